Context: an optimization exercise on an open-source flow, tuned for small area. The choices shown serve that exercise and are no tape-out recipe. Only simulation tests tie the RTL to the original design; equivalence was not proved. The runs stand in the order in which they began. Some may have run side by side, so a run need not build on the results above it, and the first need not be the original design. The series may have gaps, and a smaller design here may also do less where the tests do not look. The clock port is modelled as an ideal driver; clocking choices that lean on that would not hold on a real chip.

==> flow/design.v <==
module hex_to_7seg (
    input [3:0] hex_in,
    output reg [6:0] seg_out   
);
    always @(*) begin
        case (hex_in)
            4'h0: seg_out = 7'b0111111;   
            4'h1: seg_out = 7'b0000110;   
            4'h2: seg_out = 7'b1011011;   
            4'h3: seg_out = 7'b1001111;   
            4'h4: seg_out = 7'b1100110;   
            4'h5: seg_out = 7'b1101101;   
            4'h6: seg_out = 7'b1111101;   
            4'h7: seg_out = 7'b0000111;   
            4'h8: seg_out = 7'b1111111;   
            4'h9: seg_out = 7'b1101111;   
            4'hA: seg_out = 7'b1110111;   
            4'hB: seg_out = 7'b1110011;   
            4'hC: seg_out = 7'b1101101;   
            4'hD: seg_out = 7'b1110001;   
            4'hE: seg_out = 7'b0111000;   
            4'hF: seg_out = 7'b1000000;   
            default: seg_out = 7'b0000000;   
        endcase
    end
endmodule
module keypad_scanner (
    input wire clk,               
    input wire reset,             
    input wire [3:0] rows,        
    output reg [3:0] cols,        
    output reg [3:0] key_value,   
    output reg key_valid          
);
    reg [5:0] scan_timer;
    reg [1:0] scan_index;
    wire scan_tick;
    assign scan_tick = (scan_timer == 6'd49);
    always @(posedge clk or posedge reset) begin
        if (reset) begin
            scan_timer <= 6'd0;
            scan_index <= 2'd0;
        end else if (scan_tick) begin
            scan_timer <= 6'd0;
            scan_index <= scan_index + 2'd1;
        end else begin
            scan_timer <= scan_timer + 6'd1;
        end
    end
    always @(*) begin
        case (scan_index)
            2'b00: cols = 4'b1110; 
            2'b01: cols = 4'b1101; 
            2'b10: cols = 4'b1011; 
            2'b11: cols = 4'b0111; 
            default: cols = 4'b1111;
        endcase
    end
    reg [3:0] row_sync1, row_sync2;
    always @(posedge clk) begin
        row_sync1 <= rows;
        row_sync2 <= row_sync1;
    end
    reg [2:0] debounce_counter;
    reg [3:0] row_stable;
    reg [3:0] rows_debounced;
    always @(posedge clk or posedge reset) begin
        if (reset) begin
            debounce_counter <= 3'd0;
            row_stable <= 4'b1111;
            rows_debounced <= 4'b1111;
        end else begin
            if (row_sync2 != row_stable) begin
                debounce_counter <= 3'd0;
                row_stable <= row_sync2;
            end else begin
                if (debounce_counter < 3'd4) begin  
                    debounce_counter <= debounce_counter + 3'd1;
                end else begin
                    rows_debounced <= row_stable;
                end
            end
        end
    end
    wire [3:0] key_code;
    reg [3:0] key_code_reg;
    always @(*) begin
        key_code_reg = 4'hF;
        case (scan_index)
            2'b00: begin
                if (rows_debounced == 4'b1110)      key_code_reg = 4'h1;
                else if (rows_debounced == 4'b1101) key_code_reg = 4'h4;
                else if (rows_debounced == 4'b1011) key_code_reg = 4'h7;
                else if (rows_debounced == 4'b0111) key_code_reg = 4'hE;
            end
            2'b01: begin
                if (rows_debounced == 4'b1110)      key_code_reg = 4'h2;
                else if (rows_debounced == 4'b1101) key_code_reg = 4'h5;
                else if (rows_debounced == 4'b1011) key_code_reg = 4'h8;
                else if (rows_debounced == 4'b0111) key_code_reg = 4'h0;
            end
            2'b10: begin
                if (rows_debounced == 4'b1110)      key_code_reg = 4'h3;
                else if (rows_debounced == 4'b1101) key_code_reg = 4'h6;
                else if (rows_debounced == 4'b1011) key_code_reg = 4'h9;
                else if (rows_debounced == 4'b0111) key_code_reg = 4'hF;
            end
            2'b11: begin
                if (rows_debounced == 4'b1110)      key_code_reg = 4'hA;
                else if (rows_debounced == 4'b1101) key_code_reg = 4'hB;
                else if (rows_debounced == 4'b1011) key_code_reg = 4'hC;
                else if (rows_debounced == 4'b0111) key_code_reg = 4'hD;
            end
        endcase
    end
    assign key_code = key_code_reg;
    localparam IDLE = 2'b00;
    localparam KEY_DETECTED = 2'b01;
    localparam WAIT_RELEASE = 2'b10;
    reg [1:0] state;
    reg [3:0] detected_key;
    reg [11:0] release_timer;
    always @(posedge clk or posedge reset) begin
        if (reset) begin
            state <= IDLE;
            key_valid <= 1'b0;
            key_value <= 4'hF;
            detected_key <= 4'hF;
            release_timer <= 12'd0;
        end else begin
            key_valid <= 1'b0;   
            case (state)
                IDLE: begin
                    if (key_code != 4'hF) begin
                        detected_key <= key_code;
                        state <= KEY_DETECTED;
                        release_timer <= 12'd0;
                    end
                end
                KEY_DETECTED: begin
                    key_valid <= 1'b1;
                    key_value <= detected_key;
                    state <= WAIT_RELEASE;
                end
                WAIT_RELEASE: begin
                    if (key_code == 4'hF) begin
                        if (release_timer < 12'd2500) begin   
                            release_timer <= release_timer + 12'd1;
                        end else begin
                            state <= IDLE;
                            detected_key <= 4'hF;
                            release_timer <= 12'd0;
                        end
                    end else begin
                        release_timer <= 12'd0;
                    end
                end
                default: state <= IDLE;
            endcase
        end
    end
endmodule
module password_fsm (
    input wire clk,
    input wire reset,
    input wire [3:0] key_value,
    input wire key_valid,
    output reg [15:0] display_data
);
    localparam KEY_C = 4'hC;   
    localparam KEY_E = 4'hE;   
    localparam CHAR_A    = 4'hA;
    localparam CHAR_P    = 4'hB;
    localparam CHAR_S    = 4'hC;
    localparam CHAR_F    = 4'hD;
    localparam CHAR_L    = 4'hE;
	 localparam CHAR_I    = 4'h1;
    localparam CHAR_DASH = 4'hF;
    localparam DISP_FAIL = {CHAR_F, CHAR_A, CHAR_I, CHAR_L};   
    localparam DISP_PASS = {CHAR_P, CHAR_A, CHAR_S, CHAR_S};   
    localparam DISP_IDLE = {CHAR_DASH, CHAR_DASH, CHAR_DASH, CHAR_DASH};  
    localparam [15:0] PASSWORD = 16'h1234;   
    localparam S_IDLE     = 2'b00;
    localparam S_ENTERING = 2'b01;
    localparam S_SUCCESS  = 2'b10;
    localparam S_FAIL     = 2'b11;
    reg [1:0] state, next_state;
    reg [15:0] entered_digits;
    reg [1:0] digit_count;
    reg [16:0] timer;
    wire timer_done;
    assign timer_done = (timer == 17'd99999);
    always @(*) begin
        next_state = state;
        case (state)
            S_IDLE: begin
                if (key_valid && (key_value <= 4'd9))
                    next_state = S_ENTERING;
            end
            S_ENTERING: begin
                if (key_valid) begin
                    if (key_value == KEY_C)
                        next_state = S_IDLE;
                    else if (key_value == KEY_E)
                        next_state = (entered_digits == PASSWORD) ? S_SUCCESS : S_FAIL;
                    else if (key_value <= 4'd9 && digit_count == 2'd3)
                        next_state = (({entered_digits[11:0], key_value}) == PASSWORD) ? S_SUCCESS : S_FAIL;
                end
            end
            S_SUCCESS: begin
                if (timer_done)
                    next_state = S_IDLE;
            end
            S_FAIL: begin
                if (timer_done)
                    next_state = S_IDLE;
            end
        endcase
    end
    always @(posedge clk or posedge reset) begin
        if (reset) begin
            state <= S_IDLE;
            entered_digits <= 16'd0;
            digit_count <= 2'd0;
            display_data <= DISP_IDLE;
            timer <= 17'd0;
        end else begin
            state <= next_state;
            if (next_state != state)
                timer <= 17'd0;
            else if (!timer_done)
                timer <= timer + 17'd1;
            case (next_state)
                S_IDLE: begin
                    display_data <= DISP_IDLE;
                    entered_digits <= 16'd0;
                    digit_count <= 2'd0;
                end
                S_ENTERING: begin
                    if (state == S_IDLE && key_valid && (key_value <= 4'd9)) begin
                        entered_digits <= {12'hFFF, key_value};
                        display_data <= {12'hFFF, key_value};
                        digit_count <= 2'd1;
                    end else if (state == S_ENTERING && key_valid && (key_value <= 4'd9) && (digit_count < 3)) begin
                        entered_digits <= {entered_digits[11:0], key_value};
                        display_data <= {entered_digits[11:0], key_value};
                        digit_count <= digit_count + 2'd1;
                    end
                end
                S_SUCCESS: begin
                    display_data <= DISP_PASS;
                    entered_digits <= 16'd0;
                    digit_count <= 2'd0;
                end
                S_FAIL: begin
                    display_data <= DISP_FAIL;
                    entered_digits <= 16'd0;
                    digit_count <= 2'd0;
                end
            endcase
        end
    end
endmodule
module seven_seg_driver (
    input wire clk,               
    input wire reset,             
    input wire [15:0] digits,     
    output reg [6:0] seg_out,     
    output reg [3:0] digit_sel    
);
    reg [7:0] refresh_counter;  
    reg [1:0] current_digit_s1;  
    always @(posedge clk or posedge reset) begin
        if (reset) begin
            refresh_counter <= 8'd0; 
            current_digit_s1 <= 2'b0;
        end else begin
            refresh_counter <= refresh_counter + 8'd1; 
            current_digit_s1 <= refresh_counter[7:6];
        end
    end
    reg [3:0] current_hex_s2; 
    always @(posedge clk or posedge reset) begin
        if (reset) begin
            current_hex_s2 <= 4'hF;
        end else begin
            case (current_digit_s1)
                2'b00: current_hex_s2 <= digits[15:12];  
                2'b01: current_hex_s2 <= digits[11:8];   
                2'b10: current_hex_s2 <= digits[7:4];    
                2'b11: current_hex_s2 <= digits[3:0];    
            endcase
        end
    end
    reg [6:0] decoded_segments_s3; 
    wire [6:0] decoded_segments_comb;
    hex_to_7seg decoder_inst (
        .hex_in(current_hex_s2),
        .seg_out(decoded_segments_comb)
    );
    always @(posedge clk or posedge reset) begin
        if (reset) begin
            decoded_segments_s3 <= 7'b0000000;
        end else begin
            decoded_segments_s3 <= decoded_segments_comb;
        end
    end
    reg [1:0] current_digit_s2;
    reg [1:0] current_digit_s3;
    always @(posedge clk or posedge reset) begin
        if (reset) begin
            current_digit_s2 <= 2'b0;
            current_digit_s3 <= 2'b0;
        end else begin
            current_digit_s2 <= current_digit_s1;  
            current_digit_s3 <= current_digit_s2;  
        end
    end
    always @(posedge clk or posedge reset) begin
        if (reset) begin
            seg_out <= 7'b0000000;
            digit_sel <= 4'b1111;  
        end else begin
            seg_out <= decoded_segments_s3;
            case (current_digit_s3)
                2'b00: digit_sel <= 4'b0111;  
                2'b01: digit_sel <= 4'b1011;  
                2'b10: digit_sel <= 4'b1101;  
                2'b11: digit_sel <= 4'b1110;  
            endcase
        end
    end
endmodule
module keypad_password_system (
    input wire clk,            
    input wire reset_n,        
    input wire [3:0] keypad_rows,     
    output wire [3:0] keypad_cols,    
    output wire [6:0] seg_out,        
    output wire [3:0] digit_sel       
);
    wire reset;
    assign reset = ~reset_n;
    wire [3:0] w_key_value;
    wire w_key_valid;
    wire [15:0] w_display_data;  
    keypad_scanner u_keypad (
        .clk(clk),
        .reset(reset),
        .rows(keypad_rows),
        .cols(keypad_cols),
        .key_value(w_key_value),
        .key_valid(w_key_valid)
    );
    password_fsm u_fsm (
        .clk(clk),
        .reset(reset),
        .key_value(w_key_value),
        .key_valid(w_key_valid),
        .display_data(w_display_data)
    );
    seven_seg_driver u_display (
        .clk(clk),
        .reset(reset),
        .digits(w_display_data),  
        .seg_out(seg_out),
        .digit_sel(digit_sel)
    );
endmodule
==> flow/run.sh <==
#!/bin/bash
# synth_recipe.tcl (not shown) runs the flow's synth.tcl, then flattens the netlist and writes it again
# the make line also repeats each setting of config.mk as NAME=value (left out here)
make -C /OpenROAD-flow-scripts/flow DESIGN_CONFIG=/design/flow/config.mk WORK_HOME=/design/flow/orfs CLKGATE_MAP_FILE= SYNTH_SCRIPT=/design/flow/synth_recipe.tcl finish
==> flow/config.mk <==
export PLATFORM = sky130hd
export DESIGN_NAME = keypad_password_system
export DESIGN_NICKNAME = keypad_password_system
export VERILOG_FILES = /design/flow/design.v
export SDC_FILE = /design/flow/constraint.sdc
export NUM_CORES = 4
export LEC_CHECK = 0
export CAP_MARGIN = 20
export CORE_MARGIN = 2
export CORE_UTILIZATION = 40
export SLEW_MARGIN = 20
==> flow/constraint.sdc <==
create_clock -name core_clock -period 10.0 [get_ports {clk}]
set_input_delay 2.0000 -clock core_clock [delete_from_list [all_inputs] [get_ports {clk}]]
set_output_delay 2.0000 -clock core_clock [all_outputs]
set_load 0.01 [all_outputs]
==> results of run 1 <==
[layer usage]
layer | wire length, um | vias to the layer above
li1 | - | 2147
met1 | 5780 | 2171
met2 | 5990 | 86
met3 | 538 | 20
met4 | 284 | 0
met5 | 0 | -
[sequential cells by signal (all words and copies together), names as in the netlist, 3 cells and up]
name / flops
u_fsm.timer: 17
u_fsm.display_data: 16
u_fsm.entered_digits: 16
u_keypad.release_timer: 12
u_display.refresh_counter: 8
u_display.decoded_segments_s3: 7
u_display.seg_out: 7
u_keypad.scan_timer: 6
u_display.current_hex_s2: 4
u_display.digit_sel: 4
u_keypad.detected_key: 4
u_keypad.key_value: 4
u_keypad.row_stable: 4
u_keypad.row_sync1: 4
u_keypad.row_sync2: 4
u_keypad.rows_debounced: 4
u_keypad.debounce_counter: 3
[layout by cell type (no fill, tap or decap), types with 15 or more instances in the layout]
master,n
a21oi_1,15
dfrtp_1,91
nor2_1,43
clkdlybuf4s50_1,19
clkbuf_16,17
xor2_1,19
xnor2_1,17
dfstp_2,40
nand2_1,75
nand4_1,15
nand3_1,27
inv_1,24
o21ai_0,21
ha_1,20
[kinds of logic after synthesis]
group	Yosys count
AO/OA/AOI/OAI	104
flip-flops	139
buffers and inverters	51
XOR/XNOR	36
multiplexers	19
AND/OR/NAND/NOR	230
adder cells (fa/ha/maj)	20
[final timing paths]
path | to | slack [ps] | startpoint | cells past startpoint
min in group asynchronous | u_display.seg_out[2] | 1680 | reset_n | 1
min reg2reg | u_keypad.row_stable[3] | 320 | u_keypad.row_sync2[3] | 0
max reg2reg | u_keypad.release_timer[6] | 6900 | u_keypad.scan_index[0] | 8
max | keypad_cols[0] | 5970 | u_keypad.scan_index[0] | 4
max in group asynchronous | u_display.refresh_counter[1] | 6990 | reset_n | 2
min | u_keypad.row_stable[3] | 320 | u_keypad.row_sync2[3] | 0
[critical path, delay by kind of cell (launching register included)]
kind	cells	cell delay [ps]
adder cells (fa/ha/maj)	1	320
buffers and inverters	3	840
flip-flops	1	440
[metrics by stage]
stage          utilization  std cells  setup slack (ps)  area (sq um)  hold WS, ps
5_1_grt              0.468        841              5860          7490          330
6_report             0.468        841              5970          7490          325
2_1_floorplan            -        599              7040          6590          310
3_3_place_gp         0.431        810              6520          6900          311
4_1_cts              0.468        841              5950          7480          326
3_5_place_dp         0.431        810              6420          6900          316
[area by class of cell]
type,count,area (sq um)
Clock buffer,24,492
Clock inverter,7,90.1
Fill cell,1501,8510
Inverter,24,90.1
Multi-Input combinational cell,409,2850
Sequential cell,139,3490
Tap cell,216,270
Timing Repair Buffer,22,213
==> flow_summary.ini, run 1 <==
[status]
status = no timing/DRC/antenna violations

[synthesis]
netlist_top_cells_count = dfrtp_1 (91), nand2_1 (75), nor2_1 (43)
synth_fa_ha_area_frac = 0.0380
ys_dominant_reg_cell = dfrtp_1
muxShareOfSynthArea = 0.0382
synth_edf_count = 0
ys_ff_latch = 139
syn-instance-count = 599
yosysWarnings = 4
synth-simple-area-share = 0.185
synth_top_area_cell = dfrtp_1
syn_nets = 625
synth-xor-area-share = 0.0479
async_flop_share = 0.942
synthDistinctLibCells = 76
synth_most_common_cell = dfrtp_1
synth.avg_cell_area_sq_um = 11.0
synth.area.top_cells = dfrtp_1 (35%), dfstp_2 (16%), nand2_1 (4.3%), ha_1 (3.8%), xor2_1 (2.5%)
synth_top_area_share = 0.346
netlist_area_sq_mm = 0.00659
synth_top_family_by_area = simple AND/OR/NAND/NOR gates
synth_compound_area_frac = 0.122
yosysSeqAreaShare = 0.530

[place]
dpl.hpwl_um = 8480
gp_congestion = 0.837
io_buffer_count = 20

[cts]
htreeDepth = 4
cts.path.max_buffers = 2
cts_tree = yes
ctsHoldBuffers = 0
numCtsBuffers = 17
post_cts_buffers = 0
clk_latency_ps = 420
cts_root_buf = clkbuf_16
cts.sinks = 139
ctsResizeCount = 0
clkTransAtPathRegs_ps = 50

[floorplan]
die-area_sq_mm = 0.0175
io-pin-count = 21
start_util = 0.412
die_w_um = 132
die_y_um = 132
core-area_sq_mm = 0.0160
rows = 46

[global_routing]
grt_use_total = 0.152
globalRouteMet1Util = 0.192
met2_usage = 0.239
grt_pass1_vias = 4292
busiest_layer = met2
grt_max_degree = 69
use_met3 = 0.0423
antenna_found_initial = 0
grt_pass1_wl_um = 21200
grt_overflow = 0

[critical_path]
cp_slowest_stage_delay_ps = 550
critical_path_class = register to output port
critPathLaunchType = register
required_ps = 8000
crit_fanout = 8
crit_path_end_kind = output port
arrival_ps = 2030
cpMostUsedCell = inv_1
crit_slowest_cell = clkdlybuf4s50_1
path_cells = inv_1, ha_1, inv_1, clkdlybuf4s50_1

[routing]
ant_nets = 0
viasPerCell = 5.26
finalWirelength_um = 12600
first_iter_violations = 236
vias = 4424
remaining_drc_errors = 0
routedWlPerCell_um = 15.0
firstDrtPassIters = 4

[min_path]
hold_path.class = register to register

[sta]
final_max_slew_viol_count = 0
fin_crit_ps = 4030
max_freq_mhz = 248
rsz0062_at_grt = no
max-slew-margin-rel = 0.301
final-setup-viol-count = 0
finalHoldViolations = 0
fin_crit_sh = 0.403
setup_tns_ps = 0
tightest_slew_ps = 1040
skew_ps = 7.60

[cells_and_area]
area.growth.synth_to_final_pct = 13.8
fin_nets = 639
final_layout_size_suffix_gt1_frac = 0.178
n_antenna_cell = 0

[flow_run]
max_cap_viol_count = 0
Power of run 1 is not shown: the default activity estimate is doubtful for this run.
==> run 2: changes to the inputs <==
==> flow/design.v (replaced) <==
module hex_to_7seg (
    input  wire [4:0] code,
    output reg  [6:0] seg_out   
);
    reg [3:0] hex;
    always @(*) begin
        if (code[4])
            hex = code[3:0];
        else
            case (code[3:0])
                4'b0000: hex = 4'h1; 4'b0001: hex = 4'h4; 4'b0010: hex = 4'h7; 4'b0011: hex = 4'hE;
                4'b0100: hex = 4'h2; 4'b0101: hex = 4'h5; 4'b0110: hex = 4'h8; 4'b0111: hex = 4'h0;
                4'b1000: hex = 4'h3; 4'b1001: hex = 4'h6; 4'b1010: hex = 4'h9; 4'b1011: hex = 4'hF;
                4'b1100: hex = 4'hA; 4'b1101: hex = 4'hB; 4'b1110: hex = 4'hC; default: hex = 4'hD;
            endcase
        case (hex)
            4'h0: seg_out = 7'b0111111;
            4'h1: seg_out = 7'b0000110;
            4'h2: seg_out = 7'b1011011;
            4'h3: seg_out = 7'b1001111;
            4'h4: seg_out = 7'b1100110;
            4'h5: seg_out = 7'b1101101;
            4'h6: seg_out = 7'b1111101;
            4'h7: seg_out = 7'b0000111;
            4'h8: seg_out = 7'b1111111;
            4'h9: seg_out = 7'b1101111;
            4'hA: seg_out = 7'b1110111;   
            4'hB: seg_out = 7'b1110011;   
            4'hC: seg_out = 7'b1101101;   
            4'hD: seg_out = 7'b1110001;   
            4'hE: seg_out = 7'b0111000;   
            default: seg_out = 7'b1000000;   
        endcase
    end
endmodule
module keypad_scanner (
    input  wire       clk,
    input  wire       reset,
    input  wire [3:0] rows,
    output wire [3:0] cols,
    output wire [3:0] key_pos,     
    output wire       key_apply    
);
    reg [5:0] scan_timer;
    reg [1:0] scan_index;
    wire scan_tick = (scan_timer == 6'd49);
    always @(posedge clk or posedge reset) begin
        if (reset) begin
            scan_timer <= 6'd0;
            scan_index <= 2'd0;
        end else if (scan_tick) begin
            scan_timer <= 6'd0;
            scan_index <= scan_index + 2'd1;
        end else begin
            scan_timer <= scan_timer + 6'd1;
        end
    end
    assign cols = ~(4'b0001 << scan_index);
    reg [3:0] row_sync1, row_sync2;
    always @(posedge clk) begin
        row_sync1 <= rows;
        row_sync2 <= row_sync1;
    end
    reg row_changed;
    always @(posedge clk)
        row_changed <= reset ? (row_sync1 != 4'b1111) : (row_sync1 != row_sync2);
    reg [2:0] debounce_counter;
    reg       deb_valid;
    reg [1:0] deb_row;
    wire       one_low = (row_sync2 == 4'b1110) | (row_sync2 == 4'b1101) |
                         (row_sync2 == 4'b1011) | (row_sync2 == 4'b0111);
    wire [1:0] low_row = {~row_sync2[2] | ~row_sync2[3], ~row_sync2[1] | ~row_sync2[3]};
    always @(posedge clk or posedge reset) begin
        if (reset) begin
            debounce_counter <= 3'd0;
            deb_valid <= 1'b0;
        end else if (row_changed) begin
            debounce_counter <= 3'd0;
        end else if (debounce_counter < 3'd4) begin
            debounce_counter <= debounce_counter + 3'd1;
        end else begin
            deb_valid <= one_low;
        end
    end
    always @(posedge clk)
        if (!row_changed && debounce_counter == 3'd4)
            deb_row <= low_row;
    wire key_found = deb_valid & ~(scan_index == 2'd2 & deb_row == 2'd3);
    reg [2:0] state;
    reg [3:0] detected_key;
    reg [11:0] release_timer;
    wire waiting = (state >= 3'd2);
    always @(posedge clk or posedge reset) begin
        if (reset) begin
            state <= 3'd0;
        end else begin
            case (state)
                3'd0: if (key_found) state <= 3'd1;
                3'd6: if (!key_found && release_timer == 12'd2500) state <= 3'd0;
                default: state <= state + 3'd1;
            endcase
        end
    end
    always @(posedge clk) begin
        if (state == 3'd0)
            detected_key <= {scan_index, deb_row};
        release_timer <= (waiting && !key_found) ? release_timer + 12'd1 : 12'd0;
    end
    assign key_pos = detected_key;
    assign key_apply = (state == 3'd5);
endmodule
module password_fsm (
    input  wire        clk,
    input  wire        reset,
    input  wire [3:0]  key_pos,
    input  wire        key_apply,
    output reg  [1:0]  state,
    output reg  [11:0] digits
);
    localparam S_IDLE     = 2'b00;
    localparam S_ENTERING = 2'b01;
    localparam S_SUCCESS  = 2'b10;
    localparam S_FAIL     = 2'b11;
    localparam [3:0] P_EMPTY = 4'b1011;   
    localparam [3:0] P_1 = 4'b0000, P_2 = 4'b0100, P_3 = 4'b1000, P_4 = 4'b0001;
    localparam [3:0] P_C = 4'b1110, P_E = 4'b0011;
    wire is_digit = (key_pos[3:2] != 2'd3) & ~(key_pos[1:0] == 2'd3 & key_pos[3:2] != 2'd1);
    wire is_clear = (key_pos == P_C);
    wire is_enter = (key_pos == P_E);
    wire full = (digits[11:8] != P_EMPTY);
    wire pass = (digits == {P_1, P_2, P_3}) & (key_pos == P_4);
    reg [16:0] timer;
    wire timer_done = (timer == 17'd99999);
    always @(posedge clk or posedge reset) begin
        if (reset) begin
            state <= S_IDLE;
        end else begin
            case (state)
                S_IDLE:
                    if (key_apply && is_digit) state <= S_ENTERING;
                S_ENTERING:
                    if (key_apply) begin
                        if (is_clear) state <= S_IDLE;
                        else if (is_enter) state <= S_FAIL;
                        else if (is_digit && full) state <= pass ? S_SUCCESS : S_FAIL;
                    end
                default:
                    if (timer_done) state <= S_IDLE;
            endcase
        end
    end
    always @(posedge clk) begin
        timer <= state[1] ? timer + 17'd1 : 17'd0;
        if (key_apply && is_digit) begin
            if (state == S_IDLE)
                digits <= {P_EMPTY, P_EMPTY, key_pos};
            else if (state == S_ENTERING)
                digits <= {digits[7:0], key_pos};
        end
    end
endmodule
module seven_seg_driver (
    input  wire        clk,
    input  wire        reset,
    input  wire [1:0]  state,
    input  wire [11:0] digits,
    output wire [6:0]  seg_out,
    output wire [3:0]  digit_sel
);
    reg [7:0] counter;
    reg       started;
    always @(posedge clk or posedge reset) begin
        if (reset) begin
            counter <= 8'd252;
            started <= 1'b0;
        end else begin
            counter <= counter + 8'd1;
            started <= started | (counter[1] & counter[0]);
        end
    end
    wire [1:0] idx = started ? counter[7:6] : 2'd0;
    reg  [4:0] ch;    
    always @(*) begin
        case (state)
            2'b00: ch = 5'h1F;                        
            2'b01: case (idx)                         
                       2'd0: ch = 5'h1F;
                       2'd1: ch = {1'b0, digits[11:8]};
                       2'd2: ch = {1'b0, digits[7:4]};
                       default: ch = {1'b0, digits[3:0]};
                   endcase
            2'b10: case (idx)                         
                       2'd0: ch = 5'h1B;
                       2'd1: ch = 5'h1A;
                       default: ch = 5'h1C;
                   endcase
            default: case (idx)                       
                       2'd0: ch = 5'h1D;
                       2'd1: ch = 5'h1A;
                       2'd2: ch = 5'h11;
                       default: ch = 5'h1E;
                   endcase
        endcase
    end
    wire [6:0] seg;
    hex_to_7seg decoder_inst (.code(ch), .seg_out(seg));
    assign seg_out = (!started && !counter[1]) ? 7'b0000000 : seg;
    assign digit_sel = (!started && counter[1:0] == 2'd0) ? 4'b1111 : ~(4'b1000 >> idx);
endmodule
module keypad_password_system (
    input  wire       clk,
    input  wire       reset_n,
    input  wire [3:0] keypad_rows,
    output wire [3:0] keypad_cols,
    output wire [6:0] seg_out,
    output wire [3:0] digit_sel
);
    wire reset = ~reset_n;
    wire       key_apply;    
    wire [3:0] key_pos;      
    wire [1:0] fsm_state;
    wire [11:0] fsm_digits;
    keypad_scanner u_keypad (
        .clk(clk),
        .reset(reset),
        .rows(keypad_rows),
        .cols(keypad_cols),
        .key_pos(key_pos),
        .key_apply(key_apply)
    );
    password_fsm u_fsm (
        .clk(clk),
        .reset(reset),
        .key_pos(key_pos),
        .key_apply(key_apply),
        .state(fsm_state),
        .digits(fsm_digits)
    );
    seven_seg_driver u_display (
        .clk(clk),
        .reset(reset),
        .state(fsm_state),
        .digits(fsm_digits),
        .seg_out(seg_out),
        .digit_sel(digit_sel)
    );
endmodule
==> flow_summary.ini, run 2 <==
[cts]
numCtsBuffers = 9
ctsResizeCount = 0
cts.sinks = 82
clkTransAtPathRegs_ps = 80
htreeDepth = 3
cts.path.max_buffers = 2
cts_root_buf = clkbuf_8
ctsHoldBuffers = 0
clk_latency_ps = 350
post_cts_buffers = 0
cts_tree = yes

[critical_path]
cp.depth = 13
crit_slowest_cell = clkdlybuf4s50_1
reg2reg_to = u_fsm.timer[11]
crit_family = compound AO/OA/AOI/OAI gates
worst-path-buf-inv = 2
r2r_slack_ps = 8180
crit_path_end_kind = output port
crit_end = seg_out[3]
critical_path_class = register to output port
worstSetupStartpoint = u_display.counter[6]
path_cells = nand2_1, ha_1, nor4b_2, a32oi_1, nand2_1, a21oi_1, o21ai_0, o31a_1, inv_1, ha_1, mux2i_1, a221oi_1, clkdlybuf4s50_1
required_ps = 8000
worstRegToRegCells = 5
crit_fanout = 6
critPathLaunchType = register
r2r-start = u_fsm.timer[2]
cp_slowest_stage_delay_ps = 580
arrival_ps = 4130

[sta]
fin_crit_ps = 6130
setup_tns_ps = 0
rsz0062_at_grt = no
max_freq_mhz = 163
tightest_slew_ps = 748
finalHoldViolations = 0
fin_crit_sh = 0.613
final-setup-viol-count = 0
skew_ps = 10.1
max-slew-margin-rel = 0.501
final_max_slew_viol_count = 0

[synthesis]
synth-simple-area-share = 0.202
synth.avg_cell_area_sq_um = 9.80
synth_top_area_cell = dfxtp_1
syn-instance-count = 436
netlist_area_sq_mm = 0.00427
syn_nets = 470
synth_most_common_cell = nor2_1
synth.area.top_cells = dfxtp_1 (18%), edfxtp_1 (13%), dfrtp_1 (12%), ha_1 (8.2%), nor2_1 (5.1%)
synth_edf_count = 18
ys_ff_latch = 82
synth_fa_ha_area_frac = 0.0820
ys_dominant_reg_cell = dfxtp_1
netlist_top_cells_count = nor2_1 (58), dfxtp_1 (38), inv_1 (32), nand2_1 (32), ha_1 (28)
yosysSeqAreaShare = 0.459
muxShareOfSynthArea = 0.0120
async_flop_share = 0.317
synth_top_family_by_area = simple AND/OR/NAND/NOR gates
yosysWarnings = 4
synth-xor-area-share = 0.0779
synth_top_area_share = 0.178
synthDistinctLibCells = 66
synth_compound_area_frac = 0.118

[routing]
first_iter_violations = 130
ant_nets = 0
routedWlPerCell_um = 12.2
finalWirelength_um = 7340
firstDrtPassIters = 5
remaining_drc_errors = 0
vias = 3001
viasPerCell = 4.98

[global_routing]
grt_overflow = 0
grt_pass1_wl_um = 12500
antenna_found_initial = 0
grt_use_total = 0.135
grt_pass1_vias = 2825
grt_max_degree = 33

[min_path]
hold_path.class = register to register

[cells_and_area]
final_cell_mix = nor2_1 (58), dfxtp_1 (38), inv_1 (32), nand2_1 (32), ha_1 (28)
area.growth.synth_to_final_pct = 11.3
largest_reg_flops = 17
layout_commonest_cell = nor2_1
final_layout_size_suffix_gt1_frac = 0.101
fin_nets = 496
largestRegisters = u_fsm.timer (17), u_fsm.digits (12), u_keypad.release_timer (12)
largest_register = u_fsm.timer
n_antenna_cell = 0

[flow_run]
max_cap_viol_count = 0

[floorplan]
start_util = 0.412
die-area_sq_mm = 0.0115
core-area_sq_mm = 0.0104
die_y_um = 107
rows = 37
io-pin-count = 21
die_w_um = 107

[place]
dpl.hpwl_um = 5340
gp_congestion = 0.804
io_buffer_count = 20

[status]
status = no timing/DRC/antenna violations
run 2: changes by cell type after synthesis, moves of 15 or more:
cell      delta
dfxtp_1     +30
dfstp_2     -34
nand2_1     -43
dfrtp_1     -71
nor2_1      +15
edfxtp_1    +18
run 2: logic make-up after synthesis:
family | Yosys count
xor+xnor | 38
mux | 5
simple gates | 172
buf+inv | 41
fa+ha+maj | 28
compound gates | 70
flops | 82
run 2: final cells by class:
class | count | area, sq um
sequential | 82 | 1960
fill | 993 | 5620
timing repair buffer | 23 | 223
multi-input combinational | 313 | 2100
clock buffer | 12 | 145
clock inverter | 4 | 27.5
inverter | 33 | 124
tap | 136 | 170
run 2: worst min-delay path by stage:
stage	startpoint	end	slack [ps]	cells past startpoint
global route	u_keypad.row_sync1[0]	u_keypad.row_sync2[0]	380	0
global placement	u_keypad.row_sync1[0]	u_keypad.row_sync2[0]	360	0
detailed placement	u_keypad.row_sync1[0]	u_keypad.row_sync2[0]	360	0
finish	u_keypad.row_sync1[0]	u_keypad.row_sync2[0]	370	0
CTS	u_keypad.row_sync1[0]	u_keypad.row_sync2[0]	370	0
floorplan	u_keypad.row_sync1[0]	u_keypad.row_sync2[0]	350	0
run 2: metal layers:
| layer | part of all wire | GRT usage | up-vias |
|---|---|---|---|
| li1 | - | - | 1560 |
| met1 | 0.50 | 0.181 | 1390 |
| met2 | 0.45 | 0.208 | 42 |
| met3 | 0.035 | 0.0363 | 9 |
| met4 | 0.013 | 0.0531 | 0 |
| met5 | 0 | 0 | - |
run 2: stage by stage:
step | cell area (sq um) | worst slack [ps] | util | cells | hold WS [ps]
floorplan | 4270 | 5030 | - | 436 | 351
global placement | 4580 | 4400 | 0.442 | 587 | 360
CTS | 4750 | 3850 | 0.458 | 603 | 371
detailed placement | 4580 | 4260 | 0.442 | 587 | 359
global route | 4750 | 3420 | 0.458 | 603 | 380
finish | 4750 | 3870 | 0.458 | 603 | 370
Power of run 2 is not shown: the default activity estimate is doubtful for this run.
==> run 3: changes to the inputs <==
--- a/flow/design.v
+++ b/flow/design.v
@@ -44,5 +44,5 @@
     reg [5:0] scan_timer;
     reg [1:0] scan_index;
-    wire scan_tick = (scan_timer == 6'd49);
+    wire scan_tick = (scan_timer == 6'b001001);
     always @(posedge clk or posedge reset) begin
         if (reset) begin
@@ -53,5 +53,5 @@
             scan_index <= scan_index + 2'd1;
         end else begin
-            scan_timer <= scan_timer + 6'd1;
+            scan_timer <= {scan_timer[4:0], ~(scan_timer[5] ^ scan_timer[4])};
         end
     end
@@ -90,4 +90,5 @@
     reg [3:0] detected_key;
     reg [11:0] release_timer;
+    localparam [11:0] RELEASE_END = 12'b010000001101;   
     wire waiting = (state >= 3'd2);
     always @(posedge clk or posedge reset) begin
@@ -97,5 +98,5 @@
             case (state)
                 3'd0: if (key_found) state <= 3'd1;
-                3'd6: if (!key_found && release_timer == 12'd2500) state <= 3'd0;
+                3'd6: if (!key_found && release_timer == RELEASE_END) state <= 3'd0;
                 default: state <= state + 3'd1;
             endcase
@@ -105,5 +106,6 @@
         if (state == 3'd0)
             detected_key <= {scan_index, deb_row};
-        release_timer <= (waiting && !key_found) ? release_timer + 12'd1 : 12'd0;
+        release_timer <= (waiting && !key_found) ?
+            {release_timer[10:0], ~(release_timer[11] ^ release_timer[5] ^ release_timer[3] ^ release_timer[0])} : 12'd0;
     end
     assign key_pos = detected_key;
@@ -131,5 +133,5 @@
     wire pass = (digits == {P_1, P_2, P_3}) & (key_pos == P_4);
     reg [16:0] timer;
-    wire timer_done = (timer == 17'd99999);
+    wire timer_done = (timer == 17'b00101010001101011);   
     always @(posedge clk or posedge reset) begin
         if (reset) begin
@@ -151,5 +153,5 @@
     end
     always @(posedge clk) begin
-        timer <= state[1] ? timer + 17'd1 : 17'd0;
+        timer <= state[1] ? {timer[15:0], ~(timer[16] ^ timer[13])} : 17'd0;
         if (key_apply && is_digit) begin
             if (state == S_IDLE)
@@ -168,16 +170,23 @@
     output wire [3:0]  digit_sel
 );
-    reg [7:0] counter;
+    localparam [5:0] PRE_START = 6'b000110;
+    localparam [5:0] PRE_END   = 6'b110001;
+    reg [5:0] prescaler;
+    reg [1:0] idx;
     reg       started;
-    always @(posedge clk or posedge reset) begin
-        if (reset) begin
-            counter <= 8'd252;
+    wire pre_end = (prescaler == PRE_END);
+    always @(posedge clk or posedge reset) begin
+        if (reset) begin
+            prescaler <= PRE_START;
+            idx <= 2'd0;
             started <= 1'b0;
         end else begin
-            counter <= counter + 8'd1;
-            started <= started | (counter[1] & counter[0]);
-        end
-    end
-    wire [1:0] idx = started ? counter[7:6] : 2'd0;
+            prescaler <= {prescaler[4:0], prescaler[5] ^ prescaler[4] ^ (prescaler[4:0] == 5'd0)};
+            if (pre_end) begin
+                started <= 1'b1;
+                if (started) idx <= idx + 2'd1;
+            end
+        end
+    end
     reg  [4:0] ch;    
     always @(*) begin
@@ -205,6 +214,6 @@
     wire [6:0] seg;
     hex_to_7seg decoder_inst (.code(ch), .seg_out(seg));
-    assign seg_out = (!started && !counter[1]) ? 7'b0000000 : seg;
-    assign digit_sel = (!started && counter[1:0] == 2'd0) ? 4'b1111 : ~(4'b1000 >> idx);
+    assign seg_out = (!started && prescaler[2]) ? 7'b0000000 : seg;
+    assign digit_sel = (!started && prescaler[1]) ? 4'b1111 : ~(4'b1000 >> idx);
 endmodule
 module keypad_password_system (
==> flow_summary.ini, run 3 <==
[cts]
clk_latency_ps = 350
ctsResizeCount = 0
htreeDepth = 3
cts.path.max_buffers = 2
numCtsBuffers = 9
cts_root_buf = clkbuf_8
ctsHoldBuffers = 0
post_cts_buffers = 0
clkTransAtPathRegs_ps = 90
cts_tree = yes
cts.sinks = 82

[sta]
skew_ps = 11.6
tightest_slew_ps = 812
final_max_slew_viol_count = 0
fin_crit_sh = 0.655
finalHoldViolations = 0
max_freq_mhz = 153
setup_tns_ps = 0
max-slew-margin-rel = 0.458
final-setup-viol-count = 0
fin_crit_ps = 6550
rsz0062_at_grt = no

[synthesis]
netlist_top_cells_count = dfxtp_1 (38), and2_1 (34), nand2_1 (26)
synth-xor-area-share = 0.0243
ys_ff_latch = 82
synth_top_area_share = 0.192
synth_top_area_cell = dfxtp_1
ys_dominant_reg_cell = dfxtp_1
syn_nets = 407
yosysWarnings = 4
muxShareOfSynthArea = 0.0262
synth_most_common_cell = dfxtp_1
synth.area.top_cells = dfxtp_1 (19%), dfrtp_1 (15%), edfxtp_1 (14%), ha_1 (7.6%), and2_1 (5.4%)
synth_compound_area_frac = 0.127
synth.avg_cell_area_sq_um = 10.5
yosysSeqAreaShare = 0.493
netlist_area_sq_mm = 0.00397
synthDistinctLibCells = 67
synth_fa_ha_area_frac = 0.0757
synth_edf_count = 18
synth_top_family_by_area = simple AND/OR/NAND/NOR gates
async_flop_share = 0.317
syn-instance-count = 377
synth-simple-area-share = 0.213

[floorplan]
io-pin-count = 21
rows = 36
core-area_sq_mm = 0.00968
die_w_um = 104
die_y_um = 104
die-area_sq_mm = 0.0107
start_util = 0.409

[cells_and_area]
layout_commonest_cell = dfxtp_1
final_layout_size_suffix_gt1_frac = 0.125
fill_cells = 905
area.growth.synth_to_final_pct = 13.7
final_cell_count_no_fill = 534
largest_register = u_fsm.timer
fin_nets = 426
utilization = 0.466
largest_reg_flops = 17
n_antenna_cell = 0
final_cell_mix = dfxtp_1 (38), and2_1 (34), nand2_1 (26), nor2_1 (25)
largestRegisters = u_fsm.timer (17), u_fsm.digits (12), u_keypad.release_timer (12)

[routing]
first_iter_violations = 74
viasPerCell = 5.09
firstDrtPassIters = 4
routedWlPerCell_um = 13.1
ant_nets = 0
vias = 2718
finalWirelength_um = 7010
remaining_drc_errors = 0

[global_routing]
grt_pass1_wl_um = 12400
grt_overflow = 0
grt_use_total = 0.139
grt_max_degree = 33
grt_pass1_vias = 2608
antenna_found_initial = 0

[critical_path]
r2r-start = u_fsm.state[0]
path_cells = inv_1, ha_1, nor2_1, a221oi_2, nor2_1, o21ai_0, a211oi_1, ha_1, nand4_1, o21ai_0, a22o_1, a221oi_1, clkdlybuf4s50_1
worstSetupStartpoint = u_display.idx[0]
arrival_ps = 4550
critPathLaunchType = register
crit_family = compound AO/OA/AOI/OAI gates
cp_slowest_stage_delay_ps = 610
crit_path_end_kind = output port
crit_fanout = 11
worst-path-buf-inv = 2
crit_slowest_cell = nor2_1
critical_path_class = register to output port
required_ps = 8000

[min_path]
hold_path.class = register to register
min_from = u_display.prescaler[3]

[place]
gp_congestion = 0.841
dp_cells = 518
dpl.hpwl_um = 5110
io_buffer_count = 20

[flow_run]
max_cap_viol_count = 0

[status]
status = no timing/DRC/antenna violations
==> run 3: cell count changes after synthesis, sizes merged, moves of 5 or more <==
cell / previous run / this run
nor2: 58 / 26
and2: 5 / 34
xor2: 20 / 6
xnor2: 18 / 5
nand3: 19 / 8
inv: 33 / 24
a21oi: 18 / 10
mux2: 1 / 8
nand4: 12 / 7
nor3: 7 / 2
o21ai: 17 / 12
==> run 3: metal layers <==
layer  GRT usage  part of all wire  vias up
li1            -                 -     1369
met1       0.187              0.48     1296
met2       0.222              0.48       45
met3      0.0371             0.030        8
met4      0.0376            0.0093        0
met5           0                 0        -
==> run 3: layout make-up <==
class	count	area, sq um	share of cell area
Sequential cell	82	1950	0.434
Multi-Input combinational cell	257	1850	0.410
Timing Repair Buffer	22	215	0.0477
Tap cell	133	166	0.0369
Clock buffer	10	149	0.0330
Inverter	24	90.1	0.0200
Clock inverter	6	85.1	0.0189
==> run 3: worst paths after layout <==
kind	endpoint	cells past startpoint	slack (ps)
min in group asynchronous	u_keypad.scan_timer[0]	2	2030
setup reg to reg	u_fsm.state[1]	6	8020
hold / removal	u_display.prescaler[4]	0	380
max in group asynchronous	u_display.prescaler[2]	2	7650
setup / recovery	seg_out[3]	13	3450
hold reg to reg	u_display.prescaler[4]	0	380
==> run 3: stage by stage <==
stage | setup WS, ps | hold slack, ps | instance area, sq um
floorplan | 5020 | 351 | 3970
global placement | 4030 | 358 | 4270
detailed placement | 3810 | 364 | 4270
CTS | 3420 | 379 | 4510
global route | 3100 | 376 | 4510
finish | 3450 | 379 | 4510
==> run 3: worst register-to-register path: stages (launching register included) <==
cell,delay (ps)
dfrtp_1,660
nand4_1,240
a22oi_1,190
nor2_1,50
a221oi_1,250
o22ai_1,180
mux2_2,300
==> run 3: kinds of logic (layout without fill, tap and decap cells) <==
logic type,count (synthesis),after routing
adders and majority gates,24,24
and+or+nand+nor,146,146
DFF,82,82
xor gates and xnor gates,11,11
buffers and inverters,38,62
AOI/OAI and AO/OA,67,67
muxes,9,9
Power of run 3 is not shown: the default activity estimate is doubtful for this run.
==> run 4: changes to the inputs <==
--- a/flow/design.v
+++ b/flow/design.v
@@ -1,36 +1,15 @@
 module hex_to_7seg (
-    input  wire [4:0] code,
-    output reg  [6:0] seg_out   
-);
-    reg [3:0] hex;
-    always @(*) begin
-        if (code[4])
-            hex = code[3:0];
-        else
-            case (code[3:0])
-                4'b0000: hex = 4'h1; 4'b0001: hex = 4'h4; 4'b0010: hex = 4'h7; 4'b0011: hex = 4'hE;
-                4'b0100: hex = 4'h2; 4'b0101: hex = 4'h5; 4'b0110: hex = 4'h8; 4'b0111: hex = 4'h0;
-                4'b1000: hex = 4'h3; 4'b1001: hex = 4'h6; 4'b1010: hex = 4'h9; 4'b1011: hex = 4'hF;
-                4'b1100: hex = 4'hA; 4'b1101: hex = 4'hB; 4'b1110: hex = 4'hC; default: hex = 4'hD;
-            endcase
-        case (hex)
-            4'h0: seg_out = 7'b0111111;
-            4'h1: seg_out = 7'b0000110;
-            4'h2: seg_out = 7'b1011011;
-            4'h3: seg_out = 7'b1001111;
-            4'h4: seg_out = 7'b1100110;
-            4'h5: seg_out = 7'b1101101;
-            4'h6: seg_out = 7'b1111101;
-            4'h7: seg_out = 7'b0000111;
-            4'h8: seg_out = 7'b1111111;
-            4'h9: seg_out = 7'b1101111;
-            4'hA: seg_out = 7'b1110111;   
-            4'hB: seg_out = 7'b1110011;   
-            4'hC: seg_out = 7'b1101101;   
-            4'hD: seg_out = 7'b1110001;   
-            4'hE: seg_out = 7'b0111000;   
-            default: seg_out = 7'b1000000;   
-        endcase
-    end
+    input  wire [3:0] hex_in,
+    output wire [6:0] seg_out   
+);
+    localparam [15:0] T_A = 16'b0111011111111100;
+    localparam [15:0] T_B = 16'b0101010111011111;
+    localparam [15:0] T_C = 16'b0110011111101111;
+    localparam [15:0] T_D = 16'b0111011111110000;
+    localparam [15:0] T_E = 16'b0110001011010000;
+    localparam [15:0] T_F = 16'b0110011011100010;
+    localparam [15:0] T_G = 16'b0000111101111010;
+    assign seg_out = {T_G[hex_in], T_F[hex_in], T_E[hex_in], T_D[hex_in],
+                      T_C[hex_in], T_B[hex_in], T_A[hex_in]};
 endmodule
 module keypad_scanner (
@@ -42,16 +21,16 @@
     output wire       key_apply    
 );
+    localparam [5:0] SCAN_END = 6'b000111;
     reg [5:0] scan_timer;
     reg [1:0] scan_index;
-    wire scan_tick = (scan_timer == 6'b001001);
+    wire scan_tick = (scan_timer == SCAN_END);
     always @(posedge clk or posedge reset) begin
         if (reset) begin
             scan_timer <= 6'd0;
             scan_index <= 2'd0;
-        end else if (scan_tick) begin
-            scan_timer <= 6'd0;
-            scan_index <= scan_index + 2'd1;
-        end else begin
-            scan_timer <= {scan_timer[4:0], ~(scan_timer[5] ^ scan_timer[4])};
+        end else begin
+            scan_timer <= scan_tick ? 6'd0 : {~scan_timer[4:0], ~(scan_timer[5] ^ scan_timer[4])};
+            if (scan_tick)
+                scan_index <= scan_index + 2'd1;
         end
     end
@@ -90,5 +69,5 @@
     reg [3:0] detected_key;
     reg [11:0] release_timer;
-    localparam [11:0] RELEASE_END = 12'b010000001101;   
+    localparam [11:0] RELEASE_END = 12'b001110010011;   
     wire waiting = (state >= 3'd2);
     always @(posedge clk or posedge reset) begin
@@ -107,5 +86,5 @@
             detected_key <= {scan_index, deb_row};
         release_timer <= (waiting && !key_found) ?
-            {release_timer[10:0], ~(release_timer[11] ^ release_timer[5] ^ release_timer[3] ^ release_timer[0])} : 12'd0;
+            {~release_timer[10:0], ~(release_timer[11] ^ release_timer[0])} : 12'd0;
     end
     assign key_pos = detected_key;
@@ -127,4 +106,5 @@
     localparam [3:0] P_1 = 4'b0000, P_2 = 4'b0100, P_3 = 4'b1000, P_4 = 4'b0001;
     localparam [3:0] P_C = 4'b1110, P_E = 4'b0011;
+    localparam [16:0] TIMER_END = {5'b00000, 12'b101010101110};
     wire is_digit = (key_pos[3:2] != 2'd3) & ~(key_pos[1:0] == 2'd3 & key_pos[3:2] != 2'd1);
     wire is_clear = (key_pos == P_C);
@@ -132,6 +112,7 @@
     wire full = (digits[11:8] != P_EMPTY);
     wire pass = (digits == {P_1, P_2, P_3}) & (key_pos == P_4);
-    reg [16:0] timer;
-    wire timer_done = (timer == 17'b00101010001101011);   
+    reg [4:0] timer;
+    wire in_result = state[1];
+    wire timer_done = ({timer, digits} == TIMER_END);
     always @(posedge clk or posedge reset) begin
         if (reset) begin
@@ -152,11 +133,13 @@
         end
     end
+    wire load = key_apply & ((state == S_IDLE & is_digit) |
+                             (state == S_ENTERING & (is_enter | (is_digit & full))));
+    wire shift = in_result | (key_apply & state == S_ENTERING & is_digit);
+    wire from_timer = in_result | (state[0] & (full | is_enter));
     always @(posedge clk) begin
-        timer <= state[1] ? {timer[15:0], ~(timer[16] ^ timer[13])} : 17'd0;
-        if (key_apply && is_digit) begin
-            if (state == S_IDLE)
-                digits <= {P_EMPTY, P_EMPTY, key_pos};
-            else if (state == S_ENTERING)
-                digits <= {digits[7:0], key_pos};
+        timer <= in_result ? {~digits[11:8], ~(timer[4] ^ digits[3])} : 5'd0;
+        if (load | shift) begin
+            digits[11:4] <= load ? {P_EMPTY, P_EMPTY} : digits[7:0];
+            digits[3:0] <= from_timer ? timer[3:0] : key_pos;
         end
     end
@@ -189,29 +172,23 @@
         end
     end
-    reg  [4:0] ch;    
+    wire show_digit = (state == 2'b01) & (idx != 2'd0);
+    wire [3:0] nib = idx[1] ? (idx[0] ? digits[3:0] : digits[7:4]) : digits[11:8];
+    wire [6:0] digit_seg;
+    hex_to_7seg decoder_inst (.hex_in(nib), .seg_out(digit_seg));
+    reg [6:0] char_seg;
     always @(*) begin
-        case (state)
-            2'b00: ch = 5'h1F;                        
-            2'b01: case (idx)                         
-                       2'd0: ch = 5'h1F;
-                       2'd1: ch = {1'b0, digits[11:8]};
-                       2'd2: ch = {1'b0, digits[7:4]};
-                       default: ch = {1'b0, digits[3:0]};
-                   endcase
-            2'b10: case (idx)                         
-                       2'd0: ch = 5'h1B;
-                       2'd1: ch = 5'h1A;
-                       default: ch = 5'h1C;
-                   endcase
-            default: case (idx)                       
-                       2'd0: ch = 5'h1D;
-                       2'd1: ch = 5'h1A;
-                       2'd2: ch = 5'h11;
-                       default: ch = 5'h1E;
-                   endcase
+        case ({state, idx})
+            4'b10_00: char_seg = 7'b1110011;   
+            4'b10_01: char_seg = 7'b1110111;   
+            4'b10_10: char_seg = 7'b1101101;   
+            4'b10_11: char_seg = 7'b1101101;   
+            4'b11_00: char_seg = 7'b1110001;   
+            4'b11_01: char_seg = 7'b1110111;   
+            4'b11_10: char_seg = 7'b0000110;   
+            4'b11_11: char_seg = 7'b0111000;   
+            default:  char_seg = 7'b1000000;   
         endcase
     end
-    wire [6:0] seg;
-    hex_to_7seg decoder_inst (.code(ch), .seg_out(seg));
+    wire [6:0] seg = show_digit ? digit_seg : char_seg;
     assign seg_out = (!started && prescaler[2]) ? 7'b0000000 : seg;
     assign digit_sel = (!started && prescaler[1]) ? 4'b1111 : ~(4'b1000 >> idx);
==> flow_summary.ini, run 4 <==
[routing]
remaining_drc_errors = 0
finalWirelength_um = 5980
firstDrtPassIters = 6
first_iter_violations = 122
viasPerCell = 5.18
ant_nets = 0
routedWlPerCell_um = 13.0
vias = 2381

[cts]
cts.sinks = 70
cts.path.max_buffers = 2
cts_tree = yes
htreeDepth = 3
post_cts_buffers = 0
clk_latency_ps = 330
cts_root_buf = clkbuf_8
clkTransAtPathRegs_ps = 70
numCtsBuffers = 9
ctsHoldBuffers = 0
ctsResizeCount = 0

[synthesis]
synthDistinctLibCells = 66
synth_most_common_cell = nor2_1
synth_compound_area_frac = 0.121
syn_nets = 357
synth.avg_cell_area_sq_um = 10.5
netlist_top_cells_count = nor2_1 (40), dfxtp_1 (26), dfrtp_1 (24), inv_1 (24), ha_1 (22)
ys_dominant_reg_cell = dfxtp_1
muxShareOfSynthArea = 0.0554
netlist_area_sq_mm = 0.00346
synth-xor-area-share = 0.0177
ys_ff_latch = 70
synth_fa_ha_area_frac = 0.0796
synth_top_family_by_area = simple AND/OR/NAND/NOR gates
syn-instance-count = 329
yosysWarnings = 3
synth.area.top_cells = dfrtp_1 (17%), edfxtp_1 (16%), dfxtp_1 (15%), ha_1 (8.0%), nor2_1 (4.3%)
synth_edf_count = 18
synth_top_area_cell = dfrtp_1
synth_top_area_share = 0.174
yosysSeqAreaShare = 0.496
async_flop_share = 0.371
synth-simple-area-share = 0.185

[critical_path]
r2r-start = u_fsm.digits[11]
crit_path_end_kind = output port
worst-path-buf-inv = 2
critical_path_class = register to output port
arrival_ps = 3190
crit_slowest_cell = dfrtp_1
crit_fanout = 18
critPathLaunchType = register
cpMostUsedCell = a21oi_1
required_ps = 8000
path_cells = nor2_1, a21oi_1, inv_1, ha_1, o21ba_2, o21ai_0, a21oi_1, a211oi_1, clkdlybuf4s50_1
cp_slowest_stage_delay_ps = 720
crit_family = compound AO/OA/AOI/OAI gates
worstSetupStartpoint = u_display.idx[1]

[sta]
setup_tns_ps = 0
tightest_slew_ps = 675
skew_ps = 9.43
final-setup-viol-count = 0
rsz0062_at_grt = no
final_max_slew_viol_count = 0
fin_crit_sh = 0.519
max_freq_mhz = 193
max-slew-margin-rel = 0.547
finalHoldViolations = 0
fin_crit_ps = 5190

[cells_and_area]
fin_nets = 378
area.growth.synth_to_final_pct = 14.0
layout_commonest_cell = nor2_1
fill_cells = 760
final_layout_size_suffix_gt1_frac = 0.104
largestRegisters = u_fsm.digits (12), u_keypad.release_timer (12)
final_cell_mix = nor2_1 (40), dfxtp_1 (26), inv_1 (24), dfrtp_1 (24), ha_1 (22)
n_antenna_cell = 0

[global_routing]
grt_pass1_wl_um = 10700
antenna_found_initial = 0
grt_max_degree = 33
grt_use_total = 0.138
grt_overflow = 0
grt_pass1_vias = 2414

[min_path]
min_from = u_keypad.row_sync1[0]
hold_path.class = register to register

[flow_run]
max_cap_viol_count = 0

[status]
status = no timing/DRC/antenna violations

[floorplan]
core-area_sq_mm = 0.00830
die_w_um = 97.0
die-area_sq_mm = 0.00941
die_y_um = 97.0
start_util = 0.417
rows = 33
io-pin-count = 21

[place]
io_buffer_count = 20
dpl.hpwl_um = 4310
gp_congestion = 0.799
-- run 4: cell type report --
class / instances / area (sq um) / area share
Inverter: 24 / 90.1 / 0.0228
Clock buffer: 10 / 128 / 0.0324
Sequential cell: 70 / 1710 / 0.435
Tap cell: 105 / 131 / 0.0333
Multi-Input combinational cell: 223 / 1590 / 0.403
Clock inverter: 6 / 76.3 / 0.0194
Timing Repair Buffer: 22 / 215 / 0.0546
-- run 4: metal layers --
metal / part of all wire / GRT usage / vias up
met5: 0 / 0 / -
met4: 0.027 / 0.0715 / 0
met3: 0.038 / 0.0289 / 16
met2: 0.48 / 0.230 / 55
met1: 0.45 / 0.170 / 1122
li1: - / - / 1188
-- run 4: cell families after synthesis --
| group | Yosys count |
|---|---|
| AND/OR/NAND/NOR | 121 |
| flip-flops | 70 |
| XOR/XNOR | 7 |
| AO/OA/AOI/OAI | 58 |
| multiplexers | 15 |
| adder cells (fa/ha/maj) | 22 |
| buffers and inverters | 36 |
-- run 4: stage by stage --
stage | hold slack [ps] | area, sq um | utilization | setup WS, ps | cells
2_1_floorplan | 346 | 3460 | - | 5880 | 329
3_3_place_gp | 360 | 3740 | 0.450 | 5270 | 444
3_5_place_dp | 357 | 3740 | 0.450 | 5160 | 444
4_1_cts | 361 | 3940 | 0.475 | 4800 | 460
5_1_grt | 377 | 3940 | 0.475 | 4510 | 460
6_report | 361 | 3940 | 0.475 | 4810 | 460
-- run 4: worst paths after layout --
check	to	slack, ps	depth (start not counted)
min in group asynchronous	u_keypad.state[2]	2050	2
worst max register to register	u_fsm.digits[3]	8170	4
worst min register to register	u_keypad.row_sync2[0]	360	0
max in group asynchronous	u_display.prescaler[2]	7640	2
worst min-delay path	u_keypad.row_sync2[0]	360	0
worst max-delay path	seg_out[5]	4810	9
Power of run 4 is not shown: the default activity estimate is doubtful for this run.
==> run 5: changes to the inputs <==
--- a/flow/design.v
+++ b/flow/design.v
@@ -3,11 +3,11 @@
     output wire [6:0] seg_out   
 );
-    localparam [15:0] T_A = 16'b0111011111111100;
+    localparam [15:0] T_A = 16'b0111010011111100;
     localparam [15:0] T_B = 16'b0101010111011111;
-    localparam [15:0] T_C = 16'b0110011111101111;
-    localparam [15:0] T_D = 16'b0111011111110000;
-    localparam [15:0] T_E = 16'b0110001011010000;
-    localparam [15:0] T_F = 16'b0110011011100010;
-    localparam [15:0] T_G = 16'b0000111101111010;
+    localparam [15:0] T_C = 16'b0111011111101111;
+    localparam [15:0] T_D = 16'b0111000011110000;
+    localparam [15:0] T_E = 16'b0010001011010000;
+    localparam [15:0] T_F = 16'b0110011011101010;
+    localparam [15:0] T_G = 16'b1111111101111010;
     assign seg_out = {T_G[hex_in], T_F[hex_in], T_E[hex_in], T_D[hex_in],
                       T_C[hex_in], T_B[hex_in], T_A[hex_in]};
@@ -32,8 +32,9 @@
             scan_timer <= scan_tick ? 6'd0 : {~scan_timer[4:0], ~(scan_timer[5] ^ scan_timer[4])};
             if (scan_tick)
-                scan_index <= scan_index + 2'd1;
-        end
-    end
-    assign cols = ~(4'b0001 << scan_index);
+                scan_index <= {scan_index[0], ~scan_index[1]};
+        end
+    end
+    assign cols = {~(scan_index == 2'b10), ~(scan_index == 2'b11),
+                   ~(scan_index == 2'b01), ~(scan_index == 2'b00)};
     reg [3:0] row_sync1, row_sync2;
     always @(posedge clk) begin
@@ -50,38 +51,52 @@
                          (row_sync2 == 4'b1011) | (row_sync2 == 4'b0111);
     wire [1:0] low_row = {~row_sync2[2] | ~row_sync2[3], ~row_sync2[1] | ~row_sync2[3]};
-    always @(posedge clk or posedge reset) begin
-        if (reset) begin
-            debounce_counter <= 3'd0;
+    localparam [2:0] DEB_DONE = 3'b110;
+    wire deb_update = !row_changed && debounce_counter == DEB_DONE;
+    always @(posedge clk or posedge reset) begin
+        if (reset) begin
+            debounce_counter <= 3'b000;
             deb_valid <= 1'b0;
         end else if (row_changed) begin
-            debounce_counter <= 3'd0;
-        end else if (debounce_counter < 3'd4) begin
-            debounce_counter <= debounce_counter + 3'd1;
-        end else begin
-            deb_valid <= one_low;
+            debounce_counter <= 3'b000;
+        end else begin
+            case (debounce_counter)
+                3'b000: debounce_counter <= 3'b001;
+                3'b001: debounce_counter <= 3'b011;
+                3'b011: debounce_counter <= 3'b111;
+                default: debounce_counter <= DEB_DONE;
+            endcase
+            if (debounce_counter == DEB_DONE)
+                deb_valid <= one_low;
         end
     end
     always @(posedge clk)
-        if (!row_changed && debounce_counter == 3'd4)
+        if (deb_update)
             deb_row <= low_row;
-    wire key_found = deb_valid & ~(scan_index == 2'd2 & deb_row == 2'd3);
+    wire key_found = deb_valid & ~(scan_index == 2'b11 & deb_row == 2'd3);
+    localparam [2:0] K_IDLE = 3'b000, K_DET = 3'b001, K_W1 = 3'b011, K_W2 = 3'b111,
+                     K_W3 = 3'b110, K_W4 = 3'b101, K_W = 3'b010;
     reg [2:0] state;
     reg [3:0] detected_key;
     reg [11:0] release_timer;
     localparam [11:0] RELEASE_END = 12'b001110010011;   
-    wire waiting = (state >= 3'd2);
-    always @(posedge clk or posedge reset) begin
-        if (reset) begin
-            state <= 3'd0;
+    wire waiting = (state != K_IDLE) & (state != K_DET);
+    always @(posedge clk or posedge reset) begin
+        if (reset) begin
+            state <= K_IDLE;
         end else begin
             case (state)
-                3'd0: if (key_found) state <= 3'd1;
-                3'd6: if (!key_found && release_timer == RELEASE_END) state <= 3'd0;
-                default: state <= state + 3'd1;
+                K_IDLE: if (key_found) state <= K_DET;
+                K_DET:  state <= K_W1;
+                K_W1:   state <= K_W2;
+                K_W2:   state <= K_W3;
+                K_W3:   state <= K_W4;
+                K_W4:   state <= K_W;
+                K_W:    if (!key_found && release_timer == RELEASE_END) state <= K_IDLE;
+                default: state <= K_IDLE;
             endcase
         end
     end
     always @(posedge clk) begin
-        if (state == 3'd0)
+        if (state == K_IDLE)
             detected_key <= {scan_index, deb_row};
         release_timer <= (waiting && !key_found) ?
@@ -89,5 +104,5 @@
     end
     assign key_pos = detected_key;
-    assign key_apply = (state == 3'd5);
+    assign key_apply = (state == K_W4);
 endmodule
 module password_fsm (
@@ -103,9 +118,9 @@
     localparam S_SUCCESS  = 2'b10;
     localparam S_FAIL     = 2'b11;
-    localparam [3:0] P_EMPTY = 4'b1011;   
-    localparam [3:0] P_1 = 4'b0000, P_2 = 4'b0100, P_3 = 4'b1000, P_4 = 4'b0001;
-    localparam [3:0] P_C = 4'b1110, P_E = 4'b0011;
-    localparam [16:0] TIMER_END = {5'b00000, 12'b101010101110};
-    wire is_digit = (key_pos[3:2] != 2'd3) & ~(key_pos[1:0] == 2'd3 & key_pos[3:2] != 2'd1);
+    localparam [3:0] P_EMPTY = 4'b1111;   
+    localparam [3:0] P_1 = 4'b0000, P_2 = 4'b0100, P_3 = 4'b1100, P_4 = 4'b0001;
+    localparam [3:0] P_C = 4'b1010, P_E = 4'b0011;
+    localparam [16:0] TIMER_END = {5'b11011, 12'b101011011011};
+    wire is_digit = (key_pos[3:2] != 2'b10) & ~(key_pos[1:0] == 2'd3 & key_pos[3:2] != 2'b01);
     wire is_clear = (key_pos == P_C);
     wire is_enter = (key_pos == P_E);
@@ -168,10 +183,10 @@
             if (pre_end) begin
                 started <= 1'b1;
-                if (started) idx <= idx + 2'd1;
+                if (started) idx <= {idx[0], ~idx[1]};
             end
         end
     end
-    wire show_digit = (state == 2'b01) & (idx != 2'd0);
-    wire [3:0] nib = idx[1] ? (idx[0] ? digits[3:0] : digits[7:4]) : digits[11:8];
+    wire show_digit = (state == 2'b01) & (idx != 2'b00);
+    wire [3:0] nib = idx[1] ? (idx[0] ? digits[7:4] : digits[3:0]) : digits[11:8];
     wire [6:0] digit_seg;
     hex_to_7seg decoder_inst (.hex_in(nib), .seg_out(digit_seg));
@@ -181,10 +196,10 @@
             4'b10_00: char_seg = 7'b1110011;   
             4'b10_01: char_seg = 7'b1110111;   
+            4'b10_11: char_seg = 7'b1101101;   
             4'b10_10: char_seg = 7'b1101101;   
-            4'b10_11: char_seg = 7'b1101101;   
             4'b11_00: char_seg = 7'b1110001;   
             4'b11_01: char_seg = 7'b1110111;   
-            4'b11_10: char_seg = 7'b0000110;   
-            4'b11_11: char_seg = 7'b0111000;   
+            4'b11_11: char_seg = 7'b0000110;   
+            4'b11_10: char_seg = 7'b0111000;   
             default:  char_seg = 7'b1000000;   
         endcase
@@ -192,5 +207,6 @@
     wire [6:0] seg = show_digit ? digit_seg : char_seg;
     assign seg_out = (!started && prescaler[2]) ? 7'b0000000 : seg;
-    assign digit_sel = (!started && prescaler[1]) ? 4'b1111 : ~(4'b1000 >> idx);
+    assign digit_sel = (!started && prescaler[1]) ? 4'b1111 :
+                       {~(idx == 2'b00), ~(idx == 2'b01), ~(idx == 2'b11), ~(idx == 2'b10)};
 endmodule
 module keypad_password_system (
==> flow_summary.ini, run 5 <==
[status]
status = no timing/DRC/antenna violations

[synthesis]
synth.area.top_cells = dfrtp_1 (19%), edfxtp_1 (17%), dfxtp_1 (16%), nor2_1 (5.2%), ha_1 (2.4%)
async_flop_share = 0.371
synth.avg_cell_area_sq_um = 10.6
yosysWarnings = 3
ys_dominant_reg_cell = dfxtp_1
netlist_top_cells_count = nor2_1 (44), dfxtp_1 (26), dfrtp_1 (24)
yosysSeqAreaShare = 0.543
synth_edf_count = 18
synth_top_area_cell = dfrtp_1
syn_nets = 309
synth_top_area_share = 0.190
netlist_area_sq_mm = 0.00316
synth_most_common_cell = nor2_1
ys_ff_latch = 70
synthDistinctLibCells = 72
syn-instance-count = 297

[critical_path]
crit_path_end_kind = output port
required_ps = 8000
reg2reg_to = u_fsm.digits[7]
worstRegToRegCells = 6
arrival_ps = 2930
r2r_slack_ps = 8080
crit_fanout = 21
r2r-start = u_keypad.detected_key[0]
critical_path_class = register to output port
critPathLaunchType = register

[global_routing]
globalRouteMet1Util = 0.190
busiest_layer = met2
grt_pass1_wl_um = 9670
met2_usage = 0.224
use_met3 = 0.0342
grt_overflow = 0
grt_use_total = 0.143
grt_max_degree = 33
antenna_found_initial = 0
grt_pass1_vias = 2063

[cells_and_area]
final_cell_mix = nor2_1 (44), dfxtp_1 (26), dfrtp_1 (24), clkdlybuf4s50_1 (20), nand2_1 (19)
final_layout_size_suffix_gt1_frac = 0.115
largestRegisters = u_fsm.digits (12), u_keypad.release_timer (12)
n_antenna_cell = 0
layout_commonest_cell = nor2_1
area.growth.synth_to_final_pct = 16.0
fin_nets = 328
fill_cells = 737

[min_path]
hold_path.class = register to register
hold_end = u_keypad.row_sync2[2]
min_from = u_keypad.row_sync1[2]
hold_depth = 0

[routing]
remaining_drc_errors = 0
ant_nets = 0
vias = 2127
viasPerCell = 5.03
finalWirelength_um = 5650
firstDrtPassIters = 4
first_iter_violations = 131
routedWlPerCell_um = 13.3

[floorplan]
die_y_um = 92.9
die_w_um = 92.9
io-pin-count = 21
die-area_sq_mm = 0.00862
rows = 32
start_util = 0.411
core-area_sq_mm = 0.00769

[cts]
cts_root_buf = clkbuf_8
post_cts_buffers = 0
cts.sinks = 70
ctsResizeCount = 0
ctsHoldBuffers = 0
htreeDepth = 3
clkTransAtPathRegs_ps = 80
numCtsBuffers = 9
clk_latency_ps = 340
cts_tree = yes
cts.path.max_buffers = 2

[place]
gp_congestion = 0.809
io_buffer_count = 20
dpl.hpwl_um = 3940

[sta]
whs_ps = 372
finalHoldViolations = 0
setup_tns_ps = 0
final-setup-viol-count = 0
skew_ps = 6.51
max-slew-margin-rel = 0.461
tightest_slew_ps = 804
rsz0062_at_grt = no
fin_crit_sh = 0.493
max_freq_mhz = 203
fin_crit_ps = 4930
final_max_slew_viol_count = 0

[flow_run]
max_cap_viol_count = 0
## run 5: cell types whose count changed in the layout (fill, tap and decap cells not counted), sizes merged, moves of 4 or more
| cell | change |
|---|---|
| ha | -16 |
| xnor2 | -4 |
| and2 | -7 |
| a21boi | -4 |
| nor2 | +4 |
| inv | -5 |
| a2111oi | +4 |
## run 5: kinds of logic after synthesis
logic type | after synthesis | synth area share
simple gates | 124 | 0.206
xor+xnor | 6 | 0.0166
fa+ha+maj | 6 | 0.0238
flops | 70 | 0.543
compound gates | 48 | 0.118
buf+inv | 30 | 0.0412
mux | 13 | 0.0519
## run 5: cell type report
class,instances,area [sq um],share of cell area
repair buffers,22,213,0.0580
clock buffers,12,199,0.0543
well taps,102,128,0.0348
flip-flops and latches,70,1710,0.468
inverters,16,60.1,0.0164
clock inverters,4,37.5,0.0102
multi-input cells,197,1310,0.358
## run 5: worst max-delay path, cell delays in order (launching register included)
cell and delay, ps:
dfrtp_1 790, nor2_1 100, a21oi_1 370, inv_1 120
ha_1 240, a221oi_1 300, o21a_1 150, clkdlybuf4s50_1 530
## run 5: worst max-delay path by stage
stage               cells past startpoint    endpoint        startpoint
detailed placement                      7  seg_out[2]  u_display.idx[1]
global route                            8  seg_out[5]  u_display.idx[1]
finish                                  7  seg_out[2]  u_display.idx[1]
global placement                        8  seg_out[5]  u_display.idx[1]
CTS                                     8  seg_out[5]  u_display.idx[1]
floorplan                               8  seg_out[5]  u_display.idx[0]
## run 5: through the flow
stage / std cells / area, sq um / setup slack (ps) / utilization
2_1_floorplan: 297 / 3160 / 6300 / -
3_3_place_gp: 406 / 3420 / 5490 / 0.445
3_5_place_dp: 406 / 3420 / 5450 / 0.445
4_1_cts: 422 / 3660 / 5030 / 0.476
5_1_grt: 423 / 3660 / 4710 / 0.477
6_report: 423 / 3660 / 5070 / 0.477
## run 5: layer usage
metal  share of wire  wire length [um]
met1            0.49              2790
met2            0.46              2610
met3           0.031               175
met4           0.012                70
met5               0                 0
Power of run 5 is not shown: the default activity estimate is doubtful for this run.
==> run 6: changes to the inputs <==
==> flow/flow/run.sh (new file) <==
#!/bin/bash
# Layout flow: the standard ORFS flow (standard.sh, unchanged synthesis),
# with two settings changed:
#  - clock tree synthesis without dummy load cells,
#  - the smallest buffer (buf_1) for the input and output port buffers.
# The whole make output goes to flow_standard.log in the work folder.
set -euo pipefail
export CTS_ARGS="-sink_clustering_enable -repair_clock_nets -dont_use_dummy_load"
export BUFFER_PORTS_ARGS="-buffer_cell sky130_fd_sc_hd__buf_1"
bash standard.sh > flow_standard.log 2>&1
==> flow/standard.sh (new file) <==
#!/bin/bash
# synth_recipe.tcl (not shown) runs the flow's synth.tcl, then flattens the netlist and writes it again
# the make line also repeats each setting of config.mk as NAME=value (left out here)
make -C /OpenROAD-flow-scripts/flow DESIGN_CONFIG=/design/flow/config.mk WORK_HOME=/design/flow/orfs CLKGATE_MAP_FILE= SYNTH_SCRIPT=/design/flow/synth_recipe.tcl "${@:-finish}"
removed: flow/run.sh
==> flow_summary.ini, run 6 <==
[cts]
clk_latency_ps = 340
numCtsBuffers = 9
post_cts_buffers = 0
ctsResizeCount = 0
cts.sinks = 70
htreeDepth = 3
ctsHoldBuffers = 0
clkTransAtPathRegs_ps = 70
cts_root_buf = clkbuf_8
cts_tree = yes
cts.path.max_buffers = 2

[global_routing]
grt_max_degree = 33
grt_overflow = 0
antenna_found_initial = 0
grt_use_total = 0.147
grt_pass1_wl_um = 9830
grt_pass1_vias = 2106

[synthesis]
synthDistinctLibCells = 72
yosysSeqAreaShare = 0.543
netlist_area_sq_mm = 0.00316
synth_edf_count = 18
synth_top_area_cell = dfrtp_1
netlist_top_cells_count = nor2_1 (44), dfxtp_1 (26), dfrtp_1 (24)
yosysWarnings = 3
synth_top_area_share = 0.190
ys_ff_latch = 70
ys_dominant_reg_cell = dfxtp_1
syn-instance-count = 297
synth_most_common_cell = nor2_1
synth.area.top_cells = dfrtp_1 (19%), edfxtp_1 (17%), dfxtp_1 (16%), nor2_1 (5.2%), ha_1 (2.4%)
syn_nets = 309
async_flop_share = 0.371
synth.avg_cell_area_sq_um = 10.6

[critical_path]
arrival_ps = 2690
reg2reg_to = u_fsm.digits[9]
worstRegToRegCells = 2
crit_path_end_kind = output port
r2r-start = u_fsm.state[0]
critical_path_class = register to output port
crit_fanout = 15
required_ps = 8000
critPathLaunchType = register
r2r_slack_ps = 8060

[sta]
worst_slack_ps = 5310
fin_crit_sh = 0.469
final_max_slew_viol_count = 0
whs_ps = 370
max-slew-margin-rel = 0.282
finalHoldViolations = 0
rsz0062_at_grt = no
skew_ps = 17.2
setup_tns_ps = 0
tightest_slew_ps = 1060
max_freq_mhz = 213
final-setup-viol-count = 0
fin_crit_ps = 4690

[floorplan]
die_y_um = 92.9
core-area_sq_mm = 0.00769
rows = 32
start_util = 0.411
io-pin-count = 21
die_w_um = 92.9
die-area_sq_mm = 0.00862

[place]
preCtsSetupSlack_ps = 5750
dpl.hpwl_um = 4000
io_buffer_count = 20
gp_congestion = 0.786

[cells_and_area]
area.growth.synth_to_final_pct = 8.36
fin_nets = 327
n_antenna_cell = 0
multi_input_area_sq_mm = 0.00131
final_cell_mix = nor2_1 (44), dfxtp_1 (26), dfrtp_1 (24), buf_1 (20), nand2_1 (19)
final_layout_size_suffix_gt1_frac = 0.0927
layout_commonest_cell = nor2_1
largestRegisters = u_fsm.digits (12), u_keypad.release_timer (12)
fill_cells = 758
utilization = 0.445
seqCellArea_sq_mm = 0.00171

[min_path]
min_from = u_keypad.row_sync1[2]
hold_path.class = register to register
hold_depth = 0
hold_end = u_keypad.row_sync2[2]

[routing]
vias = 2151
finalWirelength_um = 5840
remaining_drc_errors = 0
ant_nets = 0
viasPerCell = 5.18
firstDrtPassIters = 4
routedWlPerCell_um = 14.1
first_iter_violations = 92

[flow_run]
max_cap_viol_count = 0

[status]
status = no timing/DRC/antenna violations
==> run 6: changes by cell type in the layout (fill, tap and decap cells not counted), sizes merged <==
cell	change
inv	-3
clkbuf	-4
clkdlybuf4s50	-20
clkinv	-1
buf	+20
==> run 6: worst max-delay path: stages (launching register included) <==
cell and delay [ps]:
dfrtp_1 680, mux2i_1 250, a21o_1 210, inv_1 100, ha_1 230, a2111oi_0 530, a31oi_1 80, nor2_1 120
buf_1 160
==> run 6: through the flow <==
stage                     cells  instance area, sq um
after global routing        415                  3420
after detailed placement    406                  3300
final                       415                  3420
after floorplan             297                  3160
after global placement      406                  3300
after CTS                   415                  3420
==> run 6: routing by layer <==
| metal | up-vias | GRT usage | share of wire |
|---|---|---|---|
| li1 | 1075 | - | - |
| met3 | 10 | 0.0366 | 0.045 |
| met2 | 48 | 0.241 | 0.47 |
| met1 | 1018 | 0.183 | 0.46 |
| met5 | - | 0 | 0 |
| met4 | 0 | 0.0662 | 0.019 |
==> run 6: how the worst max path moves through the flow <==
stage,startpoint,endpoint,slack [ps]
6_report,u_display.idx[0],seg_out[3],5310
5_1_grt,u_display.idx[0],seg_out[3],5060
4_1_cts,u_display.idx[0],seg_out[3],5370
3_5_place_dp,u_display.idx[1],seg_out[5],5750
3_3_place_gp,u_display.idx[1],seg_out[5],5850
2_1_floorplan,u_display.idx[0],seg_out[5],6300
==> run 6: final cells by class <==
| cell class | count | area share |
|---|---|---|
| Timing Repair Buffer | 21 | 0.0241 |
| Inverter | 16 | 0.0176 |
| Tap cell | 102 | 0.0373 |
| Clock buffer | 9 | 0.0362 |
| Sequential cell | 70 | 0.501 |
| Multi-Input combinational cell | 197 | 0.384 |
==> run 6: cells by family after synthesis <==
family                     count (synthesis)  share of synthesized area
muxes                                     13                     0.0519
and+or+nand+nor                          124                      0.206
adders and majority gates                  6                     0.0238
DFF                                       70                      0.543
AOI/OAI and AO/OA                         48                      0.118
xor gates and xnor gates                   6                     0.0166
buffers and inverters                     30                     0.0412
Power of run 6 is not shown: the default activity estimate is doubtful for this run.
==> run 7: changes to the inputs <==
--- a/flow/flow/run.sh
+++ b/flow/flow/run.sh
@@ -6,5 +6,5 @@
 # The whole make output goes to flow_standard.log in the work folder.
 set -euo pipefail
-export CTS_ARGS="-sink_clustering_enable -repair_clock_nets -dont_use_dummy_load"
+export CTS_ARGS="-sink_clustering_enable -repair_clock_nets -dont_use_dummy_load -buf_list {sky130_fd_sc_hd__clkbuf_2 sky130_fd_sc_hd__clkbuf_4} -sink_clustering_size 20 -sink_clustering_max_diameter 60"
 export BUFFER_PORTS_ARGS="-buffer_cell sky130_fd_sc_hd__buf_1"
 bash standard.sh > flow_standard.log 2>&1
==> flow_summary.ini, run 7 <==
[floorplan]
core-area_sq_mm = 0.00769
die-area_sq_mm = 0.00862
io-pin-count = 21
rows = 32
die_w_um = 92.9
start_util = 0.411
die_y_um = 92.9

[sta]
max-slew-margin-rel = 0.286
rsz0062_at_grt = no
finalHoldViolations = 0
tightest_slew_ps = 1060
worst_slack_ps = 5250
fin_crit_sh = 0.475
final-setup-viol-count = 0
fin_crit_ps = 4750
skew_ps = 30.5
max_freq_mhz = 211
setup_tns_ps = 0
final_max_slew_viol_count = 0

[critical_path]
critPathLaunchType = register
arrival_ps = 2750
worstSetupStartpoint = u_display.idx[0]
crit_path_end_kind = output port
critical_path_class = register to output port
crit_end = seg_out[3]
worstRegToRegCells = 2
r2r-start = u_fsm.state[0]
crit_fanout = 15
required_ps = 8000
r2r_slack_ps = 8060
reg2reg_to = u_fsm.digits[9]

[status]
status = no timing/DRC/antenna violations

[cells_and_area]
fill_cells = 760
area.growth.synth_to_final_pct = 6.58
seqCellArea_sq_mm = 0.00171
largestRegisters = u_fsm.digits (12), u_keypad.release_timer (12)
multi_input_area_sq_mm = 0.00131
final_cell_mix = nor2_1 (44), dfxtp_1 (26), dfrtp_1 (24), buf_1 (20), nand2_1 (19)
n_antenna_cell = 0
fin_nets = 327
final_layout_size_suffix_gt1_frac = 0.0927
utilization = 0.438
layout_commonest_cell = nor2_1

[routing]
finalWirelength_um = 5770
ant_nets = 0
firstDrtPassIters = 4
vias = 2142
viasPerCell = 5.16
remaining_drc_errors = 0
routedWlPerCell_um = 13.9
first_iter_violations = 86

[synthesis]
synth_fa_ha_area_frac = 0.0238
synth_top_area_cell = dfrtp_1
synth.area.top_cells = dfrtp_1 (19%), edfxtp_1 (17%), dfxtp_1 (16%), nor2_1 (5.2%), ha_1 (2.4%)
synth_compound_area_frac = 0.118
synth_edf_count = 18
async_flop_share = 0.371
ys_dominant_reg_cell = dfxtp_1
synth-simple-area-share = 0.206
ys_ff_latch = 70
synth_top_family_by_area = simple AND/OR/NAND/NOR gates
synth_top_area_share = 0.190
netlist_area_sq_mm = 0.00316
yosysWarnings = 3
synth.avg_cell_area_sq_um = 10.6
synth_most_common_cell = nor2_1
syn_nets = 309
synth-xor-area-share = 0.0166
syn-instance-count = 297
yosysSeqAreaShare = 0.543
netlist_top_cells_count = nor2_1 (44), dfxtp_1 (26), dfrtp_1 (24)
synthDistinctLibCells = 72
muxShareOfSynthArea = 0.0519

[cts]
clk_latency_ps = 400
htreeDepth = 3
cts.path.max_buffers = 2
numCtsBuffers = 9
post_cts_buffers = 0
cts.sinks = 70
cts_root_buf = clkbuf_4
clkTransAtPathRegs_ps = 100
cts_tree = yes
ctsResizeCount = 0
ctsHoldBuffers = 0

[global_routing]
grt_use_total = 0.147
grt_pass1_wl_um = 9770
antenna_found_initial = 0
grt_max_degree = 33
grt_pass1_vias = 2087
grt_overflow = 0

[min_path]
hold_path.class = register to register
hold_depth = 0

[place]
gp_congestion = 0.786
dpl.hpwl_um = 4000
io_buffer_count = 20
preCtsSetupSlack_ps = 5750

[flow_run]
max_cap_viol_count = 0
## run 7: cell counts after synthesis
No cell type changed its count.
## run 7: final cells by class
type                    instances  area share
repair buffers                 21      0.0245
flip-flops and latches         70       0.509
inverters                      16      0.0178
multi-input cells             197       0.390
well taps                     102      0.0379
clock buffers                   9      0.0201
## run 7: metrics by stage
step | hold slack, ps | std cells | area, sq um
global route | 385 | 415 | 3370
global placement | 358 | 406 | 3300
detailed placement | 361 | 406 | 3300
CTS | 374 | 415 | 3370
floorplan | 346 | 297 | 3160
finish | 375 | 415 | 3370
## run 7: worst max-delay path, cell delays in order, from the launching register on
cell,delay [ps]
dfrtp_1,690
mux2i_1,250
a21o_1,210
inv_1,100
ha_1,230
a2111oi_0,520
a31oi_1,80
nor2_1,120
buf_1,160
## run 7: how the worst min path moves through the flow
stage                            from                      to  slack (ps)
2_1_floorplan  u_display.prescaler[3]  u_display.prescaler[4]         350
3_3_place_gp    u_keypad.row_sync1[2]   u_keypad.row_sync2[2]         360
3_5_place_dp    u_keypad.row_sync1[2]   u_keypad.row_sync2[2]         360
4_1_cts        u_display.prescaler[0]  u_display.prescaler[1]         370
5_1_grt         u_keypad.row_sync1[0]   u_keypad.row_sync2[0]         380
6_report       u_display.prescaler[0]  u_display.prescaler[1]         380
## run 7: layer usage
layer | routed length, um | GRT usage | vias to the layer above
met5 | 0 | 0 | -
met4 | 82 | 0.0625 | 0
met3 | 236 | 0.0415 | 7
met2 | 2770 | 0.240 | 43
met1 | 2680 | 0.181 | 1015
li1 | - | - | 1077
## run 7: logic make-up after synthesis
family | count (synthesis)
flops | 70
simple gates | 124
xor+xnor | 6
fa+ha+maj | 6
compound gates | 48
mux | 13
buf+inv | 30
Power of run 7 is not shown: the default activity estimate is doubtful for this run.
==> run 8: changes to the inputs <==
==> flow/flow/run.sh (replaced) <==
#!/bin/bash
# Layout flow: the standard ORFS flow (standard.sh, unchanged synthesis),
# with two settings changed:
#  - clock tree synthesis without dummy load cells,
#  - the smallest buffer (buf_1) for the input and output port buffers.
# The whole make output goes to flow_standard.log in the work folder.
set -euo pipefail
export CTS_ARGS="-sink_clustering_enable -repair_clock_nets -dont_use_dummy_load -buf_list sky130_fd_sc_hd__clkbuf_4"
export BUFFER_PORTS_ARGS="-buffer_cell sky130_fd_sc_hd__buf_1"
bash standard.sh > flow_standard.log 2>&1
==> flow_summary.ini, run 8 <==
[status]
status = no timing/DRC/antenna violations

[critical_path]
cp_slowest_stage_delay_ps = 690
cp.depth = 8
worstRegToRegCells = 2
worst-path-buf-inv = 2
arrival_ps = 2750
crit_slowest_cell = dfrtp_1
critical_path_class = register to output port
crit_path_end_kind = output port
crit_fanout = 15
required_ps = 8000
crit_family = compound AO/OA/AOI/OAI gates
critPathLaunchType = register
path_cells = mux2i_1, a21o_1, inv_1, ha_1, a2111oi_0, a31oi_1, nor2_1, buf_1

[global_routing]
grt_pass1_wl_um = 9770
grt_use_total = 0.147
grt_max_degree = 33
grt_pass1_vias = 2087
grt_overflow = 0
antenna_found_initial = 0

[synthesis]
ys_ff_latch = 70
ys_dominant_reg_cell = dfxtp_1
syn_nets = 309
synth_most_common_cell = nor2_1
netlist_area_sq_mm = 0.00316
yosysSeqAreaShare = 0.543
syn-instance-count = 297
yosysWarnings = 3
synth_edf_count = 18
synth.avg_cell_area_sq_um = 10.6
synth_top_area_cell = dfrtp_1
netlist_top_cells_count = nor2_1 (44), dfxtp_1 (26), dfrtp_1 (24)
synthDistinctLibCells = 72
synth.area.top_cells = dfrtp_1 (19%), edfxtp_1 (17%), dfxtp_1 (16%), nor2_1 (5.2%), ha_1 (2.4%)
synth_top_area_share = 0.190
async_flop_share = 0.371

[cts]
numCtsBuffers = 9
cts.path.max_buffers = 2
ctsResizeCount = 0
clk_latency_ps = 400
clkTransAtPathRegs_ps = 100
ctsHoldBuffers = 0
cts_root_buf = clkbuf_4
cts_tree = yes
post_cts_buffers = 0
cts.sinks = 70
htreeDepth = 3

[cells_and_area]
n_antenna_cell = 0
area.growth.synth_to_final_pct = 6.58
final_cell_mix = nor2_1 (44), dfxtp_1 (26), dfrtp_1 (24), buf_1 (20), nand2_1 (19)
layout_commonest_cell = nor2_1
final_layout_size_suffix_gt1_frac = 0.0927
fin_nets = 327
largestRegisters = u_fsm.digits (12), u_keypad.release_timer (12)

[min_path]
hold_depth = 0
hold_path.class = register to register

[routing]
ant_nets = 0
remaining_drc_errors = 0
viasPerCell = 5.16
firstDrtPassIters = 4
finalWirelength_um = 5770
first_iter_violations = 86
routedWlPerCell_um = 13.9
vias = 2142

[sta]
final_max_slew_viol_count = 0
fin_crit_ps = 4750
setup_tns_ps = 0
finalHoldViolations = 0
tightest_slew_ps = 1060
skew_ps = 30.5
max-slew-margin-rel = 0.286
max_freq_mhz = 211
rsz0062_at_grt = no
final-setup-viol-count = 0
fin_crit_sh = 0.475

[place]
io_buffer_count = 20
gp_congestion = 0.786
dpl.hpwl_um = 4000

[floorplan]
rows = 32
die_y_um = 92.9
start_util = 0.411
core-area_sq_mm = 0.00769
die-area_sq_mm = 0.00862
io-pin-count = 21
die_w_um = 92.9

[flow_run]
max_cap_viol_count = 0
-- run 8: cell counts after synthesis --
Identical to the previous run, type by type.
-- run 8: layout make-up --
| type | instances | area, sq um |
|---|---|---|
| multi-input cells | 197 | 1310 |
| well taps | 102 | 128 |
| fillers | 760 | 4320 |
| inverters | 16 | 60.1 |
| repair buffers | 21 | 82.6 |
| clock buffers | 9 | 67.6 |
| flip-flops and latches | 70 | 1710 |
-- run 8: worst paths after layout --
check                      slack (ps)                            to              startpoint
setup reg to reg                 8060               u_fsm.digits[9]          u_fsm.state[0]
hold / removal                    380        u_display.prescaler[1]  u_display.prescaler[0]
hold reg to reg                   380        u_display.prescaler[1]  u_display.prescaler[0]
max in group asynchronous        8050        u_display.prescaler[2]                 reset_n
setup / recovery                 5250                    seg_out[3]        u_display.idx[0]
min in group asynchronous        1590  u_keypad.debounce_counter[1]                 reset_n
-- run 8: logic make-up after synthesis --
group                      synth area share
and+or+nand+nor                       0.206
DFF                                   0.543
AOI/OAI and AO/OA                     0.118
buffers and inverters                0.0412
muxes                                0.0519
xor gates and xnor gates             0.0166
adders and majority gates            0.0238
-- run 8: worst reg2reg max path, cell delays in order, from the launching register on --
cell,delay [ps]
dfrtp_1,550
o311ai_1,960
nand2b_1,130
-- run 8: metal layers --
layer | wire length (um) | GRT usage | vias to the layer above
met2 | 2770 | 0.240 | 43
met4 | 82 | 0.0625 | 0
li1 | - | - | 1077
met1 | 2680 | 0.181 | 1015
met3 | 236 | 0.0415 | 7
met5 | 0 | 0 | -
-- run 8: stage by stage --
step	cell area [sq um]	hold slack (ps)	setup WS, ps	util	cells
after global routing	3370	385	4970	0.438	415
after global placement	3300	358	5850	0.429	406
final	3370	375	5250	0.438	415
after floorplan	3160	346	6300	-	297
after CTS	3370	374	5280	0.438	415
after detailed placement	3300	361	5750	0.429	406
Power of run 8 is not shown: the default activity estimate is doubtful for this run.
==> run 9: changes to the inputs <==
--- a/flow/config.mk
+++ b/flow/config.mk
@@ -8,4 +8,4 @@
 export CAP_MARGIN = 20
 export CORE_MARGIN = 2
-export CORE_UTILIZATION = 40
+export CORE_UTILIZATION = 55
 export SLEW_MARGIN = 20
==> flow_summary.ini, run 9 <==
[critical_path]
critPathLaunchType = register
crit_family = flip-flops
crit_path_end_kind = output port
path_cells = nor2_1, a21oi_1, inv_1, ha_1, nor2b_1, o31ai_1, and3_1, buf_1
required_ps = 8000
arrival_ps = 2680
worst-path-buf-inv = 2
critical_path_class = register to output port
crit_slowest_cell = dfrtp_1
cp_slowest_stage_delay_ps = 820
crit_fanout = 21

[place]
dpl.hpwl_um = 3780
gp_congestion = 0.806
dp_cells = 375
io_buffer_count = 20

[routing]
viasPerCell = 5.69
vias = 2186
first_iter_violations = 94
routedWlPerCell_um = 14.4
ant_nets = 0
firstDrtPassIters = 5
remaining_drc_errors = 0
finalWirelength_um = 5530

[sta]
final-setup-viol-count = 0
max-slew-margin-rel = 0.265
finalHoldViolations = 0
max_freq_mhz = 214
fin_crit_sh = 0.468
skew_ps = 20.5
tightest_slew_ps = 1090
fin_crit_ps = 4680
setup_tns_ps = 0
final_max_slew_viol_count = 0
rsz0062_at_grt = no

[floorplan]
die-area_sq_mm = 0.00636
rows = 27
start_util = 0.570
die_w_um = 79.8
die_y_um = 79.8
core-area_sq_mm = 0.00554
io-pin-count = 21

[cts]
ctsHoldBuffers = 0
cts.path.max_buffers = 2
clkTransAtPathRegs_ps = 100
cts_tree = yes
post_cts_buffers = 0
numCtsBuffers = 9
clk_latency_ps = 400
htreeDepth = 3
cts.sinks = 70
ctsResizeCount = 0
cts_root_buf = clkbuf_4

[flow_run]
max_cap_viol_count = 0

[synthesis]
syn-instance-count = 297
yosysSeqAreaShare = 0.543
netlist_top_cells_count = nor2_1 (44), dfxtp_1 (26), dfrtp_1 (24)
synthDistinctLibCells = 72
synth_most_common_cell = nor2_1
netlist_area_sq_mm = 0.00316
synth.area.top_cells = dfrtp_1 (19%), edfxtp_1 (17%), dfxtp_1 (16%), nor2_1 (5.2%), ha_1 (2.4%)
async_flop_share = 0.371
synth_top_area_share = 0.190
syn_nets = 309
ys_ff_latch = 70
synth.avg_cell_area_sq_um = 10.6
ys_dominant_reg_cell = dfxtp_1
synth_edf_count = 18
yosysWarnings = 3
synth_top_area_cell = dfrtp_1

[global_routing]
grt_pass1_wl_um = 9520
grt_overflow = 0
grt_use_total = 0.197
grt_pass1_vias = 2072
grt_max_degree = 33
antenna_found_initial = 0

[cells_and_area]
layout_commonest_cell = nor2_1
fin_nets = 326
final_cell_count_no_fill = 384
area.growth.synth_to_final_pct = 5.19
largestRegisters = u_fsm.digits (12), u_keypad.release_timer (12)
n_antenna_cell = 0
final_cell_mix = nor2_1 (44), dfxtp_1 (26), dfrtp_1 (24), nand2_1 (19), buf_1 (19)
final_layout_size_suffix_gt1_frac = 0.0929

[status]
status = no timing/DRC/antenna violations

[min_path]
hold_path.class = register to register
-- run 9: cell types whose count changed in the layout (fill, tap and decap cells not counted), sizes merged --
cell,delta
clkbuf,+1
buf,-2
-- run 9: layout make-up --
| type | count | area (sq um) |
|---|---|---|
| multi-input cells | 197 | 1310 |
| fillers | 489 | 2220 |
| inverters | 16 | 60.1 |
| repair buffers | 20 | 76.3 |
| clock buffers | 9 | 67.6 |
| flip-flops and latches | 70 | 1710 |
| well taps | 72 | 90.1 |
-- run 9: routing by layer --
metal / up-vias / global-route usage / routed length (um)
met5: - / 0 / 0
met4: 0 / 0.108 / 89
met3: 11 / 0.0475 / 283
met2: 63 / 0.319 / 2600
met1: 1034 / 0.241 / 2550
li1: 1078 / - / -
-- run 9: cell families after synthesis --
logic type,share of synthesized area
xor gates and xnor gates,0.0166
DFF,0.543
and+or+nand+nor,0.206
AOI/OAI and AO/OA,0.118
adders and majority gates,0.0238
muxes,0.0519
buffers and inverters,0.0412
-- run 9: final timing paths --
path,startpoint,end,slack [ps],cells past startpoint
max,u_display.idx[1],seg_out[5],5320,8
min,u_display.prescaler[1],u_display.prescaler[2],370,0
max reg2reg,u_keypad.detected_key[1],u_fsm.digits[10],8060,5
min reg2reg,u_display.prescaler[1],u_display.prescaler[2],370,0
max in group asynchronous,reset_n,u_keypad.debounce_counter[1],7870,1
min in group asynchronous,reset_n,u_display.prescaler[0],1650,1
-- run 9: worst register-to-register path, cell delays in order, from the launching register on --
cell       delay (ps)
edfxtp_1          470
nand2_2           170
nand2_1            80
a2111oi_0         480
o311ai_1          420
nand2b_1          170
-- run 9: metrics by stage --
step	setup WS, ps	hold WS [ps]	instance area (sq um)	utilization
4_1_cts	5280	376	3320	0.600
3_3_place_gp	5840	355	3250	0.587
5_1_grt	5010	383	3320	0.600
3_5_place_dp	5750	363	3250	0.587
6_report	5320	369	3320	0.600
2_1_floorplan	6300	346	3160	-
Power of run 9 is not shown: the default activity estimate is doubtful for this run.
==> run 10: changes to the inputs <==
--- a/flow/flow/run.sh
+++ b/flow/flow/run.sh
@@ -6,5 +6,5 @@
 # The whole make output goes to flow_standard.log in the work folder.
 set -euo pipefail
-export CTS_ARGS="-sink_clustering_enable -repair_clock_nets -dont_use_dummy_load -buf_list sky130_fd_sc_hd__clkbuf_4"
+export CTS_ARGS="-repair_clock_nets -dont_use_dummy_load -buf_list sky130_fd_sc_hd__clkbuf_4"
 export BUFFER_PORTS_ARGS="-buffer_cell sky130_fd_sc_hd__buf_1"
 bash standard.sh > flow_standard.log 2>&1
--- a/flow/config.mk
+++ b/flow/config.mk
@@ -8,4 +8,4 @@
 export CAP_MARGIN = 20
 export CORE_MARGIN = 2
-export CORE_UTILIZATION = 55
+export CORE_UTILIZATION = 40
 export SLEW_MARGIN = 20
==> flow_summary.ini, run 10 <==
[critical_path]
crit_slowest_cell = dfrtp_1
worstSetupStartpoint = u_display.idx[0]
path_cells = mux2i_1, a21o_1, inv_1, ha_1, a2111oi_0, a31oi_1, nor2_1, buf_1
worstRegToRegCells = 2
critPathLaunchType = register
crit_fanout = 15
r2r-start = u_fsm.state[0]
cp_slowest_stage_delay_ps = 690
crit_path_end_kind = output port
critical_path_class = register to output port
required_ps = 8000
arrival_ps = 2750

[routing]
viasPerCell = 5.16
met3_length_um = 236
routedWlPerCell_um = 13.9
top_layer_used = met4
vias = 2142
ant_nets = 0
finalWirelength_um = 5770
route.met2.wl_um = 2770
first_iter_violations = 86
remaining_drc_errors = 0
firstDrtPassIters = 4
wl_met1_um = 2680

[global_routing]
grt_pass1_vias = 2087
grt_use_total = 0.147
grt_overflow = 0
grt_max_degree = 33
antenna_found_initial = 0
grt_pass1_wl_um = 9770

[synthesis]
synth_most_common_cell = nor2_1
netlist_area_sq_mm = 0.00316
syn-instance-count = 297
synth_top_area_cell = dfrtp_1
synth_top_area_share = 0.190
ys_ff_latch = 70
synth.avg_cell_area_sq_um = 10.6
yosysSeqAreaShare = 0.543
synth_edf_count = 18
netlist_top_cells_count = nor2_1 (44), dfxtp_1 (26), dfrtp_1 (24)
syn_nets = 309
async_flop_share = 0.371
synth.area.top_cells = dfrtp_1 (19%), edfxtp_1 (17%), dfxtp_1 (16%), nor2_1 (5.2%), ha_1 (2.4%)
yosysWarnings = 3
ys_dominant_reg_cell = dfxtp_1
synthDistinctLibCells = 72

[sta]
max-slew-margin-rel = 0.286
finalHoldViolations = 0
fin_crit_sh = 0.475
final_max_slew_viol_count = 0
final-setup-viol-count = 0
rsz0062_at_grt = no
max_freq_mhz = 211
tightest_slew_ps = 1060
fin_crit_ps = 4750
skew_ps = 30.5
setup_tns_ps = 0

[floorplan]
start_util = 0.411
io-pin-count = 21
die_y_um = 92.9
core-area_sq_mm = 0.00769
rows = 32
die-area_sq_mm = 0.00862
die_w_um = 92.9

[cells_and_area]
final_layout_size_suffix_gt1_frac = 0.0927
final_cell_mix = nor2_1 (44), dfxtp_1 (26), dfrtp_1 (24), buf_1 (20), nand2_1 (19)
largestRegisters = u_fsm.digits (12), u_keypad.release_timer (12)
fin_nets = 327
area.growth.synth_to_final_pct = 6.58
layout_commonest_cell = nor2_1
n_antenna_cell = 0

[cts]
htreeDepth = 3
cts_tree = yes
ctsResizeCount = 0
post_cts_buffers = 0
numCtsBuffers = 9
clkTransAtPathRegs_ps = 100
cts.sinks = 70
clk_latency_ps = 400
cts.path.max_buffers = 2
cts_root_buf = clkbuf_4
ctsHoldBuffers = 0

[status]
status = no timing/DRC/antenna violations

[min_path]
min_from = u_display.prescaler[0]
hold_depth = 0
hold_path.class = register to register

[place]
io_buffer_count = 20
dpl.hpwl_um = 4000
gp_congestion = 0.786

[flow_run]
max_cap_viol_count = 0
-- run 10: cells by family after synthesis --
| group | count (synthesis) | synth area share |
|---|---|---|
| muxes | 13 | 0.0519 |
| and+or+nand+nor | 124 | 0.206 |
| DFF | 70 | 0.543 |
| buffers and inverters | 30 | 0.0412 |
| xor gates and xnor gates | 6 | 0.0166 |
| AOI/OAI and AO/OA | 48 | 0.118 |
| adders and majority gates | 6 | 0.0238 |
-- run 10: worst paths after layout --
| path | to | slack [ps] |
|---|---|---|
| worst max-delay path | seg_out[3] | 5250 |
| worst min-delay path | u_display.prescaler[1] | 380 |
| worst max register to register | u_fsm.digits[9] | 8060 |
| worst min register to register | u_display.prescaler[1] | 380 |
| max in group asynchronous | u_display.prescaler[2] | 8050 |
| min in group asynchronous | u_keypad.debounce_counter[1] | 1590 |
-- run 10: layer usage --
metal	track usage	up-vias
li1	-	1077
met1	0.181	1015
met2	0.240	43
met3	0.0415	7
met4	0.0625	0
met5	0	-
-- run 10: cell type report --
class | count | area [sq um]
Clock buffer | 9 | 67.6
Fill cell | 760 | 4320
Inverter | 16 | 60.1
Multi-Input combinational cell | 197 | 1310
Sequential cell | 70 | 1710
Tap cell | 102 | 128
Timing Repair Buffer | 21 | 82.6
-- run 10: through the flow --
step                utilization  cells  worst slack [ps]  hold WS [ps]  instance area, sq um
finish                    0.438    415              5250           375                  3370
global route              0.438    415              4970           385                  3370
CTS                       0.438    415              5280           374                  3370
detailed placement        0.429    406              5750           361                  3300
global placement          0.429    406              5850           358                  3300
floorplan                     -    297              6300           346                  3160
-- run 10: worst max-delay path: cells and delay by family (launching register included) --
family	cells	cell delay, ps
AO/OA/AOI/OAI	3	810
flip-flops	1	690
buffers and inverters	2	260
multiplexers	1	250
adder cells (fa/ha/maj)	1	230
AND/OR/NAND/NOR	1	120
Power of run 10 is not shown: the default activity estimate is doubtful for this run.
==> run 11: changes to the inputs <==
--- a/flow/flow/run.sh
+++ b/flow/flow/run.sh
@@ -6,5 +6,5 @@
 # The whole make output goes to flow_standard.log in the work folder.
 set -euo pipefail
-export CTS_ARGS="-repair_clock_nets -dont_use_dummy_load -buf_list sky130_fd_sc_hd__clkbuf_4"
+export CTS_ARGS="-sink_clustering_enable -repair_clock_nets -dont_use_dummy_load -buf_list sky130_fd_sc_hd__clkbuf_16"
 export BUFFER_PORTS_ARGS="-buffer_cell sky130_fd_sc_hd__buf_1"
 bash standard.sh > flow_standard.log 2>&1
--- a/flow/config.mk
+++ b/flow/config.mk
@@ -8,4 +8,4 @@
 export CAP_MARGIN = 20
 export CORE_MARGIN = 2
-export CORE_UTILIZATION = 40
+export CORE_UTILIZATION = 55
 export SLEW_MARGIN = 20
==> flow_summary.ini, run 11 <==
[floorplan]
io-pin-count = 21
start_util = 0.570
die_y_um = 79.8
core-area_sq_mm = 0.00554
die_w_um = 79.8
rows = 27
die-area_sq_mm = 0.00636

[global_routing]
grt_use_total = 0.200
grt_max_degree = 33
grt_overflow = 0
grt_pass1_vias = 2086
grt_pass1_wl_um = 9700
antenna_found_initial = 0

[critical_path]
worstSetupStartpoint = u_display.idx[1]
crit_fanout = 21
critPathLaunchType = register
arrival_ps = 2590
critical_path_class = register to output port
r2r-start = u_fsm.state[0]
required_ps = 8000
crit_path_end_kind = output port

[cells_and_area]
multi_input_area_sq_mm = 0.00131
final_layout_size_suffix_gt1_frac = 0.0929
fill_cells = 469
fin_nets = 326
final_cell_mix = nor2_1 (44), dfxtp_1 (26), dfrtp_1 (24), nand2_1 (19), buf_1 (19)
n_antenna_cell = 0
area.growth.synth_to_final_pct = 10.2
layout_commonest_cell = nor2_1
largestRegisters = u_fsm.digits (12), u_keypad.release_timer (12)
utilization = 0.628
seqCellArea_sq_mm = 0.00171

[status]
status = no timing/DRC/antenna violations

[routing]
firstDrtPassIters = 4
ant_nets = 0
viasPerCell = 5.62
finalWirelength_um = 5610
first_iter_violations = 94
remaining_drc_errors = 0
routedWlPerCell_um = 14.6
vias = 2159

[synthesis]
netlist_top_cells_count = nor2_1 (44), dfxtp_1 (26), dfrtp_1 (24)
synth_edf_count = 18
synthDistinctLibCells = 72
muxShareOfSynthArea = 0.0519
syn-instance-count = 297
synth_compound_area_frac = 0.118
synth_most_common_cell = nor2_1
synth-simple-area-share = 0.206
syn_nets = 309
synth_top_area_cell = dfrtp_1
synth-xor-area-share = 0.0166
ys_ff_latch = 70
synth.area.top_cells = dfrtp_1 (19%), edfxtp_1 (17%), dfxtp_1 (16%), nor2_1 (5.2%), ha_1 (2.4%)
yosysWarnings = 3
ys_dominant_reg_cell = dfxtp_1
async_flop_share = 0.371
synth_fa_ha_area_frac = 0.0238
synth_top_family_by_area = simple AND/OR/NAND/NOR gates
synth.avg_cell_area_sq_um = 10.6
netlist_area_sq_mm = 0.00316
yosysSeqAreaShare = 0.543
synth_top_area_share = 0.190

[cts]
cts.path.max_buffers = 2
htreeDepth = 3
clk_latency_ps = 320
cts_root_buf = clkbuf_16
numCtsBuffers = 9
ctsHoldBuffers = 0
cts_tree = yes
cts.sinks = 70
post_cts_buffers = 0
clkTransAtPathRegs_ps = 50
ctsResizeCount = 0

[min_path]
hold_path.class = register to register
min_from = u_keypad.row_sync1[0]

[sta]
fin_crit_sh = 0.459
max_freq_mhz = 218
rsz0062_at_grt = no
finalHoldViolations = 0
whs_ps = 370
setup_tns_ps = 0
final-setup-viol-count = 0
max-slew-margin-rel = 0.320
tightest_slew_ps = 1000
fin_crit_ps = 4590
skew_ps = 9.37
final_max_slew_viol_count = 0

[place]
dpl.hpwl_um = 3780
io_buffer_count = 20
gp_congestion = 0.806

[flow_run]
max_cap_viol_count = 0
-- run 11: cell counts after synthesis --
Identical to the previous run, type by type.
-- run 11: logic make-up after synthesis --
group	after synthesis
fa+ha+maj	6
buf+inv	30
simple gates	124
flops	70
xor+xnor	6
compound gates	48
mux	13
-- run 11: final timing paths --
kind	end	slack, ps	cells past startpoint
min in group asynchronous	u_display.prescaler[0]	1740	1
worst min register to register	u_keypad.row_sync2[0]	370	0
worst max-delay path	seg_out[5]	5410	8
worst min-delay path	u_keypad.row_sync2[0]	370	0
max in group asynchronous	u_keypad.state[0]	7780	1
worst max register to register	u_fsm.digits[3]	8110	3
-- run 11: routing by layer --
metal,GRT usage,routed length (um),vias to the layer above
met4,0.107,76,0
li1,-,-,1079
met1,0.249,2620,1032
met3,0.0475,203,7
met5,0,0,-
met2,0.324,2710,41
-- run 11: worst max-delay path, cell delays in order (launching register included) --
cell and delay, ps:
dfrtp_1 810, nor2_1 110, a21oi_1 370, inv_1 120
ha_1 300, nor2b_1 40, o31ai_1 190, and3_1 180
buf_1 140
-- run 11: cell type report --
type | instances | area share
inverter | 16 | 0.0173
timing repair buffer | 20 | 0.0219
multi-input combinational | 197 | 0.378
tap | 72 | 0.0259
sequential | 70 | 0.493
clock buffer | 9 | 0.0647
-- run 11: metrics by stage --
stage          setup slack, ps  area [sq um]  cells
2_1_floorplan             6300          3160    297
3_3_place_gp              5840          3250    375
3_5_place_dp              5750          3250    375
4_1_cts                   5400          3480    384
5_1_grt                   5120          3480    384
6_report                  5410          3480    384
Power of run 11 is not shown: the default activity estimate is doubtful for this run.
==> run 12: changes to the inputs <==
--- a/flow/design.v
+++ b/flow/design.v
@@ -3,11 +3,11 @@
     output wire [6:0] seg_out   
 );
-    localparam [15:0] T_A = 16'b0111010011111100;
+    localparam [15:0] T_A = 16'b0111000011111100;
     localparam [15:0] T_B = 16'b0101010111011111;
     localparam [15:0] T_C = 16'b0111011111101111;
     localparam [15:0] T_D = 16'b0111000011110000;
-    localparam [15:0] T_E = 16'b0010001011010000;
+    localparam [15:0] T_E = 16'b0010010111010000;
     localparam [15:0] T_F = 16'b0110011011101010;
-    localparam [15:0] T_G = 16'b1111111101111010;
+    localparam [15:0] T_G = 16'b1111000001110010;
     assign seg_out = {T_G[hex_in], T_F[hex_in], T_E[hex_in], T_D[hex_in],
                       T_C[hex_in], T_B[hex_in], T_A[hex_in]};
@@ -206,7 +206,7 @@
     end
     wire [6:0] seg = show_digit ? digit_seg : char_seg;
-    assign seg_out = (!started && prescaler[2]) ? 7'b0000000 : seg;
-    assign digit_sel = (!started && prescaler[1]) ? 4'b1111 :
-                       {~(idx == 2'b00), ~(idx == 2'b01), ~(idx == 2'b11), ~(idx == 2'b10)};
+    assign seg_out = {seg[6] & ~(!started && prescaler[2]), seg[5:0]};
+    assign digit_sel = {~(idx == 2'b00) | (!started && prescaler[1]),
+                        ~(idx == 2'b01), ~(idx == 2'b11), ~(idx == 2'b10)};
 endmodule
 module keypad_password_system (
--- a/flow/flow/run.sh
+++ b/flow/flow/run.sh
@@ -6,5 +6,5 @@
 # The whole make output goes to flow_standard.log in the work folder.
 set -euo pipefail
-export CTS_ARGS="-sink_clustering_enable -repair_clock_nets -dont_use_dummy_load -buf_list sky130_fd_sc_hd__clkbuf_16"
+export CTS_ARGS="-sink_clustering_enable -repair_clock_nets -dont_use_dummy_load -buf_list sky130_fd_sc_hd__clkbuf_4"
 export BUFFER_PORTS_ARGS="-buffer_cell sky130_fd_sc_hd__buf_1"
 bash standard.sh > flow_standard.log 2>&1
==> flow_summary.ini, run 12 <==
[sta]
tightest_slew_ps = 751
skew_ps = 32.4
rsz0062_at_grt = no
fin_crit_sh = 0.461
final-setup-viol-count = 0
max_freq_mhz = 217
worst_slack_ps = 5390
max-slew-margin-rel = 0.496
final_max_slew_viol_count = 0
setup_tns_ps = 0
whs_ps = 355
fin_crit_ps = 4610
finalHoldViolations = 0

[critical_path]
crit_fanout = 16
r2r-start = u_fsm.state[1]
arrival_ps = 2610
reg2reg_to = u_fsm.state[0]
worstRegToRegCells = 5
crit_path_end_kind = output port
worstSetupStartpoint = u_display.idx[0]
crit_end = seg_out[4]
required_ps = 8000
critical_path_class = register to output port
critPathLaunchType = register
r2r_slack_ps = 7610

[synthesis]
yosysWarnings = 3
synth.avg_cell_area_sq_um = 10.5
syn_nets = 295
synth.area.top_cells = dfrtp_1 (20%), edfxtp_1 (18%), dfxtp_1 (17%), nor2_1 (4.8%), nand2b_1 (2.9%)
synth_top_area_share = 0.201
synth_top_area_cell = dfrtp_1
ys_dominant_reg_cell = dfxtp_1
netlist_top_cells_count = nor2_1 (38), dfxtp_1 (26), dfrtp_1 (24)
ys_ff_latch = 70
syn-instance-count = 283
synthDistinctLibCells = 50
synth_edf_count = 18
netlist_area_sq_mm = 0.00298
yosysSeqAreaShare = 0.574
async_flop_share = 0.371
synth_most_common_cell = nor2_1

[cts]
ctsHoldBuffers = 0
clkTransAtPathRegs_ps = 100
cts_root_buf = clkbuf_4
clk_latency_ps = 410
cts.sinks = 70
numCtsBuffers = 9
cts.path.max_buffers = 2
htreeDepth = 3
ctsResizeCount = 0
cts_tree = yes
post_cts_buffers = 0

[routing]
vias = 2036
finalWirelength_um = 5140
remaining_drc_errors = 0
routedWlPerCell_um = 13.7
first_iter_violations = 136
firstDrtPassIters = 4
viasPerCell = 5.44
ant_nets = 0

[global_routing]
grt_use_total = 0.188
grt_overflow = 0
grt_pass1_wl_um = 8720
grt_max_degree = 33
antenna_found_initial = 0
grt_pass1_vias = 1972

[place]
dpl.hpwl_um = 3650
gp_congestion = 0.856
preCtsSetupSlack_ps = 5800
io_buffer_count = 20

[floorplan]
start_util = 0.577
io-pin-count = 21
die_w_um = 77.7
core-area_sq_mm = 0.00517
die_y_um = 77.7
die-area_sq_mm = 0.00603
rows = 26

[cells_and_area]
seqCellArea_sq_mm = 0.00171
final_layout_size_suffix_gt1_frac = 0.0855
final_cell_mix = nor2_1 (38), dfxtp_1 (26), dfrtp_1 (24), inv_1 (20), buf_1 (20)
fill_cells = 444
layout_commonest_cell = nor2_1
n_antenna_cell = 0
area.growth.synth_to_final_pct = 6.92
multi_input_area_sq_mm = 0.00116
largestRegisters = u_fsm.digits (12), u_keypad.release_timer (12)
utilization = 0.617
fin_nets = 318

[flow_run]
max_cap_viol_count = 0

[status]
status = no timing/DRC/antenna violations

[min_path]
hold_path.class = register to register
-- run 12: cell count changes after synthesis, sizes merged, moves of 3 or more --
| cell | change |
|---|---|
| a2111oi | -4 |
| a21oi | +3 |
| a32o | +4 |
| buf | -5 |
| inv | +4 |
| nand3 | -4 |
| nand4 | +3 |
| nor2 | -6 |
| o21ai | +5 |
-- run 12: layout make-up --
| cell class | count | area share |
|---|---|---|
| flip-flops and latches | 70 | 0.537 |
| well taps | 70 | 0.0275 |
| repair buffers | 22 | 0.0282 |
| inverters | 20 | 0.0235 |
| clock buffers | 9 | 0.0212 |
| multi-input cells | 183 | 0.362 |
-- run 12: metrics by stage --
stage	area, sq um	std cells
6_report	3190	374
3_3_place_gp	3120	365
5_1_grt	3190	374
2_1_floorplan	2980	283
3_5_place_dp	3120	365
4_1_cts	3190	374
-- run 12: cell families after synthesis --
logic type	after synthesis	synth area share
simple gates	104	0.175
flops	70	0.574
compound gates	53	0.119
buf+inv	30	0.0382
mux	13	0.0482
xor+xnor	7	0.0205
fa+ha+maj	6	0.0252
-- run 12: per-layer routing --
metal / vias up / wire length (um) / part of all wire / track usage
met5: - / 0 / 0 / 0
met4: 0 / 91 / 0.018 / 0.0821
met3: 9 / 259 / 0.050 / 0.0721
met2: 44 / 2330 / 0.45 / 0.292
met1: 945 / 2450 / 0.48 / 0.234
li1: 1038 / - / - / -
-- run 12: worst max-delay path: stages, from the launching register on --
cell	delay [ps]
dfrtp_1	680
mux2i_1	150
a21oi_1	340
inv_1	110
ha_1	250
o211ai_1	190
o21ai_0	130
a22o_1	250
buf_1	120
-- run 12: how the worst min path moves through the flow --
stage,startpoint,end,depth (start not counted)
finish,u_display.prescaler[1],u_display.prescaler[2],0
global route,u_display.prescaler[1],u_display.prescaler[2],0
CTS,u_display.prescaler[1],u_display.prescaler[2],0
detailed placement,u_keypad.row_sync1[0],u_keypad.row_sync2[0],0
global placement,u_keypad.row_sync1[0],u_keypad.row_sync2[0],0
floorplan,u_keypad.row_sync1[0],u_keypad.row_sync2[0],0
Power of run 12 is not shown: the default activity estimate is doubtful for this run.
==> run 13: changes to the inputs <==
--- a/flow/config.mk
+++ b/flow/config.mk
@@ -8,4 +8,4 @@
 export CAP_MARGIN = 20
 export CORE_MARGIN = 2
-export CORE_UTILIZATION = 55
+export CORE_UTILIZATION = 70
 export SLEW_MARGIN = 20
==> flow_summary.ini, run 13 <==
[status]
status = no timing/DRC/antenna violations

[cells_and_area]
n_antenna_cell = 0
final_cell_mix = nor2_1 (38), dfxtp_1 (26), dfrtp_1 (24), inv_1 (20), buf_1 (20)
area.growth.synth_to_final_pct = 6.08
final_layout_size_suffix_gt1_frac = 0.0855
fin_nets = 318
largestRegisters = u_fsm.digits (12), u_keypad.release_timer (12)
layout_commonest_cell = nor2_1

[cts]
cts_tree = yes
cts.path.max_buffers = 2
cts.sinks = 70
ctsHoldBuffers = 0
clkTransAtPathRegs_ps = 90
clk_latency_ps = 420
cts_root_buf = clkbuf_4
post_cts_buffers = 0
numCtsBuffers = 9
htreeDepth = 3
ctsResizeCount = 0

[critical_path]
crit_slowest_cell = dfrtp_1
cp_slowest_stage_delay_ps = 670
r2r_slack_ps = 7620
reg2reg_to = u_fsm.state[0]
r2r-start = u_fsm.state[1]
crit_family = multiplexers
cp.depth = 6
required_ps = 8000
worst-path-buf-inv = 1
crit_fanout = 16
worstRegToRegCells = 5
crit_path_end_kind = output port
arrival_ps = 2720
critical_path_class = register to output port
path_cells = mux2_2, mux2i_1, nor2_1, a221oi_1, o22a_1, buf_1
critPathLaunchType = register

[global_routing]
antenna_found_initial = 0
grt_pass1_vias = 2029
grt_overflow = 0
grt_pass1_wl_um = 8930
grt_max_degree = 33
grt_use_total = 0.241

[sta]
max_freq_mhz = 212
finalHoldViolations = 0
fin_crit_ps = 4720
setup_tns_ps = 0
skew_ps = 27.7
tightest_slew_ps = 711
final-setup-viol-count = 0
rsz0062_at_grt = no
fin_crit_sh = 0.472
max-slew-margin-rel = 0.523
final_max_slew_viol_count = 0

[min_path]
hold_depth = 0
hold_path.class = register to register
hold_end = u_keypad.row_sync2[0]
min_from = u_keypad.row_sync1[0]

[floorplan]
rows = 23
core-area_sq_mm = 0.00406
die-area_sq_mm = 0.00480
start_util = 0.735
die_y_um = 69.3
io-pin-count = 21
die_w_um = 69.3

[synthesis]
synthDistinctLibCells = 50
yosysSeqAreaShare = 0.574
synth.avg_cell_area_sq_um = 10.5
synth_edf_count = 18
synth.area.top_cells = dfrtp_1 (20%), edfxtp_1 (18%), dfxtp_1 (17%), nor2_1 (4.8%), nand2b_1 (2.9%)
async_flop_share = 0.371
ys_ff_latch = 70
syn-instance-count = 283
synth_top_area_cell = dfrtp_1
synth_top_area_share = 0.201
yosysWarnings = 3
netlist_top_cells_count = nor2_1 (38), dfxtp_1 (26), dfrtp_1 (24)
netlist_area_sq_mm = 0.00298
synth_most_common_cell = nor2_1
ys_dominant_reg_cell = dfxtp_1
syn_nets = 295

[routing]
finalWirelength_um = 5220
firstDrtPassIters = 5
vias = 2100
remaining_drc_errors = 0
viasPerCell = 5.93
ant_nets = 0
routedWlPerCell_um = 14.7
first_iter_violations = 101

[flow_run]
max_cap_viol_count = 0

[place]
io_buffer_count = 20
gp_congestion = 0.903
dpl.hpwl_um = 3710
[run 13: cell counts in the layout (fill, tap and decap cells not counted)]
No cell type changed its count.
[run 13: logic make-up after synthesis]
logic type / count (synthesis) / share of synthesized area
flip-flops: 70 / 0.574
multiplexers: 13 / 0.0482
adder cells (fa/ha/maj): 6 / 0.0252
AND/OR/NAND/NOR: 104 / 0.175
buffers and inverters: 30 / 0.0382
XOR/XNOR: 7 / 0.0205
AO/OA/AOI/OAI: 53 / 0.119
[run 13: worst max path at each step]
stage                                start         end  slack, ps
after CTS                 u_display.idx[0]  seg_out[2]       5300
after floorplan           u_display.idx[1]  seg_out[6]       6230
final                     u_display.idx[0]  seg_out[2]       5280
after detailed placement  u_display.idx[0]  seg_out[2]       5740
after global routing      u_display.idx[0]  seg_out[6]       5020
after global placement    u_display.idx[0]  seg_out[6]       5780
[run 13: worst register-to-register path: stages, from the launching register on]
cell and delay (ps):
dfrtp_1 560, inv_1 270, or3_1 430, or4_1 450
a32o_1 270, mux2_4 300
[run 13: cell type report]
class | count | area [sq um]
clock buffer | 9 | 67.6
fill | 292 | 892
inverter | 20 | 75.1
multi-input combinational | 183 | 1160
sequential | 70 | 1710
tap | 50 | 62.6
timing repair buffer | 22 | 90.1
[run 13: stage by stage]
stage | cell area [sq um] | utilization | setup WS (ps) | instances | hold WS [ps]
after floorplan | 2980 | - | 6230 | 283 | 351
after global placement | 3100 | 0.763 | 5780 | 345 | 361
after detailed placement | 3100 | 0.763 | 5740 | 345 | 361
after CTS | 3170 | 0.780 | 5300 | 354 | 373
after global routing | 3170 | 0.780 | 5020 | 354 | 379
final | 3170 | 0.780 | 5280 | 354 | 372
[run 13: layer usage]
layer,global-route usage,part of all wire,up-vias
li1,-,-,1035
met1,0.299,0.46,1000
met2,0.386,0.48,50
met3,0.0683,0.041,15
met4,0.122,0.025,0
met5,0,0,-
Power of run 13 is not shown: the default activity estimate is doubtful for this run.
==> run 14: changes to the inputs <==
--- a/flow/flow/run.sh
+++ b/flow/flow/run.sh
@@ -6,5 +6,5 @@
 # The whole make output goes to flow_standard.log in the work folder.
 set -euo pipefail
-export CTS_ARGS="-sink_clustering_enable -repair_clock_nets -dont_use_dummy_load -buf_list sky130_fd_sc_hd__clkbuf_4"
+export CTS_ARGS="-sink_clustering_enable -repair_clock_nets -dont_use_dummy_load -buf_list sky130_fd_sc_hd__clkbuf_8 -sink_clustering_levels 1 -sink_clustering_size 40 -sink_clustering_max_diameter 300"
 export BUFFER_PORTS_ARGS="-buffer_cell sky130_fd_sc_hd__buf_1"
 bash standard.sh > flow_standard.log 2>&1
--- a/flow/config.mk
+++ b/flow/config.mk
@@ -8,4 +8,4 @@
 export CAP_MARGIN = 20
 export CORE_MARGIN = 2
-export CORE_UTILIZATION = 70
+export CORE_UTILIZATION = 55
 export SLEW_MARGIN = 20
==> flow_summary.ini, run 14 <==
[flow_run]
max_cap_viol_count = 0

[synthesis]
synth_edf_count = 18
synthDistinctLibCells = 50
synth_top_area_cell = dfrtp_1
synth_top_area_share = 0.201
ys_ff_latch = 70
netlist_top_cells_count = nor2_1 (38), dfxtp_1 (26), dfrtp_1 (24)
syn-instance-count = 283
yosysWarnings = 3
yosysSeqAreaShare = 0.574
synth.avg_cell_area_sq_um = 10.5
synth_most_common_cell = nor2_1
async_flop_share = 0.371
synth.area.top_cells = dfrtp_1 (20%), edfxtp_1 (18%), dfxtp_1 (17%), nor2_1 (4.8%), nand2b_1 (2.9%)
ys_dominant_reg_cell = dfxtp_1
syn_nets = 295
netlist_area_sq_mm = 0.00298

[routing]
ant_nets = 0
first_iter_violations = 83
viasPerCell = 5.45
vias = 2040
firstDrtPassIters = 4
routedWlPerCell_um = 13.8
finalWirelength_um = 5150
remaining_drc_errors = 0

[place]
preCtsSetupSlack_ps = 5800
dp_cells = 365
io_buffer_count = 20
dpl.hpwl_um = 3650
dpl_cell_area_sq_mm = 0.00312
gp_congestion = 0.856

[cells_and_area]
final_cell_mix = nor2_1 (38), dfxtp_1 (26), dfrtp_1 (24), inv_1 (20), buf_1 (20)
fin_nets = 318
stdcell_area_sq_mm = 0.00325
area.growth.synth_to_final_pct = 8.80
n_antenna_cell = 0
largestRegisters = u_fsm.digits (12), u_keypad.release_timer (12)
layout_commonest_cell = nor2_1
final_cell_count_no_fill = 374
final_layout_size_suffix_gt1_frac = 0.0855

[sta]
setup_tns_ps = 0
fin_crit_sh = 0.454
fin_crit_ps = 4540
rsz0062_at_grt = no
max_freq_mhz = 220
worst_slack_ps = 5460
final-setup-viol-count = 0
skew_ps = 20.6
finalHoldViolations = 0
max-slew-margin-rel = 0.514
tightest_slew_ps = 725
final_max_slew_viol_count = 0

[critical_path]
worstRegToRegCells = 5
crit_slowest_cell = dfrtp_1
arrival_ps = 2540
cp_slowest_stage_delay_ps = 670
reg2reg_to = u_fsm.state[0]
critPathLaunchType = register
critical_path_class = register to output port
path_cells = mux2i_1, nand2_1, o21ai_0, ha_1, nor2_1, a211o_1, a32o_1, buf_1
required_ps = 8000
crit_path_end_kind = output port
crit_family = compound AO/OA/AOI/OAI gates
r2r-start = u_fsm.state[1]
r2r_slack_ps = 7600
crit_fanout = 16
worst-path-buf-inv = 1

[global_routing]
grt_pass1_vias = 1960
grt_max_degree = 33
antenna_found_initial = 0
grt_use_total = 0.191
grt_overflow = 0
grt_pass1_wl_um = 8790

[min_path]
hold_depth = 0
hold_path.class = register to register
min_from = u_display.prescaler[1]
hold_end = u_display.prescaler[2]

[floorplan]
die_y_um = 77.7
die_w_um = 77.7
io-pin-count = 21
rows = 26
core-area_sq_mm = 0.00517
start_util = 0.577
die-area_sq_mm = 0.00603

[cts]
cts.sinks = 70
cts_root_buf = clkbuf_8
ctsHoldBuffers = 0
cts.path.max_buffers = 2
cts_tree = yes
ctsResizeCount = 0
htreeDepth = 3
numCtsBuffers = 9
post_cts_buffers = 0
clkTransAtPathRegs_ps = 60
clk_latency_ps = 340

[status]
status = no timing/DRC/antenna violations
-- run 14: cell counts after synthesis --
Identical to the previous run, type by type.
-- run 14: area by class of cell --
| type | instances | area (sq um) |
|---|---|---|
| Fill cell | 437 | 1930 |
| Sequential cell | 70 | 1710 |
| Multi-Input combinational cell | 183 | 1160 |
| Clock buffer | 9 | 124 |
| Timing Repair Buffer | 22 | 90.1 |
| Tap cell | 70 | 87.6 |
| Inverter | 20 | 75.1 |
-- run 14: kinds of logic after synthesis --
group	after synthesis	share of synthesized area
mux	13	0.0482
buf+inv	30	0.0382
simple gates	104	0.175
compound gates	53	0.119
xor+xnor	7	0.0205
flops	70	0.574
fa+ha+maj	6	0.0252
-- run 14: how the worst max path moves through the flow --
stage,cells past startpoint,end,slack (ps),start
after floorplan,7,seg_out[6],6230,u_display.idx[1]
after global placement,9,seg_out[6],5820,u_display.idx[0]
after detailed placement,9,seg_out[6],5800,u_display.idx[0]
after CTS,9,seg_out[6],5440,u_display.idx[0]
after global routing,9,seg_out[4],5200,u_display.idx[0]
final,8,seg_out[5],5460,u_display.idx[0]
-- run 14: per-stage QoR --
stage / utilization / hold WS, ps
detailed placement: 0.604 / 359
CTS: 0.628 / 363
global route: 0.628 / 366
finish: 0.628 / 367
global placement: 0.604 / 360
floorplan: - / 351
-- run 14: metal layers --
layer / global-route usage / vias up / share of wire
met5: 0 / - / 0
met4: 0.100 / 0 / 0.025
met3: 0.0616 / 12 / 0.042
met2: 0.292 / 46 / 0.44
met1: 0.241 / 950 / 0.49
li1: - / 1032 / -
Power of run 14 is not shown: the default activity estimate is doubtful for this run.
==> run 15: changes to the inputs <==
--- a/flow/design.v
+++ b/flow/design.v
@@ -7,5 +7,5 @@
     localparam [15:0] T_C = 16'b0111011111101111;
     localparam [15:0] T_D = 16'b0111000011110000;
-    localparam [15:0] T_E = 16'b0010010111010000;
+    localparam [15:0] T_E = 16'b0010111111010000;
     localparam [15:0] T_F = 16'b0110011011101010;
     localparam [15:0] T_G = 16'b1111000001110010;
@@ -73,5 +73,5 @@
         if (deb_update)
             deb_row <= low_row;
-    wire key_found = deb_valid & ~(scan_index == 2'b11 & deb_row == 2'd3);
+    wire key_found = deb_valid & ~(scan_index == 2'b11 & deb_row == 2'b11);
     localparam [2:0] K_IDLE = 3'b000, K_DET = 3'b001, K_W1 = 3'b011, K_W2 = 3'b111,
                      K_W3 = 3'b110, K_W4 = 3'b101, K_W = 3'b010;
@@ -122,5 +122,5 @@
     localparam [3:0] P_C = 4'b1010, P_E = 4'b0011;
     localparam [16:0] TIMER_END = {5'b11011, 12'b101011011011};
-    wire is_digit = (key_pos[3:2] != 2'b10) & ~(key_pos[1:0] == 2'd3 & key_pos[3:2] != 2'b01);
+    wire is_digit = (key_pos[3:2] != 2'b10) & ~(key_pos[1:0] == 2'b11 & key_pos[3:2] != 2'b01);
     wire is_clear = (key_pos == P_C);
     wire is_enter = (key_pos == P_E);
==> flow/flow/run.sh (replaced) <==
#!/bin/bash
# Layout flow: the standard ORFS flow (standard.sh, unchanged synthesis),
# with two settings changed:
#  - clock tree synthesis without dummy load cells,
#  - the smallest buffer (buf_1) for the input and output port buffers.
# The whole make output goes to flow_standard.log in the work folder.
set -euo pipefail
export CTS_ARGS="-sink_clustering_enable -repair_clock_nets -dont_use_dummy_load -buf_list sky130_fd_sc_hd__clkbuf_4"
export BUFFER_PORTS_ARGS="-buffer_cell sky130_fd_sc_hd__buf_1"
bash standard.sh > flow_standard.log 2>&1
==> flow_summary.ini, run 15 <==
[global_routing]
use_met3 = 0.0791
globalRouteMet1Util = 0.218
grt_pass1_wl_um = 8740
grt_use_total = 0.188
busiest_layer = met2
grt_overflow = 0
antenna_found_initial = 0
grt_max_degree = 33
met2_usage = 0.310
grt_pass1_vias = 1993

[routing]
first_iter_violations = 89
firstDrtPassIters = 4
remaining_drc_errors = 0
viasPerCell = 5.43
finalWirelength_um = 5060
vias = 2037
ant_nets = 0
routedWlPerCell_um = 13.5

[cts]
cts.path.max_buffers = 2
numCtsBuffers = 9
cts_tree = yes
cts.sinks = 70
ctsResizeCount = 0
cts_root_buf = clkbuf_4
ctsHoldBuffers = 0
clkTransAtPathRegs_ps = 90
clk_latency_ps = 400
post_cts_buffers = 0
htreeDepth = 3

[floorplan]
die-area_sq_mm = 0.00601
rows = 26
core-area_sq_mm = 0.00517
io-pin-count = 21
start_util = 0.575
die_w_um = 77.5
die_y_um = 77.5

[synthesis]
synth_edf_count = 18
synth.area.top_cells = dfrtp_1 (20%), edfxtp_1 (18%), dfxtp_1 (18%), nor2_1 (4.5%), mux2_2 (3.0%)
synthDistinctLibCells = 46
synth.avg_cell_area_sq_um = 10.5
netlist_top_cells_count = nor2_1 (36), dfxtp_1 (26), dfrtp_1 (24), nand2_1 (24), inv_1 (19)
yosysSeqAreaShare = 0.576
synth_most_common_cell = nor2_1
ys_dominant_reg_cell = dfxtp_1
netlist_area_sq_mm = 0.00297
syn-instance-count = 284
synth_top_area_cell = dfrtp_1
ys_ff_latch = 70
yosysWarnings = 3
async_flop_share = 0.371
synth_top_area_share = 0.202
syn_nets = 295

[cells_and_area]
layout_commonest_cell = nor2_1
area.growth.synth_to_final_pct = 6.90
seqCellArea_sq_mm = 0.00171
n_antenna_cell = 0
multi_input_area_sq_mm = 0.00115
fill_cells = 454
utilization = 0.615
final_layout_size_suffix_gt1_frac = 0.0918
final_cell_mix = nor2_1 (36), dfxtp_1 (26), nand2_1 (24), dfrtp_1 (24), buf_1 (20)
largestRegisters = u_fsm.digits (12), u_keypad.release_timer (12)
fin_nets = 318

[sta]
rsz0062_at_grt = no
tightest_slew_ps = 923
max-slew-margin-rel = 0.379
fin_crit_ps = 4780
final-setup-viol-count = 0
worst_slack_ps = 5220
finalHoldViolations = 0
whs_ps = 364
final_max_slew_viol_count = 0
skew_ps = 26.7
max_freq_mhz = 209
setup_tns_ps = 0
fin_crit_sh = 0.478

[critical_path]
crit_fanout = 17
critical_path_class = register to output port
crit_path_end_kind = output port
arrival_ps = 2780
crit_slowest_cell = dfrtp_1
critPathLaunchType = register
path_cells = mux2_2, mux2i_1, inv_1, ha_1, a221o_1, a21oi_1, buf_1
worst-path-buf-inv = 2
required_ps = 8000
cp_slowest_stage_delay_ps = 680
crit_family = multiplexers

[place]
io_buffer_count = 20
preCtsSetupSlack_ps = 5640
dpl.hpwl_um = 3590
gp_congestion = 0.805

[flow_run]
max_cap_viol_count = 0

[status]
status = no timing/DRC/antenna violations

[min_path]
hold_path.class = register to register
==> run 15: cell families after synthesis <==
kind of cell / after synthesis / synth area share
xor+xnor: 7 / 0.0206
simple gates: 108 / 0.186
compound gates: 49 / 0.0993
mux: 16 / 0.0589
flops: 70 / 0.576
buf+inv: 29 / 0.0374
fa+ha+maj: 5 / 0.0210
==> run 15: worst reg2reg max path, stage by stage (launching register included) <==
cell and delay, ps:
edfxtp_1 450, nor4b_2 340, nand2_1 120, or4_4 500
a22o_1 280, mux2_4 300
==> run 15: final timing paths <==
kind                            cells past startpoint                    from                     end  slack [ps]
worst max-delay path                                7        u_display.idx[0]              seg_out[2]        5220
worst min-delay path                                0  u_display.prescaler[3]  u_display.prescaler[4]         360
worst max register to register                      5         u_fsm.digits[8]          u_fsm.state[0]        7920
worst min register to register                      0  u_display.prescaler[3]  u_display.prescaler[4]         360
max in group asynchronous                           2                 reset_n  u_display.prescaler[2]        8060
min in group asynchronous                           2                 reset_n  u_keypad.scan_timer[3]        1600
==> run 15: stage by stage <==
step,cell area (sq um),std cells
after floorplan,2970,284
after global placement,3110,366
after detailed placement,3110,366
after CTS,3180,375
after global routing,3180,375
final,3180,375
==> run 15: per-layer routing <==
metal | vias up | part of all wire
met5 | - | 0
met4 | 0 | 0.018
met3 | 8 | 0.047
met2 | 47 | 0.49
met1 | 949 | 0.45
li1 | 1033 | -
==> run 15: area by class of cell <==
cell class / count / share of cell area
Multi-Input combinational cell: 185 / 0.361
Clock buffer: 9 / 0.0213
Tap cell: 70 / 0.0275
Sequential cell: 70 / 0.539
Timing Repair Buffer: 22 / 0.0283
Inverter: 19 / 0.0224
Power of run 15 is not shown: the default activity estimate is doubtful for this run.
==> run 16: changes to the inputs <==
--- a/flow/flow/run.sh
+++ b/flow/flow/run.sh
@@ -6,5 +6,6 @@
 # The whole make output goes to flow_standard.log in the work folder.
 set -euo pipefail
-export CTS_ARGS="-sink_clustering_enable -repair_clock_nets -dont_use_dummy_load -buf_list sky130_fd_sc_hd__clkbuf_4"
+export CTS_ARGS="-sink_clustering_enable -repair_clock_nets -dont_use_dummy_load -buf_list sky130_fd_sc_hd__clkbuf_16 -sink_clustering_size 70 -sink_clustering_max_diameter 300"
+export PRE_CTS_TCL="$PWD/flow/pre_cts.tcl"
 export BUFFER_PORTS_ARGS="-buffer_cell sky130_fd_sc_hd__buf_1"
 bash standard.sh > flow_standard.log 2>&1
==> flow/flow/pre_cts.tcl (new file) <==
set_max_fanout 100 [current_design]
==> flow_summary.ini, run 16 <==
[cts]
numCtsBuffers = 9
cts.sinks = 70
ctsResizeCount = 0
clkTransAtPathRegs_ps = 50
post_cts_buffers = 0
ctsHoldBuffers = 0
cts_tree = yes
clk_latency_ps = 330

[cells_and_area]
multi_input_area_sq_mm = 0.00115
area.growth.synth_to_final_pct = 12.2
n_antenna_cell = 0
seqCellArea_sq_mm = 0.00171
final_cell_mix = nor2_1 (36), dfxtp_1 (26), nand2_1 (24), dfrtp_1 (24), buf_1 (20)
largestRegisters = u_fsm.digits (12), u_keypad.release_timer (12)
fill_cells = 423
final_layout_size_suffix_gt1_frac = 0.0918
fin_nets = 318
layout_commonest_cell = nor2_1

[routing]
viasPerCell = 5.44
finalWirelength_um = 5140
remaining_drc_errors = 0
routedWlPerCell_um = 13.7
firstDrtPassIters = 4
ant_nets = 0
vias = 2039
first_iter_violations = 85

[critical_path]
reg2reg_to = u_fsm.state[0]
critPathLaunchType = register
worstRegToRegCells = 5
r2r_slack_ps = 7930
r2r-start = u_fsm.digits[8]
required_ps = 8000
crit_fanout = 17
crit_path_end_kind = output port
arrival_ps = 2710
critical_path_class = register to output port

[floorplan]
core-area_sq_mm = 0.00517
io-pin-count = 21
rows = 26
die_w_um = 77.5
start_util = 0.575
die-area_sq_mm = 0.00601
die_y_um = 77.5

[synthesis]
synth_edf_count = 18
ys_ff_latch = 70
yosysSeqAreaShare = 0.576
netlist_area_sq_mm = 0.00297
synthDistinctLibCells = 46
syn_nets = 295
yosysWarnings = 3
synth.avg_cell_area_sq_um = 10.5
syn-instance-count = 284
synth_top_area_cell = dfrtp_1
synth_most_common_cell = nor2_1
synth_top_area_share = 0.202
ys_dominant_reg_cell = dfxtp_1
synth.area.top_cells = dfrtp_1 (20%), edfxtp_1 (18%), dfxtp_1 (18%), nor2_1 (4.5%), mux2_2 (3.0%)
netlist_top_cells_count = nor2_1 (36), dfxtp_1 (26), dfrtp_1 (24), nand2_1 (24), inv_1 (19)
async_flop_share = 0.371

[flow_run]
max_cap_viol_count = 0

[place]
dpl.hpwl_um = 3590
io_buffer_count = 20
gp_congestion = 0.805

[sta]
final_max_slew_viol_count = 0
fin_crit_ps = 4710
finalHoldViolations = 0
final-setup-viol-count = 0
max_freq_mhz = 212
setup_tns_ps = 0
skew_ps = 12.1
max-slew-margin-rel = 0.383
rsz0062_at_grt = no
tightest_slew_ps = 917
fin_crit_sh = 0.471

[min_path]
hold_end = u_display.prescaler[4]
hold_path.class = register to register
min_from = u_display.prescaler[3]
hold_depth = 0

[global_routing]
grt_overflow = 0
antenna_found_initial = 0
grt_pass1_wl_um = 8800
grt_pass1_vias = 1976
grt_max_degree = 33
grt_use_total = 0.190

[status]
status = no timing/DRC/antenna violations
## run 16: changes by cell type in the layout (fill, tap and decap cells not counted)
cell       previous run  this run
clkbuf_4              9         0
clkbuf_16             0         9
## run 16: how the worst max path moves through the flow
stage	start	endpoint	slack [ps]	cells after the start
2_1_floorplan	u_display.idx[0]	seg_out[2]	6060	7
6_report	u_display.idx[0]	seg_out[2]	5290	7
3_5_place_dp	u_display.idx[0]	seg_out[2]	5640	7
5_1_grt	u_display.idx[0]	seg_out[0]	5100	8
3_3_place_gp	u_display.idx[0]	seg_out[2]	5710	7
4_1_cts	u_display.idx[0]	seg_out[2]	5280	7
## run 16: layout make-up
cell class                 instances  area share
timing repair buffer              22      0.0270
sequential                        70       0.514
inverter                          19      0.0214
multi-input combinational        185       0.344
tap                               70      0.0262
clock buffer                       9      0.0675
## run 16: per-stage QoR
| stage | hold slack [ps] | std cells | cell area [sq um] | worst slack (ps) | utilization |
|---|---|---|---|---|---|
| floorplan | 351 | 284 | 2970 | 6060 | - |
| global placement | 361 | 366 | 3110 | 5710 | 0.602 |
| detailed placement | 362 | 366 | 3110 | 5640 | 0.602 |
| CTS | 365 | 375 | 3340 | 5280 | 0.645 |
| global route | 376 | 375 | 3340 | 5100 | 0.645 |
| finish | 368 | 375 | 3340 | 5290 | 0.645 |
## run 16: kinds of logic (layout without fill, tap and decap cells)
kind of cell,Yosys count,after routing,synth area share
adders and majority gates,5,5,0.0210
AOI/OAI and AO/OA,49,49,0.0993
and+or+nand+nor,108,108,0.186
DFF,70,70,0.576
buffers and inverters,29,50,0.0374
xor gates and xnor gates,7,7,0.0206
muxes,16,16,0.0589
## run 16: per-layer routing
layer  vias to the layer above  track usage  routed length (um)
li1                       1032            -                   -
met1                       952        0.223                2310
met2                        40        0.312                2470
met3                        15       0.0721                 241
met4                         0       0.0786                 114
met5                         -            0                   0
## run 16: critical path, cell delays in order (launching register included)
cell,delay [ps]
dfrtp_1,670
mux2_2,390
mux2i_1,310
inv_1,140
ha_1,240
a221o_1,320
a21oi_1,150
buf_1,160
Power of run 16 is not shown: the default activity estimate is doubtful for this run.
==> run 17: changes to the inputs <==
==> flow/flow/run.sh (replaced) <==
#!/bin/bash
# Layout flow: the standard ORFS flow (standard.sh, unchanged synthesis),
# with two settings changed:
#  - clock tree synthesis without dummy load cells,
#  - the smallest buffer (buf_1) for the input and output port buffers.
# The whole make output goes to flow_standard.log in the work folder.
set -euo pipefail
export CTS_ARGS="-sink_clustering_enable -repair_clock_nets -dont_use_dummy_load -buf_list sky130_fd_sc_hd__clkbuf_4"
export BUFFER_PORTS_ARGS="-buffer_cell sky130_fd_sc_hd__buf_1"
bash standard.sh > flow_standard.log 2>&1
--- a/flow/config.mk
+++ b/flow/config.mk
@@ -6,6 +6,8 @@
 export NUM_CORES = 4
 export LEC_CHECK = 0
-export CAP_MARGIN = 20
+export CAP_MARGIN = 0
 export CORE_MARGIN = 2
 export CORE_UTILIZATION = 55
-export SLEW_MARGIN = 20
+export GPL_ROUTABILITY_DRIVEN = 0
+export GPL_TIMING_DRIVEN = 0
+export SLEW_MARGIN = 0
removed: flow/flow/pre_cts.tcl
==> flow_summary.ini, run 17 <==
[status]
status = no timing/DRC/antenna violations

[critical_path]
crit_family = multiplexers
required_ps = 8000
cp_slowest_stage_delay_ps = 360
crit_path_end_kind = output port
critPathLaunchType = register
worst-path-buf-inv = 3
path_cells = buf_2, mux2_2, mux2i_1, inv_1, ha_1, a221o_1, a21oi_1, buf_1
arrival_ps = 2610
crit_slowest_cell = mux2_2
critical_path_class = register to output port
crit_fanout = 8

[synthesis]
yosysSeqAreaShare = 0.576
netlist_area_sq_mm = 0.00297
synth_top_area_cell = dfrtp_1
synth_top_area_share = 0.202
netlist_top_cells_count = nor2_1 (36), dfxtp_1 (26), dfrtp_1 (24), nand2_1 (24), inv_1 (19)
synth_edf_count = 18
yosysWarnings = 3
async_flop_share = 0.371
synth.avg_cell_area_sq_um = 10.5
ys_dominant_reg_cell = dfxtp_1
syn_nets = 295
ys_ff_latch = 70
synth_most_common_cell = nor2_1
synthDistinctLibCells = 46
syn-instance-count = 284
synth.area.top_cells = dfrtp_1 (20%), edfxtp_1 (18%), dfxtp_1 (18%), nor2_1 (4.5%), mux2_2 (3.0%)

[floorplan]
die_w_um = 77.5
die_y_um = 77.5
io-pin-count = 21
rows = 26
start_util = 0.575
die-area_sq_mm = 0.00601
core-area_sq_mm = 0.00517

[global_routing]
grt_overflow = 0
grt_use_total = 0.186
grt_max_degree = 33
grt_pass1_vias = 2019
antenna_found_initial = 0
grt_pass1_wl_um = 8760

[cells_and_area]
final_cell_mix = nor2_1 (36), dfxtp_1 (26), nand2_1 (24), dfrtp_1 (24)
n_antenna_cell = 0
final_layout_size_suffix_gt1_frac = 0.0955
fin_nets = 327
final_cell_count_no_fill = 384
layout_commonest_cell = nor2_1
fill_cells = 430
largestRegisters = u_fsm.digits (12), u_keypad.release_timer (12)
area.growth.synth_to_final_pct = 8.04

[cts]
cts.sinks = 70
cts.path.max_buffers = 2
clk_latency_ps = 390
ctsHoldBuffers = 0
cts_tree = yes
htreeDepth = 3
post_cts_buffers = 0
clkTransAtPathRegs_ps = 80
ctsResizeCount = 0
cts_root_buf = clkbuf_4
numCtsBuffers = 9

[sta]
fin_crit_sh = 0.461
tightest_slew_ps = 883
skew_ps = 24.3
final-setup-viol-count = 0
max_freq_mhz = 217
fin_crit_ps = 4610
rsz0062_at_grt = no
final_max_slew_viol_count = 0
finalHoldViolations = 0
setup_tns_ps = 0
max-slew-margin-rel = 0.406

[place]
dp_cells = 375
dpl.hpwl_um = 3670
io_buffer_count = 20

[routing]
finalWirelength_um = 5150
first_iter_violations = 116
firstDrtPassIters = 6
routedWlPerCell_um = 13.4
remaining_drc_errors = 0
viasPerCell = 5.43
ant_nets = 0
vias = 2085

[flow_run]
max_cap_viol_count = 0

[min_path]
hold_path.class = register to register
[run 17: worst register-to-register path: stages, from the launching register on]
cell and delay [ps]:
edfxtp_1 470, nor4b_2 320, nand2_1 120, or4_4 510
a22o_1 280, mux2_4 300
[run 17: cells by family (layout without fill, tap and decap cells)]
group / count (synthesis) / count (layout) / synth area share
AND/OR/NAND/NOR: 108 / 108 / 0.186
flip-flops: 70 / 70 / 0.576
AO/OA/AOI/OAI: 49 / 49 / 0.0993
buffers and inverters: 29 / 59 / 0.0374
multiplexers: 16 / 16 / 0.0589
XOR/XNOR: 7 / 7 / 0.0206
adder cells (fa/ha/maj): 5 / 5 / 0.0210
[run 17: cell type report]
| cell class | count | area, sq um | share of cell area |
|---|---|---|---|
| sequential | 70 | 1710 | 0.533 |
| multi-input combinational | 185 | 1150 | 0.357 |
| tap | 70 | 87.6 | 0.0273 |
| timing repair buffer | 21 | 83.8 | 0.0261 |
| inverter | 19 | 71.3 | 0.0222 |
| clock buffer | 9 | 67.6 | 0.0210 |
| buffer | 10 | 40.0 | 0.0125 |
[run 17: per-stage QoR]
step / utilization / setup slack (ps) / hold slack, ps / instance area (sq um)
after floorplan: - / 6060 / 351 / 2970
after global placement: 0.606 / 5680 / 359 / 3140
after detailed placement: 0.608 / 5800 / 363 / 3150
after CTS: 0.621 / 5350 / 374 / 3210
after global routing: 0.621 / 5210 / 382 / 3210
final: 0.621 / 5390 / 374 / 3210
[run 17: per-layer routing]
layer | global-route usage | vias up | wire (um)
li1 | - | 1056 | -
met1 | 0.233 | 977 | 2430
met2 | 0.308 | 44 | 2430
met3 | 0.0477 | 8 | 208
met4 | 0.0732 | 0 | 74
met5 | 0 | - | 0
[run 17: worst paths after layout]
check	startpoint	endpoint	slack, ps	cells after the start
max	u_display.idx[0]	seg_out[2]	5390	8
max in group asynchronous	reset_n	u_keypad.state[2]	7910	1
max reg2reg	u_fsm.digits[8]	u_fsm.state[0]	7890	5
min in group asynchronous	reset_n	u_display.prescaler[0]	1630	1
min reg2reg	u_keypad.row_sync1[2]	u_keypad.row_sync2[2]	370	0
min	u_keypad.row_sync1[2]	u_keypad.row_sync2[2]	370	0
Power of run 17 is not shown: the default activity estimate is doubtful for this run.
==> run 18: changes to the inputs <==
--- a/flow/config.mk
+++ b/flow/config.mk
@@ -9,5 +9,3 @@
 export CORE_MARGIN = 2
 export CORE_UTILIZATION = 55
-export GPL_ROUTABILITY_DRIVEN = 0
-export GPL_TIMING_DRIVEN = 0
 export SLEW_MARGIN = 0
==> flow_summary.ini, run 18 <==
[cts]
ctsResizeCount = 0
ctsHoldBuffers = 0
cts.sinks = 70
cts_tree = yes
cts_root_buf = clkbuf_4
numCtsBuffers = 9
htreeDepth = 3
post_cts_buffers = 0
cts.path.max_buffers = 2
clk_latency_ps = 390
clkTransAtPathRegs_ps = 90

[sta]
tightest_slew_ps = 1180
final_max_slew_viol_count = 0
final-setup-viol-count = 0
fin_crit_ps = 4780
setup_tns_ps = 0
whs_ps = 364
max_freq_mhz = 209
finalHoldViolations = 0
rsz0062_at_grt = no
fin_crit_sh = 0.478
max-slew-margin-rel = 0.202
skew_ps = 26.3

[cells_and_area]
fin_nets = 318
fill_cells = 454
area.growth.synth_to_final_pct = 6.90
largestRegisters = u_fsm.digits (12), u_keypad.release_timer (12)
final_layout_size_suffix_gt1_frac = 0.0918
final_cell_mix = nor2_1 (36), dfxtp_1 (26), nand2_1 (24), dfrtp_1 (24), buf_1 (20)
n_antenna_cell = 0
layout_commonest_cell = nor2_1

[routing]
first_iter_violations = 89
firstDrtPassIters = 4
remaining_drc_errors = 0
routedWlPerCell_um = 13.5
met3_length_um = 229
top_layer_used = met4
vias = 2046
viasPerCell = 5.46
finalWirelength_um = 5050
route.met2.wl_um = 2480
wl_met1_um = 2250
ant_nets = 0

[synthesis]
synthDistinctLibCells = 46
synth_top_area_share = 0.202
synth_top_area_cell = dfrtp_1
ys_ff_latch = 70
netlist_top_cells_count = nor2_1 (36), dfxtp_1 (26), dfrtp_1 (24), nand2_1 (24), inv_1 (19)
synth_edf_count = 18
synth_most_common_cell = nor2_1
netlist_area_sq_mm = 0.00297
yosysWarnings = 3
syn_nets = 295
yosysSeqAreaShare = 0.576
synth.area.top_cells = dfrtp_1 (20%), edfxtp_1 (18%), dfxtp_1 (18%), nor2_1 (4.5%), mux2_2 (3.0%)
async_flop_share = 0.371
ys_dominant_reg_cell = dfxtp_1
syn-instance-count = 284
synth.avg_cell_area_sq_um = 10.5

[status]
status = no timing/DRC/antenna violations

[critical_path]
critPathLaunchType = register
cp.depth = 7
crit_fanout = 17
critical_path_class = register to output port
required_ps = 8000
cp_slowest_stage_delay_ps = 680
worstRegToRegCells = 5
crit_path_end_kind = output port
path_cells = mux2_2, mux2i_1, inv_1, ha_1, a221o_1, a21oi_1, buf_1
arrival_ps = 2780
worst-path-buf-inv = 2
crit_slowest_cell = dfrtp_1
crit_family = multiplexers

[place]
io_buffer_count = 20
gp_congestion = 0.805
dpl.hpwl_um = 3590

[floorplan]
die-area_sq_mm = 0.00601
start_util = 0.575
die_y_um = 77.5
core-area_sq_mm = 0.00517
io-pin-count = 21
rows = 26
die_w_um = 77.5

[min_path]
hold_path.class = register to register
hold_depth = 0

[global_routing]
grt_pass1_wl_um = 8740
grt_max_degree = 33
grt_pass1_vias = 1993
antenna_found_initial = 0
grt_use_total = 0.188
grt_overflow = 0

[flow_run]
max_cap_viol_count = 0
-- run 18: cell counts after synthesis --
No cell type changed its count.
-- run 18: per-layer routing --
metal | vias up | track usage
li1 | 1030 | -
met1 | 960 | 0.218
met2 | 48 | 0.310
met3 | 8 | 0.0791
met4 | 0 | 0.0679
met5 | - | 0
-- run 18: layout make-up --
| class | count | area [sq um] | share of cell area |
|---|---|---|---|
| Inverter | 19 | 71.3 | 0.0224 |
| Sequential cell | 70 | 1710 | 0.539 |
| Multi-Input combinational cell | 185 | 1150 | 0.361 |
| Timing Repair Buffer | 22 | 90.1 | 0.0283 |
| Clock buffer | 9 | 67.6 | 0.0213 |
| Tap cell | 70 | 87.6 | 0.0275 |
-- run 18: final timing paths --
kind,from,to,slack [ps]
setup / recovery,u_display.idx[0],seg_out[2],5220
hold / removal,u_display.prescaler[3],u_display.prescaler[4],360
setup reg to reg,u_fsm.digits[8],u_fsm.state[0],7900
hold reg to reg,u_display.prescaler[3],u_display.prescaler[4],360
max in group asynchronous,reset_n,u_display.prescaler[2],8060
min in group asynchronous,reset_n,u_keypad.scan_timer[3],1600
-- run 18: per-stage QoR --
step | cell area (sq um) | util | cells | setup WS [ps]
3_3_place_gp | 3110 | 0.602 | 366 | 5710
2_1_floorplan | 2970 | - | 284 | 6060
4_1_cts | 3180 | 0.615 | 375 | 5180
6_report | 3180 | 0.615 | 375 | 5220
3_5_place_dp | 3110 | 0.602 | 366 | 5640
5_1_grt | 3180 | 0.615 | 375 | 4990
-- run 18: kinds of logic (layout without fill, tap and decap cells) --
group           count (synthesis)  in the layout  synth area share
compound gates                 49             49            0.0993
flops                          70             70             0.576
mux                            16             16            0.0589
xor+xnor                        7              7            0.0206
fa+ha+maj                       5              5            0.0210
simple gates                  108            108             0.186
buf+inv                        29             50            0.0374
Power of run 18 is not shown: the default activity estimate is doubtful for this run.
==> run 19: changes to the inputs <==
--- a/flow/flow/run.sh
+++ b/flow/flow/run.sh
@@ -6,5 +6,5 @@
 # The whole make output goes to flow_standard.log in the work folder.
 set -euo pipefail
-export CTS_ARGS="-sink_clustering_enable -repair_clock_nets -dont_use_dummy_load -buf_list sky130_fd_sc_hd__clkbuf_4"
+export CTS_ARGS="-sink_clustering_enable -repair_clock_nets -dont_use_dummy_load -root_buf sky130_fd_sc_hd__clkbuf_4 -buf_list sky130_fd_sc_hd__clkbuf_2"
 export BUFFER_PORTS_ARGS="-buffer_cell sky130_fd_sc_hd__buf_1"
 bash standard.sh > flow_standard.log 2>&1
--- a/flow/config.mk
+++ b/flow/config.mk
@@ -6,6 +6,6 @@
 export NUM_CORES = 4
 export LEC_CHECK = 0
-export CAP_MARGIN = 0
+export CAP_MARGIN = 20
 export CORE_MARGIN = 2
 export CORE_UTILIZATION = 55
-export SLEW_MARGIN = 0
+export SLEW_MARGIN = 20
==> flow_summary.ini, run 19 <==
[synthesis]
async_flop_share = 0.371
synth_fa_ha_area_frac = 0.0210
synth_top_area_share = 0.202
synth.avg_cell_area_sq_um = 10.5
synth-xor-area-share = 0.0206
netlist_area_sq_mm = 0.00297
syn_nets = 295
synth_most_common_cell = nor2_1
ys_dominant_reg_cell = dfxtp_1
syn-instance-count = 284
synth_compound_area_frac = 0.0993
yosysSeqAreaShare = 0.576
muxShareOfSynthArea = 0.0589
synth_top_family_by_area = simple AND/OR/NAND/NOR gates
synth_top_area_cell = dfrtp_1
yosysWarnings = 3
synthDistinctLibCells = 46
ys_ff_latch = 70
synth_edf_count = 18
netlist_top_cells_count = nor2_1 (36), dfxtp_1 (26), dfrtp_1 (24), nand2_1 (24), inv_1 (19)
synth.area.top_cells = dfrtp_1 (20%), edfxtp_1 (18%), dfxtp_1 (18%), nor2_1 (4.5%), mux2_2 (3.0%)
synth-simple-area-share = 0.186

[routing]
first_iter_violations = 89
routedWlPerCell_um = 13.5
ant_nets = 0
firstDrtPassIters = 4
remaining_drc_errors = 0
vias = 2037
viasPerCell = 5.43
finalWirelength_um = 5060

[global_routing]
grt_use_total = 0.188
met2_usage = 0.310
grt_pass1_vias = 1993
globalRouteMet1Util = 0.218
antenna_found_initial = 0
busiest_layer = met2
use_met3 = 0.0791
grt_max_degree = 33
grt_pass1_wl_um = 8740
grt_overflow = 0

[cells_and_area]
area.growth.synth_to_final_pct = 6.90
largestRegisters = u_fsm.digits (12), u_keypad.release_timer (12)
fill_cells = 454
final_layout_size_suffix_gt1_frac = 0.0918
final_cell_count_no_fill = 375
fin_nets = 318
layout_commonest_cell = nor2_1
final_cell_mix = nor2_1 (36), dfxtp_1 (26), nand2_1 (24), dfrtp_1 (24), buf_1 (20)
n_antenna_cell = 0

[critical_path]
critical_path_class = register to output port
worst-path-buf-inv = 2
path_cells = mux2_2, mux2i_1, inv_1, ha_1, a221o_1, a21oi_1, buf_1
crit_slowest_cell = dfrtp_1
cp.depth = 7
arrival_ps = 2780
cp_slowest_stage_delay_ps = 680
r2r-start = u_fsm.digits[8]
critPathLaunchType = register
crit_fanout = 17
crit_path_end_kind = output port
reg2reg_to = u_fsm.state[0]
crit_family = multiplexers
required_ps = 8000
worstRegToRegCells = 5
r2r_slack_ps = 7920

[floorplan]
core-area_sq_mm = 0.00517
die_w_um = 77.5
io-pin-count = 21
die-area_sq_mm = 0.00601
die_y_um = 77.5
start_util = 0.575
rows = 26

[cts]
ctsResizeCount = 0
post_cts_buffers = 0
ctsHoldBuffers = 0
clkTransAtPathRegs_ps = 90
htreeDepth = 3
cts.sinks = 70
cts.path.max_buffers = 2
clk_latency_ps = 400
numCtsBuffers = 9
cts_tree = yes
cts_root_buf = clkbuf_4

[place]
io_buffer_count = 20
dp_cells = 366
dpl.hpwl_um = 3590
preCtsSetupSlack_ps = 5640
gp_congestion = 0.805

[sta]
final_max_slew_viol_count = 0
rsz0062_at_grt = no
final-setup-viol-count = 0
max-slew-margin-rel = 0.379
skew_ps = 26.7
worst_slack_ps = 5220
setup_tns_ps = 0
fin_crit_sh = 0.478
fin_crit_ps = 4780
max_freq_mhz = 209
finalHoldViolations = 0
tightest_slew_ps = 923

[flow_run]
max_cap_viol_count = 0

[min_path]
hold_end = u_display.prescaler[4]
hold_depth = 0
min_from = u_display.prescaler[3]
hold_path.class = register to register

[status]
status = no timing/DRC/antenna violations
[run 19: cell count changes in the layout (fill, tap and decap cells not counted)]
cell and change:
o21ai_0 -1, o21ai_1 +1
[run 19: area by class of cell]
class                           instances  area [sq um]  share of cell area
Inverter                               19          71.3              0.0224
Sequential cell                        70          1710               0.539
Timing Repair Buffer                   22          90.1              0.0283
Multi-Input combinational cell        185          1150               0.361
Clock buffer                            9          67.6              0.0213
Tap cell                               70          87.6              0.0275
[run 19: how the worst max path moves through the flow]
stage                                 from    endpoint  slack, ps
after floorplan           u_display.idx[0]  seg_out[2]       6060
after global placement    u_display.idx[0]  seg_out[2]       5710
after detailed placement  u_display.idx[0]  seg_out[2]       5640
after CTS                 u_display.idx[0]  seg_out[2]       5180
after global routing      u_display.idx[0]  seg_out[0]       4990
final                     u_display.idx[0]  seg_out[2]       5220
[run 19: logic make-up (layout without fill, tap and decap cells)]
group / count (synthesis) / count (layout)
adder cells (fa/ha/maj): 5 / 5
buffers and inverters: 29 / 50
XOR/XNOR: 7 / 7
AO/OA/AOI/OAI: 49 / 49
multiplexers: 16 / 16
AND/OR/NAND/NOR: 108 / 108
flip-flops: 70 / 70
[run 19: metal layers]
| layer | vias to the layer above | wire [um] | share of wire |
|---|---|---|---|
| li1 | 1033 | - | - |
| met1 | 949 | 2260 | 0.45 |
| met2 | 47 | 2470 | 0.49 |
| met3 | 8 | 238 | 0.047 |
| met4 | 0 | 89 | 0.018 |
| met5 | - | 0 | 0 |
[run 19: worst register-to-register path: stages (launching register included)]
cell,delay [ps]
edfxtp_1,450
nor4b_2,340
nand2_1,120
or4_4,500
a22o_1,280
mux2_4,300
[run 19: per-stage QoR]
stage	utilization	hold slack, ps	area [sq um]
after floorplan	-	351	2970
after global placement	0.602	361	3110
after detailed placement	0.602	362	3110
after CTS	0.615	361	3180
after global routing	0.615	372	3180
final	0.615	364	3180
Power of run 19 is not shown: the default activity estimate is doubtful for this run.

## port drivers added, routing unchanged
Ports are ideal in the flow. The routed layouts listed here were re-timed in OpenROAD. Step 1 (the two cells are an assumption about what drives the block):
set clk [get_ports {clk}]
set_driving_cell -lib_cell sky130_fd_sc_hd__clkbuf_16 $clk
set_driving_cell -lib_cell sky130_fd_sc_hd__buf_2 [delete_from_list [all_inputs] $clk]
Step 2 moves the port delays by t, midway between the first and last clock arrival at a register: inputs arrive t later, outputs are due t later. That takes back most of the time a late clock gives input paths. Slacks: ideal ports / drivers / drivers and shift; pairs: ideal ports / drivers.
run | t, ns | setup slack, ns | hold WS [ns] | cell pins on the clock port's net
run 1 | 0.463 | 5.970 / 5.927 / 6.389 | 0.325 / 0.325 / 0.325 | 1
run 2 | 0.376 | 3.874 / 3.842 / 4.218 | 0.370 / 0.370 / 0.370 | 1
run 3 | 0.372 | 3.448 / 3.420 / 3.792 | 0.379 / 0.379 / 0.379 | 1
run 4 | 0.352 | 4.815 / 4.787 / 5.139 | 0.361 / 0.361 / 0.361 | 1
run 5 | 0.364 | 5.068 / 5.041 / 5.405 | 0.372 / 0.372 / 0.372 | 1
run 6 | 0.363 | 5.312 / 5.285 / 5.648 | 0.370 / 0.370 / 0.370 | 1
run 7 | 0.413 | 5.253 / 5.227 / 5.640 | 0.375 / 0.375 / 0.375 | 1
run 8 | 0.413 | 5.253 / 5.227 / 5.640 | 0.375 / 0.375 / 0.375 | 1
run 9 | 0.413 | 5.319 / 5.295 / 5.708 | 0.369 / 0.369 / 0.369 | 1
run 10 | 0.413 | 5.253 / 5.227 / 5.640 | 0.375 / 0.375 / 0.375 | 1
run 11 | 0.346 | 5.408 / 5.377 / 5.722 | 0.370 / 0.370 / 0.370 | 1
run 12 | 0.419 | 5.386 / 5.362 / 5.781 | 0.355 / 0.355 / 0.355 | 1
run 13 | 0.435 | 5.277 / 5.252 / 5.687 | 0.372 / 0.372 / 0.372 | 1
run 14 | 0.356 | 5.459 / 5.432 / 5.789 | 0.367 / 0.367 / 0.367 | 1
run 15 | 0.406 | 5.219 / 5.195 / 5.602 | 0.364 / 0.364 / 0.364 | 1
run 16 | 0.354 | 5.285 / 5.254 / 5.608 | 0.368 / 0.368 / 0.368 | 1
run 17 | 0.406 | 5.386 / 5.362 / 5.768 | 0.374 / 0.374 / 0.374 | 1
run 18 | 0.406 | 5.220 / 5.196 / 5.602 | 0.364 / 0.364 / 0.364 | 1
run 19 | 0.406 | 5.219 / 5.195 / 5.602 | 0.364 / 0.364 / 0.364 | 1
After both steps every run listed still meets setup and hold.
